Source: an optimization exercise on an open RTL-to-GDS flow (aim: small area, a short achievable clock period and few clock cycles). Production flows keep margins and buffers that such runs may drop.
The RTL was checked by simulation tests, not by an equivalence proof against the original design.
Order is by start time. A run may have started before the one above it ended, and the first run may already hold edits.
Some runs may be left out. An edit can pass the tests and still lose a function that they never use.

[flow/design.v]
module FFT_TOP #(
    parameter N = 32,
    word_size = 16
) (
    input wire clk, reset, en,
    input wire input_valid, receiver_ready,
    input wire [word_size*2-1: 0] i_input_sample1, i_input_sample2,
    output wire output_valid,
    output wire [word_size*2-1: 0] o_output_sample1, o_output_sample2
);
localparam S_IN = 2'd0, S_COMP = 2'd1, S_OUT = 2'd2;
reg [1:0] state;
reg [3:0] in_cnt;
reg [6:0] q;             
reg [4:0] out_m;         
reg direct;              
reg [2:0] drain;
reg v1, v2;
reg sw1, sw2;
reg [4:0] a1_1, a2_1, a1_2, a2_2;
reg l4_1, l4_2;          
reg [3:0] p_1, p_2;
reg [31:0] bank0 [0:15];
reg [31:0] bank1 [0:15];
wire [2:0] s = q[6:4];
wire [3:0] p = q[3:0];
reg [4:0] a1, a2;
reg [3:0] tw_idx;
always @(*) begin
    case (s)
        3'd0: begin a1 = {p, 1'b0};               a2 = {p, 1'b1};               tw_idx = 4'd0; end
        3'd1: begin a1 = {p[2:0], 1'b0, p[3]};    a2 = {p[2:0], 1'b1, p[3]};    tw_idx = {p[3], 3'b0}; end
        3'd2: begin a1 = {p[1:0], 1'b0, p[3:2]};  a2 = {p[1:0], 1'b1, p[3:2]};  tw_idx = {p[3:2], 2'b0}; end
        3'd3: begin a1 = {p[0], 1'b0, p[3:1]};    a2 = {p[0], 1'b1, p[3:1]};    tw_idx = {p[3:1], 1'b0}; end
        default: begin a1 = {1'b0, p};            a2 = {1'b1, p};               tw_idx = p; end
    endcase
end
wire par1 = ^a1;
wire issuing = (state == S_COMP);
reg [31:0] tw_rom;
always @(*) begin
    case (tw_idx)
        4'd0:  tw_rom = {16'h7fff, 16'h0000};
        4'd1:  tw_rom = {16'h7d89, 16'he708};
        4'd2:  tw_rom = {16'h7640, 16'hcf05};
        4'd3:  tw_rom = {16'h6a6c, 16'hb8e4};
        4'd4:  tw_rom = {16'h5a81, 16'ha57f};
        4'd5:  tw_rom = {16'h471c, 16'h9594};
        4'd6:  tw_rom = {16'h30fb, 16'h89c0};
        4'd7:  tw_rom = {16'h18f8, 16'h8277};
        4'd8:  tw_rom = {16'h0000, 16'h8001};
        4'd9:  tw_rom = {16'he708, 16'h8277};
        4'd10: tw_rom = {16'hcf05, 16'h89c0};
        4'd11: tw_rom = {16'hb8e4, 16'h9594};
        4'd12: tw_rom = {16'ha57f, 16'ha57f};
        4'd13: tw_rom = {16'h9594, 16'hb8e4};
        4'd14: tw_rom = {16'h89c0, 16'hcf05};
        default: tw_rom = {16'h8277, 16'he708};
    endcase
end
wire [4:0] oa0 = {out_m[3:0], 1'b0};
wire opar = ^out_m[3:0];
reg [3:0] ridx0, ridx1;
always @(*) begin
    if (issuing) begin
        ridx0 = par1 ? a2[3:0] : a1[3:0];
        ridx1 = par1 ? a1[3:0] : a2[3:0];
    end else begin
        ridx0 = opar ? {oa0[3:1], 1'b1} : oa0[3:0];
        ridx1 = opar ? oa0[3:0] : {oa0[3:1], 1'b1};
    end
end
wire [31:0] rdata0 = bank0[ridx0];
wire [31:0] rdata1 = bank1[ridx1];
reg [31:0] rd0, rd1;
reg [31:0] tw;
always @(posedge clk) begin
    rd0 <= rdata0;
    rd1 <= rdata1;
    tw <= tw_rom;
end
wire [31:0] A1 = sw1 ? rd1 : rd0;
wire [31:0] B1 = sw1 ? rd0 : rd1;
wire signed [15:0] Wr = tw[31:16], Wi = tw[15:0];
wire signed [15:0] Br = B1[31:16], Bi = B1[15:0];
reg signed [31:0] RR, II, RI, IR;
reg [31:0] A2;
always @(posedge clk) begin
    RR <= Wr * Br;
    II <= Wi * Bi;
    RI <= Wr * Bi;
    IR <= Wi * Br;
    A2 <= A1;
end
wire [31:0] Rs = RR - II + 32'h4000;
wire [31:0] Is = RI + IR + 32'h4000;
wire [15:0] Tr = Rs[30:15], Ti = Is[30:15];
wire [15:0] Ar = A2[31:16], Ai = A2[15:0];
wire [31:0] out1 = {Ar + Tr, Ai + Ti};
wire [31:0] out2 = {Ar - Tr, Ai - Ti};
wire [3:0] in_a = {in_cnt[0], in_cnt[1], in_cnt[2], in_cnt[3]};
wire in_par = ^in_cnt;
reg we;
reg [3:0] widx0, widx1;
reg [31:0] wd0, wd1;
always @(*) begin
    if (state == S_IN) begin
        we = input_valid;
        widx0 = in_a;
        widx1 = in_a;
        wd0 = in_par ? i_input_sample2 : i_input_sample1;
        wd1 = in_par ? i_input_sample1 : i_input_sample2;
    end else begin
        we = v2;
        widx0 = sw2 ? a2_2[3:0] : a1_2[3:0];
        widx1 = sw2 ? a1_2[3:0] : a2_2[3:0];
        wd0 = sw2 ? out2 : out1;
        wd1 = sw2 ? out1 : out2;
    end
end
always @(posedge clk) begin
    if (we) begin
        bank0[widx0] <= wd0;
        bank1[widx1] <= wd1;
    end
end
reg [31:0] o1, o2, hold;
reg ov;
assign output_valid = ov;
assign o_output_sample1 = o1;
assign o_output_sample2 = o2;
wire d_beat = v2 && l4_2 && p_2[0];           
wire m_beat = (state == S_OUT) && (drain == 3'd0) && receiver_ready;
always @(posedge clk) begin
    if (v2 && l4_2 && !p_2[0])
        hold <= out1;
    if (d_beat) begin
        o1 <= hold;
        o2 <= out1;
    end else if (m_beat) begin
        o1 <= opar ? rdata1 : rdata0;
        o2 <= opar ? rdata0 : rdata1;
    end
end
always @(posedge clk or posedge reset) begin
    if (reset) begin
        state <= S_IN;
        in_cnt <= 4'd0;
        q <= 7'd0;
        out_m <= 5'd0;
        direct <= 1'b0;
        drain <= 3'd0;
        v1 <= 1'b0; v2 <= 1'b0;
        sw1 <= 1'b0; sw2 <= 1'b0;
        a1_1 <= 5'd0; a2_1 <= 5'd0; a1_2 <= 5'd0; a2_2 <= 5'd0;
        l4_1 <= 1'b0; l4_2 <= 1'b0;
        p_1 <= 4'd0; p_2 <= 4'd0;
        ov <= 1'b0;
    end else begin
        v1 <= issuing;
        sw1 <= par1;
        a1_1 <= a1; a2_1 <= a2;
        l4_1 <= (s == 3'd4);
        p_1 <= p;
        v2 <= v1;
        sw2 <= sw1;
        a1_2 <= a1_1; a2_2 <= a2_1;
        l4_2 <= l4_1;
        p_2 <= p_1;
        ov <= 1'b0;
        case (state)
            S_IN: begin
                if (input_valid) begin
                    in_cnt <= in_cnt + 4'd1;
                    if (in_cnt == 4'd15) begin
                        state <= S_COMP;
                        q <= 7'd0;
                    end
                end
            end
            S_COMP: begin
                q <= q + 7'd1;
                if (q == 7'd79) begin
                    state <= S_OUT;
                    drain <= 3'd2;
                end
            end
            default: ;
        endcase
        if (d_beat) begin
            if (p_2 == 4'd1) begin
                direct <= receiver_ready;
                if (receiver_ready) begin
                    ov <= 1'b1;
                    out_m <= 5'd1;
                end else
                    out_m <= 5'd0;
            end else if (direct) begin
                ov <= 1'b1;
                out_m <= out_m + 5'd1;
            end
        end
        if (state == S_OUT) begin
            if (drain != 3'd0)
                drain <= drain - 3'd1;
            else if (receiver_ready) begin
                ov <= 1'b1;
                out_m <= out_m + 5'd1;
                if (out_m[3:0] == 4'd15) begin
                    state <= S_IN;
                    out_m <= 5'd0;
                end
            end
        end
    end
end
endmodule
[flow/constraint.sdc]
create_clock -name core_clock -period 10.0 [get_ports {clk}]
set_input_delay 2.0000 -clock core_clock [delete_from_list [all_inputs] [get_ports {clk}]]
set_output_delay 2.0000 -clock core_clock [all_outputs]
set_load 0.01 [all_outputs]
[flow/run.sh]
#!/bin/bash
# synth_recipe.tcl (not shown) runs the flow's synth.tcl, then flattens the netlist and writes it again
# the make line also repeats each setting of config.mk as NAME=value (left out here)
make -C /OpenROAD-flow-scripts/flow DESIGN_CONFIG=/design/flow/config.mk WORK_HOME=/design/flow/orfs CLKGATE_MAP_FILE= SYNTH_SCRIPT=/design/flow/synth_recipe.tcl finish
[flow/config.mk]
export PLATFORM = sky130hd
export DESIGN_NAME = FFT_TOP
export DESIGN_NICKNAME = FFT_TOP
export VERILOG_FILES = /design/flow/design.v
export SDC_FILE = /design/flow/constraint.sdc
export NUM_CORES = 4
export LEC_CHECK = 0
export CAP_MARGIN = 20
export CORE_MARGIN = 2
export CORE_UTILIZATION = 40
export SLEW_MARGIN = 20
==> results of run 1 <==
worst register-to-register path: stages, from the launching register on:
cell and delay, ps:
dfrtp_4 830, mux2_2 930, nand2_1 250, fa_1 540, fa_1 530, fa_1 510, inv_1 60, fa_1 480
fa_1 490, inv_1 50, fa_1 470, inv_1 40, ha_1 340, and3_1 200, nand3_1 90, o31ai_1 540
a211oi_1 260, o31ai_1 790, a21oi_1 220, o21ai_0 320, a21o_1 170, a21oi_1 70, xnor2_1 120
Yosys cell counts (80+ instances only):
cell type,count,area share
a32oi_1,193,0.017
nor2b_1,83,0.0052
xnor2_1,188,0.017
and2_1,428,0.027
nor2_1,285,0.011
edfxtp_1,1120,0.34
fa_1,1028,0.21
dfxtp_1,252,0.051
a21oi_1,214,0.011
mux2i_1,307,0.031
nand2_1,1185,0.045
clkbuf_1,330,0.013
ha_1,509,0.064
o21ai_0,130,0.0066
a21o_1,80,0.0061
inv_1,1314,0.050
worst min path at each step:
stage	endpoint	depth (start not counted)	from
floorplan	a1_2[0]	0	a1_1[0]
global placement	p_2[0]	0	p_1[0]
detailed placement	l4_2	0	l4_1
CTS	a2_2[3]	0	a2_1[3]
global route	a2_2[3]	0	a2_1[3]
finish	a2_2[3]	0	a2_1[3]
metrics by stage:
stage | instance area (um^2) | util | setup WS, ps | cells
after global routing | 109500 | 0.4454 | 971.2 | 12210
after floorplan | 98910 | - | 2699 | 8825
after detailed placement | 104400 | 0.4245 | 1681 | 11930
after CTS | 109500 | 0.4452 | 1640 | 12210
final | 109500 | 0.4454 | 1591 | 12210
after global placement | 104400 | 0.4245 | 1719 | 11930
layer usage:
layer	routed length, um	share of wire
met1	114600	0.40
met2	135000	0.48
met3	22440	0.079
met4	12160	0.043
met5	0	0
layout make-up:
cell class / instances / area [um^2] / share of cell area
Multi-Input combinational cell: 5643 / 52690 / 0.4810
Sequential cell: 1424 / 39990 / 0.3651
Inverter: 1318 / 4947 / 0.04516
Clock buffer: 192 / 4119 / 0.03760
Tap cell: 3220 / 4029 / 0.03678
Timing Repair Buffer: 325 / 2795 / 0.02552
Clock inverter: 86 / 958.4 / 0.008750
Antenna cell: 3 / 7.507 / 0.00006853
kinds of logic (layout without fill, tap and decap cells):
family | count (synthesis) | count (layout) | share of synthesized area
flops | 1424 | 1424 | 0.4042
xor+xnor | 255 | 255 | 0.02258
other cells | 0 | 3 | 0
buf+inv | 1758 | 1921 | 0.06859
fa+ha+maj | 1537 | 1537 | 0.2725
compound gates | 1077 | 1077 | 0.07897
simple gates | 2401 | 2401 | 0.1146
mux | 373 | 373 | 0.03862
state kept, by name, indices dropped and copies added (netlist names), 7 cells and up:
register,flops
RI,31
rd1,32
bank1,512
o2,32
bank0,512
IR,31
o1,32
A2,32
hold,32
tw,32
II,31
rd0,32
RR,31
q,7
==> results.cfg, run 1 <==
[status]
status = timing/DRC/antenna clean

[grt]
grt_pass1_wl_um = 424400
grt.total_usage = 0.2261
grt_antenna_before_repair = 7
use_met1 = 0.2951
grt_pass1_vias = 67740
grtUsageMet3 = 0.04155
grt_max_degree = 118
grtUsageMet2 = 0.3719
grt-busiest-layer = met2
grt.overflow.total = 0

[critical_path]
cp-startpoint = sw1
r2r_end = IR[30]
slowest_stage = mux2_2
worst-r2r-cell-count = 22
max_stage_delay_ps = 880
crit_chain = mux2_2 -> nand2_1 -> fa_1 -> fa_1 -> fa_1 -> inv_1 -> fa_1 -> fa_1 -> inv_1 -> fa_1 -> inv_1 -> ha_1 -> and3_1 -> nand3_1 -> o31ai_1 -> a211oi_1 -> o31ai_1 -> a21oi_1 -> o21ai_0 -> a21o_1 -> a21oi_1 -> xnor2_1
regToRegSetupSlack_ps = 1590
start_kind = flip-flop
crit_fanout = 40
r2r-start = sw1
endpoint_kind = flip-flop
arrival_ps = 9110
setup.worst_path.end = IR[30]
worstSetupPathType = flip-flop to flip-flop
cpMostUsedCell = fa_1
critPathTopFamily = adder cells
crit_buf_inv = 3
path_depth = 22
required_ps = 10700

[routing]
first_iter_violations = 6048
wl_um = 284300
wl_per_cell_um = 23.28
routed_via_density = 5.468
vias = 66770
drc_errors = 0
dr.pass1.iters = 6
ant_nets = 0

[logic_synthesis]
yosys_warnings = 1
avgSynthCellArea_um2 = 11.21
synth_area_um2 = 98910
synth-edff-count = 1120
ys_ff_latch = 1424
synth_cells = 8825
ys.flop_type = edfxtp_1
synthDistinctLibCells = 97
yosysSeqAreaShare = 0.4042
syn_nets = 10430
synth-async-reset-ratio = 0.03652

[clocking]
htree_levels = 4
cts_num_sinks = 1424
ctsResizeCount = 0
cts_setup_buffers = 0
cts_buffer_depth = 3
cts_buffers = 155
cts_tree = built
hold_buffers = 0
clk_pin_slew_ps = 60
clk_latency_ps = 860
root_buffer = clkbuf_16

[timing]
relSlewSlack = 0.1300
min_period_over_period = 0.8409
skew_ps = 119.0
period_needed_ps = 8409
maxSlewViolCount = 0
fin_tns_setup_ps = 0
hold_viol_final = 0
max_freq_ghz = 0.1189
grt_setup_unrepaired = false
whs_ps = 339.5
worstMarginPinSlew_ps = 1296
setup-violations-final = 0

[cells_and_area]
area_delta_synth_final_pct = 10.75
fillers = 22780
final_common_cell = inv_1
layout-drive-gt1-share = 0.07332
nNetsFinal = 10470
layout_common_cells = inv_1 (1,313), nand2_1 (1,184), edfxtp_1 (1,120), fa_1 (1,028), ha_1 (509)

[placement]
gp_congestion = 0.8710
dp_hpwl_um = 196400
portBuffers = 132

[job]
maxCapViolCount = 0

[floorplan]
start_util = 0.4022
die_y_um = 501.3
floorplan.die_area_um2 = 251300
core_area_um2 = 245900
die_x_um = 501.3
ioPinCount = 134
rows = 182

[worst_hold_path]
hold_class = flip-flop to flip-flop
Testbench counts, summed over its fixed seeds: cycles 27,136.
Power of run 1 is left out: the tool's default activity adds up to more than one toggle a clock period on the data nets, which glitch-free logic cannot reach.
==> run 2: changes to the inputs <==
==> flow/design.v (replaced) <==
module FFT_TOP #(
    parameter N = 32,
    word_size = 16
) (
    input wire clk, reset, en,
    input wire input_valid, receiver_ready,
    input wire [word_size*2-1: 0] i_input_sample1, i_input_sample2,
    output wire output_valid,
    output wire [word_size*2-1: 0] o_output_sample1, o_output_sample2
);
localparam S_IN = 2'd0, S_COMP = 2'd1, S_OUT = 2'd2;
reg [1:0] state;
reg [3:0] in_cnt;
reg [6:0] q;             
reg [4:0] out_m;         
reg direct;              
reg [2:0] drain;
reg rr_r;
reg g_v, r_v, m_v;
reg g_sw, r_sw, m_sw;
reg [3:0] g_i0, g_i1;
reg [3:0] r_w0, r_w1, m_w0, m_w1;
reg g_l4, r_l4, m_l4;
reg [3:0] g_tw;
reg [3:0] g_p, r_p, m_p;
reg [31:0] bank0 [0:15];
reg [31:0] bank1 [0:15];
wire [2:0] s = q[6:4];
wire [3:0] p = q[3:0];
reg [4:0] a1, a2;
reg [3:0] tw_idx;
always @(*) begin
    case (s)
        3'd0: begin a1 = {p, 1'b0};               a2 = {p, 1'b1};               tw_idx = 4'd0; end
        3'd1: begin a1 = {p[2:0], 1'b0, p[3]};    a2 = {p[2:0], 1'b1, p[3]};    tw_idx = {p[3], 3'b0}; end
        3'd2: begin a1 = {p[1:0], 1'b0, p[3:2]};  a2 = {p[1:0], 1'b1, p[3:2]};  tw_idx = {p[3:2], 2'b0}; end
        3'd3: begin a1 = {p[0], 1'b0, p[3:1]};    a2 = {p[0], 1'b1, p[3:1]};    tw_idx = {p[3:1], 1'b0}; end
        default: begin a1 = {1'b0, p};            a2 = {1'b1, p};               tw_idx = p; end
    endcase
end
wire par1 = ^a1;
wire issuing = (state == S_COMP);
wire d_beat, m_beat;
reg [4:0] out_m_n;
always @(*) begin
    out_m_n = out_m;
    if (d_beat)
        out_m_n = (m_p == 4'd1) ? (rr_r ? 5'd1 : 5'd0) : (direct ? out_m + 5'd1 : out_m);
    if (m_beat)
        out_m_n = (out_m[3:0] == 4'd15) ? 5'd0 : out_m + 5'd1;
end
wire opar = ^out_m_n[3:0];
wire [3:0] oi0 = opar ? {out_m_n[2:0], 1'b1} : {out_m_n[2:0], 1'b0};
wire [3:0] oi1 = opar ? {out_m_n[2:0], 1'b0} : {out_m_n[2:0], 1'b1};
always @(posedge clk) begin
    g_i0 <= issuing ? (par1 ? a2[3:0] : a1[3:0]) : oi0;
    g_i1 <= issuing ? (par1 ? a1[3:0] : a2[3:0]) : oi1;
    g_sw <= issuing ? par1 : opar;
    g_tw <= tw_idx;
    g_p <= p;
    g_l4 <= (s == 3'd4);
    r_sw <= g_sw; r_w0 <= g_i0; r_w1 <= g_i1; r_l4 <= g_l4; r_p <= g_p;
    m_sw <= r_sw; m_w0 <= r_w0; m_w1 <= r_w1; m_l4 <= r_l4; m_p <= r_p;
end
reg [23:0] dr_c, di_c;
always @(*) begin
    case (g_tw)
        4'd0: begin dr_c = 24'h400005; di_c = 24'h000000; end
        4'd1: begin dr_c = 24'h42ac71; di_c = 24'h195070; end
        4'd2: begin dr_c = 24'h556200; di_c = 24'ha45009; end
        4'd3: begin dr_c = 24'h56e568; di_c = 24'ha31188; end
        4'd4: begin dr_c = 24'h2adc01; di_c = 24'hb89405; end
        4'd5: begin dr_c = 24'h2150a8; di_c = 24'hc4ac48; end
        4'd6: begin dr_c = 24'h34102d; di_c = 24'hc72a00; end
        4'd7: begin dr_c = 24'h0b1030; di_c = 24'hc0e555; end
        4'd8: begin dr_c = 24'h000000; di_c = 24'hc00001; end
        4'd9: begin dr_c = 24'h195070; di_c = 24'hc0e555; end
        4'd10: begin dr_c = 24'ha45009; di_c = 24'hc72a00; end
        4'd11: begin dr_c = 24'ha31188; di_c = 24'hc4ac48; end
        4'd12: begin dr_c = 24'hb89405; di_c = 24'hb89405; end
        4'd13: begin dr_c = 24'hc4ac48; di_c = 24'ha31188; end
        4'd14: begin dr_c = 24'hc72a00; di_c = 24'ha45009; end
        default: begin dr_c = 24'hc0e555; di_c = 24'h195070; end
    endcase
end
wire [31:0] rdata0 = bank0[g_i0];
wire [31:0] rdata1 = bank1[g_i1];
wire [31:0] rA = g_sw ? rdata1 : rdata0;
wire [31:0] rB = g_sw ? rdata0 : rdata1;
reg [31:0] r_A, r_B;
reg [23:0] r_dr, r_di;
always @(posedge clk) begin
    r_A <= rA;
    r_B <= rB;
    r_dr <= dr_c;
    r_di <= di_c;
end
function [17:0] pprow;
    input [15:0] x;
    input [2:0] d;
    reg [16:0] m;
    begin
        m = d[0] ? {x[15], x} : (d[1] ? {x, 1'b0} : 17'd0);
        pprow = {~(m[16] ^ d[2]), m ^ {17{d[2]}}};
    end
endfunction
localparam [30:0] KROW = 31'h00004000 - 31'h55540000;
wire [15:0] Br = r_B[31:16], Bi = r_B[15:0];
wire [31*19-1:0] re_rows, im_rows;
genvar gi;
generate
    for (gi = 0; gi < 8; gi = gi + 1) begin : pp
        wire [2:0] cr = r_dr[3*gi+2:3*gi];
        wire [2:0] ci = r_di[3*gi+2:3*gi];
        wire [2:0] cn = {ci[2] ^ (ci[1] | ci[0]), ci[1:0]};     
        wire [48:0] sr0 = {31'd0, pprow(Br, cr)} << (2*gi);     
        wire [48:0] sr1 = {31'd0, pprow(Bi, cn)} << (2*gi);     
        wire [48:0] si0 = {31'd0, pprow(Bi, cr)} << (2*gi);     
        wire [48:0] si1 = {31'd0, pprow(Br, ci)} << (2*gi);     
        assign re_rows[31*(2*gi)+30:31*(2*gi)] = sr0[30:0];
        assign re_rows[31*(2*gi+1)+30:31*(2*gi+1)] = sr1[30:0];
        assign im_rows[31*(2*gi)+30:31*(2*gi)] = si0[30:0];
        assign im_rows[31*(2*gi+1)+30:31*(2*gi+1)] = si1[30:0];
        assign re_rows[31*16+2*gi+1:31*16+2*gi] = {1'b0, cr[2]};
        assign re_rows[31*17+2*gi+1:31*17+2*gi] = {1'b0, cn[2]};
        assign im_rows[31*16+2*gi+1:31*16+2*gi] = {1'b0, cr[2]};
        assign im_rows[31*17+2*gi+1:31*17+2*gi] = {1'b0, ci[2]};
    end
endgenerate
assign re_rows[31*17-1:31*16+16] = 15'd0;
assign re_rows[31*18-1:31*17+16] = 15'd0;
assign im_rows[31*17-1:31*16+16] = 15'd0;
assign im_rows[31*18-1:31*17+16] = 15'd0;
assign re_rows[31*19-1:31*18] = KROW;
assign im_rows[31*19-1:31*18] = KROW;
wire [30:0] re_s, re_c, im_s, im_c;
csa_tree19 re_tree (.rows(re_rows), .s(re_s), .c(re_c));
csa_tree19 im_tree (.rows(im_rows), .s(im_s), .c(im_c));
reg [30:0] m_sR, m_cR, m_sI, m_cI;
reg [31:0] m_A;
always @(posedge clk) begin
    m_sR <= re_s;
    m_cR <= re_c;
    m_sI <= im_s;
    m_cI <= im_c;
    m_A <= r_A;
end
wire [30:0] Ar15 = {m_A[31:16], 15'd0};
wire [30:0] Ai15 = {m_A[15:0], 15'd0};
wire [30:0] sum1r = Ar15 + m_sR + m_cR;
wire [30:0] sum2r = Ar15 + ~m_sR + ~m_cR + 31'd32769;
wire [30:0] sum1i = Ai15 + m_sI + m_cI;
wire [30:0] sum2i = Ai15 + ~m_sI + ~m_cI + 31'd32769;
wire [31:0] out1 = {sum1r[30:15], sum1i[30:15]};
wire [31:0] out2 = {sum2r[30:15], sum2i[30:15]};
wire [3:0] in_a = {in_cnt[0], in_cnt[1], in_cnt[2], in_cnt[3]};
wire in_par = ^in_cnt;
reg we;
reg [3:0] widx0, widx1;
reg [31:0] wd0, wd1;
always @(*) begin
    if (state == S_IN) begin
        we = 1'b1;
        widx0 = in_a;
        widx1 = in_a;
        wd0 = in_par ? i_input_sample2 : i_input_sample1;
        wd1 = in_par ? i_input_sample1 : i_input_sample2;
    end else begin
        we = m_v;
        widx0 = m_w0;
        widx1 = m_w1;
        wd0 = m_sw ? out2 : out1;
        wd1 = m_sw ? out1 : out2;
    end
end
always @(posedge clk) begin
    if (we) begin
        bank0[widx0] <= wd0;
        bank1[widx1] <= wd1;
    end
end
reg [31:0] o1, o2, hold;
reg ov;
assign output_valid = ov;
assign o_output_sample1 = o1;
assign o_output_sample2 = o2;
assign d_beat = m_v && m_l4 && m_p[0];         
assign m_beat = (state == S_OUT) && (drain == 3'd0) && rr_r;
always @(posedge clk) begin
    if (m_v && m_l4 && !m_p[0])
        hold <= out1;
    if (d_beat) begin
        o1 <= hold;
        o2 <= out1;
    end else if (m_beat) begin
        o1 <= rA;
        o2 <= rB;
    end
end
always @(posedge clk or posedge reset) begin
    if (reset) begin
        state <= S_IN;
        in_cnt <= 4'd0;
        q <= 7'd0;
        out_m <= 5'd0;
        direct <= 1'b0;
        drain <= 3'd0;
        rr_r <= 1'b0;
        g_v <= 1'b0; r_v <= 1'b0; m_v <= 1'b0;
        ov <= 1'b0;
    end else begin
        rr_r <= receiver_ready;
        out_m <= out_m_n;
        g_v <= issuing;
        r_v <= g_v;
        m_v <= r_v;
        ov <= 1'b0;
        case (state)
            S_IN: begin
                if (input_valid) begin
                    in_cnt <= in_cnt + 4'd1;
                    if (in_cnt == 4'd15) begin
                        state <= S_COMP;
                        q <= 7'd0;
                    end
                end
            end
            S_COMP: begin
                q <= q + 7'd1;
                if (q == 7'd79) begin
                    state <= S_OUT;
                    drain <= 3'd3;
                end
            end
            default: ;
        endcase
        if (d_beat) begin
            if (m_p == 4'd1) begin
                direct <= rr_r;
                ov <= rr_r;
            end else
                ov <= direct;
        end
        if (state == S_OUT) begin
            if (drain != 3'd0)
                drain <= drain - 3'd1;
            else if (rr_r) begin
                ov <= 1'b1;
                if (out_m[3:0] == 4'd15)
                    state <= S_IN;
            end
        end
    end
end
endmodule
module csa_tree19 (
    input wire [31*19-1:0] rows,
    output wire [30:0] s, c
);
function [61:0] csa;
    input [30:0] a, b, d;
    begin
        csa[30:0] = a ^ b ^ d;
        csa[61:31] = {(a[29:0] & b[29:0]) | (a[29:0] & d[29:0]) | (b[29:0] & d[29:0]), 1'b0};
    end
endfunction
wire [30:0] r [0:18];
genvar i;
generate
    for (i = 0; i < 19; i = i + 1) begin : split
        assign r[i] = rows[31*i+30:31*i];
    end
endgenerate
wire [61:0] l1_0 = csa(r[0], r[1], r[2]);
wire [61:0] l1_1 = csa(r[3], r[4], r[5]);
wire [61:0] l1_2 = csa(r[6], r[7], r[8]);
wire [61:0] l1_3 = csa(r[9], r[10], r[11]);
wire [61:0] l1_4 = csa(r[12], r[13], r[14]);
wire [61:0] l1_5 = csa(r[15], r[16], r[17]);
wire [61:0] l2_0 = csa(l1_0[30:0], l1_0[61:31], l1_1[30:0]);
wire [61:0] l2_1 = csa(l1_1[61:31], l1_2[30:0], l1_2[61:31]);
wire [61:0] l2_2 = csa(l1_3[30:0], l1_3[61:31], l1_4[30:0]);
wire [61:0] l2_3 = csa(l1_4[61:31], l1_5[30:0], l1_5[61:31]);
wire [61:0] l3_0 = csa(l2_0[30:0], l2_0[61:31], l2_1[30:0]);
wire [61:0] l3_1 = csa(l2_1[61:31], l2_2[30:0], l2_2[61:31]);
wire [61:0] l3_2 = csa(l2_3[30:0], l2_3[61:31], r[18]);
wire [61:0] l4_0 = csa(l3_0[30:0], l3_0[61:31], l3_1[30:0]);
wire [61:0] l4_1 = csa(l3_1[61:31], l3_2[30:0], l3_2[61:31]);
wire [61:0] l5_0 = csa(l4_0[30:0], l4_0[61:31], l4_1[30:0]);
wire [61:0] l6_0 = csa(l5_0[30:0], l5_0[61:31], l4_1[61:31]);
assign s = l6_0[30:0];
assign c = l6_0[61:31];
endmodule
==> run 2 against run 1 <==
Net effect:
- largest cell class unchanged
- sequential cell count increased by 21
- sequential share of layout area rose by 6.1 points
- first-iteration DRC count fell by 8.0%
- design area down 14%
- via count shrank 20%
- clock skew is 42 ps lower
- global-route usage rose by 0.86 points
- still clean on timing, DRC and antenna
- hold slack got worse by 35 ps
==> results.cfg, run 2 <==
[clocking]
cts_tree = built
cts_buffer_depth = 3
cts_buffers = 152
ctsResizeCount = 0
cts_num_sinks = 1445
root_buffer = clkbuf_16
cts_setup_buffers = 0
htree_levels = 4
clk_pin_slew_ps = 70
clk_latency_ps = 840
hold_buffers = 0

[timing]
hold_viol_final = 0
setup-violations-final = 0
skew_ps = 76.98
max_freq_ghz = 0.1584
fin_tns_setup_ps = 0
grt_setup_unrepaired = false
maxSlewViolCount = 0
period_needed_ps = 6314
relSlewSlack = 0.02263
worstMarginPinSlew_ps = 1461
min_period_over_period = 0.6314

[logic_synthesis]
syn_nets = 7582
ys.flop_type = edfxtp_1
synth-edff-count = 1120
yosysSeqAreaShare = 0.4766
synth_top_area_frac = 0.3981
ys_ff_latch = 1445
yosys_warnings = 2
synthTopCellsByArea = edfxtp_1 (40%), fa_1 (12%), mux4_2 (8.5%)
synth_cells = 6593
avgSynthCellArea_um2 = 12.81
synth_area_um2 = 84480
synth-async-reset-ratio = 0.01799
synthDistinctLibCells = 77
post-synth-top-count-cell = edfxtp_1
synth_commonest_cells = edfxtp_1 (1,120), inv_1 (666), nand2_1 (637)
yosysTopAreaCell = edfxtp_1

[grt]
grt_pass1_vias = 54070
grt.overflow.total = 0
grt_antenna_before_repair = 10
grt_max_degree = 130
grt.total_usage = 0.2347
grt_pass1_wl_um = 370300

[job]
maxCapViolCount = 0

[critical_path]
r2r-start = r_di[20]
r2r_end = m_sR[17]
start_kind = flip-flop
required_ps = 10620
worstSetupPathType = flip-flop to flip-flop
endpoint_kind = flip-flop
crit_fanout = 41
cp-startpoint = r_di[20]
regToRegSetupSlack_ps = 3690
arrival_ps = 6940
worst-r2r-cell-count = 13

[placement]
dp_hpwl_um = 167100
gp_congestion = 0.9029
portBuffers = 132

[cells_and_area]
nNetsFinal = 7622
layout-drive-gt1-share = 0.1357
layout_common_cells = edfxtp_1 (1,120), inv_1 (663), nand2_1 (636), fa_1 (516), xnor2_1 (414)
final_common_cell = edfxtp_1
area_delta_synth_final_pct = 12.07
fillers = 19070
top_regs = bank0 x512, bank1 x512

[routing]
met2_length_um = 118400
first_iter_violations = 5565
drt-met1-wl_um = 99680
top_layer_used = met5
ant_nets = 0
wl_met3_um = 19140
routed_via_density = 5.547
vias = 53140
drc_errors = 0
dr.pass1.iters = 6
wl_per_cell_um = 26.26
wl_um = 251600

[floorplan]
die_y_um = 463.6
core_area_um2 = 209800
start_util = 0.4027
ioPinCount = 134
rows = 168
floorplan.die_area_um2 = 214900
die_x_um = 463.6

[worst_hold_path]
min_path_cells = 0
min_from = r_A[14]
whs_endpoint = m_A[14]
hold_class = flip-flop to flip-flop

[status]
status = timing/DRC/antenna clean
[run 2: cell count changes after synthesis, moves of 58 or more]
cell	change
nand2_1	-548
inv_1	-648
mux4_2	+320
xnor2_1	+229
fa_1	-512
ha_1	-105
xor2_1	+138
o211ai_1	-62
and2_1	-412
o21ai_0	+151
a22oi_1	+62
a32oi_1	-176
mux2i_1	-241
nand4_1	-58
[run 2: kinds of logic after synthesis]
family / Yosys count / share of synthesized area
AO/OA/AOI/OAI: 861 / 0.06352
multiplexers: 465 / 0.1037
XOR/XNOR: 622 / 0.06448
adder cells (fa/ha/maj): 929 / 0.1832
buffers and inverters: 1087 / 0.04864
AND/OR/NAND/NOR: 1184 / 0.05991
flip-flops: 1445 / 0.4766
[run 2: worst max path at each step]
stage                          end
after floorplan           m_sI[10]
after detailed placement  m_sR[17]
after CTS                 m_sR[17]
after global placement    m_sR[17]
final                     m_sR[17]
after global routing      m_sR[17]
[run 2: worst max-delay path, cell delays in order, from the launching register on]
cell and delay (ps):
dfxtp_1 300, buf_4 440, nand2b_1 520, clkinv_1 1030, a22oi_1 560, fa_1 500
fa_1 550, inv_1 60, fa_1 500, inv_1 60, fa_1 500, fa_1 500
inv_1 50, fa_1 510
[run 2: through the flow]
step | worst slack [ps] | util | hold WS (ps) | cell area, um^2 | cells
final | 3686 | 0.4513 | 304.3 | 94680 | 9580
after global placement | 3988 | 0.4262 | 310.7 | 89400 | 9281
after detailed placement | 3949 | 0.4262 | 312.1 | 89410 | 9283
after CTS | 3944 | 0.4507 | 304.5 | 94540 | 9556
after floorplan | 5150 | - | 309.6 | 84480 | 6593
after global routing | 3541 | 0.4513 | 311.3 | 94680 | 9578
[run 2: final cells by class]
type                    count  area (um^2)  share of cell area
clock buffers             187         4103             0.04333
repair buffers            304         2623             0.02770
clock inverters            86         1028             0.01086
diodes                     23        57.56           0.0006079
inverters                 669         2511             0.02652
flip-flops and latches   1445        40330              0.4259
well taps                2805         3510             0.03707
multi-input cells        4061        40530              0.4280
[run 2: per-layer routing]
layer  track usage  vias up
met4        0.1239        2
met3       0.03394      446
met5             0        -
li1              -    23040
met1        0.3106    27400
met2        0.3751     2257
Testbench counts for the RTL of run 2, summed over its fixed seeds: cycles 27,392.
Power of run 2 is left out for the same reason.
==> run 3: changes to the inputs <==
--- a/flow/config.mk
+++ b/flow/config.mk
@@ -9,3 +9,4 @@
 export CORE_MARGIN = 2
 export CORE_UTILIZATION = 40
+export SETUP_SLACK_MARGIN = 5
 export SLEW_MARGIN = 20
==> run 3 against run 2 <==
Net effect:
- register-to-register slack better by 1400 ps
- core utilization up 0.19 points
- design area up 0.42%
- highest routed layer unchanged
- critical endpoint unchanged
- clock skew about the same
- sequential cell count did not move
- critical path depth fell by 1
- die area stayed put
- first-iteration DRC count shrank 2.5%
- count of clock-buffer cells in the layout stayed put
- synthesized cell count stayed put
- largest cell class unchanged
==> results.cfg, run 3 <==
[grt]
grtUsageMet2 = 0.3742
grtUsageMet3 = 0.03671
grt.total_usage = 0.2353
grt_pass1_wl_um = 371000
use_met1 = 0.3103
grt-busiest-layer = met2
grt_pass1_vias = 54120
grt_antenna_before_repair = 12
grt_max_degree = 130
grt.overflow.total = 0

[logic_synthesis]
synth-edff-count = 1120
yosysSeqAreaShare = 0.4766
synthTopCellsByArea = edfxtp_1 (40%), fa_1 (12%), mux4_2 (8.5%)
synthAdderAreaFrac = 0.1832
yosysTopAreaCell = edfxtp_1
synth_cells = 6593
yosys_warnings = 2
synth_commonest_cells = edfxtp_1 (1,120), inv_1 (666), nand2_1 (637)
synth_area_um2 = 84480
synth-xor-area-share = 0.06448
synth_compound_area_frac = 0.06352
synth-async-reset-ratio = 0.01799
ys.flop_type = edfxtp_1
synthDistinctLibCells = 77
avgSynthCellArea_um2 = 12.81
synth_top_family_by_area = adder cells
syn_nets = 7582
yosys.area_share.simple = 0.05991
muxShareOfSynthArea = 0.1037
ys_ff_latch = 1445
post-synth-top-count-cell = edfxtp_1
synth_top_area_frac = 0.3981

[worst_hold_path]
min_path_cells = 0
min_from = r_A[14]
hold_class = flip-flop to flip-flop
whs_endpoint = m_A[14]

[routing]
routed_via_density = 5.545
first_iter_violations = 5425
dr.pass1.iters = 6
wl_per_cell_um = 26.35
wl_um = 253000
drc_errors = 0
vias = 53240
ant_nets = 0

[floorplan]
die_x_um = 463.6
ioPinCount = 134
start_util = 0.4027
core_area_um2 = 209800
die_y_um = 463.6
rows = 168
floorplan.die_area_um2 = 214900

[cells_and_area]
final_common_cell = edfxtp_1
seq_area_um2 = 40330
fillers = 19030
layout-drive-gt1-share = 0.1423
nNetsFinal = 7645
layout_common_cells = edfxtp_1 (1,120), inv_1 (659), nand2_1 (634), fa_1 (516), xnor2_1 (414)
area_delta_synth_final_pct = 12.54
multiInputGateArea_um2 = 40620
top_regs = bank0 x512, bank1 x512

[placement]
dp_hpwl_um = 167100
portBuffers = 132
gp_congestion = 0.9029

[critical_path]
arrival_ps = 5560
cpMostUsedCell = fa_1
required_ps = 10620
regToRegSetupSlack_ps = 5070
start_kind = flip-flop
worst-r2r-cell-count = 12
max_stage_delay_ps = 960
crit_buf_inv = 3
endpoint_kind = flip-flop
critPathTopFamily = adder cells
crit_fanout = 28
worstSetupPathType = flip-flop to flip-flop
r2r-start = r_B[20]
crit_chain = nand2_1 -> o21ai_0 -> xnor2_1 -> fa_1 -> fa_1 -> inv_1 -> fa_1 -> inv_1 -> fa_1 -> fa_1 -> inv_1 -> fa_1
slowest_stage = dfxtp_2
r2r_end = m_sR[17]

[timing]
maxSlewViolCount = 0
grt_setup_unrepaired = false
min_period_over_period = 0.4933
period_needed_ps = 4933
skew_ps = 76.58
worstMarginPinSlew_ps = 1460
max_freq_ghz = 0.2027
fin_tns_setup_ps = 0
hold_viol_final = 0
relSlewSlack = 0.02291
setup-violations-final = 0

[clocking]
cts_buffer_depth = 3
cts_num_sinks = 1445
cts_buffers = 152
cts_tree = built
root_buffer = clkbuf_16
clk_pin_slew_ps = 60
clk_latency_ps = 840
htree_levels = 4

[job]
maxCapViolCount = 0

[status]
status = timing/DRC/antenna clean
[run 3: how the worst max path moves through the flow]
| stage | endpoint | startpoint | cells past startpoint | slack [ps] |
|---|---|---|---|---|
| after detailed placement | m_sR[17] | r_di[18] | 13 | 3950 |
| after floorplan | m_sI[10] | r_dr[5] | 14 | 5150 |
| after global placement | m_sR[17] | r_di[18] | 13 | 3990 |
| after global routing | m_sR[17] | r_B[20] | 12 | 5010 |
| after CTS | m_sR[17] | r_dr[7] | 11 | 4970 |
| final | m_sR[17] | r_B[20] | 12 | 5070 |
[run 3: repair_timing]
| item | CTS | global route |
|---|---|---|
| resized for setup | 21 | 34 |
| setup endpoints to repair | 132 | 214 |
| hold buffers | 0 | 0 |
| gates cloned | 3 | 0 |
| buffers inserted | 10 | 10 |
[run 3: area by class of cell]
class                           count  share of cell area
Clock inverter                     86             0.01082
Clock buffer                      187             0.04315
Timing Repair Buffer              324             0.03034
Multi-Input combinational cell   4062              0.4272
Tap cell                         2805             0.03691
Timing Repair inverter              2           0.0001579
Inverter                          669             0.02662
Sequential cell                  1445              0.4242
Antenna cell                       22           0.0005790
[run 3: cell families after synthesis]
group,count (synthesis)
AO/OA/AOI/OAI,861
multiplexers,465
XOR/XNOR,622
AND/OR/NAND/NOR,1184
adder cells (fa/ha/maj),929
buffers and inverters,1087
flip-flops,1445
[run 3: through the flow]
step	instances	utilization	setup WS, ps	hold WS, ps	instance area, um^2
4_1_cts	9569	0.4516	4975	304.5	94730
6_report	9602	0.4532	5067	307.2	95080
2_1_floorplan	6593	-	5150	309.6	84480
5_1_grt	9601	0.4532	5006	311.3	95080
3_3_place_gp	9281	0.4262	3988	310.7	89400
3_5_place_dp	9283	0.4262	3949	312.1	89410
[run 3: metal layers]
metal | up-vias | routed length [um]
met5 | - | 40
li1 | 23100 | -
met4 | 6 | 14770
met3 | 472 | 18990
met2 | 2233 | 118500
met1 | 27430 | 100700
Power of run 3 is left out for the same reason.
==> run 4: changes to the inputs <==
==> flow/flow/run.sh (new file) <==
#!/bin/bash
# The standard layout, with timing repair aimed at a 4 ns period: the clock
# stays at the design's period, repair_timing is only told to keep a 6 ns
# setup margin. Every step's output goes to its own log here.
set -e
export SETUP_SLACK_MARGIN=6.0
bash standard.sh > standard.log 2>&1
==> flow/standard.sh (new file) <==
#!/bin/bash
# synth_recipe.tcl (not shown) runs the flow's synth.tcl, then flattens the netlist and writes it again
# the make line also repeats each setting of config.mk as NAME=value (left out here)
make -C /OpenROAD-flow-scripts/flow DESIGN_CONFIG=/design/flow/config.mk WORK_HOME=/design/flow/orfs CLKGATE_MAP_FILE= SYNTH_SCRIPT=/design/flow/synth_recipe.tcl "${@:-finish}"
--- a/flow/config.mk
+++ b/flow/config.mk
@@ -9,4 +9,3 @@
 export CORE_MARGIN = 2
 export CORE_UTILIZATION = 40
-export SETUP_SLACK_MARGIN = 5
 export SLEW_MARGIN = 20
removed: flow/run.sh
==> run 4 against run 3 <==
Net effect:
- now fails the layout checks on capacitance limit, slew limit
- maximum frequency increased by 8.9%
- final cell count increased by 2.9%
- critical path depth increased by 4
- global-route usage increased by 1.4 points
- register-to-register slack improved by 400 ps
- design area increased by 8.6%
- sequential share of layout area decreased by 3.3 points
- hold slack improved by 0.95 ps
- count of clock-buffer cells in the layout increased by 7
- core utilization increased by 3.9 points
- highest routed layer unchanged
==> results.cfg, run 4 <==
[timing]
fin_tns_setup_ps = 0
grt_setup_unrepaired = true
setup-violations-final = 0
maxSlewViolCount = 29
period_needed_ps = 4529
hold_viol_final = 0
min_period_over_period = 0.4529
skew_ps = 35.36
worstMarginPinSlew_ps = 1593
relSlewSlack = -0.06623
max_freq_ghz = 0.2208

[clocking]
cts_num_sinks = 1445
cts_tree = built
cts_buffers = 151
clk_pin_slew_ps = 60
htree_levels = 4
cts_buffer_depth = 3
hold_buffers = 0
clk_latency_ps = 820
root_buffer = clkbuf_16

[critical_path]
setup.worst_path.end = m_sI[21]
arrival_ps = 5220
required_ps = 10690
regToRegSetupSlack_ps = 5470
worstSetupPathType = flip-flop to flip-flop
start_kind = flip-flop
endpoint_kind = flip-flop
cp-startpoint = r_di[15]
r2r-start = r_di[15]
r2r_end = m_sI[21]
crit_fanout = 5
worst-r2r-cell-count = 16

[routing]
ant_nets = 0
first_iter_violations = 6020
routed_via_density = 5.701
wl_um = 275300
wl_per_cell_um = 27.87
dr.pass1.iters = 6
vias = 56330
drc_errors = 0

[placement]
gp_congestion = 0.8733
dp_hpwl_um = 163600
placement.cell_area_um2 = 89620
dp_cells = 9262
portBuffers = 132

[logic_synthesis]
post-synth-top-count-cell = edfxtp_1
yosys_warnings = 2
yosysSeqAreaShare = 0.4766
synth_cells = 6593
synth_top_area_frac = 0.3981
synth-edff-count = 1120
ys_ff_latch = 1445
synth_commonest_cells = edfxtp_1 (1,120), inv_1 (666), nand2_1 (637)
syn_nets = 7582
ys.flop_type = edfxtp_1
synth-async-reset-ratio = 0.01799
synthTopCellsByArea = edfxtp_1 (40%), fa_1 (12%), mux4_2 (8.5%)
avgSynthCellArea_um2 = 12.81
yosysTopAreaCell = edfxtp_1
synthDistinctLibCells = 77
synth_area_um2 = 84480

[floorplan]
rows = 168
die_x_um = 463.6
core_area_um2 = 209800
floorplan.die_area_um2 = 214900
ioPinCount = 134
start_util = 0.4027
die_y_um = 463.6

[cells_and_area]
final_cell_area_um2 = 103300
seq_area_um2 = 40450
layout_common_cells = edfxtp_1 (1,120), nand2_1 (619), inv_1 (579), fa_1 (391), xnor2_1 (375)
final_common_cell = edfxtp_1
layout-drive-gt1-share = 0.2633
fillers = 18020
final_cells = 9881
area_delta_synth_final_pct = 22.25
multiInputGateArea_um2 = 44010
top_regs = bank0 x512, bank1 x512
nNetsFinal = 7929

[grt]
grt_pass1_vias = 56520
grt_max_degree = 100
grt.overflow.total = 0
grt_pass1_wl_um = 390700
grt_antenna_before_repair = 10
grt.total_usage = 0.2489

[status]
status = failed layout checks
violations = capacitance limit, slew limit

[worst_hold_path]
hold_class = flip-flop to flip-flop

[job]
maxCapViolCount = 2
## run 4: cell counts after synthesis
No cell type changed its count.
## run 4: layout make-up
cell class / instances / share of cell area
Multi-Input combinational cell: 4068 / 0.4261
Sequential cell: 1445 / 0.3916
Timing Repair Buffer: 604 / 0.07385
Clock buffer: 194 / 0.03927
Tap cell: 2805 / 0.03398
Inverter: 669 / 0.02522
Clock inverter: 88 / 0.009619
Antenna cell: 7 / 0.0001696
Timing Repair inverter: 1 / 0.0001090
## run 4: how the worst min path moves through the flow
stage | startpoint | endpoint | depth (start not counted)
2_1_floorplan | r_A[0] | m_A[0] | 0
4_1_cts | r_A[10] | m_A[10] | 0
3_3_place_gp | r_w0[1] | m_w0[1] | 0
6_report | r_A[10] | m_A[10] | 0
5_1_grt | r_A[10] | m_A[10] | 0
3_5_place_dp | r_A[11] | m_A[11] | 0
## run 4: repair_timing
item,CTS,global route
gates cloned,47,13
pin swaps,222,169
endpoints found under the setup margin,1118,1049
gates resized for setup,753,362
setup buffers,206,63
## run 4: metal layers
metal | wire length (um) | vias to the layer above | GRT usage
li1 | - | 23720 | -
met1 | 104400 | 28920 | 0.3219
met2 | 124500 | 2966 | 0.3877
met3 | 26270 | 727 | 0.05000
met4 | 20180 | 2 | 0.1487
met5 | 10 | - | 0
## run 4: kinds of logic after synthesis
kind of cell,share of synthesized area
flops,0.4766
mux,0.1037
fa+ha+maj,0.1832
xor+xnor,0.06448
buf+inv,0.04864
compound gates,0.06352
simple gates,0.05991
## run 4: stage by stage
| step | setup slack [ps] | util | hold WS [ps] |
|---|---|---|---|
| 2_1_floorplan | 5836 | - | 309.6 |
| 3_3_place_gp | 4592 | 0.4272 | 309.6 |
| 3_5_place_dp | 4601 | 0.4272 | 312.1 |
| 4_1_cts | 5556 | 0.4806 | 302.1 |
| 5_1_grt | 5396 | 0.4923 | 302.6 |
| 6_report | 5471 | 0.4923 | 308.2 |
## run 4: critical path, stage by stage, from the launching register on
cell,delay (ps)
dfxtp_4,400
buf_6,150
buf_12,120
buf_16,140
buf_12,130
nand2_4,60
a21boi_4,180
xor2_2,170
fa_1,460
fa_1,530
inv_2,40
fa_2,520
inv_2,40
fa_2,540
fa_2,450
inv_2,70
fa_2,420
Power of run 4 is left out for the same reason.
==> run 5: changes to the inputs <==
--- a/flow/design.v
+++ b/flow/design.v
@@ -63,23 +63,23 @@
     m_sw <= r_sw; m_w0 <= r_w0; m_w1 <= r_w1; m_l4 <= r_l4; m_p <= r_p;
 end
-reg [23:0] dr_c, di_c;
+reg [23:0] dr_c, di_c, dn_c;
 always @(*) begin
     case (g_tw)
-        4'd0: begin dr_c = 24'h400005; di_c = 24'h000000; end
-        4'd1: begin dr_c = 24'h42ac71; di_c = 24'h195070; end
-        4'd2: begin dr_c = 24'h556200; di_c = 24'ha45009; end
-        4'd3: begin dr_c = 24'h56e568; di_c = 24'ha31188; end
-        4'd4: begin dr_c = 24'h2adc01; di_c = 24'hb89405; end
-        4'd5: begin dr_c = 24'h2150a8; di_c = 24'hc4ac48; end
-        4'd6: begin dr_c = 24'h34102d; di_c = 24'hc72a00; end
-        4'd7: begin dr_c = 24'h0b1030; di_c = 24'hc0e555; end
-        4'd8: begin dr_c = 24'h000000; di_c = 24'hc00001; end
-        4'd9: begin dr_c = 24'h195070; di_c = 24'hc0e555; end
-        4'd10: begin dr_c = 24'ha45009; di_c = 24'hc72a00; end
-        4'd11: begin dr_c = 24'ha31188; di_c = 24'hc4ac48; end
-        4'd12: begin dr_c = 24'hb89405; di_c = 24'hb89405; end
-        4'd13: begin dr_c = 24'hc4ac48; di_c = 24'ha31188; end
-        4'd14: begin dr_c = 24'hc72a00; di_c = 24'ha45009; end
-        default: begin dr_c = 24'hc0e555; di_c = 24'h195070; end
+        4'd0: begin dr_c = 24'h400005; di_c = 24'h000000; dn_c = 24'h000000; end
+        4'd1: begin dr_c = 24'h42ac71; di_c = 24'h195070; dn_c = 24'h0b1150; end
+        4'd2: begin dr_c = 24'h556200; di_c = 24'ha45009; dn_c = 24'h34102d; end
+        4'd3: begin dr_c = 24'h56e568; di_c = 24'ha31188; dn_c = 24'h2150a8; end
+        4'd4: begin dr_c = 24'h2adc01; di_c = 24'hb89405; dn_c = 24'h2adc01; end
+        4'd5: begin dr_c = 24'h2150a8; di_c = 24'hc4ac48; dn_c = 24'h56e568; end
+        4'd6: begin dr_c = 24'h34102d; di_c = 24'hc72a00; dn_c = 24'h556200; end
+        4'd7: begin dr_c = 24'h0b1030; di_c = 24'hc0e555; dn_c = 24'h42ac71; end
+        4'd8: begin dr_c = 24'h000000; di_c = 24'hc00001; dn_c = 24'h400005; end
+        4'd9: begin dr_c = 24'h195070; di_c = 24'hc0e555; dn_c = 24'h42ac71; end
+        4'd10: begin dr_c = 24'ha45009; di_c = 24'hc72a00; dn_c = 24'h556200; end
+        4'd11: begin dr_c = 24'ha31188; di_c = 24'hc4ac48; dn_c = 24'h56e568; end
+        4'd12: begin dr_c = 24'hb89405; di_c = 24'hb89405; dn_c = 24'h2adc01; end
+        4'd13: begin dr_c = 24'hc4ac48; di_c = 24'ha31188; dn_c = 24'h2150a8; end
+        4'd14: begin dr_c = 24'hc72a00; di_c = 24'ha45009; dn_c = 24'h34102d; end
+        default: begin dr_c = 24'hc0e555; di_c = 24'h195070; dn_c = 24'h0b1150; end
     endcase
 end
@@ -89,10 +89,12 @@
 wire [31:0] rB = g_sw ? rdata0 : rdata1;
 reg [31:0] r_A, r_B;
-reg [23:0] r_dr, r_di;
+reg [23:0] r_dr0, r_dr1, r_di, r_dn;
 always @(posedge clk) begin
     r_A <= rA;
     r_B <= rB;
-    r_dr <= dr_c;
+    r_dr0 <= dr_c;
+    r_dr1 <= dr_c;
     r_di <= di_c;
+    r_dn <= dn_c;
 end
 function [17:0] pprow;
@@ -111,10 +113,11 @@
 generate
     for (gi = 0; gi < 8; gi = gi + 1) begin : pp
-        wire [2:0] cr = r_dr[3*gi+2:3*gi];
+        wire [2:0] cr0 = r_dr0[3*gi+2:3*gi];
+        wire [2:0] cr1 = r_dr1[3*gi+2:3*gi];
         wire [2:0] ci = r_di[3*gi+2:3*gi];
-        wire [2:0] cn = {ci[2] ^ (ci[1] | ci[0]), ci[1:0]};     
-        wire [48:0] sr0 = {31'd0, pprow(Br, cr)} << (2*gi);     
+        wire [2:0] cn = r_dn[3*gi+2:3*gi];                      
+        wire [48:0] sr0 = {31'd0, pprow(Br, cr0)} << (2*gi);    
         wire [48:0] sr1 = {31'd0, pprow(Bi, cn)} << (2*gi);     
-        wire [48:0] si0 = {31'd0, pprow(Bi, cr)} << (2*gi);     
+        wire [48:0] si0 = {31'd0, pprow(Bi, cr1)} << (2*gi);    
         wire [48:0] si1 = {31'd0, pprow(Br, ci)} << (2*gi);     
         assign re_rows[31*(2*gi)+30:31*(2*gi)] = sr0[30:0];
@@ -122,7 +125,7 @@
         assign im_rows[31*(2*gi)+30:31*(2*gi)] = si0[30:0];
         assign im_rows[31*(2*gi+1)+30:31*(2*gi+1)] = si1[30:0];
-        assign re_rows[31*16+2*gi+1:31*16+2*gi] = {1'b0, cr[2]};
+        assign re_rows[31*16+2*gi+1:31*16+2*gi] = {1'b0, cr0[2]};
         assign re_rows[31*17+2*gi+1:31*17+2*gi] = {1'b0, cn[2]};
-        assign im_rows[31*16+2*gi+1:31*16+2*gi] = {1'b0, cr[2]};
+        assign im_rows[31*16+2*gi+1:31*16+2*gi] = {1'b0, cr1[2]};
         assign im_rows[31*17+2*gi+1:31*17+2*gi] = {1'b0, ci[2]};
     end
@@ -188,13 +191,7 @@
 assign m_beat = (state == S_OUT) && (drain == 3'd0) && rr_r;
 always @(posedge clk) begin
-    if (m_v && m_l4 && !m_p[0])
-        hold <= out1;
-    if (d_beat) begin
-        o1 <= hold;
-        o2 <= out1;
-    end else if (m_beat) begin
-        o1 <= rA;
-        o2 <= rB;
-    end
+    hold <= out1;
+    o1 <= d_beat ? hold : rA;
+    o2 <= d_beat ? out1 : rB;
 end
 always @(posedge clk or posedge reset) begin
==> run 5 against run 4 <==
Net effect:
- the run now finishes clean
- first-iteration DRC count up 15%
- highest routed layer unchanged
- wire length shrank 0.71%
- design area down 1.9%
- global-route usage rose by 0.24 points
==> results.cfg, run 5 <==
[clocking]
root_buffer = clkbuf_16
clk_pin_slew_ps = 60
cts_num_sinks = 1450
cts_tree = built
cts_buffer_depth = 3
clk_latency_ps = 830
cts_buffers = 156
htree_levels = 4

[timing]
fin_tns_setup_ps = 0
maxSlewViolCount = 0
max_freq_ghz = 0.2221
setup-violations-final = 0
worst_slack_ps = 5498
skew_ps = 70.98
min_period_over_period = 0.4502
grt_setup_unrepaired = true
period_needed_ps = 4502
relSlewSlack = 0.2370
hold_viol_final = 0
worstMarginPinSlew_ps = 1144

[routing]
vias = 56110
routed_via_density = 5.672
dr.pass1.iters = 7
wl_um = 273400
wl_per_cell_um = 27.64
first_iter_violations = 6913
ant_nets = 0
drc_errors = 0

[placement]
dp_hpwl_um = 160900
post-place-ws_ps = 4555
placement.cell_area_um2 = 88220
gp_congestion = 0.9047
portBuffers = 132

[worst_hold_path]
hold_class = flip-flop to flip-flop

[floorplan]
die_x_um = 460.5
rows = 167
core_area_um2 = 207100
floorplan.die_area_um2 = 212000
ioPinCount = 134
die_y_um = 460.5
start_util = 0.4025

[logic_synthesis]
yosysTopAreaCell = edfxtp_1
yosys_warnings = 2
synth-edff-count = 1024
synth_commonest_cells = edfxtp_1 (1,024), nand2_1 (770), inv_1 (665)
ys.flop_type = edfxtp_1
synth_top_area_frac = 0.3690
synth_cells = 6654
ys_ff_latch = 1450
synth-async-reset-ratio = 0.01793
post-synth-top-count-cell = edfxtp_1
synthTopCellsByArea = edfxtp_1 (37%), fa_1 (12%), dfxtp_1 (9.6%)
avgSynthCellArea_um2 = 12.52
synthDistinctLibCells = 77
yosysSeqAreaShare = 0.4729
syn_nets = 7645
synth_area_um2 = 83340

[cells_and_area]
area_delta_synth_final_pct = 21.61
seq_area_um2 = 39630
layout-drive-gt1-share = 0.2420
multiInputGateArea_um2 = 43230
nNetsFinal = 7949
final_cell_area_um2 = 101300
top_regs = bank0 x512, bank1 x512
final_common_cell = edfxtp_1
layout_common_cells = edfxtp_1 (1,024), nand2_1 (755), inv_1 (612), fa_1 (419), ha_1 (366)
fillers = 17660

[grt]
grt_pass1_vias = 55750
grt.overflow.total = 0
grt_pass1_wl_um = 384700
grt_antenna_before_repair = 15
grt.total_usage = 0.2514
grt_max_degree = 91

[job]
maxCapViolCount = 0

[critical_path]
required_ps = 10720
worstSetupPathType = flip-flop to flip-flop
arrival_ps = 5230
start_kind = flip-flop
endpoint_kind = flip-flop
crit_fanout = 6

[status]
status = timing/DRC/antenna clean
run 5: cell types whose count changed after synthesis, moves of 24 or more:
cell	delta
o21ai_0	+57
a21boi_0	+24
and3_1	-59
xnor2_1	-57
mux2i_1	-32
edfxtp_1	-96
xor2_1	+41
dfxtp_1	+101
nand2_1	+133
o22ai_1	-29
run 5: repair_timing:
action	in CTS	in global routing
buffers inserted	154	78
hold endpoints to repair	0	0
hold buffers	0	0
pin swaps	142	207
gates resized for setup	562	395
cloned	41	24
endpoints found under the setup margin	1047	1054
run 5: critical path, stage by stage, from the launching register on:
cell	delay, ps
dfxtp_4	360
buf_12	130
nor2b_4	180
buf_12	170
buf_6	100
a22oi_2	60
xnor2_2	160
fa_2	550
inv_2	50
fa_2	550
fa_2	490
fa_2	510
fa_2	550
inv_2	40
fa_2	520
run 5: worst paths after layout:
check	start	to	slack, ps	cells after the start
max	r_dn[6]	m_sI[17]	5500	14
min	r_A[30]	m_A[30]	320	0
max reg2reg	r_dn[6]	m_sI[17]	5500	14
min reg2reg	r_A[30]	m_A[30]	320	0
max in group asynchronous	reset	g_v	8010	2
min in group asynchronous	reset	ov	1620	2
run 5: kinds of logic after synthesis:
group           synth area share
compound gates           0.06619
xor+xnor                 0.06369
fa+ha+maj                 0.1860
buf+inv                  0.04972
flops                     0.4729
mux                       0.1006
simple gates             0.06100
run 5: area by class of cell:
| cell class | count | share of cell area |
|---|---|---|
| clock inverter | 82 | 0.009840 |
| tap | 2788 | 0.03442 |
| clock buffer | 209 | 0.04217 |
| timing repair buffer | 558 | 0.07082 |
| antenna | 13 | 0.0003210 |
| sequential | 1450 | 0.3910 |
| multi-input combinational | 4123 | 0.4266 |
| inverter | 669 | 0.02485 |
run 5: through the flow:
stage	hold slack [ps]	cells	utilization
2_1_floorplan	309.6	6654	-
3_3_place_gp	309.8	9287	0.4258
3_5_place_dp	312.1	9291	0.4260
4_1_cts	306.7	9777	0.4754
5_1_grt	320.6	9892	0.4894
6_report	320.3	9892	0.4894
run 5: layer usage:
metal  share of wire  up-vias  GRT usage  routed length (um)
met5         0.00034        -          0                  92
met4           0.053       12     0.1093               14370
met3            0.11      732    0.06544               31220
met2            0.45     3160     0.3927              123800
met1            0.38    28600     0.3301              103900
li1                -    23610          -                   -
Testbench counts for the RTL of run 5, summed over its fixed seeds: cycles 27,392.
Power of run 5 is left out for the same reason.
==> run 6: changes to the inputs <==
==> flow/flow/run.sh (replaced) <==
#!/bin/bash
# The standard layout, with timing repair aimed at a 4 ns period: the clock
# stays at the design's period, repair_timing is only told to keep a 6 ns
# setup margin, without gate cloning (clones overloaded some nets).
# Every step's output goes to its own log here.
set -e
export SETUP_SLACK_MARGIN=6.0
export SKIP_GATE_CLONING=1
bash standard.sh > standard.log 2>&1
==> run 6 against run 5 <==
Net effect:
- clock skew up 1.1 ps
- global-route usage rose by 0.43 points
- hold slack got worse by 3.6 ps
- synthesized cell count did not move
- critical path type unchanged
==> results.cfg, run 6 <==
[status]
status = timing/DRC/antenna clean

[placement]
gp_congestion = 0.9047
post-place-ws_ps = 4555
dp_hpwl_um = 160900
portBuffers = 132

[routing]
drc_errors = 0
ant_nets = 0
routed_via_density = 5.624
wl_met3_um = 31070
wl_um = 274700
wl_per_cell_um = 27.56
vias = 56060
dr.pass1.iters = 8
met2_length_um = 125600
first_iter_violations = 6788
top_layer_used = met5
drt-met1-wl_um = 104600

[grt]
grt_pass1_vias = 56070
grt_max_degree = 91
grt.overflow.total = 0
grt_pass1_wl_um = 390100
grt.total_usage = 0.2557
grt_antenna_before_repair = 21

[clocking]
clk_latency_ps = 830
cts_tree = built
cts_buffers = 156
root_buffer = clkbuf_16
htree_levels = 4
cts_buffer_depth = 3
cts_num_sinks = 1450
clk_pin_slew_ps = 60
hold_buffers = 0

[logic_synthesis]
synthAdderAreaFrac = 0.1860
synth_commonest_cells = edfxtp_1 (1,024), nand2_1 (770), inv_1 (665)
synth_compound_area_frac = 0.06619
synth_top_family_by_area = adder cells
synth_cells = 6654
ys_ff_latch = 1450
avgSynthCellArea_um2 = 12.52
synth-edff-count = 1024
synth-xor-area-share = 0.06369
synthDistinctLibCells = 77
synthTopCellsByArea = edfxtp_1 (37%), fa_1 (12%), dfxtp_1 (9.6%)
ys.flop_type = edfxtp_1
muxShareOfSynthArea = 0.1006
yosysTopAreaCell = edfxtp_1
post-synth-top-count-cell = edfxtp_1
synth_area_um2 = 83340
synth-async-reset-ratio = 0.01793
syn_nets = 7645
synth_top_area_frac = 0.3690
yosysSeqAreaShare = 0.4729
yosys_warnings = 2
yosys.area_share.simple = 0.06100

[critical_path]
crit_chain = buf_12 -> nor2b_4 -> buf_12 -> buf_16 -> buf_12 -> buf_12 -> a21boi_2 -> xor2_1 -> fa_2 -> fa_1 -> fa_1 -> fa_1 -> inv_1 -> fa_2 -> fa_2
worst-r2r-cell-count = 15
cp-startpoint = r_dr0[15]
required_ps = 10690
cpMostUsedCell = buf_12
endpoint_kind = flip-flop
slowest_stage = fa_1
crit_buf_inv = 6
r2r_end = m_sR[12]
max_stage_delay_ps = 540
worstSetupPathType = flip-flop to flip-flop
arrival_ps = 5230
r2r-start = r_dr0[15]
regToRegSetupSlack_ps = 5460
critPathTopFamily = adder cells
crit_fanout = 6
start_kind = flip-flop

[timing]
relSlewSlack = 0.2243
maxSlewViolCount = 0
period_needed_ps = 4542
fin_tns_setup_ps = 0
grt_setup_unrepaired = true
min_period_over_period = 0.4542
worst_slack_ps = 5458
setup-violations-final = 0
hold_viol_final = 0
worstMarginPinSlew_ps = 1164
skew_ps = 72.06
max_freq_ghz = 0.2202

[floorplan]
start_util = 0.4025
floorplan.die_area_um2 = 212000
die_y_um = 460.5
rows = 167
core_area_um2 = 207100
ioPinCount = 134
die_x_um = 460.5

[cells_and_area]
layout-drive-gt1-share = 0.2588
final_common_cell = edfxtp_1
nNetsFinal = 8017
seq_area_um2 = 39580
area_delta_synth_final_pct = 22.53
top_regs = bank0 x512, bank1 x512
multiInputGateArea_um2 = 43360
fillers = 17570
layout_common_cells = edfxtp_1 (1,024), nand2_1 (742), inv_1 (592), fa_1 (399), ha_1 (364)

[job]
maxCapViolCount = 0

[worst_hold_path]
whs_endpoint = m_A[30]
min_from = r_A[30]
hold_class = flip-flop to flip-flop
min_path_cells = 0
run 6: area by class of cell:
| class | count | share of cell area |
|---|---|---|
| diodes | 20 | 0.0004901 |
| clock buffers | 209 | 0.04186 |
| clock inverters | 82 | 0.009766 |
| inverters | 669 | 0.02485 |
| multi-input cells | 4108 | 0.4246 |
| flip-flops and latches | 1450 | 0.3876 |
| well taps | 2788 | 0.03416 |
| repair buffers | 641 | 0.07670 |
run 6: cells by family after synthesis:
logic type | Yosys count
DFF | 1450
and+or+nand+nor | 1248
buffers and inverters | 1096
adders and majority gates | 931
AOI/OAI and AO/OA | 895
xor gates and xnor gates | 606
muxes | 428
run 6: through the flow:
step	cells	utilization	instance area, um^2	hold slack [ps]
global route	9960	0.4931	102100	323.4
floorplan	6654	-	84320	309.6
finish	9967	0.4931	102100	316.7
detailed placement	9291	0.4260	88220	312.1
global placement	9287	0.4258	88170	309.8
CTS	9835	0.4784	99070	306.7
run 6: what timing repair did:
item,CTS,global route
buffers inserted,253,112
setup endpoints to repair,1047,1063
pin swaps,176,196
gates resized for setup,641,436
hold endpoints to repair,0,0
run 6: how the worst max path moves through the flow:
stage	end	slack (ps)	depth (start not counted)
after global placement	m_sR[14]	4560	13
final	m_sR[12]	5460	15
after floorplan	m_sI[10]	5820	16
after detailed placement	m_sR[14]	4560	13
after CTS	m_sR[12]	5550	15
after global routing	m_sI[17]	5390	15
run 6: layer usage:
layer	vias up	track usage
li1	23700	-
met1	28570	0.3358
met2	3076	0.3974
met3	706	0.06782
met4	10	0.1138
met5	-	0
Power of run 6 is left out for the same reason.
==> run 7: changes to the inputs <==
--- a/flow/design.v
+++ b/flow/design.v
@@ -17,11 +17,11 @@
 reg [2:0] drain;
 reg rr_r;
-reg g_v, r_v, m_v;
-reg g_sw, r_sw, m_sw;
+reg g_v, r_v, k_v, m_v;
+reg g_sw, r_sw, k_sw, m_sw;
 reg [3:0] g_i0, g_i1;
-reg [3:0] r_w0, r_w1, m_w0, m_w1;
-reg g_l4, r_l4, m_l4;
+reg [3:0] r_w0, r_w1, k_w0, k_w1, m_w0, m_w1;
+reg g_l4, r_l4, k_l4, m_l4;
 reg [3:0] g_tw;
-reg [3:0] g_p, r_p, m_p;
+reg [3:0] g_p, r_p, k_p, m_p;
 reg [31:0] bank0 [0:15];
 reg [31:0] bank1 [0:15];
@@ -61,5 +61,6 @@
     g_l4 <= (s == 3'd4);
     r_sw <= g_sw; r_w0 <= g_i0; r_w1 <= g_i1; r_l4 <= g_l4; r_p <= g_p;
-    m_sw <= r_sw; m_w0 <= r_w0; m_w1 <= r_w1; m_l4 <= r_l4; m_p <= r_p;
+    k_sw <= r_sw; k_w0 <= r_w0; k_w1 <= r_w1; k_l4 <= r_l4; k_p <= r_p;
+    m_sw <= k_sw; m_w0 <= k_w0; m_w1 <= k_w1; m_l4 <= k_l4; m_p <= k_p;
 end
 reg [23:0] dr_c, di_c, dn_c;
@@ -137,24 +138,28 @@
 assign re_rows[31*19-1:31*18] = KROW;
 assign im_rows[31*19-1:31*18] = KROW;
+wire [31*4-1:0] re_r4, im_r4;
+csa_19to4 re_tree (.rows(re_rows), .o(re_r4));
+csa_19to4 im_tree (.rows(im_rows), .o(im_r4));
+reg [31*4-1:0] k_re, k_im;
+reg [31:0] k_A;
+always @(posedge clk) begin
+    k_re <= re_r4;
+    k_im <= im_r4;
+    k_A <= r_A;
+end
 wire [30:0] re_s, re_c, im_s, im_c;
-csa_tree19 re_tree (.rows(re_rows), .s(re_s), .c(re_c));
-csa_tree19 im_tree (.rows(im_rows), .s(im_s), .c(im_c));
-reg [30:0] m_sR, m_cR, m_sI, m_cI;
-reg [31:0] m_A;
-always @(posedge clk) begin
-    m_sR <= re_s;
-    m_cR <= re_c;
-    m_sI <= im_s;
-    m_cI <= im_c;
-    m_A <= r_A;
-end
-wire [30:0] Ar15 = {m_A[31:16], 15'd0};
-wire [30:0] Ai15 = {m_A[15:0], 15'd0};
-wire [30:0] sum1r = Ar15 + m_sR + m_cR;
-wire [30:0] sum2r = Ar15 + ~m_sR + ~m_cR + 31'd32769;
-wire [30:0] sum1i = Ai15 + m_sI + m_cI;
-wire [30:0] sum2i = Ai15 + ~m_sI + ~m_cI + 31'd32769;
-wire [31:0] out1 = {sum1r[30:15], sum1i[30:15]};
-wire [31:0] out2 = {sum2r[30:15], sum2i[30:15]};
+csa_4to2 re_tree2 (.rows(k_re), .s(re_s), .c(re_c));
+csa_4to2 im_tree2 (.rows(k_im), .s(im_s), .c(im_c));
+wire [30:0] Rs = re_s + re_c;
+wire [30:0] Is = im_s + im_c;
+reg [31:0] m_T, m_A;
+always @(posedge clk) begin
+    m_T <= {Rs[30:15], Is[30:15]};
+    m_A <= k_A;
+end
+wire [15:0] Tr = m_T[31:16], Ti = m_T[15:0];
+wire [15:0] Ar = m_A[31:16], Ai = m_A[15:0];
+wire [31:0] out1 = {Ar + Tr, Ai + Ti};
+wire [31:0] out2 = {Ar - Tr, Ai - Ti};
 wire [3:0] in_a = {in_cnt[0], in_cnt[1], in_cnt[2], in_cnt[3]};
 wire in_par = ^in_cnt;
@@ -204,5 +209,5 @@
         drain <= 3'd0;
         rr_r <= 1'b0;
-        g_v <= 1'b0; r_v <= 1'b0; m_v <= 1'b0;
+        g_v <= 1'b0; r_v <= 1'b0; k_v <= 1'b0; m_v <= 1'b0;
         ov <= 1'b0;
     end else begin
@@ -211,5 +216,6 @@
         g_v <= issuing;
         r_v <= g_v;
-        m_v <= r_v;
+        k_v <= r_v;
+        m_v <= k_v;
         ov <= 1'b0;
         case (state)
@@ -227,5 +233,5 @@
                 if (q == 7'd79) begin
                     state <= S_OUT;
-                    drain <= 3'd3;
+                    drain <= 3'd4;
                 end
             end
@@ -251,7 +257,7 @@
 end
 endmodule
-module csa_tree19 (
+module csa_19to4 (
     input wire [31*19-1:0] rows,
-    output wire [30:0] s, c
+    output wire [31*4-1:0] o
 );
 function [61:0] csa;
@@ -284,6 +290,19 @@
 wire [61:0] l4_0 = csa(l3_0[30:0], l3_0[61:31], l3_1[30:0]);
 wire [61:0] l4_1 = csa(l3_1[61:31], l3_2[30:0], l3_2[61:31]);
-wire [61:0] l5_0 = csa(l4_0[30:0], l4_0[61:31], l4_1[30:0]);
-wire [61:0] l6_0 = csa(l5_0[30:0], l5_0[61:31], l4_1[61:31]);
+assign o = {l4_1, l4_0};
+endmodule
+module csa_4to2 (
+    input wire [31*4-1:0] rows,
+    output wire [30:0] s, c
+);
+function [61:0] csa;
+    input [30:0] a, b, d;
+    begin
+        csa[30:0] = a ^ b ^ d;
+        csa[61:31] = {(a[29:0] & b[29:0]) | (a[29:0] & d[29:0]) | (b[29:0] & d[29:0]), 1'b0};
+    end
+endfunction
+wire [61:0] l5_0 = csa(rows[30:0], rows[61:31], rows[92:62]);
+wire [61:0] l6_0 = csa(l5_0[30:0], l5_0[61:31], rows[123:93]);
 assign s = l6_0[30:0];
 assign c = l6_0[61:31];
==> run 7 against run 6 <==
Net effect:
- area after synthesis rose by 2.4%
- sequential cell count up 175
- wire length decreased by 15%
- design area fell by 5.5%
- maximum frequency rose by 15%
- non-clock buffer count shrank 339
- hold slack got worse by 12 ps
- worst setup slack improved by 600 ps
- core utilization is 3.8 points lower
- final cell count fell by 1.2%
- critical path depth grew 1
- register-to-register slack gained 600 ps
- critical endpoint is now m_T[15]
- largest cell class is now flip-flops and latches
==> results.cfg, run 7 <==
[critical_path]
required_ps = 10710
crit_fanout = 4
max_stage_delay_ps = 510
setup.worst_path.end = m_T[15]
endpoint_kind = flip-flop
crit_chain = inv_1 -> fa_1 -> fa_1 -> inv_1 -> ha_1 -> nand4_1 -> nor4_2 -> o211ai_1 -> buf_4 -> o211ai_1 -> nand4_1 -> buf_4 -> a311oi_2 -> o21a_1 -> nor2_1 -> xnor2_1
path_depth = 16
slowest_stage = fa_1
arrival_ps = 4650
cp-startpoint = k_im[17]
regToRegSetupSlack_ps = 6060
crit_buf_inv = 4
r2r-start = k_im[17]
worstSetupPathType = flip-flop to flip-flop
start_kind = flip-flop
worst-r2r-cell-count = 16
critPathTopFamily = adder cells
r2r_end = m_T[15]

[timing]
whs_ps = 304.9
min_period_over_period = 0.3939
maxSlewViolCount = 0
hold_viol_final = 0
period_needed_ps = 3939
setup-violations-final = 0
skew_ps = 78.42
worst_slack_ps = 6061
worstMarginPinSlew_ps = 1204
relSlewSlack = 0.1962
grt_setup_unrepaired = true
max_freq_ghz = 0.2539
fin_tns_setup_ps = 0

[logic_synthesis]
synthDistinctLibCells = 70
synth-edff-count = 1024
synth_top_area_frac = 0.3602
ys_ff_latch = 1625
synth_cells = 6833
synth-async-reset-ratio = 0.01662
ys.flop_type = edfxtp_1
syn_nets = 7690
yosys_warnings = 3
post-synth-top-count-cell = edfxtp_1
avgSynthCellArea_um2 = 12.49
yosysSeqAreaShare = 0.5028
synth_commonest_cells = edfxtp_1 (1,024), inv_1 (747), nand2_1 (736)
synth_area_um2 = 85360
synthTopCellsByArea = edfxtp_1 (36%), dfxtp_1 (13%), fa_1 (11%)
yosysTopAreaCell = edfxtp_1

[grt]
grt.total_usage = 0.2157
grt_max_degree = 86
grt_pass1_wl_um = 348000
grt_antenna_before_repair = 11
grt.overflow.total = 0
grt_pass1_vias = 53150

[floorplan]
core_area_um2 = 212100
ioPinCount = 134
floorplan.die_area_um2 = 217100
die_y_um = 466.0
rows = 169
start_util = 0.4025
die_x_um = 466.0

[routing]
drt-met1-wl_um = 97180
vias = 52600
met2_length_um = 111900
ant_nets = 0
routed_via_density = 5.341
wl_met3_um = 15960
dr.pass1.iters = 6
top_layer_used = met5
first_iter_violations = 4964
drc_errors = 0
wl_per_cell_um = 23.72
wl_um = 233700

[clocking]
root_buffer = clkbuf_16
cts_tree = built
cts_num_sinks = 1625
cts_buffers = 170
clk_pin_slew_ps = 70
htree_levels = 4
cts_buffer_depth = 3
clk_latency_ps = 840
hold_buffers = 0

[status]
status = timing/DRC/antenna clean

[job]
maxCapViolCount = 0

[placement]
dp_hpwl_um = 150700
portBuffers = 132
post-place-ws_ps = 5302
dp_cells = 9510
gp_congestion = 0.8833

[cells_and_area]
nNetsFinal = 7724
layout_common_cells = edfxtp_1 (1,024), inv_1 (745), nand2_1 (736), dfxtp_1 (533), fa_1 (469)
top_regs = bank0 x512, bank1 x512
multiInputGateArea_um2 = 38490
final_common_cell = edfxtp_1
layout-drive-gt1-share = 0.1375
fillers = 18980
final_cells = 9849
seq_area_um2 = 42990
area_delta_synth_final_pct = 13.09

[worst_hold_path]
min_from = k_w1[0]
hold_class = flip-flop to flip-flop
run 7: cell count changes in the layout (fill, tap and decap cells not counted), moves of 46 or more:
| cell | change |
|---|---|
| nor2_1 | +57 |
| inv_2 | -70 |
| dfxtp_1 | +202 |
| xnor2_1 | +47 |
| ha_1 | -46 |
| fa_2 | -116 |
| buf_12 | -141 |
| buf_6 | -52 |
| a21boi_0 | +58 |
| o21ai_1 | -58 |
| o21ai_0 | +83 |
| fa_1 | +70 |
| buf_4 | -93 |
| inv_1 | +153 |
run 7: how the worst min path moves through the flow:
stage	end	slack, ps	depth (start not counted)
CTS	m_w1[0]	300	0
global placement	m_p[1]	310	0
finish	m_w1[0]	300	0
floorplan	k_A[0]	310	0
detailed placement	k_w1[3]	310	0
global route	m_w0[3]	310	0
run 7: metrics by stage:
stage	util	instance area [um^2]
5_1_grt	0.4551	96530
4_1_cts	0.4540	96290
3_3_place_gp	0.4248	90100
6_report	0.4551	96530
2_1_floorplan	-	85360
3_5_place_dp	0.4251	90150
run 7: area by class of cell:
class	count	share of cell area
Clock buffer	222	0.04972
Timing Repair Buffer	302	0.02743
Multi-Input combinational cell	4012	0.3987
Sequential cell	1625	0.4454
Inverter	756	0.02940
Tap cell	2821	0.03656
Antenna cell	12	0.0003111
Clock inverter	99	0.01248
run 7: logic make-up after synthesis:
group | count (synthesis) | share of synthesized area
flops | 1625 | 0.5028
simple gates | 1300 | 0.06263
buf+inv | 1196 | 0.05300
compound gates | 877 | 0.06323
fa+ha+maj | 789 | 0.1570
xor+xnor | 627 | 0.06433
mux | 419 | 0.09708
run 7: worst reg2reg max path: cells and delay by family (launching register included):
family | cells | cell delay (ps)
adder cells (fa/ha/maj) | 3 | 1420
AO/OA/AOI/OAI | 4 | 850
AND/OR/NAND/NOR | 4 | 720
buffers and inverters | 4 | 480
flip-flops | 1 | 300
XOR/XNOR | 1 | 110
run 7: repair_timing:
| item | CTS | global route |
|---|---|---|
| resized for setup | 23 | 28 |
| pin swaps | 3 | 7 |
| buffers inserted | 3 | 3 |
| endpoints found under the setup margin | 177 | 134 |
run 7: layer usage:
metal	up-vias	global-route usage
met5	-	0
met2	1854	0.3540
met4	8	0.07812
met1	27020	0.2902
li1	23370	-
met3	359	0.03318
Testbench counts for the RTL of run 7, summed over its fixed seeds: cycles 27,648.
Power of run 7 is left out for the same reason.
==> run 8: changes to the inputs <==
==> flow/design.v (replaced) <==
module FFT_TOP #(
    parameter N = 32,
    word_size = 16
) (
    input wire clk, reset, en,
    input wire input_valid, receiver_ready,
    input wire [word_size*2-1: 0] i_input_sample1, i_input_sample2,
    output wire output_valid,
    output wire [word_size*2-1: 0] o_output_sample1, o_output_sample2
);
localparam S_IN = 2'd0, S_COMP = 2'd1, S_OUT = 2'd2;
reg [1:0] state;
reg [3:0] in_cnt;
reg [5:0] q;             
reg [4:0] out_m;         
reg direct;              
reg [2:0] drain;
reg rr_r;                
function [1:0] bank_of;
    input [4:0] a;
    bank_of = {a[1] ^ a[3] ^ a[4], a[0] ^ a[2] ^ a[4]};
endfunction
function [4:0] rotl5;
    input [4:0] x;
    input [2:0] s;
    case (s)
        3'd0: rotl5 = x;
        3'd1: rotl5 = {x[3:0], x[4]};
        3'd2: rotl5 = {x[2:0], x[4:3]};
        3'd3: rotl5 = {x[1:0], x[4:2]};
        default: rotl5 = {x[0], x[4:1]};
    endcase
endfunction
wire issuing = (state == S_COMP);
wire [2:0] s = (q < 6'd32) ? {1'b0, q[4:3]} : 3'd4;
wire [2:0] i3 = (q < 6'd32) ? q[2:0] : q[2:0] - 3'd2;    
wire slot_v = issuing && !(q == 6'd32 || q == 6'd33);
reg [4:0] aP1, aP2, aQ1, aQ2;
reg [3:0] twP, twQ;
always @(*) begin
    if (s == 3'd4) begin
        aP1 = {1'b0, i3, 1'b0};
        aP2 = {1'b1, i3, 1'b0};
        aQ1 = {1'b0, i3, 1'b1};
        aQ2 = {1'b1, i3, 1'b1};
        twP = {i3, 1'b0};
        twQ = {i3, 1'b1};
    end else begin
        aP1 = rotl5({1'b0, i3, 1'b0}, s);
        aQ1 = rotl5({1'b1, i3, 1'b0}, s);
        aP2 = aP1 | (5'd1 << s);
        aQ2 = aQ1 | (5'd1 << s);
        case (s)
            3'd0: begin twP = 4'd0;              twQ = 4'd0; end
            3'd1: begin twP = 4'd0;              twQ = 4'd8; end
            3'd2: begin twP = {1'b0, i3[2], 2'b0}; twQ = {1'b1, i3[2], 2'b0}; end
            default: begin twP = {1'b0, i3[2:1], 1'b0}; twQ = {1'b1, i3[2:1], 1'b0}; end
        endcase
    end
end
wire d_beat, m_beat, d_first;
reg [4:0] out_m_n;
always @(*) begin
    out_m_n = out_m;
    if (d_beat)
        out_m_n = d_first ? (rr_r ? 5'd1 : 5'd0) : (direct ? out_m + 5'd1 : out_m);
    if (m_beat)
        out_m_n = (out_m[3:0] == 4'd15) ? 5'd0 : out_m + 5'd1;
end
wire [4:0] oa1 = {out_m_n[3:0], 1'b0};
wire [4:0] oa2 = {out_m_n[3:0], 1'b1};
wire [4:0] ad0 = issuing ? aP1 : oa1;
wire [4:0] ad1 = issuing ? aP2 : oa2;
wire [4:0] ad2 = aQ1;
wire [4:0] ad3 = aQ2;
wire [1:0] bk0 = bank_of(ad0), bk1 = bank_of(ad1), bk2 = bank_of(ad2), bk3 = bank_of(ad3);
reg [1:0] g_src0, g_src1, g_src2, g_src3;    
reg [1:0] g_op0, g_op1, g_op2, g_op3;        
reg [2:0] g_ix0, g_ix1, g_ix2, g_ix3;        
reg [3:0] g_twP, g_twQ;
reg g_l4, g_v;
reg [2:0] g_i;
function [1:0] op_in;        
    input [1:0] b, k0, k1, k2, k3;
    op_in = (k0 == b) ? 2'd0 : (k1 == b) ? 2'd1 : (k2 == b) ? 2'd2 : 2'd3;
endfunction
function [2:0] ix_in;
    input [1:0] b, k0, k1, k2, k3;
    input [4:0] x0, x1, x2, x3;
    ix_in = (k0 == b) ? x0[4:2] : (k1 == b) ? x1[4:2] : (k2 == b) ? x2[4:2] : x3[4:2];
endfunction
always @(posedge clk) begin
    g_src0 <= bk0; g_src1 <= bk1; g_src2 <= bk2; g_src3 <= bk3;
    g_op0 <= op_in(2'd0, bk0, bk1, bk2, bk3);
    g_op1 <= op_in(2'd1, bk0, bk1, bk2, bk3);
    g_op2 <= op_in(2'd2, bk0, bk1, bk2, bk3);
    g_op3 <= op_in(2'd3, bk0, bk1, bk2, bk3);
    g_ix0 <= ix_in(2'd0, bk0, bk1, bk2, bk3, ad0, ad1, ad2, ad3);
    g_ix1 <= ix_in(2'd1, bk0, bk1, bk2, bk3, ad0, ad1, ad2, ad3);
    g_ix2 <= ix_in(2'd2, bk0, bk1, bk2, bk3, ad0, ad1, ad2, ad3);
    g_ix3 <= ix_in(2'd3, bk0, bk1, bk2, bk3, ad0, ad1, ad2, ad3);
    g_twP <= twP;
    g_twQ <= twQ;
    g_l4 <= (s == 3'd4);
    g_i <= i3;
end
reg [31:0] bank0 [0:7];
reg [31:0] bank1 [0:7];
reg [31:0] bank2 [0:7];
reg [31:0] bank3 [0:7];
function [71:0] tw_digits;       
    input [3:0] k;
    case (k)
        4'd0: tw_digits = {24'h400005, 24'h000000, 24'h000000};
        4'd1: tw_digits = {24'h42ac71, 24'h195070, 24'h0b1150};
        4'd2: tw_digits = {24'h556200, 24'ha45009, 24'h34102d};
        4'd3: tw_digits = {24'h56e568, 24'ha31188, 24'h2150a8};
        4'd4: tw_digits = {24'h2adc01, 24'hb89405, 24'h2adc01};
        4'd5: tw_digits = {24'h2150a8, 24'hc4ac48, 24'h56e568};
        4'd6: tw_digits = {24'h34102d, 24'hc72a00, 24'h556200};
        4'd7: tw_digits = {24'h0b1030, 24'hc0e555, 24'h42ac71};
        4'd8: tw_digits = {24'h000000, 24'hc00001, 24'h400005};
        4'd9: tw_digits = {24'h195070, 24'hc0e555, 24'h42ac71};
        4'd10: tw_digits = {24'ha45009, 24'hc72a00, 24'h556200};
        4'd11: tw_digits = {24'ha31188, 24'hc4ac48, 24'h56e568};
        4'd12: tw_digits = {24'hb89405, 24'hb89405, 24'h2adc01};
        4'd13: tw_digits = {24'hc4ac48, 24'ha31188, 24'h2150a8};
        4'd14: tw_digits = {24'hc72a00, 24'ha45009, 24'h34102d};
        default: tw_digits = {24'hc0e555, 24'h195070, 24'h0b1150};
    endcase
endfunction
wire [31:0] rd0 = bank0[g_ix0];
wire [31:0] rd1 = bank1[g_ix1];
wire [31:0] rd2 = bank2[g_ix2];
wire [31:0] rd3 = bank3[g_ix3];
function [31:0] pick;
    input [1:0] b;
    input [31:0] x0, x1, x2, x3;
    case (b)
        2'd0: pick = x0;
        2'd1: pick = x1;
        2'd2: pick = x2;
        default: pick = x3;
    endcase
endfunction
wire [31:0] rAP = pick(g_src0, rd0, rd1, rd2, rd3);
wire [31:0] rBP = pick(g_src1, rd0, rd1, rd2, rd3);
wire [31:0] rAQ = pick(g_src2, rd0, rd1, rd2, rd3);
wire [31:0] rBQ = pick(g_src3, rd0, rd1, rd2, rd3);
wire [71:0] dgP = tw_digits(g_twP);
wire [71:0] dgQ = tw_digits(g_twQ);
wire [31:0] outP1, outP2, outQ1, outQ2;
bfu bfP (.clk(clk), .A(rAP), .B(rBP), .dr(dgP[71:48]), .di(dgP[47:24]), .dn(dgP[23:0]),
    .out1(outP1), .out2(outP2));
bfu bfQ (.clk(clk), .A(rAQ), .B(rBQ), .dr(dgQ[71:48]), .di(dgQ[47:24]), .dn(dgQ[23:0]),
    .out1(outQ1), .out2(outQ2));
reg r_v, k_v, m_v;
reg r_l4, k_l4, m_l4;
reg [2:0] r_i, k_i, m_i;
reg [1:0] r_op0, r_op1, r_op2, r_op3, k_op0, k_op1, k_op2, k_op3, m_op0, m_op1, m_op2, m_op3;
reg [2:0] r_ix0, r_ix1, r_ix2, r_ix3, k_ix0, k_ix1, k_ix2, k_ix3, m_ix0, m_ix1, m_ix2, m_ix3;
always @(posedge clk) begin
    r_l4 <= g_l4; k_l4 <= r_l4; m_l4 <= k_l4;
    r_i <= g_i; k_i <= r_i; m_i <= k_i;
    r_op0 <= g_op0; r_op1 <= g_op1; r_op2 <= g_op2; r_op3 <= g_op3;
    k_op0 <= r_op0; k_op1 <= r_op1; k_op2 <= r_op2; k_op3 <= r_op3;
    m_op0 <= k_op0; m_op1 <= k_op1; m_op2 <= k_op2; m_op3 <= k_op3;
    r_ix0 <= g_ix0; r_ix1 <= g_ix1; r_ix2 <= g_ix2; r_ix3 <= g_ix3;
    k_ix0 <= r_ix0; k_ix1 <= r_ix1; k_ix2 <= r_ix2; k_ix3 <= r_ix3;
    m_ix0 <= k_ix0; m_ix1 <= k_ix1; m_ix2 <= k_ix2; m_ix3 <= k_ix3;
end
wire [3:0] in_a = {in_cnt[0], in_cnt[1], in_cnt[2], in_cnt[3]};
wire [1:0] inb1 = bank_of({1'b0, in_a});
wire [1:0] inb2 = bank_of({1'b1, in_a});
wire in_phase = (state == S_IN);
function [31:0] wsel;
    input in_ph;
    input [1:0] b, inb1, op;
    input [31:0] s1, s2, p1, p2, q1, q2;
    if (in_ph)
        wsel = (inb1 == b) ? s1 : s2;
    else
        wsel = pick(op, p1, p2, q1, q2);
endfunction
wire [31:0] wd0 = wsel(in_phase, 2'd0, inb1, m_op0, i_input_sample1, i_input_sample2, outP1, outP2, outQ1, outQ2);
wire [31:0] wd1 = wsel(in_phase, 2'd1, inb1, m_op1, i_input_sample1, i_input_sample2, outP1, outP2, outQ1, outQ2);
wire [31:0] wd2 = wsel(in_phase, 2'd2, inb1, m_op2, i_input_sample1, i_input_sample2, outP1, outP2, outQ1, outQ2);
wire [31:0] wd3 = wsel(in_phase, 2'd3, inb1, m_op3, i_input_sample1, i_input_sample2, outP1, outP2, outQ1, outQ2);
wire [2:0] in_ix1 = {1'b0, in_a[3:2]};
wire [2:0] in_ix2 = {1'b1, in_a[3:2]};
wire we0 = in_phase ? (inb1 == 2'd0 || inb2 == 2'd0) : m_v;
wire we1 = in_phase ? (inb1 == 2'd1 || inb2 == 2'd1) : m_v;
wire we2 = in_phase ? (inb1 == 2'd2 || inb2 == 2'd2) : m_v;
wire we3 = in_phase ? (inb1 == 2'd3 || inb2 == 2'd3) : m_v;
wire [2:0] wi0 = in_phase ? ((inb1 == 2'd0) ? in_ix1 : in_ix2) : m_ix0;
wire [2:0] wi1 = in_phase ? ((inb1 == 2'd1) ? in_ix1 : in_ix2) : m_ix1;
wire [2:0] wi2 = in_phase ? ((inb1 == 2'd2) ? in_ix1 : in_ix2) : m_ix2;
wire [2:0] wi3 = in_phase ? ((inb1 == 2'd3) ? in_ix1 : in_ix2) : m_ix3;
always @(posedge clk) begin
    if (we0) bank0[wi0] <= wd0;
    if (we1) bank1[wi1] <= wd1;
    if (we2) bank2[wi2] <= wd2;
    if (we3) bank3[wi3] <= wd3;
end
reg [31:0] o1, o2;
reg ov;
assign output_valid = ov;
assign o_output_sample1 = o1;
assign o_output_sample2 = o2;
assign d_beat = m_v && m_l4;                  
assign d_first = (m_i == 3'd0);
assign m_beat = (state == S_OUT) && (drain == 3'd0) && rr_r;
always @(posedge clk) begin
    o1 <= d_beat ? outP1 : rAP;
    o2 <= d_beat ? outQ1 : rBP;
end
always @(posedge clk or posedge reset) begin
    if (reset) begin
        state <= S_IN;
        in_cnt <= 4'd0;
        q <= 6'd0;
        out_m <= 5'd0;
        direct <= 1'b0;
        drain <= 3'd0;
        rr_r <= 1'b0;
        g_v <= 1'b0; r_v <= 1'b0; k_v <= 1'b0; m_v <= 1'b0;
        ov <= 1'b0;
    end else begin
        rr_r <= receiver_ready;
        out_m <= out_m_n;
        g_v <= slot_v;
        r_v <= g_v;
        k_v <= r_v;
        m_v <= k_v;
        ov <= 1'b0;
        case (state)
            S_IN: begin
                if (input_valid) begin
                    in_cnt <= in_cnt + 4'd1;
                    if (in_cnt == 4'd15) begin
                        state <= S_COMP;
                        q <= 6'd0;
                    end
                end
            end
            S_COMP: begin
                q <= q + 6'd1;
                if (q == 6'd41) begin
                    state <= S_OUT;
                    drain <= 3'd4;
                end
            end
            default: ;
        endcase
        if (d_beat) begin
            if (d_first) begin
                direct <= rr_r;
                ov <= rr_r;
            end else
                ov <= direct;
        end
        if (state == S_OUT) begin
            if (drain != 3'd0)
                drain <= drain - 3'd1;
            else if (rr_r) begin
                ov <= 1'b1;
                if (out_m[3:0] == 4'd15)
                    state <= S_IN;
            end
        end
    end
end
endmodule
module bfu (
    input wire clk,
    input wire [31:0] A, B,
    input wire [23:0] dr, di, dn,
    output wire [31:0] out1, out2
);
reg [31:0] r_A, r_B;
reg [23:0] r_dr0, r_dr1, r_di, r_dn;
always @(posedge clk) begin
    r_A <= A;
    r_B <= B;
    r_dr0 <= dr;
    r_dr1 <= dr;
    r_di <= di;
    r_dn <= dn;
end
function [17:0] pprow;
    input [15:0] x;
    input [2:0] d;
    reg [16:0] m;
    begin
        m = d[0] ? {x[15], x} : (d[1] ? {x, 1'b0} : 17'd0);
        pprow = {~(m[16] ^ d[2]), m ^ {17{d[2]}}};
    end
endfunction
localparam [30:0] KROW = 31'h00004000 - 31'h55540000;
wire [15:0] Br = r_B[31:16], Bi = r_B[15:0];
wire [31*19-1:0] re_rows, im_rows;
genvar gi;
generate
    for (gi = 0; gi < 8; gi = gi + 1) begin : pp
        wire [2:0] cr0 = r_dr0[3*gi+2:3*gi];
        wire [2:0] cr1 = r_dr1[3*gi+2:3*gi];
        wire [2:0] ci = r_di[3*gi+2:3*gi];
        wire [2:0] cn = r_dn[3*gi+2:3*gi];                      
        wire [48:0] sr0 = {31'd0, pprow(Br, cr0)} << (2*gi);    
        wire [48:0] sr1 = {31'd0, pprow(Bi, cn)} << (2*gi);     
        wire [48:0] si0 = {31'd0, pprow(Bi, cr1)} << (2*gi);    
        wire [48:0] si1 = {31'd0, pprow(Br, ci)} << (2*gi);     
        assign re_rows[31*(2*gi)+30:31*(2*gi)] = sr0[30:0];
        assign re_rows[31*(2*gi+1)+30:31*(2*gi+1)] = sr1[30:0];
        assign im_rows[31*(2*gi)+30:31*(2*gi)] = si0[30:0];
        assign im_rows[31*(2*gi+1)+30:31*(2*gi+1)] = si1[30:0];
        assign re_rows[31*16+2*gi+1:31*16+2*gi] = {1'b0, cr0[2]};
        assign re_rows[31*17+2*gi+1:31*17+2*gi] = {1'b0, cn[2]};
        assign im_rows[31*16+2*gi+1:31*16+2*gi] = {1'b0, cr1[2]};
        assign im_rows[31*17+2*gi+1:31*17+2*gi] = {1'b0, ci[2]};
    end
endgenerate
assign re_rows[31*17-1:31*16+16] = 15'd0;
assign re_rows[31*18-1:31*17+16] = 15'd0;
assign im_rows[31*17-1:31*16+16] = 15'd0;
assign im_rows[31*18-1:31*17+16] = 15'd0;
assign re_rows[31*19-1:31*18] = KROW;
assign im_rows[31*19-1:31*18] = KROW;
wire [31*4-1:0] re_r4, im_r4;
csa_19to4 re_tree (.rows(re_rows), .o(re_r4));
csa_19to4 im_tree (.rows(im_rows), .o(im_r4));
reg [31*4-1:0] k_re, k_im;
reg [31:0] k_A;
always @(posedge clk) begin
    k_re <= re_r4;
    k_im <= im_r4;
    k_A <= r_A;
end
wire [30:0] re_s, re_c, im_s, im_c;
csa_4to2 re_tree2 (.rows(k_re), .s(re_s), .c(re_c));
csa_4to2 im_tree2 (.rows(k_im), .s(im_s), .c(im_c));
wire [30:0] Rs = re_s + re_c;
wire [30:0] Is = im_s + im_c;
reg [31:0] m_T, m_A;
always @(posedge clk) begin
    m_T <= {Rs[30:15], Is[30:15]};
    m_A <= k_A;
end
wire [15:0] Tr = m_T[31:16], Ti = m_T[15:0];
wire [15:0] Ar = m_A[31:16], Ai = m_A[15:0];
assign out1 = {Ar + Tr, Ai + Ti};
assign out2 = {Ar - Tr, Ai - Ti};
endmodule
module csa_19to4 (
    input wire [31*19-1:0] rows,
    output wire [31*4-1:0] o
);
function [61:0] csa;
    input [30:0] a, b, d;
    begin
        csa[30:0] = a ^ b ^ d;
        csa[61:31] = {(a[29:0] & b[29:0]) | (a[29:0] & d[29:0]) | (b[29:0] & d[29:0]), 1'b0};
    end
endfunction
wire [30:0] r [0:18];
genvar i;
generate
    for (i = 0; i < 19; i = i + 1) begin : split
        assign r[i] = rows[31*i+30:31*i];
    end
endgenerate
wire [61:0] l1_0 = csa(r[0], r[1], r[2]);
wire [61:0] l1_1 = csa(r[3], r[4], r[5]);
wire [61:0] l1_2 = csa(r[6], r[7], r[8]);
wire [61:0] l1_3 = csa(r[9], r[10], r[11]);
wire [61:0] l1_4 = csa(r[12], r[13], r[14]);
wire [61:0] l1_5 = csa(r[15], r[16], r[17]);
wire [61:0] l2_0 = csa(l1_0[30:0], l1_0[61:31], l1_1[30:0]);
wire [61:0] l2_1 = csa(l1_1[61:31], l1_2[30:0], l1_2[61:31]);
wire [61:0] l2_2 = csa(l1_3[30:0], l1_3[61:31], l1_4[30:0]);
wire [61:0] l2_3 = csa(l1_4[61:31], l1_5[30:0], l1_5[61:31]);
wire [61:0] l3_0 = csa(l2_0[30:0], l2_0[61:31], l2_1[30:0]);
wire [61:0] l3_1 = csa(l2_1[61:31], l2_2[30:0], l2_2[61:31]);
wire [61:0] l3_2 = csa(l2_3[30:0], l2_3[61:31], r[18]);
wire [61:0] l4_0 = csa(l3_0[30:0], l3_0[61:31], l3_1[30:0]);
wire [61:0] l4_1 = csa(l3_1[61:31], l3_2[30:0], l3_2[61:31]);
assign o = {l4_1, l4_0};
endmodule
module csa_4to2 (
    input wire [31*4-1:0] rows,
    output wire [30:0] s, c
);
function [61:0] csa;
    input [30:0] a, b, d;
    begin
        csa[30:0] = a ^ b ^ d;
        csa[61:31] = {(a[29:0] & b[29:0]) | (a[29:0] & d[29:0]) | (b[29:0] & d[29:0]), 1'b0};
    end
endfunction
wire [61:0] l5_0 = csa(rows[30:0], rows[61:31], rows[92:62]);
wire [61:0] l6_0 = csa(l5_0[30:0], l5_0[61:31], rows[123:93]);
assign s = l6_0[30:0];
assign c = l6_0[61:31];
endmodule
==> run 8 against run 7 <==
Net effect:
- critical path depth decreased by 15
- hold slack improved by 8.3 ps
- area after synthesis increased by 47%
- global-route usage increased by 3.2 points
- register-to-register slack improved by 30 ps
- sequential cell count increased by 403
- worst setup slack improved by 33 ps
- sequential share of layout area decreased by 8.2 points
- highest routed layer unchanged
- wire length increased by 69%
==> results.cfg, run 8 <==
[status]
status = timing/DRC/antenna clean

[cells_and_area]
layout_common_cells = inv_1 (1,525), edfxtp_1 (1,024), nand2_1 (1,008), dfxtp_1 (900), fa_1 (866)
layout-drive-gt1-share = 0.1382
area_delta_synth_final_pct = 11.85
fillers = 28330
final_common_cell = inv_1
nNetsFinal = 12450

[routing]
drc_errors = 0
wl_met3_um = 36560
wl_um = 395500
drt-met1-wl_um = 154700
ant_nets = 0
top_layer_used = met5
routed_via_density = 5.497
wl_per_cell_um = 25.98
vias = 83700
met2_length_um = 178600
first_iter_violations = 8883
dr.pass1.iters = 6

[worst_hold_path]
min_path_cells = 0
min_from = k_ix2[0]
whs_endpoint = m_ix2[0]
hold_class = flip-flop to flip-flop

[timing]
worstMarginPinSlew_ps = 1211
fin_tns_setup_ps = 0
period_needed_ps = 3906
skew_ps = 118.3
max_freq_ghz = 0.2560
maxSlewViolCount = 0
hold_viol_final = 0
setup-violations-final = 0
relSlewSlack = 0.1843
grt_setup_unrepaired = true
min_period_over_period = 0.3906

[placement]
portBuffers = 132
dp_hpwl_um = 284700
gp_congestion = 0.9708

[logic_synthesis]
synth-edff-count = 1024
post-synth-top-count-cell = inv_1
ys.flop_type = edfxtp_1
synth_cells = 10970
yosys_warnings = 4
yosysTopAreaCell = edfxtp_1
synthDistinctLibCells = 104
syn_nets = 12560
avgSynthCellArea_um2 = 11.45
synth_commonest_cells = inv_1 (1,527), edfxtp_1 (1,024), nand2_1 (1,008)
synth_area_um2 = 125600
yosysSeqAreaShare = 0.4059
synth-async-reset-ratio = 0.01282
synth_top_area_frac = 0.2448
synthTopCellsByArea = edfxtp_1 (24%), dfxtp_1 (16%), fa_1 (14%)
ys_ff_latch = 2028

[job]
maxCapViolCount = 0

[critical_path]
crit_buf_inv = 1
worst-r2r-cell-count = 9
worstSetupPathType = flip-flop to output pin
critPathTopFamily = buffers and inverters
regToRegSetupSlack_ps = 6090
required_ps = 8000
crit_chain = clkdlybuf4s50_1
cp-startpoint = o2[20]
r2r_end = bfP.k_re[20]
endpoint_kind = output pin
r2r-start = bfP.r_B[11]
arrival_ps = 1910
max_stage_delay_ps = 600
slowest_stage = clkdlybuf4s50_1
start_kind = flip-flop
crit_fanout = 1

[clocking]
cts_buffers = 218
clk_pin_slew_ps = 60
root_buffer = clkbuf_16
cts_tree = built
cts_buffer_depth = 4
htree_levels = 4
cts_num_sinks = 2028
clk_latency_ps = 940
hold_buffers = 0

[grt]
grt_pass1_vias = 85220
grt.total_usage = 0.2475
grt.overflow.total = 0
grt_max_degree = 115
grt_antenna_before_repair = 34
grt_pass1_wl_um = 577800

[floorplan]
ioPinCount = 134
core_area_um2 = 312200
die_x_um = 564.4
floorplan.die_area_um2 = 318500
rows = 205
die_y_um = 564.4
start_util = 0.4024
[run 8: worst max path at each step]
stage	end	cells past startpoint	slack, ps
floorplan	bfP.k_re[21]	12	6090
global placement	bfQ.m_T[31]	15	4980
detailed placement	bfQ.m_T[31]	15	5000
CTS	bfQ.m_T[31]	17	6000
global route	bfQ.m_T[18]	14	5970
finish	o_output_sample2[20]	1	6090
[run 8: cell families (layout without fill, tap and decap cells)]
logic type | after synthesis | after routing | synth area share
simple gates | 1717 | 1717 | 0.05801
compound gates | 1565 | 1565 | 0.07736
xor+xnor | 1055 | 1055 | 0.07357
flops | 2028 | 2028 | 0.4059
other cells | 0 | 44 | 0
fa+ha+maj | 1532 | 1532 | 0.2043
mux | 837 | 837 | 0.1139
buf+inv | 2231 | 2309 | 0.06700
[run 8: through the flow]
| step | worst slack, ps | hold slack [ps] | utilization | std cells | cell area [um^2] |
|---|---|---|---|---|---|
| 2_1_floorplan | 6090 | 309.6 | - | 10970 | 125600 |
| 3_3_place_gp | 4983 | 309.5 | 0.4207 | 14740 | 131300 |
| 3_5_place_dp | 5002 | 312.1 | 0.4208 | 14740 | 131400 |
| 4_1_cts | 6000 | 316.8 | 0.4474 | 15160 | 139600 |
| 5_1_grt | 5965 | 326.6 | 0.4499 | 15210 | 140400 |
| 6_report | 6094 | 313.2 | 0.4500 | 15230 | 140500 |
[run 8: cell type report]
cell class	count	area, um^2	area share
well taps	4140	5180	0.03687
diodes	44	110.1	0.0007838
repair buffers	363	3312	0.02358
inverters	1539	5777	0.04112
flip-flops and latches	2028	51110	0.3638
clock inverters	117	1544	0.01099
multi-input cells	6706	67310	0.4792
clock buffers	290	6132	0.04365
[run 8: timing repair]
action | 4_1_cts | 5_1_grt
gates cloned | 0 | 0
buffers inserted | 13 | 21
pin swaps | 6 | 28
gates resized for setup | 107 | 96
endpoints found under the setup margin | 706 | 583
[run 8: layer usage]
metal / vias up / GRT usage
met5: - / 0
met4: 14 / 0.1402
met3: 814 / 0.05619
met2: 3756 / 0.3858
met1: 42490 / 0.3176
li1: 36630 / -
Testbench counts for the RTL of run 8, summed over its fixed seeds: cycles 17,920.
Power of run 8 is left out for the same reason.
==> run 9: changes to the inputs <==
==> flow/design.v: back to that of run 7 <==
==> flow/flow/run.sh (replaced) <==
#!/bin/bash
# The standard layout, with timing repair aimed at a 3.6 ns period: the clock
# stays at the design's period, repair_timing is only told to keep a 6.4 ns
# setup margin, without gate cloning (clones overloaded some nets).
# Every step's output goes to its own log here.
set -e
export SETUP_SLACK_MARGIN=6.4
export SKIP_GATE_CLONING=1
bash standard.sh > standard.log 2>&1
==> run 9 against run 8 <==
Net effect:
- core utilization up 1.3 points
- clock skew decreased by 41 ps
- via count is 36% lower
- non-clock buffer count increased by 13
- critical path type is now flip-flop to flip-flop
==> results.cfg, run 9 <==
[clocking]
htree_levels = 4
clk_pin_slew_ps = 60
hold_buffers = 0
cts_tree = built
cts_buffers = 170
root_buffer = clkbuf_16
cts_buffer_depth = 3
clk_latency_ps = 840
cts_num_sinks = 1625

[placement]
gp_congestion = 0.8833
dp_cells = 9510
portBuffers = 132
placement.cell_area_um2 = 90150
dp_hpwl_um = 150700

[floorplan]
floorplan.die_area_um2 = 217100
start_util = 0.4025
die_x_um = 466.0
core_area_um2 = 212100
ioPinCount = 134
rows = 169
die_y_um = 466.0

[grt]
grt.overflow.total = 0
grt_max_degree = 86
grt_antenna_before_repair = 14
grt_pass1_vias = 53490
grt.total_usage = 0.2180
grt_pass1_wl_um = 351200

[critical_path]
critPathTopFamily = compound AO/OA/AOI/OAI gates
slowest_stage = fa_1
required_ps = 10740
crit_buf_inv = 2
endpoint_kind = flip-flop
start_kind = flip-flop
worstSetupPathType = flip-flop to flip-flop
max_stage_delay_ps = 510
crit_fanout = 5
arrival_ps = 4430
regToRegSetupSlack_ps = 6310
crit_chain = inv_2 -> fa_1 -> fa_1 -> inv_2 -> ha_4 -> a211o_1 -> a21oi_4 -> a21oi_2 -> o21a_1 -> a41o_4 -> o211ai_4 -> o21ai_4 -> or3_1 -> a32oi_2

[logic_synthesis]
synth-edff-count = 1024
synth_area_um2 = 85360
yosysSeqAreaShare = 0.5028
synthTopCellsByArea = edfxtp_1 (36%), dfxtp_1 (13%), fa_1 (11%)
syn_nets = 7690
synth_top_area_frac = 0.3602
synth_commonest_cells = edfxtp_1 (1,024), inv_1 (747), nand2_1 (736)
avgSynthCellArea_um2 = 12.49
post-synth-top-count-cell = edfxtp_1
synth_cells = 6833
yosys_warnings = 3
ys_ff_latch = 1625
ys.flop_type = edfxtp_1
synth-async-reset-ratio = 0.01662
synthDistinctLibCells = 70
yosysTopAreaCell = edfxtp_1

[timing]
setup-violations-final = 0
max_freq_ghz = 0.2710
hold_viol_final = 0
worstMarginPinSlew_ps = 1116
fin_tns_setup_ps = 0
maxSlewViolCount = 0
period_needed_ps = 3690
min_period_over_period = 0.3690
relSlewSlack = 0.2465
skew_ps = 77.67
grt_setup_unrepaired = true

[routing]
routed_via_density = 5.387
met2_length_um = 115000
wl_per_cell_um = 24.45
drt-met1-wl_um = 98940
top_layer_used = met5
wl_met3_um = 18560
first_iter_violations = 5335
vias = 53470
drc_errors = 0
dr.pass1.iters = 7
ant_nets = 0
wl_um = 242700

[job]
maxCapViolCount = 0

[cells_and_area]
post-route-util = 0.4630
layout_common_cells = edfxtp_1 (1,024), inv_1 (741), nand2_1 (736), dfxtp_1 (514), fa_1 (469)
layout-drive-gt1-share = 0.1564
final_common_cell = edfxtp_1
top_regs = bank0 x512, bank1 x512
fillers = 18840
final_cell_area_um2 = 98190
final_cells = 9926
nNetsFinal = 7798
area_delta_synth_final_pct = 15.03

[status]
status = timing/DRC/antenna clean

[worst_hold_path]
hold_class = flip-flop to flip-flop
-- run 9: changes by cell type after synthesis, sizes merged, moves of 169 or more --
cell / delta
dfxtp: -404
clkbuf: -180
a21oi: -192
mux2i: -169
fa: -396
ha: -345
xnor2: -191
inv: -782
xor2: -237
nand2: -273
o21ai: -223
-- run 9: final timing paths --
check | depth (start not counted) | endpoint | from
worst max-delay path | 14 | m_T[30] | k_re[73]
worst min-delay path | 0 | m_w1[0] | k_w1[0]
worst max register to register | 14 | m_T[30] | k_re[73]
worst min register to register | 0 | m_w1[0] | k_w1[0]
max in group asynchronous | 2 | in_cnt[3] | reset
min in group asynchronous | 2 | ov | reset
-- run 9: cell type report --
class | count | area (um^2) | share of cell area
clock buffers | 222 | 4800 | 0.04888
well taps | 2821 | 3530 | 0.03595
inverters | 756 | 2838 | 0.02890
flip-flops and latches | 1625 | 43040 | 0.4383
clock inverters | 99 | 1205 | 0.01227
repair buffers | 376 | 3845 | 0.03916
diodes | 15 | 37.54 | 0.0003823
multi-input cells | 4012 | 38890 | 0.3961
-- run 9: kinds of logic after synthesis --
kind of cell | after synthesis | share of synthesized area
AOI/OAI and AO/OA | 877 | 0.06323
xor gates and xnor gates | 627 | 0.06433
adders and majority gates | 789 | 0.1570
buffers and inverters | 1196 | 0.05300
DFF | 1625 | 0.5028
muxes | 419 | 0.09708
and+or+nand+nor | 1300 | 0.06263
-- run 9: layer usage --
| metal | vias to the layer above | GRT usage |
|---|---|---|
| met5 | - | 0 |
| met2 | 2056 | 0.3572 |
| met4 | 8 | 0.08151 |
| met1 | 27470 | 0.2926 |
| met3 | 407 | 0.03374 |
| li1 | 23530 | - |
-- run 9: timing repair --
action | 4_1_cts | 5_1_grt
resized for setup | 197 | 117
pin swaps | 32 | 38
buffers inserted | 34 | 46
gates cloned | 0 | 0
endpoints found under the setup margin | 567 | 642
hold endpoints to repair | 0 | 0
-- run 9: metrics by stage --
| stage | worst slack (ps) | hold WS (ps) |
|---|---|---|
| finish | 6310 | 306.0 |
| global route | 6098 | 309.8 |
| CTS | 6189 | 304.8 |
| detailed placement | 5302 | 312.1 |
| global placement | 5312 | 309.9 |
| floorplan | 6400 | 309.6 |
-- run 9: worst reg2reg max path, cell delays in order (launching register included) --
cell,delay (ps)
dfxtp_2,320
inv_2,30
fa_1,490
fa_1,510
inv_2,50
ha_4,200
a211o_1,330
a21oi_4,180
a21oi_2,90
o21a_1,180
a41o_4,270
o211ai_4,270
o21ai_4,120
or3_1,340
a32oi_2,230
Testbench counts for the RTL of run 9, summed over its fixed seeds: cycles 27,648.
Power of run 9 is left out for the same reason.
==> run 10: changes to the inputs <==
==> flow/design.v (replaced) <==
module FFT_TOP #(
    parameter N = 32,
    word_size = 16
) (
    input wire clk, reset, en,
    input wire input_valid, receiver_ready,
    input wire [word_size*2-1: 0] i_input_sample1, i_input_sample2,
    output wire output_valid,
    output wire [word_size*2-1: 0] o_output_sample1, o_output_sample2
);
localparam S_IN = 2'd0, S_COMP = 2'd1, S_OUT = 2'd2;
reg [1:0] state;
reg [3:0] in_cnt;
reg [5:0] q;             
reg [4:0] out_m;         
reg direct;              
reg [2:0] drain;
reg rr_r;                
function [1:0] bank_of;
    input [4:0] a;
    bank_of = {a[1] ^ a[3] ^ a[4], a[0] ^ a[2] ^ a[4]};
endfunction
function [4:0] rotl5;
    input [4:0] x;
    input [2:0] s;
    case (s)
        3'd0: rotl5 = x;
        3'd1: rotl5 = {x[3:0], x[4]};
        3'd2: rotl5 = {x[2:0], x[4:3]};
        3'd3: rotl5 = {x[1:0], x[4:2]};
        default: rotl5 = {x[0], x[4:1]};
    endcase
endfunction
wire comp = (state == S_COMP);
wire pre = (state == S_IN) && (in_cnt >= 4'd7) && (in_cnt != 4'd15);
wire [2:0] t0 = in_cnt[2:0] + 3'd1;                       
wire issuing = comp || pre;
wire [2:0] s = pre ? 3'd0 : (q < 6'd24) ? {1'b0, q[4:3]} + 3'd1 : 3'd4;
wire [2:0] i3 = pre ? {t0[0], t0[1], t0[2]} : (q < 6'd24) ? q[2:0] : q[2:0] - 3'd2;    
wire slot_v = pre || (comp && !(q == 6'd24 || q == 6'd25));
reg [4:0] aP1, aP2, aQ1, aQ2;
reg [3:0] twP, twQ;
always @(*) begin
    if (s == 3'd4) begin
        aP1 = {1'b0, i3, 1'b0};
        aP2 = {1'b1, i3, 1'b0};
        aQ1 = {1'b0, i3, 1'b1};
        aQ2 = {1'b1, i3, 1'b1};
        twP = {i3, 1'b0};
        twQ = {i3, 1'b1};
    end else begin
        aP1 = rotl5({1'b0, i3, 1'b0}, s);
        aQ1 = rotl5({1'b1, i3, 1'b0}, s);
        aP2 = aP1 | (5'd1 << s);
        aQ2 = aQ1 | (5'd1 << s);
        case (s)
            3'd0: begin twP = 4'd0;              twQ = 4'd0; end
            3'd1: begin twP = 4'd0;              twQ = 4'd8; end
            3'd2: begin twP = {1'b0, i3[2], 2'b0}; twQ = {1'b1, i3[2], 2'b0}; end
            default: begin twP = {1'b0, i3[2:1], 1'b0}; twQ = {1'b1, i3[2:1], 1'b0}; end
        endcase
    end
end
wire d_beat, m_beat, d_first;
reg [4:0] out_m_n;
always @(*) begin
    out_m_n = out_m;
    if (d_beat)
        out_m_n = d_first ? (rr_r ? 5'd1 : 5'd0) : (direct ? out_m + 5'd1 : out_m);
    if (m_beat)
        out_m_n = (out_m[3:0] == 4'd15) ? 5'd0 : out_m + 5'd1;
end
wire [4:0] oa1 = {out_m_n[3:0], 1'b0};
wire [4:0] oa2 = {out_m_n[3:0], 1'b1};
wire [4:0] ad0 = issuing ? aP1 : oa1;
wire [4:0] ad1 = issuing ? aP2 : oa2;
wire [4:0] ad2 = aQ1;
wire [4:0] ad3 = aQ2;
wire [1:0] bk0 = bank_of(ad0), bk1 = bank_of(ad1), bk2 = bank_of(ad2), bk3 = bank_of(ad3);
reg [1:0] g_src0, g_src1, g_src2, g_src3;    
reg [1:0] g_op0, g_op1, g_op2, g_op3;        
reg [2:0] g_ix0, g_ix1, g_ix2, g_ix3;        
reg [3:0] g_twP, g_twQ;
reg g_l4, g_v, g_pre;
reg [2:0] g_i;
function [1:0] op_in;        
    input [1:0] b, k0, k1, k2, k3;
    op_in = (k0 == b) ? 2'd0 : (k1 == b) ? 2'd1 : (k2 == b) ? 2'd2 : 2'd3;
endfunction
function [2:0] ix_in;
    input [1:0] b, k0, k1, k2, k3;
    input [4:0] x0, x1, x2, x3;
    ix_in = (k0 == b) ? x0[4:2] : (k1 == b) ? x1[4:2] : (k2 == b) ? x2[4:2] : x3[4:2];
endfunction
always @(posedge clk) begin
    g_src0 <= bk0; g_src1 <= bk1; g_src2 <= bk2; g_src3 <= bk3;
    g_op0 <= op_in(2'd0, bk0, bk1, bk2, bk3);
    g_op1 <= op_in(2'd1, bk0, bk1, bk2, bk3);
    g_op2 <= op_in(2'd2, bk0, bk1, bk2, bk3);
    g_op3 <= op_in(2'd3, bk0, bk1, bk2, bk3);
    g_ix0 <= ix_in(2'd0, bk0, bk1, bk2, bk3, ad0, ad1, ad2, ad3);
    g_ix1 <= ix_in(2'd1, bk0, bk1, bk2, bk3, ad0, ad1, ad2, ad3);
    g_ix2 <= ix_in(2'd2, bk0, bk1, bk2, bk3, ad0, ad1, ad2, ad3);
    g_ix3 <= ix_in(2'd3, bk0, bk1, bk2, bk3, ad0, ad1, ad2, ad3);
    g_twP <= twP;
    g_twQ <= twQ;
    g_l4 <= (s == 3'd4);
    g_i <= i3;
    g_pre <= pre;
end
reg [31:0] bank0 [0:7];
reg [31:0] bank1 [0:7];
reg [31:0] bank2 [0:7];
reg [31:0] bank3 [0:7];
function [71:0] tw_digits;       
    input [3:0] k;
    case (k)
        4'd0: tw_digits = {24'h400005, 24'h000000, 24'h000000};
        4'd1: tw_digits = {24'h42ac71, 24'h195070, 24'h0b1150};
        4'd2: tw_digits = {24'h556200, 24'ha45009, 24'h34102d};
        4'd3: tw_digits = {24'h56e568, 24'ha31188, 24'h2150a8};
        4'd4: tw_digits = {24'h2adc01, 24'hb89405, 24'h2adc01};
        4'd5: tw_digits = {24'h2150a8, 24'hc4ac48, 24'h56e568};
        4'd6: tw_digits = {24'h34102d, 24'hc72a00, 24'h556200};
        4'd7: tw_digits = {24'h0b1030, 24'hc0e555, 24'h42ac71};
        4'd8: tw_digits = {24'h000000, 24'hc00001, 24'h400005};
        4'd9: tw_digits = {24'h195070, 24'hc0e555, 24'h42ac71};
        4'd10: tw_digits = {24'ha45009, 24'hc72a00, 24'h556200};
        4'd11: tw_digits = {24'ha31188, 24'hc4ac48, 24'h56e568};
        4'd12: tw_digits = {24'hb89405, 24'hb89405, 24'h2adc01};
        4'd13: tw_digits = {24'hc4ac48, 24'ha31188, 24'h2150a8};
        4'd14: tw_digits = {24'hc72a00, 24'ha45009, 24'h34102d};
        default: tw_digits = {24'hc0e555, 24'h195070, 24'h0b1150};
    endcase
endfunction
wire [31:0] rd0 = bank0[g_ix0];
wire [31:0] rd1 = bank1[g_ix1];
wire [31:0] rd2 = bank2[g_ix2];
wire [31:0] rd3 = bank3[g_ix3];
function [31:0] pick;
    input [1:0] b;
    input [31:0] x0, x1, x2, x3;
    case (b)
        2'd0: pick = x0;
        2'd1: pick = x1;
        2'd2: pick = x2;
        default: pick = x3;
    endcase
endfunction
wire [31:0] rAP = pick(g_src0, rd0, rd1, rd2, rd3);
wire [31:0] rBP = g_pre ? i_input_sample1 : pick(g_src1, rd0, rd1, rd2, rd3);
wire [31:0] rAQ = pick(g_src2, rd0, rd1, rd2, rd3);
wire [31:0] rBQ = g_pre ? i_input_sample2 : pick(g_src3, rd0, rd1, rd2, rd3);
wire [71:0] dgP = tw_digits(g_twP);
wire [71:0] dgQ = tw_digits(g_twQ);
wire [31:0] outP1, outP2, outQ1, outQ2;
bfu bfP (.clk(clk), .A(rAP), .B(rBP), .dr(dgP[71:48]), .di(dgP[47:24]), .dn(dgP[23:0]),
    .out1(outP1), .out2(outP2));
bfu bfQ (.clk(clk), .A(rAQ), .B(rBQ), .dr(dgQ[71:48]), .di(dgQ[47:24]), .dn(dgQ[23:0]),
    .out1(outQ1), .out2(outQ2));
reg r_v, k_v, m_v;
reg r_l4, k_l4, m_l4;
reg [2:0] r_i, k_i, m_i;
reg [1:0] r_op0, r_op1, r_op2, r_op3, k_op0, k_op1, k_op2, k_op3, m_op0, m_op1, m_op2, m_op3;
reg [2:0] r_ix0, r_ix1, r_ix2, r_ix3, k_ix0, k_ix1, k_ix2, k_ix3, m_ix0, m_ix1, m_ix2, m_ix3;
always @(posedge clk) begin
    r_l4 <= g_l4; k_l4 <= r_l4; m_l4 <= k_l4;
    r_i <= g_i; k_i <= r_i; m_i <= k_i;
    r_op0 <= g_op0; r_op1 <= g_op1; r_op2 <= g_op2; r_op3 <= g_op3;
    k_op0 <= r_op0; k_op1 <= r_op1; k_op2 <= r_op2; k_op3 <= r_op3;
    m_op0 <= k_op0; m_op1 <= k_op1; m_op2 <= k_op2; m_op3 <= k_op3;
    r_ix0 <= g_ix0; r_ix1 <= g_ix1; r_ix2 <= g_ix2; r_ix3 <= g_ix3;
    k_ix0 <= r_ix0; k_ix1 <= r_ix1; k_ix2 <= r_ix2; k_ix3 <= r_ix3;
    m_ix0 <= k_ix0; m_ix1 <= k_ix1; m_ix2 <= k_ix2; m_ix3 <= k_ix3;
end
wire [3:0] in_a = {in_cnt[0], in_cnt[1], in_cnt[2], in_cnt[3]};
wire [1:0] inb1 = bank_of({1'b0, in_a});
wire [1:0] inb2 = bank_of({1'b1, in_a});
wire in_phase = (state == S_IN) && !in_cnt[3];
function [31:0] wsel;
    input in_ph;
    input [1:0] b, inb1, op;
    input [31:0] s1, s2, p1, p2, q1, q2;
    if (in_ph)
        wsel = (inb1 == b) ? s1 : s2;
    else
        wsel = pick(op, p1, p2, q1, q2);
endfunction
wire [31:0] wd0 = wsel(in_phase, 2'd0, inb1, m_op0, i_input_sample1, i_input_sample2, outP1, outP2, outQ1, outQ2);
wire [31:0] wd1 = wsel(in_phase, 2'd1, inb1, m_op1, i_input_sample1, i_input_sample2, outP1, outP2, outQ1, outQ2);
wire [31:0] wd2 = wsel(in_phase, 2'd2, inb1, m_op2, i_input_sample1, i_input_sample2, outP1, outP2, outQ1, outQ2);
wire [31:0] wd3 = wsel(in_phase, 2'd3, inb1, m_op3, i_input_sample1, i_input_sample2, outP1, outP2, outQ1, outQ2);
wire [2:0] in_ix1 = {1'b0, in_a[3:2]};
wire [2:0] in_ix2 = {1'b1, in_a[3:2]};
wire we0 = in_phase ? (inb1 == 2'd0 || inb2 == 2'd0) : m_v;
wire we1 = in_phase ? (inb1 == 2'd1 || inb2 == 2'd1) : m_v;
wire we2 = in_phase ? (inb1 == 2'd2 || inb2 == 2'd2) : m_v;
wire we3 = in_phase ? (inb1 == 2'd3 || inb2 == 2'd3) : m_v;
wire [2:0] wi0 = in_phase ? ((inb1 == 2'd0) ? in_ix1 : in_ix2) : m_ix0;
wire [2:0] wi1 = in_phase ? ((inb1 == 2'd1) ? in_ix1 : in_ix2) : m_ix1;
wire [2:0] wi2 = in_phase ? ((inb1 == 2'd2) ? in_ix1 : in_ix2) : m_ix2;
wire [2:0] wi3 = in_phase ? ((inb1 == 2'd3) ? in_ix1 : in_ix2) : m_ix3;
always @(posedge clk) begin
    if (we0) bank0[wi0] <= wd0;
    if (we1) bank1[wi1] <= wd1;
    if (we2) bank2[wi2] <= wd2;
    if (we3) bank3[wi3] <= wd3;
end
reg [31:0] o1, o2;
reg ov;
assign output_valid = ov;
assign o_output_sample1 = o1;
assign o_output_sample2 = o2;
assign d_beat = m_v && m_l4;                  
assign d_first = (m_i == 3'd0);
assign m_beat = (state == S_OUT) && (drain == 3'd0) && rr_r;
always @(posedge clk) begin
    o1 <= d_beat ? outP1 : rAP;
    o2 <= d_beat ? outQ1 : rBP;
end
always @(posedge clk or posedge reset) begin
    if (reset) begin
        state <= S_IN;
        in_cnt <= 4'd0;
        q <= 6'd0;
        out_m <= 5'd0;
        direct <= 1'b0;
        drain <= 3'd0;
        rr_r <= 1'b0;
        g_v <= 1'b0; r_v <= 1'b0; k_v <= 1'b0; m_v <= 1'b0;
        ov <= 1'b0;
    end else begin
        rr_r <= receiver_ready;
        out_m <= out_m_n;
        g_v <= slot_v;
        r_v <= g_v;
        k_v <= r_v;
        m_v <= k_v;
        ov <= 1'b0;
        case (state)
            S_IN: begin
                if (input_valid) begin
                    in_cnt <= in_cnt + 4'd1;
                    if (in_cnt == 4'd15) begin
                        state <= S_COMP;
                        q <= 6'd0;
                    end
                end
            end
            S_COMP: begin
                q <= q + 6'd1;
                if (q == 6'd33) begin
                    state <= S_OUT;
                    drain <= 3'd4;
                end
            end
            default: ;
        endcase
        if (d_beat) begin
            if (d_first) begin
                direct <= rr_r;
                ov <= rr_r;
            end else
                ov <= direct;
        end
        if (state == S_OUT) begin
            if (drain != 3'd0)
                drain <= drain - 3'd1;
            else if (rr_r) begin
                ov <= 1'b1;
                if (out_m[3:0] == 4'd15)
                    state <= S_IN;
            end
        end
    end
end
endmodule
module bfu (
    input wire clk,
    input wire [31:0] A, B,
    input wire [23:0] dr, di, dn,
    output wire [31:0] out1, out2
);
reg [31:0] r_A, r_B;
reg [23:0] r_dr0, r_dr1, r_di, r_dn;
always @(posedge clk) begin
    r_A <= A;
    r_B <= B;
    r_dr0 <= dr;
    r_dr1 <= dr;
    r_di <= di;
    r_dn <= dn;
end
function [17:0] pprow;
    input [15:0] x;
    input [2:0] d;
    reg [16:0] m;
    begin
        m = d[0] ? {x[15], x} : (d[1] ? {x, 1'b0} : 17'd0);
        pprow = {~(m[16] ^ d[2]), m ^ {17{d[2]}}};
    end
endfunction
localparam [30:0] KROW = 31'h00004000 - 31'h55540000;
wire [15:0] Br = r_B[31:16], Bi = r_B[15:0];
wire [31*19-1:0] re_rows, im_rows;
genvar gi;
generate
    for (gi = 0; gi < 8; gi = gi + 1) begin : pp
        wire [2:0] cr0 = r_dr0[3*gi+2:3*gi];
        wire [2:0] cr1 = r_dr1[3*gi+2:3*gi];
        wire [2:0] ci = r_di[3*gi+2:3*gi];
        wire [2:0] cn = r_dn[3*gi+2:3*gi];                      
        wire [48:0] sr0 = {31'd0, pprow(Br, cr0)} << (2*gi);    
        wire [48:0] sr1 = {31'd0, pprow(Bi, cn)} << (2*gi);     
        wire [48:0] si0 = {31'd0, pprow(Bi, cr1)} << (2*gi);    
        wire [48:0] si1 = {31'd0, pprow(Br, ci)} << (2*gi);     
        assign re_rows[31*(2*gi)+30:31*(2*gi)] = sr0[30:0];
        assign re_rows[31*(2*gi+1)+30:31*(2*gi+1)] = sr1[30:0];
        assign im_rows[31*(2*gi)+30:31*(2*gi)] = si0[30:0];
        assign im_rows[31*(2*gi+1)+30:31*(2*gi+1)] = si1[30:0];
        assign re_rows[31*16+2*gi+1:31*16+2*gi] = {1'b0, cr0[2]};
        assign re_rows[31*17+2*gi+1:31*17+2*gi] = {1'b0, cn[2]};
        assign im_rows[31*16+2*gi+1:31*16+2*gi] = {1'b0, cr1[2]};
        assign im_rows[31*17+2*gi+1:31*17+2*gi] = {1'b0, ci[2]};
    end
endgenerate
assign re_rows[31*17-1:31*16+16] = 15'd0;
assign re_rows[31*18-1:31*17+16] = 15'd0;
assign im_rows[31*17-1:31*16+16] = 15'd0;
assign im_rows[31*18-1:31*17+16] = 15'd0;
assign re_rows[31*19-1:31*18] = KROW;
assign im_rows[31*19-1:31*18] = KROW;
wire [31*4-1:0] re_r4, im_r4;
dadda19to4 re_tree (.rows(re_rows), .o(re_r4));
dadda19to4 im_tree (.rows(im_rows), .o(im_r4));
reg [31*4-1:0] k_re, k_im;
reg [31:0] k_A;
always @(posedge clk) begin
    k_re <= re_r4;
    k_im <= im_r4;
    k_A <= r_A;
end
wire [30:0] re_s, re_c, im_s, im_c;
csa_4to2 re_tree2 (.rows(k_re), .s(re_s), .c(re_c));
csa_4to2 im_tree2 (.rows(k_im), .s(im_s), .c(im_c));
wire [30:0] Rs = re_s + re_c;
wire [30:0] Is = im_s + im_c;
reg [31:0] m_T, m_A;
always @(posedge clk) begin
    m_T <= {Rs[30:15], Is[30:15]};
    m_A <= k_A;
end
wire [15:0] Tr = m_T[31:16], Ti = m_T[15:0];
wire [15:0] Ar = m_A[31:16], Ai = m_A[15:0];
assign out1 = {Ar + Tr, Ai + Ti};
assign out2 = {Ar - Tr, Ai - Ti};
endmodule
module csa_4to2 (
    input wire [31*4-1:0] rows,
    output wire [30:0] s, c
);
function [61:0] csa;
    input [30:0] a, b, d;
    begin
        csa[30:0] = a ^ b ^ d;
        csa[61:31] = {(a[29:0] & b[29:0]) | (a[29:0] & d[29:0]) | (b[29:0] & d[29:0]), 1'b0};
    end
endfunction
wire [61:0] l5_0 = csa(rows[30:0], rows[61:31], rows[92:62]);
wire [61:0] l6_0 = csa(l5_0[30:0], l5_0[61:31], rows[123:93]);
assign s = l6_0[30:0];
assign c = l6_0[61:31];
endmodule
module dadda19to4 (
    input wire [31*19-1:0] rows,
    output wire [31*4-1:0] o
);
wire h0_s = rows[10] ^ rows[41];
wire h0_c = rows[10] & rows[41];
wire f1_s = rows[12] ^ rows[43] ^ rows[74];
wire f1_c = (rows[12] & rows[43]) | (rows[12] & rows[74]) | (rows[43] & rows[74]);
wire h2_s = rows[105] ^ rows[136];
wire h2_c = rows[105] & rows[136];
wire f3_s = rows[13] ^ rows[44] ^ rows[75];
wire f3_c = (rows[13] & rows[44]) | (rows[13] & rows[75]) | (rows[44] & rows[75]);
wire h4_s = rows[106] ^ rows[137];
wire h4_c = rows[106] & rows[137];
wire f5_s = rows[14] ^ rows[45] ^ rows[76];
wire f5_c = (rows[14] & rows[45]) | (rows[14] & rows[76]) | (rows[45] & rows[76]);
wire f6_s = rows[107] ^ rows[138] ^ rows[169];
wire f6_c = (rows[107] & rows[138]) | (rows[107] & rows[169]) | (rows[138] & rows[169]);
wire f7_s = rows[200] ^ rows[231] ^ rows[262];
wire f7_c = (rows[200] & rows[231]) | (rows[200] & rows[262]) | (rows[231] & rows[262]);
wire f8_s = rows[293] ^ rows[324] ^ rows[355];
wire f8_c = (rows[293] & rows[324]) | (rows[293] & rows[355]) | (rows[324] & rows[355]);
wire f9_s = rows[15] ^ rows[46] ^ rows[77];
wire f9_c = (rows[15] & rows[46]) | (rows[15] & rows[77]) | (rows[46] & rows[77]);
wire f10_s = rows[108] ^ rows[139] ^ rows[170];
wire f10_c = (rows[108] & rows[139]) | (rows[108] & rows[170]) | (rows[139] & rows[170]);
wire f11_s = rows[201] ^ rows[232] ^ rows[263];
wire f11_c = (rows[201] & rows[232]) | (rows[201] & rows[263]) | (rows[232] & rows[263]);
wire h12_s = rows[294] ^ rows[325];
wire h12_c = rows[294] & rows[325];
wire f13_s = rows[16] ^ rows[47] ^ rows[78];
wire f13_c = (rows[16] & rows[47]) | (rows[16] & rows[78]) | (rows[47] & rows[78]);
wire f14_s = rows[109] ^ rows[140] ^ rows[171];
wire f14_c = (rows[109] & rows[140]) | (rows[109] & rows[171]) | (rows[140] & rows[171]);
wire f15_s = rows[202] ^ rows[233] ^ rows[264];
wire f15_c = (rows[202] & rows[233]) | (rows[202] & rows[264]) | (rows[233] & rows[264]);
wire h16_s = rows[295] ^ rows[326];
wire h16_c = rows[295] & rows[326];
wire f17_s = rows[17] ^ rows[48] ^ rows[79];
wire f17_c = (rows[17] & rows[48]) | (rows[17] & rows[79]) | (rows[48] & rows[79]);
wire f18_s = rows[110] ^ rows[141] ^ rows[172];
wire f18_c = (rows[110] & rows[141]) | (rows[110] & rows[172]) | (rows[141] & rows[172]);
wire f19_s = rows[203] ^ rows[234] ^ rows[265];
wire f19_c = (rows[203] & rows[234]) | (rows[203] & rows[265]) | (rows[234] & rows[265]);
wire h20_s = rows[296] ^ rows[327];
wire h20_c = rows[296] & rows[327];
wire f21_s = rows[80] ^ rows[111] ^ rows[142];
wire f21_c = (rows[80] & rows[111]) | (rows[80] & rows[142]) | (rows[111] & rows[142]);
wire f22_s = rows[173] ^ rows[204] ^ rows[235];
wire f22_c = (rows[173] & rows[204]) | (rows[173] & rows[235]) | (rows[204] & rows[235]);
wire f23_s = rows[266] ^ rows[297] ^ rows[328];
wire f23_c = (rows[266] & rows[297]) | (rows[266] & rows[328]) | (rows[297] & rows[328]);
wire f24_s = rows[81] ^ rows[112] ^ rows[143];
wire f24_c = (rows[81] & rows[112]) | (rows[81] & rows[143]) | (rows[112] & rows[143]);
wire f25_s = rows[174] ^ rows[205] ^ rows[236];
wire f25_c = (rows[174] & rows[205]) | (rows[174] & rows[236]) | (rows[205] & rows[236]);
wire h26_s = rows[267] ^ rows[298];
wire h26_c = rows[267] & rows[298];
wire f27_s = rows[144] ^ rows[175] ^ rows[206];
wire f27_c = (rows[144] & rows[175]) | (rows[144] & rows[206]) | (rows[175] & rows[206]);
wire h28_s = rows[145] ^ rows[176];
wire h28_c = rows[145] & rows[176];
wire h29_s = rows[6] ^ rows[37];
wire h29_c = rows[6] & rows[37];
wire f30_s = rows[8] ^ rows[39] ^ rows[70];
wire f30_c = (rows[8] & rows[39]) | (rows[8] & rows[70]) | (rows[39] & rows[70]);
wire h31_s = rows[101] ^ rows[132];
wire h31_c = rows[101] & rows[132];
wire f32_s = rows[9] ^ rows[40] ^ rows[71];
wire f32_c = (rows[9] & rows[40]) | (rows[9] & rows[71]) | (rows[40] & rows[71]);
wire h33_s = rows[102] ^ rows[133];
wire h33_c = rows[102] & rows[133];
wire f34_s = h0_s ^ rows[72] ^ rows[103];
wire f34_c = (h0_s & rows[72]) | (h0_s & rows[103]) | (rows[72] & rows[103]);
wire f35_s = rows[134] ^ rows[165] ^ rows[196];
wire f35_c = (rows[134] & rows[165]) | (rows[134] & rows[196]) | (rows[165] & rows[196]);
wire f36_s = rows[227] ^ rows[258] ^ rows[289];
wire f36_c = (rows[227] & rows[258]) | (rows[227] & rows[289]) | (rows[258] & rows[289]);
wire f37_s = rows[11] ^ rows[42] ^ rows[73];
wire f37_c = (rows[11] & rows[42]) | (rows[11] & rows[73]) | (rows[42] & rows[73]);
wire f38_s = rows[104] ^ rows[135] ^ rows[166];
wire f38_c = (rows[104] & rows[135]) | (rows[104] & rows[166]) | (rows[135] & rows[166]);
wire f39_s = rows[197] ^ rows[228] ^ rows[259];
wire f39_c = (rows[197] & rows[228]) | (rows[197] & rows[259]) | (rows[228] & rows[259]);
wire h40_s = rows[290] ^ rows[321];
wire h40_c = rows[290] & rows[321];
wire f41_s = f1_s ^ h2_s ^ rows[167];
wire f41_c = (f1_s & h2_s) | (f1_s & rows[167]) | (h2_s & rows[167]);
wire f42_s = rows[198] ^ rows[229] ^ rows[260];
wire f42_c = (rows[198] & rows[229]) | (rows[198] & rows[260]) | (rows[229] & rows[260]);
wire f43_s = rows[291] ^ rows[322] ^ rows[353];
wire f43_c = (rows[291] & rows[322]) | (rows[291] & rows[353]) | (rows[322] & rows[353]);
wire f44_s = rows[384] ^ rows[415] ^ rows[508];
wire f44_c = (rows[384] & rows[415]) | (rows[384] & rows[508]) | (rows[415] & rows[508]);
wire f45_s = f3_s ^ h4_s ^ rows[168];
wire f45_c = (f3_s & h4_s) | (f3_s & rows[168]) | (h4_s & rows[168]);
wire f46_s = rows[199] ^ rows[230] ^ rows[261];
wire f46_c = (rows[199] & rows[230]) | (rows[199] & rows[261]) | (rows[230] & rows[261]);
wire f47_s = rows[292] ^ rows[323] ^ rows[354];
wire f47_c = (rows[292] & rows[323]) | (rows[292] & rows[354]) | (rows[323] & rows[354]);
wire f48_s = rows[385] ^ rows[416] ^ f1_c;
wire f48_c = (rows[385] & rows[416]) | (rows[385] & f1_c) | (rows[416] & f1_c);
wire f49_s = f5_s ^ f6_s ^ f7_s;
wire f49_c = (f5_s & f6_s) | (f5_s & f7_s) | (f6_s & f7_s);
wire f50_s = f8_s ^ rows[386] ^ rows[417];
wire f50_c = (f8_s & rows[386]) | (f8_s & rows[417]) | (rows[386] & rows[417]);
wire f51_s = rows[448] ^ rows[479] ^ rows[510];
wire f51_c = (rows[448] & rows[479]) | (rows[448] & rows[510]) | (rows[479] & rows[510]);
wire f52_s = rows[541] ^ 1'b1 ^ f3_c;
wire f52_c = (rows[541] & 1'b1) | (rows[541] & f3_c) | (1'b1 & f3_c);
wire f53_s = f9_s ^ f10_s ^ f11_s;
wire f53_c = (f9_s & f10_s) | (f9_s & f11_s) | (f10_s & f11_s);
wire f54_s = h12_s ^ rows[356] ^ rows[387];
wire f54_c = (h12_s & rows[356]) | (h12_s & rows[387]) | (rows[356] & rows[387]);
wire f55_s = rows[418] ^ rows[449] ^ rows[480];
wire f55_c = (rows[418] & rows[449]) | (rows[418] & rows[480]) | (rows[449] & rows[480]);
wire f56_s = f5_c ^ f6_c ^ f7_c;
wire f56_c = (f5_c & f6_c) | (f5_c & f7_c) | (f6_c & f7_c);
wire f57_s = f13_s ^ f14_s ^ f15_s;
wire f57_c = (f13_s & f14_s) | (f13_s & f15_s) | (f14_s & f15_s);
wire f58_s = h16_s ^ rows[357] ^ rows[388];
wire f58_c = (h16_s & rows[357]) | (h16_s & rows[388]) | (rows[357] & rows[388]);
wire f59_s = rows[419] ^ rows[450] ^ rows[481];
wire f59_c = (rows[419] & rows[450]) | (rows[419] & rows[481]) | (rows[450] & rows[481]);
wire f60_s = f9_c ^ f10_c ^ f11_c;
wire f60_c = (f9_c & f10_c) | (f9_c & f11_c) | (f10_c & f11_c);
wire f61_s = f17_s ^ f18_s ^ f19_s;
wire f61_c = (f17_s & f18_s) | (f17_s & f19_s) | (f18_s & f19_s);
wire f62_s = h20_s ^ rows[358] ^ rows[389];
wire f62_c = (h20_s & rows[358]) | (h20_s & rows[389]) | (rows[358] & rows[389]);
wire f63_s = rows[420] ^ rows[451] ^ rows[482];
wire f63_c = (rows[420] & rows[451]) | (rows[420] & rows[482]) | (rows[451] & rows[482]);
wire f64_s = f13_c ^ f14_c ^ f15_c;
wire f64_c = (f13_c & f14_c) | (f13_c & f15_c) | (f14_c & f15_c);
wire f65_s = f21_s ^ f22_s ^ f23_s;
wire f65_c = (f21_s & f22_s) | (f21_s & f23_s) | (f22_s & f23_s);
wire f66_s = rows[359] ^ rows[390] ^ rows[421];
wire f66_c = (rows[359] & rows[390]) | (rows[359] & rows[421]) | (rows[390] & rows[421]);
wire f67_s = rows[452] ^ rows[483] ^ 1'b1;
wire f67_c = (rows[452] & rows[483]) | (rows[452] & 1'b1) | (rows[483] & 1'b1);
wire f68_s = f17_c ^ f18_c ^ f19_c;
wire f68_c = (f17_c & f18_c) | (f17_c & f19_c) | (f18_c & f19_c);
wire f69_s = f24_s ^ f25_s ^ h26_s;
wire f69_c = (f24_s & f25_s) | (f24_s & h26_s) | (f25_s & h26_s);
wire f70_s = rows[329] ^ rows[360] ^ rows[391];
wire f70_c = (rows[329] & rows[360]) | (rows[329] & rows[391]) | (rows[360] & rows[391]);
wire f71_s = rows[422] ^ rows[453] ^ rows[484];
wire f71_c = (rows[422] & rows[453]) | (rows[422] & rows[484]) | (rows[453] & rows[484]);
wire f72_s = 1'b1 ^ f21_c ^ f22_c;
wire f72_c = (1'b1 & f21_c) | (1'b1 & f22_c) | (f21_c & f22_c);
wire f73_s = f27_s ^ rows[237] ^ rows[268];
wire f73_c = (f27_s & rows[237]) | (f27_s & rows[268]) | (rows[237] & rows[268]);
wire f74_s = rows[299] ^ rows[330] ^ rows[361];
wire f74_c = (rows[299] & rows[330]) | (rows[299] & rows[361]) | (rows[330] & rows[361]);
wire f75_s = rows[392] ^ rows[423] ^ rows[454];
wire f75_c = (rows[392] & rows[423]) | (rows[392] & rows[454]) | (rows[423] & rows[454]);
wire f76_s = rows[485] ^ f24_c ^ f25_c;
wire f76_c = (rows[485] & f24_c) | (rows[485] & f25_c) | (f24_c & f25_c);
wire f77_s = h28_s ^ rows[207] ^ rows[238];
wire f77_c = (h28_s & rows[207]) | (h28_s & rows[238]) | (rows[207] & rows[238]);
wire f78_s = rows[269] ^ rows[300] ^ rows[331];
wire f78_c = (rows[269] & rows[300]) | (rows[269] & rows[331]) | (rows[300] & rows[331]);
wire f79_s = rows[362] ^ rows[393] ^ rows[424];
wire f79_c = (rows[362] & rows[393]) | (rows[362] & rows[424]) | (rows[393] & rows[424]);
wire f80_s = rows[455] ^ rows[486] ^ 1'b1;
wire f80_c = (rows[455] & rows[486]) | (rows[455] & 1'b1) | (rows[486] & 1'b1);
wire f81_s = rows[208] ^ rows[239] ^ rows[270];
wire f81_c = (rows[208] & rows[239]) | (rows[208] & rows[270]) | (rows[239] & rows[270]);
wire f82_s = rows[301] ^ rows[332] ^ rows[363];
wire f82_c = (rows[301] & rows[332]) | (rows[301] & rows[363]) | (rows[332] & rows[363]);
wire f83_s = rows[394] ^ rows[425] ^ rows[456];
wire f83_c = (rows[394] & rows[425]) | (rows[394] & rows[456]) | (rows[425] & rows[456]);
wire f84_s = rows[209] ^ rows[240] ^ rows[271];
wire f84_c = (rows[209] & rows[240]) | (rows[209] & rows[271]) | (rows[240] & rows[271]);
wire f85_s = rows[302] ^ rows[333] ^ rows[364];
wire f85_c = (rows[302] & rows[333]) | (rows[302] & rows[364]) | (rows[333] & rows[364]);
wire h86_s = rows[395] ^ rows[426];
wire h86_c = rows[395] & rows[426];
wire f87_s = rows[272] ^ rows[303] ^ rows[334];
wire f87_c = (rows[272] & rows[303]) | (rows[272] & rows[334]) | (rows[303] & rows[334]);
wire h88_s = rows[273] ^ rows[304];
wire h88_c = rows[273] & rows[304];
wire f89_s = rows[4] ^ rows[35] ^ rows[66];
wire f89_c = (rows[4] & rows[35]) | (rows[4] & rows[66]) | (rows[35] & rows[66]);
wire h90_s = rows[5] ^ rows[36];
wire h90_c = rows[5] & rows[36];
wire f91_s = h29_s ^ rows[68] ^ rows[99];
wire f91_c = (h29_s & rows[68]) | (h29_s & rows[99]) | (rows[68] & rows[99]);
wire f92_s = rows[130] ^ rows[161] ^ rows[192];
wire f92_c = (rows[130] & rows[161]) | (rows[130] & rows[192]) | (rows[161] & rows[192]);
wire f93_s = rows[7] ^ rows[38] ^ rows[69];
wire f93_c = (rows[7] & rows[38]) | (rows[7] & rows[69]) | (rows[38] & rows[69]);
wire f94_s = rows[100] ^ rows[131] ^ rows[162];
wire f94_c = (rows[100] & rows[131]) | (rows[100] & rows[162]) | (rows[131] & rows[162]);
wire h95_s = rows[193] ^ rows[224];
wire h95_c = rows[193] & rows[224];
wire f96_s = f30_s ^ h31_s ^ rows[163];
wire f96_c = (f30_s & h31_s) | (f30_s & rows[163]) | (h31_s & rows[163]);
wire f97_s = rows[194] ^ rows[225] ^ rows[256];
wire f97_c = (rows[194] & rows[225]) | (rows[194] & rows[256]) | (rows[225] & rows[256]);
wire f98_s = rows[287] ^ rows[504] ^ rows[535];
wire f98_c = (rows[287] & rows[504]) | (rows[287] & rows[535]) | (rows[504] & rows[535]);
wire f99_s = f32_s ^ h33_s ^ rows[164];
wire f99_c = (f32_s & h33_s) | (f32_s & rows[164]) | (h33_s & rows[164]);
wire f100_s = rows[195] ^ rows[226] ^ rows[257];
wire f100_c = (rows[195] & rows[226]) | (rows[195] & rows[257]) | (rows[226] & rows[257]);
wire f101_s = rows[288] ^ f30_c ^ h31_c;
wire f101_c = (rows[288] & f30_c) | (rows[288] & h31_c) | (f30_c & h31_c);
wire f102_s = f34_s ^ f35_s ^ f36_s;
wire f102_c = (f34_s & f35_s) | (f34_s & f36_s) | (f35_s & f36_s);
wire f103_s = rows[320] ^ rows[351] ^ rows[506];
wire f103_c = (rows[320] & rows[351]) | (rows[320] & rows[506]) | (rows[351] & rows[506]);
wire f104_s = rows[537] ^ f32_c ^ h33_c;
wire f104_c = (rows[537] & f32_c) | (rows[537] & h33_c) | (f32_c & h33_c);
wire f105_s = f37_s ^ f38_s ^ f39_s;
wire f105_c = (f37_s & f38_s) | (f37_s & f39_s) | (f38_s & f39_s);
wire f106_s = h40_s ^ rows[352] ^ h0_c;
wire f106_c = (h40_s & rows[352]) | (h40_s & h0_c) | (rows[352] & h0_c);
wire f107_s = f34_c ^ f35_c ^ f36_c;
wire f107_c = (f34_c & f35_c) | (f34_c & f36_c) | (f35_c & f36_c);
wire f108_s = f41_s ^ f42_s ^ f43_s;
wire f108_c = (f41_s & f42_s) | (f41_s & f43_s) | (f42_s & f43_s);
wire f109_s = f44_s ^ rows[539] ^ f37_c;
wire f109_c = (f44_s & rows[539]) | (f44_s & f37_c) | (rows[539] & f37_c);
wire f110_s = f38_c ^ f39_c ^ h40_c;
wire f110_c = (f38_c & f39_c) | (f38_c & h40_c) | (f39_c & h40_c);
wire f111_s = f45_s ^ f46_s ^ f47_s;
wire f111_c = (f45_s & f46_s) | (f45_s & f47_s) | (f46_s & f47_s);
wire f112_s = f48_s ^ h2_c ^ f41_c;
wire f112_c = (f48_s & h2_c) | (f48_s & f41_c) | (h2_c & f41_c);
wire f113_s = f42_c ^ f43_c ^ f44_c;
wire f113_c = (f42_c & f43_c) | (f42_c & f44_c) | (f43_c & f44_c);
wire f114_s = f49_s ^ f50_s ^ f51_s;
wire f114_c = (f49_s & f50_s) | (f49_s & f51_s) | (f50_s & f51_s);
wire f115_s = f52_s ^ h4_c ^ f45_c;
wire f115_c = (f52_s & h4_c) | (f52_s & f45_c) | (h4_c & f45_c);
wire f116_s = f46_c ^ f47_c ^ f48_c;
wire f116_c = (f46_c & f47_c) | (f46_c & f48_c) | (f47_c & f48_c);
wire f117_s = f53_s ^ f54_s ^ f55_s;
wire f117_c = (f53_s & f54_s) | (f53_s & f55_s) | (f54_s & f55_s);
wire f118_s = f56_s ^ f8_c ^ f49_c;
wire f118_c = (f56_s & f8_c) | (f56_s & f49_c) | (f8_c & f49_c);
wire f119_s = f50_c ^ f51_c ^ f52_c;
wire f119_c = (f50_c & f51_c) | (f50_c & f52_c) | (f51_c & f52_c);
wire f120_s = f57_s ^ f58_s ^ f59_s;
wire f120_c = (f57_s & f58_s) | (f57_s & f59_s) | (f58_s & f59_s);
wire f121_s = f60_s ^ h12_c ^ f53_c;
wire f121_c = (f60_s & h12_c) | (f60_s & f53_c) | (h12_c & f53_c);
wire f122_s = f54_c ^ f55_c ^ f56_c;
wire f122_c = (f54_c & f55_c) | (f54_c & f56_c) | (f55_c & f56_c);
wire f123_s = f61_s ^ f62_s ^ f63_s;
wire f123_c = (f61_s & f62_s) | (f61_s & f63_s) | (f62_s & f63_s);
wire f124_s = f64_s ^ h16_c ^ f57_c;
wire f124_c = (f64_s & h16_c) | (f64_s & f57_c) | (h16_c & f57_c);
wire f125_s = f58_c ^ f59_c ^ f60_c;
wire f125_c = (f58_c & f59_c) | (f58_c & f60_c) | (f59_c & f60_c);
wire f126_s = f65_s ^ f66_s ^ f67_s;
wire f126_c = (f65_s & f66_s) | (f65_s & f67_s) | (f66_s & f67_s);
wire f127_s = f68_s ^ h20_c ^ f61_c;
wire f127_c = (f68_s & h20_c) | (f68_s & f61_c) | (h20_c & f61_c);
wire f128_s = f62_c ^ f63_c ^ f64_c;
wire f128_c = (f62_c & f63_c) | (f62_c & f64_c) | (f63_c & f64_c);
wire f129_s = f69_s ^ f70_s ^ f71_s;
wire f129_c = (f69_s & f70_s) | (f69_s & f71_s) | (f70_s & f71_s);
wire f130_s = f72_s ^ f23_c ^ f65_c;
wire f130_c = (f72_s & f23_c) | (f72_s & f65_c) | (f23_c & f65_c);
wire f131_s = f66_c ^ f67_c ^ f68_c;
wire f131_c = (f66_c & f67_c) | (f66_c & f68_c) | (f67_c & f68_c);
wire f132_s = f73_s ^ f74_s ^ f75_s;
wire f132_c = (f73_s & f74_s) | (f73_s & f75_s) | (f74_s & f75_s);
wire f133_s = f76_s ^ h26_c ^ f69_c;
wire f133_c = (f76_s & h26_c) | (f76_s & f69_c) | (h26_c & f69_c);
wire f134_s = f70_c ^ f71_c ^ f72_c;
wire f134_c = (f70_c & f71_c) | (f70_c & f72_c) | (f71_c & f72_c);
wire f135_s = f77_s ^ f78_s ^ f79_s;
wire f135_c = (f77_s & f78_s) | (f77_s & f79_s) | (f78_s & f79_s);
wire f136_s = f80_s ^ f27_c ^ f73_c;
wire f136_c = (f80_s & f27_c) | (f80_s & f73_c) | (f27_c & f73_c);
wire f137_s = f74_c ^ f75_c ^ f76_c;
wire f137_c = (f74_c & f75_c) | (f74_c & f76_c) | (f75_c & f76_c);
wire f138_s = f81_s ^ f82_s ^ f83_s;
wire f138_c = (f81_s & f82_s) | (f81_s & f83_s) | (f82_s & f83_s);
wire f139_s = rows[487] ^ h28_c ^ f77_c;
wire f139_c = (rows[487] & h28_c) | (rows[487] & f77_c) | (h28_c & f77_c);
wire f140_s = f78_c ^ f79_c ^ f80_c;
wire f140_c = (f78_c & f79_c) | (f78_c & f80_c) | (f79_c & f80_c);
wire f141_s = f84_s ^ f85_s ^ h86_s;
wire f141_c = (f84_s & f85_s) | (f84_s & h86_s) | (f85_s & h86_s);
wire f142_s = rows[457] ^ rows[488] ^ 1'b1;
wire f142_c = (rows[457] & rows[488]) | (rows[457] & 1'b1) | (rows[488] & 1'b1);
wire f143_s = f81_c ^ f82_c ^ f83_c;
wire f143_c = (f81_c & f82_c) | (f81_c & f83_c) | (f82_c & f83_c);
wire f144_s = f87_s ^ rows[365] ^ rows[396];
wire f144_c = (f87_s & rows[365]) | (f87_s & rows[396]) | (rows[365] & rows[396]);
wire f145_s = rows[427] ^ rows[458] ^ rows[489];
wire f145_c = (rows[427] & rows[458]) | (rows[427] & rows[489]) | (rows[458] & rows[489]);
wire f146_s = f84_c ^ f85_c ^ h86_c;
wire f146_c = (f84_c & f85_c) | (f84_c & h86_c) | (f85_c & h86_c);
wire f147_s = h88_s ^ rows[335] ^ rows[366];
wire f147_c = (h88_s & rows[335]) | (h88_s & rows[366]) | (rows[335] & rows[366]);
wire f148_s = rows[397] ^ rows[428] ^ rows[459];
wire f148_c = (rows[397] & rows[428]) | (rows[397] & rows[459]) | (rows[428] & rows[459]);
wire f149_s = rows[490] ^ 1'b1 ^ f87_c;
wire f149_c = (rows[490] & 1'b1) | (rows[490] & f87_c) | (1'b1 & f87_c);
wire f150_s = rows[336] ^ rows[367] ^ rows[398];
wire f150_c = (rows[336] & rows[367]) | (rows[336] & rows[398]) | (rows[367] & rows[398]);
wire f151_s = rows[429] ^ rows[460] ^ rows[491];
wire f151_c = (rows[429] & rows[460]) | (rows[429] & rows[491]) | (rows[460] & rows[491]);
wire f152_s = rows[337] ^ rows[368] ^ rows[399];
wire f152_c = (rows[337] & rows[368]) | (rows[337] & rows[399]) | (rows[368] & rows[399]);
wire h153_s = rows[430] ^ rows[461];
wire h153_c = rows[430] & rows[461];
wire f154_s = rows[2] ^ rows[33] ^ rows[64];
wire f154_c = (rows[2] & rows[33]) | (rows[2] & rows[64]) | (rows[33] & rows[64]);
wire h155_s = rows[3] ^ rows[34];
wire h155_c = rows[3] & rows[34];
wire f156_s = f89_s ^ rows[97] ^ rows[128];
wire f156_c = (f89_s & rows[97]) | (f89_s & rows[128]) | (rows[97] & rows[128]);
wire h157_s = rows[159] ^ rows[500];
wire h157_c = rows[159] & rows[500];
wire f158_s = h90_s ^ rows[67] ^ rows[98];
wire f158_c = (h90_s & rows[67]) | (h90_s & rows[98]) | (rows[67] & rows[98]);
wire f159_s = rows[129] ^ rows[160] ^ f89_c;
wire f159_c = (rows[129] & rows[160]) | (rows[129] & f89_c) | (rows[160] & f89_c);
wire f160_s = f91_s ^ f92_s ^ rows[223];
wire f160_c = (f91_s & f92_s) | (f91_s & rows[223]) | (f92_s & rows[223]);
wire f161_s = rows[502] ^ rows[533] ^ h90_c;
wire f161_c = (rows[502] & rows[533]) | (rows[502] & h90_c) | (rows[533] & h90_c);
wire f162_s = f93_s ^ f94_s ^ h95_s;
wire f162_c = (f93_s & f94_s) | (f93_s & h95_s) | (f94_s & h95_s);
wire f163_s = h29_c ^ f91_c ^ f92_c;
wire f163_c = (h29_c & f91_c) | (h29_c & f92_c) | (f91_c & f92_c);
wire f164_s = f96_s ^ f97_s ^ f98_s;
wire f164_c = (f96_s & f97_s) | (f96_s & f98_s) | (f97_s & f98_s);
wire f165_s = f93_c ^ f94_c ^ h95_c;
wire f165_c = (f93_c & f94_c) | (f93_c & h95_c) | (f94_c & h95_c);
wire f166_s = f99_s ^ f100_s ^ f101_s;
wire f166_c = (f99_s & f100_s) | (f99_s & f101_s) | (f100_s & f101_s);
wire f167_s = f96_c ^ f97_c ^ f98_c;
wire f167_c = (f96_c & f97_c) | (f96_c & f98_c) | (f97_c & f98_c);
wire f168_s = f102_s ^ f103_s ^ f104_s;
wire f168_c = (f102_s & f103_s) | (f102_s & f104_s) | (f103_s & f104_s);
wire f169_s = f99_c ^ f100_c ^ f101_c;
wire f169_c = (f99_c & f100_c) | (f99_c & f101_c) | (f100_c & f101_c);
wire f170_s = f105_s ^ f106_s ^ f107_s;
wire f170_c = (f105_s & f106_s) | (f105_s & f107_s) | (f106_s & f107_s);
wire f171_s = f102_c ^ f103_c ^ f104_c;
wire f171_c = (f102_c & f103_c) | (f102_c & f104_c) | (f103_c & f104_c);
wire f172_s = f108_s ^ f109_s ^ f110_s;
wire f172_c = (f108_s & f109_s) | (f108_s & f110_s) | (f109_s & f110_s);
wire f173_s = f105_c ^ f106_c ^ f107_c;
wire f173_c = (f105_c & f106_c) | (f105_c & f107_c) | (f106_c & f107_c);
wire f174_s = f111_s ^ f112_s ^ f113_s;
wire f174_c = (f111_s & f112_s) | (f111_s & f113_s) | (f112_s & f113_s);
wire f175_s = f108_c ^ f109_c ^ f110_c;
wire f175_c = (f108_c & f109_c) | (f108_c & f110_c) | (f109_c & f110_c);
wire f176_s = f114_s ^ f115_s ^ f116_s;
wire f176_c = (f114_s & f115_s) | (f114_s & f116_s) | (f115_s & f116_s);
wire f177_s = f111_c ^ f112_c ^ f113_c;
wire f177_c = (f111_c & f112_c) | (f111_c & f113_c) | (f112_c & f113_c);
wire f178_s = f117_s ^ f118_s ^ f119_s;
wire f178_c = (f117_s & f118_s) | (f117_s & f119_s) | (f118_s & f119_s);
wire f179_s = f114_c ^ f115_c ^ f116_c;
wire f179_c = (f114_c & f115_c) | (f114_c & f116_c) | (f115_c & f116_c);
wire f180_s = f120_s ^ f121_s ^ f122_s;
wire f180_c = (f120_s & f121_s) | (f120_s & f122_s) | (f121_s & f122_s);
wire f181_s = f117_c ^ f118_c ^ f119_c;
wire f181_c = (f117_c & f118_c) | (f117_c & f119_c) | (f118_c & f119_c);
wire f182_s = f123_s ^ f124_s ^ f125_s;
wire f182_c = (f123_s & f124_s) | (f123_s & f125_s) | (f124_s & f125_s);
wire f183_s = f120_c ^ f121_c ^ f122_c;
wire f183_c = (f120_c & f121_c) | (f120_c & f122_c) | (f121_c & f122_c);
wire f184_s = f126_s ^ f127_s ^ f128_s;
wire f184_c = (f126_s & f127_s) | (f126_s & f128_s) | (f127_s & f128_s);
wire f185_s = f123_c ^ f124_c ^ f125_c;
wire f185_c = (f123_c & f124_c) | (f123_c & f125_c) | (f124_c & f125_c);
wire f186_s = f129_s ^ f130_s ^ f131_s;
wire f186_c = (f129_s & f130_s) | (f129_s & f131_s) | (f130_s & f131_s);
wire f187_s = f126_c ^ f127_c ^ f128_c;
wire f187_c = (f126_c & f127_c) | (f126_c & f128_c) | (f127_c & f128_c);
wire f188_s = f132_s ^ f133_s ^ f134_s;
wire f188_c = (f132_s & f133_s) | (f132_s & f134_s) | (f133_s & f134_s);
wire f189_s = f129_c ^ f130_c ^ f131_c;
wire f189_c = (f129_c & f130_c) | (f129_c & f131_c) | (f130_c & f131_c);
wire f190_s = f135_s ^ f136_s ^ f137_s;
wire f190_c = (f135_s & f136_s) | (f135_s & f137_s) | (f136_s & f137_s);
wire f191_s = f132_c ^ f133_c ^ f134_c;
wire f191_c = (f132_c & f133_c) | (f132_c & f134_c) | (f133_c & f134_c);
wire f192_s = f138_s ^ f139_s ^ f140_s;
wire f192_c = (f138_s & f139_s) | (f138_s & f140_s) | (f139_s & f140_s);
wire f193_s = f135_c ^ f136_c ^ f137_c;
wire f193_c = (f135_c & f136_c) | (f135_c & f137_c) | (f136_c & f137_c);
wire f194_s = f141_s ^ f142_s ^ f143_s;
wire f194_c = (f141_s & f142_s) | (f141_s & f143_s) | (f142_s & f143_s);
wire f195_s = f138_c ^ f139_c ^ f140_c;
wire f195_c = (f138_c & f139_c) | (f138_c & f140_c) | (f139_c & f140_c);
wire f196_s = f144_s ^ f145_s ^ f146_s;
wire f196_c = (f144_s & f145_s) | (f144_s & f146_s) | (f145_s & f146_s);
wire f197_s = f141_c ^ f142_c ^ f143_c;
wire f197_c = (f141_c & f142_c) | (f141_c & f143_c) | (f142_c & f143_c);
wire f198_s = f147_s ^ f148_s ^ f149_s;
wire f198_c = (f147_s & f148_s) | (f147_s & f149_s) | (f148_s & f149_s);
wire f199_s = f144_c ^ f145_c ^ f146_c;
wire f199_c = (f144_c & f145_c) | (f144_c & f146_c) | (f145_c & f146_c);
wire f200_s = f150_s ^ f151_s ^ h88_c;
wire f200_c = (f150_s & f151_s) | (f150_s & h88_c) | (f151_s & h88_c);
wire f201_s = f147_c ^ f148_c ^ f149_c;
wire f201_c = (f147_c & f148_c) | (f147_c & f149_c) | (f148_c & f149_c);
wire f202_s = f152_s ^ h153_s ^ rows[492];
wire f202_c = (f152_s & h153_s) | (f152_s & rows[492]) | (h153_s & rows[492]);
wire f203_s = 1'b1 ^ f150_c ^ f151_c;
wire f203_c = (1'b1 & f150_c) | (1'b1 & f151_c) | (f150_c & f151_c);
wire f204_s = rows[400] ^ rows[431] ^ rows[462];
wire f204_c = (rows[400] & rows[431]) | (rows[400] & rows[462]) | (rows[431] & rows[462]);
wire f205_s = rows[493] ^ f152_c ^ h153_c;
wire f205_c = (rows[493] & f152_c) | (rows[493] & h153_c) | (f152_c & h153_c);
wire f206_s = rows[401] ^ rows[432] ^ rows[463];
wire f206_c = (rows[401] & rows[432]) | (rows[401] & rows[463]) | (rows[432] & rows[463]);
wire h207_s = rows[494] ^ 1'b1;
wire h207_c = rows[494] & 1'b1;
assign o[30:0] = {rows[464], f206_s, f204_s, f202_s, f200_s, f198_s, f196_s, f194_s, f192_s, f190_s, f188_s, f186_s, f184_s, f182_s, f180_s, f178_s, f176_s, f174_s, f172_s, f170_s, f168_s, f166_s, f164_s, f162_s, f160_s, f158_s, f156_s, h155_s, f154_s, rows[1], rows[0]};
assign o[61:31] = {rows[495], h207_s, f205_s, f203_s, f201_s, f199_s, f197_s, f195_s, f193_s, f191_s, f189_s, f187_s, f185_s, f183_s, f181_s, f179_s, f177_s, f175_s, f173_s, f171_s, f169_s, f167_s, f165_s, f163_s, f161_s, f159_s, h157_s, rows[65], rows[95], rows[32], rows[31]};
assign o[92:62] = {f206_c, f204_c, f202_c, f200_c, f198_c, f196_c, f194_c, f192_c, f190_c, f188_c, f186_c, f184_c, f182_c, f180_c, f178_c, f176_c, f174_c, f172_c, f170_c, f168_c, f166_c, f164_c, f162_c, f160_c, f158_c, f156_c, rows[531], rows[96], rows[498], 1'b0, rows[496]};
assign o[123:93] = {h207_c, f205_c, f203_c, f201_c, f199_c, f197_c, f195_c, f193_c, f191_c, f189_c, f187_c, f185_c, f183_c, f181_c, f179_c, f177_c, f175_c, f173_c, f171_c, f169_c, f167_c, f165_c, f163_c, f161_c, f159_c, h157_c, h155_c, f154_c, rows[529], 1'b0, rows[527]};
endmodule
==> run 10 against run 9 <==
Net effect:
- via count increased by 55%
- clock skew grew 56 ps
- hold slack worse by 36 ps
- worst setup slack lost 360 ps
- sequential cell count up 460
- area after synthesis rose by 43%
- count of clock-buffer cells in the layout is 84 higher
- final cell count rose by 48%
- global-route usage is 4.0 points higher
- maximum frequency decreased by 8.8%
- core utilization decreased by 0.49 points
- wire length increased by 67%
==> results.cfg, run 10 <==
[critical_path]
worstSetupPathType = flip-flop to flip-flop
endpoint_kind = flip-flop
crit_fanout = 4
cpMostUsedCell = fa_1
arrival_ps = 4860
crit_buf_inv = 0
start_kind = flip-flop
required_ps = 10810
crit_chain = fa_1 -> fa_1 -> ha_1 -> a211o_1 -> a21oi_2 -> a221o_2 -> or4_4 -> a211oi_4 -> o31a_1 -> o21a_1 -> nor2_2 -> xnor2_2
critPathTopFamily = compound AO/OA/AOI/OAI gates
slowest_stage = or4_4
max_stage_delay_ps = 600

[placement]
portBuffers = 132
gp_congestion = 0.9659
dp_hpwl_um = 285800

[floorplan]
floorplan.die_area_um2 = 310200
rows = 203
die_y_um = 557.0
die_x_um = 557.0
start_util = 0.4009
ioPinCount = 134
core_area_um2 = 305000

[worst_hold_path]
hold_class = flip-flop to flip-flop

[routing]
dr.pass1.iters = 9
first_iter_violations = 8420
ant_nets = 0
routed_via_density = 5.659
vias = 82860
drc_errors = 0
wl_per_cell_um = 27.64
wl_um = 404700

[clocking]
hold_buffers = 0
htree_levels = 4
cts_buffer_depth = 4
clk_pin_slew_ps = 60
cts_num_sinks = 2085
clk_latency_ps = 940
cts_tree = built
root_buffer = clkbuf_16
cts_buffers = 225

[grt]
grt_antenna_before_repair = 58
grt_pass1_vias = 84390
grt.total_usage = 0.2582
grt.overflow.total = 0
grt_pass1_wl_um = 585100
grt_max_degree = 70

[timing]
max_freq_ghz = 0.2472
grt_setup_unrepaired = true
setup-violations-final = 0
relSlewSlack = 0.1175
hold_viol_final = 0
maxSlewViolCount = 0
period_needed_ps = 4046
worstMarginPinSlew_ps = 1315
skew_ps = 133.8
fin_tns_setup_ps = 0
min_period_over_period = 0.4046

[logic_synthesis]
ys_ff_latch = 2085
synth_commonest_cells = dfxtp_1 (1,035), edfxtp_1 (1,024), nand2_1 (1,002)
yosysTopAreaCell = edfxtp_1
avgSynthCellArea_um2 = 11.94
synth_top_area_frac = 0.2514
ys.flop_type = dfxtp_1
post-synth-top-count-cell = dfxtp_1
synth_area_um2 = 122300
synth-async-reset-ratio = 0.01247
synth_cells = 10240
synthDistinctLibCells = 111
synthTopCellsByArea = edfxtp_1 (25%), dfxtp_1 (17%), fa_1 (14%)
syn_nets = 11590
yosys_warnings = 3
synth-edff-count = 1024
yosysSeqAreaShare = 0.4261

[cells_and_area]
nNetsFinal = 11580
layout_common_cells = edfxtp_1 (1,024), nand2_1 (995), dfxtp_1 (947), fa_1 (864), inv_1 (789)
area_delta_synth_final_pct = 14.25
fillers = 27470
final_common_cell = edfxtp_1
layout-drive-gt1-share = 0.1796

[job]
maxCapViolCount = 0

[status]
status = timing/DRC/antenna clean
## run 10: changes by cell type in the layout (fill, tap and decap cells not counted), sizes merged, moves of 178 or more
cell / previous run / this run
a21oi: 142 / 320
dfxtp: 574 / 1035
fa: 470 / 869
mux2: 71 / 255
nand2: 736 / 1003
o21ai: 345 / 565
xnor2: 367 / 716
## run 10: area by class of cell
class / instances / area [um^2] / share of cell area
Multi-Input combinational cell: 6637 / 66620 / 0.4767
Sequential cell: 2085 / 52280 / 0.3741
Clock buffer: 306 / 6337 / 0.04535
Tap cell: 4100 / 5130 / 0.03671
Timing Repair Buffer: 470 / 4658 / 0.03334
Inverter: 815 / 3065 / 0.02194
Clock inverter: 116 / 1366 / 0.009778
Antenna cell: 114 / 285.3 / 0.002042
## run 10: final timing paths
| kind | startpoint | endpoint | slack, ps | depth (start not counted) |
|---|---|---|---|---|
| min in group asynchronous | reset | rr_r | 1590 | 2 |
| worst min register to register | bfP.k_A[28] | bfP.m_A[28] | 270 | 0 |
| worst min-delay path | bfP.k_A[28] | bfP.m_A[28] | 270 | 0 |
| worst max-delay path | bfQ.k_re[11] | bfQ.m_T[29] | 5950 | 12 |
| worst max register to register | bfQ.k_re[11] | bfQ.m_T[29] | 5950 | 12 |
| max in group asynchronous | reset | q[3] | 7950 | 2 |
## run 10: repair_timing
item                                    in CTS  in global routing
gates cloned                                 0                  0
pin swaps                                   65                102
endpoints found under the setup margin    1035                801
gates resized for setup                    387                255
setup buffers                               65                 68
endpoints found under the hold margin        0                  0
## run 10: logic make-up after synthesis
logic type | share of synthesized area
compound gates | 0.08111
xor+xnor | 0.07610
fa+ha+maj | 0.1842
buf+inv | 0.04744
flops | 0.4261
mux | 0.1197
simple gates | 0.06535
## run 10: metrics by stage
stage / cells / hold WS [ps] / cell area [um^2] / util / worst slack (ps)
CTS: 14460 / 266.5 / 137700 / 0.4513 / 5948
floorplan: 10240 / 309.6 / 122400 / - / 5996
detailed placement: 13970 / 312.0 / 127900 / 0.4194 / 5243
finish: 14640 / 270.0 / 139700 / 0.4581 / 5954
global placement: 13970 / 310.1 / 127900 / 0.4194 / 5339
global route: 14630 / 282.2 / 139700 / 0.4580 / 5883
## run 10: per-layer routing
metal  part of all wire  vias up  GRT usage
met5            0.00036        -          0
met4              0.060       22     0.1358
met3              0.089     1085    0.04876
met2               0.46     4099     0.4097
met1               0.39    42310     0.3357
li1                   -    35340          -
## run 10: worst register-to-register path, delay by kind of cell, from the launching register on
| family | cells | cell delay [ps] |
|---|---|---|
| adder cells (fa/ha/maj) | 3 | 1350 |
| flip-flops | 1 | 320 |
| AO/OA/AOI/OAI | 6 | 1380 |
| AND/OR/NAND/NOR | 2 | 680 |
| XOR/XNOR | 1 | 220 |
Testbench counts for the RTL of run 10, summed over its fixed seeds: cycles 15,872.
Power of run 10 is left out for the same reason.
==> run 11: changes to the inputs <==
--- a/flow/config.mk
+++ b/flow/config.mk
@@ -8,4 +8,4 @@
 export CAP_MARGIN = 20
 export CORE_MARGIN = 2
-export CORE_UTILIZATION = 40
+export CORE_UTILIZATION = 55
 export SLEW_MARGIN = 20
==> run 11 against run 10 <==
Net effect:
- final cell count shrank 8.4%
- critical endpoint is now bfQ.m_T[31]
- worst setup slack gained 100 ps
- clock skew shrank 50 ps
- global-route usage grew 9.8 points
- sequential share of layout area grew 0.49 points
- sequential cell count is the same
- area after synthesis is the same
- still clean on timing, DRC and antenna
- core utilization grew 16 points
- design area shrank 1.3%
==> results.cfg, run 11 <==
[status]
status = timing/DRC/antenna clean

[critical_path]
slowest_stage = fa_1
r2r_end = bfQ.m_T[31]
start_kind = flip-flop
max_stage_delay_ps = 580
arrival_ps = 4700
worstSetupPathType = flip-flop to flip-flop
r2r-start = bfQ.k_re[33]
crit_chain = fa_1 -> fa_1 -> ha_1 -> nand4b_1 -> a211o_1 -> o211a_4 -> or4_4 -> a211oi_4 -> o31a_1 -> o41a_1 -> a21oi_1 -> xnor2_1
regToRegSetupSlack_ps = 6060
crit_fanout = 3
required_ps = 10760
cpMostUsedCell = fa_1
endpoint_kind = flip-flop
worst-r2r-cell-count = 12

[clocking]
clk_latency_ps = 920
root_buffer = clkbuf_16
cts_buffers = 215
cts_num_sinks = 2085
hold_buffers = 0
htree_levels = 4
cts_buffer_depth = 3
cts_tree = built
clk_pin_slew_ps = 60

[cells_and_area]
layout-drive-gt1-share = 0.1773
final_common_cell = edfxtp_1
layout_common_cells = edfxtp_1 (1,024), nand2_1 (991), dfxtp_1 (956), fa_1 (864), inv_1 (789)
final_cell_area_um2 = 137900
fillers = 17570
area_delta_synth_final_pct = 12.75
nNetsFinal = 11550

[routing]
drc_errors = 0
dr.pass1.iters = 8
wl_um = 403900
first_iter_violations = 8861
routed_via_density = 6.158
wl_per_cell_um = 30.11
ant_nets = 0
vias = 82590

[worst_hold_path]
min_from = k_i[0]
whs_endpoint = m_i[0]
hold_class = flip-flop to flip-flop
min_path_cells = 0

[logic_synthesis]
post-synth-top-count-cell = dfxtp_1
ys_ff_latch = 2085
yosys_warnings = 3
synth_cells = 10240
synth_area_um2 = 122300
synth_commonest_cells = dfxtp_1 (1,035), edfxtp_1 (1,024), nand2_1 (1,002)
syn_nets = 11590
ys.flop_type = dfxtp_1
synth-async-reset-ratio = 0.01247
avgSynthCellArea_um2 = 11.94
yosysSeqAreaShare = 0.4261
synth-edff-count = 1024
synthDistinctLibCells = 111
synthTopCellsByArea = edfxtp_1 (25%), dfxtp_1 (17%), fa_1 (14%)
yosysTopAreaCell = edfxtp_1
synth_top_area_frac = 0.2514

[placement]
gp_congestion = 0.9677
placement.cell_area_um2 = 126600
portBuffers = 132
dp_hpwl_um = 279300

[grt]
grt_max_degree = 128
grt_antenna_before_repair = 41
grt_pass1_vias = 83460
grt.total_usage = 0.3566
grt.overflow.total = 0
grt_pass1_wl_um = 578300

[floorplan]
start_util = 0.5518
ioPinCount = 134
die_x_um = 475.6
rows = 173
die_y_um = 475.6
core_area_um2 = 221700
floorplan.die_area_um2 = 226200

[timing]
relSlewSlack = 0.2017
whs_ps = 300.6
worstMarginPinSlew_ps = 1197
skew_ps = 83.63
hold_viol_final = 0
period_needed_ps = 3943
min_period_over_period = 0.3943
maxSlewViolCount = 0
grt_setup_unrepaired = true
fin_tns_setup_ps = 0
max_freq_ghz = 0.2536
setup-violations-final = 0

[job]
maxCapViolCount = 0
## run 11: critical path: cells and delay by family (launching register included)
family,cells,cell delay [ps]
and+or+nand+nor,2,610
adders and majority gates,3,1310
AOI/OAI and AO/OA,6,1370
DFF,1,320
xor gates and xnor gates,1,190
## run 11: layout make-up
class | instances | area [um^2] | area share
inverter | 815 | 3077 | 0.02231
clock buffer | 296 | 6202 | 0.04498
tap | 2975 | 3722 | 0.02699
antenna | 48 | 120.1 | 0.0008711
timing repair buffer | 447 | 4359 | 0.03161
clock inverter | 110 | 1473 | 0.01068
multi-input combinational | 6637 | 66680 | 0.4835
sequential | 2085 | 52260 | 0.3790
## run 11: routing by layer
metal,up-vias,GRT usage,part of all wire,wire length (um)
met2,4301,0.5583,0.46,185500
met4,16,0.1560,0.052,20940
li1,35190,-,-,-
met1,42210,0.4781,0.39,156900
met3,885,0.08065,0.10,40250
met5,-,0,0.00064,260
## run 11: worst max path at each step
| stage | cells past startpoint | from | slack (ps) | to |
|---|---|---|---|---|
| 3_3_place_gp | 12 | q[3] | 5200 | g_ix1[1] |
| 3_5_place_dp | 12 | q[3] | 5220 | g_ix1[1] |
| 4_1_cts | 14 | bfQ.k_re[4] | 6000 | bfQ.m_T[31] |
| 6_report | 12 | bfQ.k_re[33] | 6060 | bfQ.m_T[31] |
| 5_1_grt | 12 | bfQ.k_re[33] | 5870 | bfQ.m_T[31] |
| 2_1_floorplan | 8 | in_cnt[0] | 6000 | bank3[2][0] |
## run 11: through the flow
step	setup WS, ps	utilization	instances
after floorplan	5996	-	10240
after global placement	5196	0.5709	12850
after detailed placement	5224	0.5709	12850
after CTS	6004	0.6143	13320
after global routing	5866	0.6220	13400
final	6058	0.6221	13410
## run 11: repair_timing
action,4_1_cts,5_1_grt
endpoints found under the hold margin,0,0
gates resized for setup,381,249
buffers inserted,57,48
endpoints found under the setup margin,1348,1287
pin swaps,85,110
## run 11: logic make-up after synthesis
| logic type | synth area share |
|---|---|
| AOI/OAI and AO/OA | 0.08111 |
| xor gates and xnor gates | 0.07610 |
| DFF | 0.4261 |
| adders and majority gates | 0.1842 |
| and+or+nand+nor | 0.06535 |
| buffers and inverters | 0.04744 |
| muxes | 0.1197 |
Power of run 11 is left out for the same reason.
==> run 12: changes to the inputs <==
--- a/flow/design.v
+++ b/flow/design.v
@@ -36,7 +36,7 @@
 wire [2:0] t0 = in_cnt[2:0] + 3'd1;                       
 wire issuing = comp || pre;
-wire [2:0] s = pre ? 3'd0 : (q < 6'd24) ? {1'b0, q[4:3]} + 3'd1 : 3'd4;
-wire [2:0] i3 = pre ? {t0[0], t0[1], t0[2]} : (q < 6'd24) ? q[2:0] : q[2:0] - 3'd2;    
-wire slot_v = pre || (comp && !(q == 6'd24 || q == 6'd25));
+wire [2:0] s = pre ? 3'd0 : {1'b0, q[4:3]} + 3'd1;
+wire [2:0] i3 = pre ? {t0[0], t0[1], t0[2]} : q[2:0];
+wire slot_v = pre || comp;
 reg [4:0] aP1, aP2, aQ1, aQ2;
 reg [3:0] twP, twQ;
@@ -49,4 +49,11 @@
         twP = {i3, 1'b0};
         twQ = {i3, 1'b1};
+    end else if (s == 3'd3) begin
+        aP1 = rotl5({i3[1:0], i3[2], 2'b00}, 3'd3);
+        aQ1 = rotl5({i3[1:0], i3[2], 2'b10}, 3'd3);
+        aP2 = aP1 | 5'd8;
+        aQ2 = aQ1 | 5'd8;
+        twP = {i3[1:0], i3[2], 1'b0};
+        twQ = {i3[1:0], i3[2], 1'b0};
     end else begin
         aP1 = rotl5({1'b0, i3, 1'b0}, s);
@@ -58,5 +65,5 @@
             3'd1: begin twP = 4'd0;              twQ = 4'd8; end
             3'd2: begin twP = {1'b0, i3[2], 2'b0}; twQ = {1'b1, i3[2], 2'b0}; end
-            default: begin twP = {1'b0, i3[2:1], 1'b0}; twQ = {1'b1, i3[2:1], 1'b0}; end
+            default: begin twP = 4'd0;              twQ = 4'd0; end
         endcase
     end
@@ -250,5 +257,5 @@
             S_COMP: begin
                 q <= q + 6'd1;
-                if (q == 6'd33) begin
+                if (q == 6'd31) begin
                     state <= S_OUT;
                     drain <= 3'd4;
@@ -344,15 +351,21 @@
 csa_4to2 re_tree2 (.rows(k_re), .s(re_s), .c(re_c));
 csa_4to2 im_tree2 (.rows(k_im), .s(im_s), .c(im_c));
-wire [30:0] Rs = re_s + re_c;
-wire [30:0] Is = im_s + im_c;
-reg [31:0] m_T, m_A;
+wire [15:0] re_lo = {1'b0, re_s[14:0]} + {1'b0, re_c[14:0]};
+wire [15:0] im_lo = {1'b0, im_s[14:0]} + {1'b0, im_c[14:0]};
+reg [15:0] m_sR, m_cR, m_sI, m_cI;
+reg m_kR, m_kI;
+reg [31:0] m_A;
 always @(posedge clk) begin
-    m_T <= {Rs[30:15], Is[30:15]};
+    m_sR <= re_s[30:15];
+    m_cR <= re_c[30:15];
+    m_kR <= re_lo[15];
+    m_sI <= im_s[30:15];
+    m_cI <= im_c[30:15];
+    m_kI <= im_lo[15];
     m_A <= k_A;
 end
-wire [15:0] Tr = m_T[31:16], Ti = m_T[15:0];
 wire [15:0] Ar = m_A[31:16], Ai = m_A[15:0];
-assign out1 = {Ar + Tr, Ai + Ti};
-assign out2 = {Ar - Tr, Ai - Ti};
+assign out1 = {Ar + m_sR + m_cR + {15'd0, m_kR}, Ai + m_sI + m_cI + {15'd0, m_kI}};
+assign out2 = {Ar + ~m_sR + ~m_cR + {15'd0, ~m_kR} + 16'd1, Ai + ~m_sI + ~m_cI + {15'd0, ~m_kI} + 16'd1};
 endmodule
 module csa_4to2 (
==> run 12 against run 11 <==
Net effect:
- count of clock-buffer cells in the layout is the same
- critical path depth grew 4
- register-to-register slack is essentially flat
- worst setup slack gained 4.9 ps
- sequential share of layout area shrank 0.072 points
- critical path type unchanged
- critical endpoint is now bank2[1][14]
==> results.cfg, run 12 <==
[status]
status = timing/DRC/antenna clean

[placement]
portBuffers = 132
post-place-ws_ps = 4811
placement.cell_area_um2 = 128400
gp_congestion = 1.013
dp_hpwl_um = 297600
dp_cells = 12810

[timing]
max_freq_ghz = 0.2540
skew_ps = 103.7
period_needed_ps = 3938
maxSlewViolCount = 0
setup-violations-final = 0
hold_viol_final = 0
worst_slack_ps = 6062
relSlewSlack = 0.1901
min_period_over_period = 0.3938
grt_setup_unrepaired = true
worstMarginPinSlew_ps = 1215
fin_tns_setup_ps = 0

[logic_synthesis]
synthDistinctLibCells = 95
yosys.area_share.simple = 0.05952
yosysTopAreaCell = edfxtp_1
avgSynthCellArea_um2 = 12.21
yosys_warnings = 3
synth_cells = 10130
synth_compound_area_frac = 0.07582
ys_ff_latch = 2152
synth_commonest_cells = dfxtp_1 (1,102), edfxtp_1 (1,024), fa_1 (989)
syn_nets = 11540
synthAdderAreaFrac = 0.1951
synth-xor-area-share = 0.06988
yosysSeqAreaShare = 0.4321
synth_top_family_by_area = adder cells
ys.flop_type = dfxtp_1
synth-edff-count = 1024
post-synth-top-count-cell = dfxtp_1
synthTopCellsByArea = edfxtp_1 (25%), dfxtp_1 (18%), fa_1 (16%)
synth-async-reset-ratio = 0.01208
muxShareOfSynthArea = 0.1206
synth_top_area_frac = 0.2485
synth_area_um2 = 123700

[critical_path]
slowest_stage = fa_1
crit_chain = inv_2 -> fa_1 -> inv_2 -> ha_4 -> fa_2 -> a21o_1 -> a21o_1 -> a21oi_4 -> o21ai_4 -> a211oi_4 -> buf_6 -> mux2i_4 -> a21oi_2 -> a21oi_2 -> a211oi_4 -> buf_12
required_ps = 10710
worstSetupPathType = flip-flop to flip-flop
critPathTopFamily = compound AO/OA/AOI/OAI gates
crit_fanout = 8
arrival_ps = 4650
crit_buf_inv = 4
endpoint_kind = flip-flop
max_stage_delay_ps = 510
start_kind = flip-flop

[routing]
vias = 84200
drc_errors = 0
wl_per_cell_um = 32.21
routed_via_density = 6.269
first_iter_violations = 10520
wl_um = 432600
dr.pass1.iters = 6
ant_nets = 0

[grt]
grt.overflow.total = 0
grt.total_usage = 0.3758
grt_pass1_vias = 84200
grt_max_degree = 82
grt_pass1_wl_um = 610500
grt_antenna_before_repair = 52

[floorplan]
start_util = 0.5517
floorplan.die_area_um2 = 228800
ioPinCount = 134
die_y_um = 478.3
die_x_um = 478.3
rows = 174
core_area_um2 = 224200

[clocking]
root_buffer = clkbuf_16
clk_latency_ps = 960
cts_buffers = 223
cts_tree = built
cts_buffer_depth = 3
htree_levels = 4
clk_pin_slew_ps = 70
cts_num_sinks = 2152

[cells_and_area]
nNetsFinal = 11620
area_delta_synth_final_pct = 14.62
layout_common_cells = edfxtp_1 (1,024), dfxtp_1 (1,008), fa_1 (974), nand2_1 (931), inv_1 (834)
layout-drive-gt1-share = 0.1997
final_cells = 13430
final_cell_area_um2 = 141800
final_common_cell = edfxtp_1

[job]
maxCapViolCount = 0

[worst_hold_path]
hold_class = flip-flop to flip-flop
## run 12: final cells by class
class,count,area [um^2]
sequential,2152,53650
clock buffer,296,6282
clock inverter,126,1563
fill,17340,82430
timing repair buffer,527,5231
multi-input combinational,6438,67990
antenna,29,72.57
tap,2992,3744
inverter,870,3279
## run 12: worst paths after layout
path | endpoint | from | depth (start not counted) | slack, ps
worst min register to register | bfP.m_A[17] | bfP.k_A[17] | 0 | 290
max in group asynchronous | q[3] | reset | 2 | 7990
worst max-delay path | bank2[1][14] | bfQ.m_sI[0] | 16 | 6060
min in group asynchronous | r_v | reset | 2 | 1580
worst max register to register | bank2[1][14] | bfQ.m_sI[0] | 16 | 6060
worst min-delay path | bfP.m_A[17] | bfP.k_A[17] | 0 | 290
## run 12: logic make-up after synthesis
group	Yosys count
DFF	2152
and+or+nand+nor	1739
buffers and inverters	1541
AOI/OAI and AO/OA	1514
adders and majority gates	1336
xor gates and xnor gates	982
muxes	867
## run 12: per-layer routing
| metal | track usage | vias to the layer above | part of all wire |
|---|---|---|---|
| met5 | 0 | - | 0.00052 |
| met4 | 0.2033 | 28 | 0.065 |
| met3 | 0.09920 | 1202 | 0.12 |
| met2 | 0.5544 | 5146 | 0.44 |
| met1 | 0.5091 | 42890 | 0.38 |
| li1 | - | 34930 | - |
## run 12: metrics by stage
step	utilization	hold slack [ps]
after floorplan	-	309.6
after global routing	0.6322	295.2
after global placement	0.5727	310.1
final	0.6324	286.0
after detailed placement	0.5728	312.1
after CTS	0.6236	289.5
## run 12: repair_timing
| item | CTS | global route |
|---|---|---|
| buffers inserted | 108 | 65 |
| gates resized for setup | 636 | 289 |
| hold endpoints to repair | 0 | 0 |
| setup endpoints to repair | 1336 | 1285 |
| pin swaps | 132 | 101 |
| hold buffers | 0 | 0 |
Testbench counts for the RTL of run 12, summed over its fixed seeds: cycles 15,360.
Power of run 12 is left out for the same reason.
==> run 13: changes to the inputs <==
==> flow/flow/run.sh (replaced) <==
#!/bin/bash
# The standard layout, with timing repair aimed at a 3.3 ns period: the clock
# stays at the design's period, repair_timing is only told to keep a 6.7 ns
# setup margin, without gate cloning (clones overloaded some nets).
# Every step's output goes to its own log here.
set -e
export SETUP_SLACK_MARGIN=6.7
export SKIP_GATE_CLONING=1
bash standard.sh > standard.log 2>&1
--- a/flow/config.mk
+++ b/flow/config.mk
@@ -8,4 +8,4 @@
 export CAP_MARGIN = 20
 export CORE_MARGIN = 2
-export CORE_UTILIZATION = 55
+export CORE_UTILIZATION = 60
 export SLEW_MARGIN = 20
==> run 13 against run 12 <==
Net effect:
- die area fell by 8.3%
- core utilization is 8.3 points higher
- critical path type unchanged
- first-iteration DRC count is 9.1% higher
- sequential cell count unchanged
- area after synthesis is the same
- wire length up 1.2%
- non-clock buffer count up 209
- worst setup slack worse by 130 ps
- via count rose by 2.7%
- final cell count fell by 0.87%
- sequential share of layout area fell by 1.1 points
==> results.cfg, run 13 <==
[clocking]
cts_num_sinks = 2152
htree_levels = 4
clk_pin_slew_ps = 70
cts_buffers = 215
hold_buffers = 0
root_buffer = clkbuf_16
clk_latency_ps = 900
cts_buffer_depth = 3
cts_tree = built

[cells_and_area]
multiInputGateArea_um2 = 69860
nNetsFinal = 11820
fillers = 14000
seq_area_um2 = 53730
layout_common_cells = edfxtp_1 (1,024), dfxtp_1 (964), fa_1 (946), nand2_1 (881), inv_1 (832)
final_common_cell = edfxtp_1
post-route-util = 0.7149
layout-drive-gt1-share = 0.2490
area_delta_synth_final_pct = 18.34
final_cell_area_um2 = 146400

[timing]
period_needed_ps = 4068
relSlewSlack = 0.1313
setup-violations-final = 0
hold_viol_final = 0
worstMarginPinSlew_ps = 1294
maxSlewViolCount = 0
max_freq_ghz = 0.2458
grt_setup_unrepaired = true
skew_ps = 48.65
fin_tns_setup_ps = 0
min_period_over_period = 0.4068

[routing]
vias = 86450
wl_um = 437700
dr.pass1.iters = 8
first_iter_violations = 11470
ant_nets = 0
drc_errors = 0
routed_via_density = 6.494
wl_per_cell_um = 32.88

[logic_synthesis]
post-synth-top-count-cell = dfxtp_1
synth_top_area_frac = 0.2485
synth-edff-count = 1024
synth_commonest_cells = dfxtp_1 (1,102), edfxtp_1 (1,024), fa_1 (989)
synth-async-reset-ratio = 0.01208
avgSynthCellArea_um2 = 12.21
synth_area_um2 = 123700
ys.flop_type = dfxtp_1
syn_nets = 11540
synth_cells = 10130
ys_ff_latch = 2152
synthTopCellsByArea = edfxtp_1 (25%), dfxtp_1 (18%), fa_1 (16%)
yosysTopAreaCell = edfxtp_1
yosys_warnings = 3
synthDistinctLibCells = 95
yosysSeqAreaShare = 0.4321

[grt]
grt.total_usage = 0.4086
grt_pass1_wl_um = 608000
grt_pass1_vias = 86030
grt.overflow.total = 0
grt_max_degree = 71
grt_antenna_before_repair = 46

[floorplan]
core_area_um2 = 204800
rows = 166
start_util = 0.6041
floorplan.die_area_um2 = 209800
die_x_um = 458.1
ioPinCount = 134
die_y_um = 458.1

[critical_path]
crit_fanout = 8
start_kind = flip-flop
worstSetupPathType = flip-flop to flip-flop
endpoint_kind = flip-flop
required_ps = 10640
arrival_ps = 4710

[status]
status = timing/DRC/antenna clean

[job]
maxCapViolCount = 0

[worst_hold_path]
hold_class = flip-flop to flip-flop

[placement]
dp_hpwl_um = 285500
placement.cell_area_um2 = 128300
gp_congestion = 1.006
portBuffers = 132
[run 13: cell counts after synthesis]
No cell type changed its count.
[run 13: area by class of cell]
class / instances / share of cell area
inverter: 870 / 0.02254
tap: 2688 / 0.02297
sequential: 2152 / 0.3670
antenna: 26 / 0.0004444
clock inverter: 120 / 0.01014
timing repair buffer: 736 / 0.05874
multi-input combinational: 6438 / 0.4771
clock buffer: 283 / 0.04105
[run 13: cells by family after synthesis]
family | Yosys count | synth area share
flops | 2152 | 0.4321
simple gates | 1739 | 0.05952
buf+inv | 1541 | 0.04695
compound gates | 1514 | 0.07582
fa+ha+maj | 1336 | 0.1951
xor+xnor | 982 | 0.06988
mux | 867 | 0.1206
[run 13: path summary, 6_finish.rpt]
kind	cells after the start	startpoint	slack [ps]	to
hold / removal	0	bfP.k_A[13]	320	bfP.m_A[13]
setup reg to reg	14	bfP.m_cR[1]	5930	bank0[6][29]
max in group asynchronous	3	reset	8140	state[0]
hold reg to reg	0	bfP.k_A[13]	320	bfP.m_A[13]
min in group asynchronous	3	reset	1520	ov
setup / recovery	14	bfP.m_cR[1]	5930	bank0[6][29]
[run 13: what timing repair did]
action	CTS	global route
hold endpoints to repair	0	0
pin swaps	189	251
setup buffers	215	175
gates resized for setup	1198	600
setup endpoints to repair	1879	1297
[run 13: critical path: stages, from the launching register on]
cell	delay (ps)
dfxtp_2	340
fa_2	610
ha_4	210
a211o_1	320
a211oi_2	280
o32ai_2	170
o41ai_2	230
buf_4	190
o211ai_1	180
xnor2_4	470
buf_4	200
nor2_2	40
a2111oi_4	250
a211oi_2	80
buf_4	220
[run 13: layer usage]
layer  part of all wire  track usage  wire length (um)  vias up
met3               0.14       0.1438             59960     1596
met4              0.082       0.2571             35880       28
met2               0.42       0.5843            184400     6078
li1                   -            -                 -    35330
met5            0.00053            0               231        -
met1               0.36       0.5330            157300    43430
[run 13: per-stage QoR]
step                      setup WS [ps]  cells  hold WS [ps]
after floorplan                    6285  10130         309.5
after global placement             5156  12490         309.6
after detailed placement           5062  12490         312.1
after CTS                          6036  13110         302.2
after global routing               5843  13290         307.2
final                              5932  13310         316.6
Power of run 13 is left out for the same reason.
==> run 14: changes to the inputs <==
--- a/flow/design.v
+++ b/flow/design.v
@@ -351,21 +351,15 @@
 csa_4to2 re_tree2 (.rows(k_re), .s(re_s), .c(re_c));
 csa_4to2 im_tree2 (.rows(k_im), .s(im_s), .c(im_c));
-wire [15:0] re_lo = {1'b0, re_s[14:0]} + {1'b0, re_c[14:0]};
-wire [15:0] im_lo = {1'b0, im_s[14:0]} + {1'b0, im_c[14:0]};
-reg [15:0] m_sR, m_cR, m_sI, m_cI;
-reg m_kR, m_kI;
-reg [31:0] m_A;
+wire [30:0] Rs = re_s + re_c;
+wire [30:0] Is = im_s + im_c;
+reg [31:0] m_T, m_A;
 always @(posedge clk) begin
-    m_sR <= re_s[30:15];
-    m_cR <= re_c[30:15];
-    m_kR <= re_lo[15];
-    m_sI <= im_s[30:15];
-    m_cI <= im_c[30:15];
-    m_kI <= im_lo[15];
+    m_T <= {Rs[30:15], Is[30:15]};
     m_A <= k_A;
 end
+wire [15:0] Tr = m_T[31:16], Ti = m_T[15:0];
 wire [15:0] Ar = m_A[31:16], Ai = m_A[15:0];
-assign out1 = {Ar + m_sR + m_cR + {15'd0, m_kR}, Ai + m_sI + m_cI + {15'd0, m_kI}};
-assign out2 = {Ar + ~m_sR + ~m_cR + {15'd0, ~m_kR} + 16'd1, Ai + ~m_sI + ~m_cI + {15'd0, ~m_kI} + 16'd1};
+assign out1 = {Ar + Tr, Ai + Ti};
+assign out2 = {Ar - Tr, Ai - Ti};
 endmodule
 module csa_4to2 (
==> flow/flow/run.sh (replaced) <==
#!/bin/bash
# The standard layout, with timing repair aimed at a 3.6 ns period: the clock
# stays at the design's period, repair_timing is only told to keep a 6.4 ns
# setup margin, without gate cloning (clones overloaded some nets).
# Every step's output goes to its own log here.
set -e
export SETUP_SLACK_MARGIN=6.4
export SKIP_GATE_CLONING=1
bash standard.sh > standard.log 2>&1
--- a/flow/config.mk
+++ b/flow/config.mk
@@ -8,4 +8,4 @@
 export CAP_MARGIN = 20
 export CORE_MARGIN = 2
-export CORE_UTILIZATION = 60
+export CORE_UTILIZATION = 55
 export SLEW_MARGIN = 20
==> run 14 against run 13 <==
Net effect:
- die area rose by 7.2%
- final cell count fell by 0.30%
- highest routed layer unchanged
- wire length fell by 11%
- area after synthesis fell by 1.7%
- core utilization fell by 9.1 points
- register-to-register slack improved by 210 ps
- critical path depth fell by 2
- worst setup slack improved by 210 ps
- first-iteration DRC count fell by 15%
- design area fell by 6.4%
- sequential share of layout area rose by 1.4 points
- count of clock-buffer cells in the layout rose by 10
==> results.cfg, run 14 <==
[critical_path]
worstSetupPathType = flip-flop to flip-flop
crit_fanout = 3
start_kind = flip-flop
required_ps = 10780
endpoint_kind = flip-flop
arrival_ps = 4650

[cells_and_area]
final_common_cell = edfxtp_1
area_delta_synth_final_pct = 12.66
layout_common_cells = edfxtp_1 (1,024), nand2_1 (969), dfxtp_1 (950), fa_1 (866), inv_1 (811)
nNetsFinal = 11440
layout-drive-gt1-share = 0.1754
final_cell_area_um2 = 137000

[routing]
wl_per_cell_um = 29.47
ant_nets = 0
dr.pass1.iters = 8
first_iter_violations = 9796
drc_errors = 0
routed_via_density = 6.136
wl_um = 391100
vias = 81450

[placement]
placement.cell_area_um2 = 125800
post-place-ws_ps = 5399
gp_congestion = 0.9509
portBuffers = 132
dp_hpwl_um = 270800

[grt]
grt.total_usage = 0.3474
grt-busiest-layer = met2
grtUsageMet3 = 0.07422
grt.overflow.total = 0
grtUsageMet2 = 0.5444
use_met1 = 0.4717
grt_pass1_vias = 82280
grt_antenna_before_repair = 32
grt_max_degree = 159
grt_pass1_wl_um = 562900

[logic_synthesis]
avgSynthCellArea_um2 = 11.98
ys.flop_type = dfxtp_1
synthTopCellsByArea = edfxtp_1 (25%), dfxtp_1 (17%), fa_1 (14%)
synth_cells = 10150
synth-edff-count = 1024
synth-async-reset-ratio = 0.01248
post-synth-top-count-cell = dfxtp_1
synth_top_area_frac = 0.2528
syn_nets = 11500
yosysTopAreaCell = edfxtp_1
synth_area_um2 = 121600
synthDistinctLibCells = 91
yosys_warnings = 3
ys_ff_latch = 2084
synth_commonest_cells = dfxtp_1 (1,034), edfxtp_1 (1,024), nand2_1 (975)
yosysSeqAreaShare = 0.4283

[timing]
hold_viol_final = 0
max_freq_ghz = 0.2589
grt_setup_unrepaired = true
worstMarginPinSlew_ps = 1114
setup-violations-final = 0
skew_ps = 74.55
whs_ps = 305.2
maxSlewViolCount = 0
worst_slack_ps = 6137
relSlewSlack = 0.2529
min_period_over_period = 0.3863
period_needed_ps = 3863
fin_tns_setup_ps = 0

[floorplan]
die_x_um = 474.3
ioPinCount = 134
floorplan.die_area_um2 = 224900
start_util = 0.5536
rows = 172
core_area_um2 = 219700
die_y_um = 474.3

[clocking]
htree_levels = 4
cts_buffers = 217
clk_latency_ps = 920
cts_tree = built
clk_pin_slew_ps = 70
cts_buffer_depth = 3
root_buffer = clkbuf_16
cts_num_sinks = 2084
hold_buffers = 0

[status]
status = timing/DRC/antenna clean

[job]
maxCapViolCount = 0

[worst_hold_path]
hold_class = flip-flop to flip-flop
-- run 14: cell types whose count changed after synthesis, sizes merged, moves of 25 or more --
cell    change
ha         +60
inv        -42
o21ai      -66
dfxtp      -68
clkbuf     +28
nand3      -28
nor2       +67
a21oi      +52
mux2i      +25
fa        -120
xor2       +35
-- run 14: path summary, 6_finish.rpt --
kind,slack [ps],cells after the start,to,start
max,6140,12,bfP.m_T[14],bfP.k_im[73]
min,310,0,bfP.k_A[11],bfP.r_A[11]
max reg2reg,6140,12,bfP.m_T[14],bfP.k_im[73]
min reg2reg,310,0,bfP.k_A[11],bfP.r_A[11]
max in group asynchronous,8070,2,q[3],reset
min in group asynchronous,1470,2,ov,reset
-- run 14: repair_timing --
action,4_1_cts,5_1_grt
setup endpoints to repair,1188,848
resized for setup,366,262
endpoints found under the hold margin,0,0
pin swaps,82,122
buffers inserted,59,50
-- run 14: layout make-up --
type,instances,area [um^2]
Multi-Input combinational cell,6529,66080
Sequential cell,2084,52280
Clock inverter,118,1499
Antenna cell,24,60.06
Fill cell,17100,82690
Timing Repair Buffer,434,4190
Inverter,833,3133
Tap cell,2958,3701
Clock buffer,293,6105
-- run 14: cell families after synthesis --
| family | after synthesis | share of synthesized area |
|---|---|---|
| xor+xnor | 1040 | 0.07507 |
| buf+inv | 1539 | 0.04790 |
| simple gates | 1799 | 0.06238 |
| mux | 898 | 0.1240 |
| compound gates | 1516 | 0.07745 |
| fa+ha+maj | 1276 | 0.1849 |
| flops | 2084 | 0.4283 |
-- run 14: worst max-delay path, stage by stage, from the launching register on --
cell and delay [ps]:
dfxtp_2 320, fa_1 560, fa_1 430, ha_1 280, and3_4 170, a221o_2 450, nor4_4 350, o21ai_4 140
nand4_1 210, a21oi_2 120, or3_4 440, and2_4 150, xor2_1 140
-- run 14: through the flow --
stage	std cells	utilization
global route	13260	0.6236
global placement	12730	0.5726
detailed placement	12730	0.5726
floorplan	10150	-
CTS	13200	0.6159
finish	13270	0.6237
-- run 14: layer usage --
| metal | wire length [um] | up-vias | part of all wire |
|---|---|---|---|
| met1 | 154100 | 41650 | 0.39 |
| li1 | - | 34760 | - |
| met3 | 37840 | 824 | 0.097 |
| met2 | 180500 | 4205 | 0.46 |
| met5 | 256 | - | 0.00065 |
| met4 | 18360 | 14 | 0.047 |
Testbench counts for the RTL of run 14, summed over its fixed seeds: cycles 15,360.
Power of run 14 is left out for the same reason.
==> run 15: changes to the inputs <==
--- a/flow/config.mk
+++ b/flow/config.mk
@@ -9,3 +9,4 @@
 export CORE_MARGIN = 2
 export CORE_UTILIZATION = 55
+export CTS_CLUSTER_SIZE = 30
 export SLEW_MARGIN = 20
==> run 15 against run 14 <==
Net effect:
- core utilization stayed put
- first-iteration DRC count unchanged
- die area did not move
- critical path depth did not move
- hold slack unchanged
- global-route usage stayed put
- final cell count unchanged
- area after synthesis unchanged
- synthesized cell count unchanged
- maximum frequency unchanged
- count of clock-buffer cells in the layout did not move
- critical endpoint unchanged
- sequential share of layout area is the same
==> results.cfg, run 15 <==
[status]
status = timing/DRC/antenna clean

[floorplan]
ioPinCount = 134
rows = 172
floorplan.die_area_um2 = 224900
core_area_um2 = 219700
start_util = 0.5536
die_x_um = 474.3
die_y_um = 474.3

[timing]
max_freq_ghz = 0.2589
skew_ps = 74.55
setup-violations-final = 0
min_period_over_period = 0.3863
hold_viol_final = 0
worstMarginPinSlew_ps = 1114
relSlewSlack = 0.2529
grt_setup_unrepaired = true
period_needed_ps = 3863
fin_tns_setup_ps = 0
maxSlewViolCount = 0

[logic_synthesis]
yosysTopAreaCell = edfxtp_1
synthTopCellsByArea = edfxtp_1 (25%), dfxtp_1 (17%), fa_1 (14%)
synth_area_um2 = 121600
avgSynthCellArea_um2 = 11.98
syn_nets = 11500
synth_top_area_frac = 0.2528
yosysSeqAreaShare = 0.4283
synth_commonest_cells = dfxtp_1 (1,034), edfxtp_1 (1,024), nand2_1 (975)
post-synth-top-count-cell = dfxtp_1
yosys_warnings = 3
ys.flop_type = dfxtp_1
synth-edff-count = 1024
synth-async-reset-ratio = 0.01248
ys_ff_latch = 2084
synth_cells = 10150
synthDistinctLibCells = 91

[cells_and_area]
final_common_cell = edfxtp_1
post-route-util = 0.6237
layout_common_cells = edfxtp_1 (1,024), nand2_1 (969), dfxtp_1 (950), fa_1 (866), inv_1 (811)
layout-drive-gt1-share = 0.1754
area_delta_synth_final_pct = 12.66
nNetsFinal = 11440

[critical_path]
arrival_ps = 4650
r2r-start = bfP.k_im[73]
required_ps = 10780
start_kind = flip-flop
endpoint_kind = flip-flop
regToRegSetupSlack_ps = 6140
worstSetupPathType = flip-flop to flip-flop
r2r_end = bfP.m_T[14]
crit_fanout = 3
worst-r2r-cell-count = 12

[clocking]
cts_buffers = 217
clk_latency_ps = 920
root_buffer = clkbuf_16
hold_buffers = 0
cts_num_sinks = 2084
cts_tree = built
clk_pin_slew_ps = 70
cts_buffer_depth = 3
htree_levels = 4

[placement]
gp_congestion = 0.9509
portBuffers = 132
dp_hpwl_um = 270800

[routing]
drc_errors = 0
ant_nets = 0
first_iter_violations = 9796
vias = 81450
routed_via_density = 6.136
wl_per_cell_um = 29.47
wl_um = 391100
dr.pass1.iters = 8

[grt]
grt_pass1_vias = 82280
grt_max_degree = 159
grt_antenna_before_repair = 32
grt.overflow.total = 0
grt.total_usage = 0.3474
grt_pass1_wl_um = 562900

[worst_hold_path]
min_path_cells = 0
hold_class = flip-flop to flip-flop
min_from = bfP.r_A[11]
whs_endpoint = bfP.k_A[11]

[job]
maxCapViolCount = 0
[run 15: routing by layer]
| layer | GRT usage | wire (um) | vias to the layer above |
|---|---|---|---|
| li1 | - | - | 34760 |
| met1 | 0.4717 | 154100 | 41650 |
| met2 | 0.5444 | 180500 | 4205 |
| met3 | 0.07422 | 37840 | 824 |
| met4 | 0.1420 | 18360 | 14 |
| met5 | 0.004975 | 256 | - |
[run 15: critical path, stage by stage, from the launching register on]
cell and delay, ps:
dfxtp_2 320, fa_1 560, fa_1 430, ha_1 280, and3_4 170, a221o_2 450
nor4_4 350, o21ai_4 140, nand4_1 210, a21oi_2 120, or3_4 440, and2_4 150
xor2_1 140
[run 15: what timing repair did]
item | in CTS | in global routing
pin swaps | 82 | 122
resized for setup | 366 | 262
endpoints found under the setup margin | 1188 | 848
buffers inserted | 59 | 50
[run 15: logic make-up after synthesis]
logic type	share of synthesized area
adder cells (fa/ha/maj)	0.1849
multiplexers	0.1240
AO/OA/AOI/OAI	0.07745
flip-flops	0.4283
buffers and inverters	0.04790
XOR/XNOR	0.07507
AND/OR/NAND/NOR	0.06238
[run 15: worst max path at each step]
stage                       startpoint            to  slack (ps)
after floorplan              in_cnt[0]   bank0[4][0]        6090
final                     bfP.k_im[73]   bfP.m_T[14]        6140
after global placement    bfQ.k_re[13]   bfQ.m_T[30]        5380
after CTS                  bfP.k_im[7]   bfP.m_T[14]        6120
after detailed placement    bfP.m_T[1]  bank2[1][15]        5400
after global routing      bfP.k_im[73]   bfP.m_T[14]        5980
[run 15: layout make-up]
type / instances / area (um^2)
flip-flops and latches: 2084 / 52280
clock inverters: 118 / 1499
inverters: 833 / 3133
repair buffers: 434 / 4190
fillers: 17100 / 82690
diodes: 24 / 60.06
clock buffers: 293 / 6105
well taps: 2958 / 3701
multi-input cells: 6529 / 66080
[run 15: per-stage QoR]
step / setup slack [ps] / area (um^2) / std cells / hold slack, ps
after global placement: 5380 / 125800 / 12730 / 310.0
after global routing: 5982 / 137000 / 13260 / 310.8
after detailed placement: 5399 / 125800 / 12730 / 312.1
after floorplan: 6094 / 121800 / 10150 / 309.6
final: 6137 / 137000 / 13270 / 305.2
after CTS: 6117 / 135300 / 13200 / 308.7
Power of run 15 is left out for the same reason.
==> run 16: changes to the inputs <==
--- a/flow/config.mk
+++ b/flow/config.mk
@@ -8,5 +8,4 @@
 export CAP_MARGIN = 20
 export CORE_MARGIN = 2
-export CORE_UTILIZATION = 55
-export CTS_CLUSTER_SIZE = 30
+export CORE_UTILIZATION = 65
 export SLEW_MARGIN = 20
==> run 16 against run 15 <==
Net effect:
- maximum frequency shrank 0.30%
- first-iteration DRC count grew 4.6%
- via count grew 1.8%
- core utilization grew 11 points
- sequential share of layout area grew 0.17 points
- wire length shrank 2.9%
- largest cell class unchanged
- highest routed layer unchanged
==> results.cfg, run 16 <==
[grt]
grt.total_usage = 0.3998
grt-busiest-layer = met2
grtUsageMet2 = 0.6150
use_met1 = 0.5174
grt_pass1_wl_um = 554400
grt.overflow.total = 0
grtUsageMet3 = 0.1031
grt_max_degree = 86
grt_antenna_before_repair = 51
grt_pass1_vias = 84110

[clocking]
cts_tree = built
clk_latency_ps = 890
cts_num_sinks = 2084
clk_pin_slew_ps = 60
root_buffer = clkbuf_16
cts_buffer_depth = 3
cts_buffers = 210
htree_levels = 4
hold_buffers = 0

[critical_path]
regToRegSetupSlack_ps = 6130
crit_chain = fa_1 -> fa_1 -> ha_1 -> a311o_1 -> o221a_4 -> nor4_4 -> o21ai_4 -> buf_4 -> buf_6 -> nand3_4 -> a21boi_4 -> o21a_4 -> nor2_4 -> xnor2_4
crit_fanout = 3
cpMostUsedCell = fa_1
required_ps = 10770
worstSetupPathType = flip-flop to flip-flop
slowest_stage = fa_1
endpoint_kind = flip-flop
max_stage_delay_ps = 560
arrival_ps = 4640
start_kind = flip-flop

[timing]
skew_ps = 60.16
relSlewSlack = 0.2278
grt_setup_unrepaired = true
min_period_over_period = 0.3874
hold_viol_final = 0
max_freq_ghz = 0.2581
worstMarginPinSlew_ps = 1158
maxSlewViolCount = 0
fin_tns_setup_ps = 0
period_needed_ps = 3874
setup-violations-final = 0

[floorplan]
floorplan.die_area_um2 = 190600
ioPinCount = 134
core_area_um2 = 185600
rows = 158
start_util = 0.6553
die_x_um = 436.6
die_y_um = 436.6

[logic_synthesis]
synth_area_um2 = 121600
synth-async-reset-ratio = 0.01248
synth_commonest_cells = dfxtp_1 (1,034), edfxtp_1 (1,024), nand2_1 (975)
synth_cells = 10150
avgSynthCellArea_um2 = 11.98
syn_nets = 11500
synthTopCellsByArea = edfxtp_1 (25%), dfxtp_1 (17%), fa_1 (14%)
synth_top_area_frac = 0.2528
post-synth-top-count-cell = dfxtp_1
yosysTopAreaCell = edfxtp_1
yosys_warnings = 3
ys.flop_type = dfxtp_1
synthDistinctLibCells = 91
yosysSeqAreaShare = 0.4283
synth-edff-count = 1024
ys_ff_latch = 2084

[job]
maxCapViolCount = 0

[placement]
dp_hpwl_um = 260000
portBuffers = 132
gp_congestion = 0.9769

[cells_and_area]
fillers = 12300
layout-drive-gt1-share = 0.1753
post-route-util = 0.7353
nNetsFinal = 11460
final_common_cell = edfxtp_1
area_delta_synth_final_pct = 12.22
layout_common_cells = edfxtp_1 (1,024), nand2_1 (969), dfxtp_1 (940), fa_1 (864), inv_1 (806)

[routing]
wl_per_cell_um = 29.61
vias = 82890
wl_um = 379600
dr.pass1.iters = 8
first_iter_violations = 10240
drc_errors = 0
routed_via_density = 6.466
ant_nets = 0

[worst_hold_path]
hold_class = flip-flop to flip-flop

[status]
status = timing/DRC/antenna clean
-- run 16: cell count changes in the layout (fill, tap and decap cells not counted), moves of 5 or more --
cell | before | now
buf_12 | 16 | 24
buf_4 | 212 | 227
clkbuf_16 | 221 | 215
clkinv_4 | 9 | 1
dfxtp_1 | 950 | 940
dfxtp_4 | 25 | 34
diode_2 | 24 | 42
ha_1 | 389 | 384
ha_2 | 3 | 8
inv_1 | 811 | 806
inv_6 | 11 | 6
nor2_4 | 46 | 41
-- run 16: path summary, 6_finish.rpt --
check / startpoint / to / cells after the start
min reg2reg: bfP.r_A[18] / bfP.k_A[18] / 0
min in group asynchronous: reset / ov / 2
max: bfP.k_im[7] / bfP.m_T[8] / 14
max reg2reg: bfP.k_im[7] / bfP.m_T[8] / 14
max in group asynchronous: reset / q[3] / 2
min: bfP.r_A[18] / bfP.k_A[18] / 0
-- run 16: per-stage QoR --
step / std cells / hold slack [ps] / setup slack (ps) / cell area [um^2]
3_3_place_gp: 12250 / 309.8 / 5165 / 125200
3_5_place_dp: 12250 / 312.0 / 5354 / 125200
5_1_grt: 12800 / 311.4 / 6066 / 136500
4_1_cts: 12710 / 319.5 / 6148 / 134600
2_1_floorplan: 10150 / 309.6 / 6094 / 121800
6_report: 12820 / 313.3 / 6126 / 136500
-- run 16: metal layers --
| metal | vias to the layer above | routed length, um |
|---|---|---|
| met5 | - | 209 |
| met4 | 30 | 25650 |
| met3 | 1244 | 46390 |
| met2 | 5427 | 173000 |
| met1 | 41380 | 134400 |
| li1 | 34810 | - |
-- run 16: kinds of logic (layout without fill, tap and decap cells) --
family          Yosys count  in the layout  share of synthesized area
simple gates           1799           1799                    0.06238
buf+inv                1539           1684                    0.04790
mux                     898            898                     0.1240
fa+ha+maj              1276           1276                     0.1849
other cells               0             42                          0
xor+xnor               1040           1040                    0.07507
flops                  2084           2084                     0.4283
compound gates         1516           1516                    0.07745
-- run 16: cell type report --
| type | count | area, um^2 | share of cell area |
|---|---|---|---|
| inverters | 833 | 3133 | 0.02295 |
| repair buffers | 456 | 4462 | 0.03269 |
| clock inverters | 111 | 1535 | 0.01125 |
| multi-input cells | 6529 | 65980 | 0.4834 |
| well taps | 2480 | 3103 | 0.02273 |
| diodes | 42 | 105.1 | 0.0007700 |
| clock buffers | 284 | 5869 | 0.04300 |
| flip-flops and latches | 2084 | 52310 | 0.3832 |
-- run 16: worst max-delay path, delay by kind of cell, from the launching register on --
family | cells | cell delay, ps
buffers and inverters | 2 | 300
adders and majority gates | 3 | 1300
DFF | 1 | 310
AOI/OAI and AO/OA | 5 | 1070
xor gates and xnor gates | 1 | 190
and+or+nand+nor | 3 | 590
-- run 16: what timing repair did --
action | CTS | global route
resized for setup | 367 | 263
pin swaps | 95 | 104
setup endpoints to repair | 1225 | 898
buffers inserted | 63 | 67
Power of run 16 is left out for the same reason.
==> run 17: changes to the inputs <==
--- a/flow/design.v
+++ b/flow/design.v
@@ -351,15 +351,20 @@
 csa_4to2 re_tree2 (.rows(k_re), .s(re_s), .c(re_c));
 csa_4to2 im_tree2 (.rows(k_im), .s(im_s), .c(im_c));
-wire [30:0] Rs = re_s + re_c;
-wire [30:0] Is = im_s + im_c;
+wire [15:0] re_lo = {1'b0, re_s[14:0]} + {1'b0, re_c[14:0]};
+wire [15:0] im_lo = {1'b0, im_s[14:0]} + {1'b0, im_c[14:0]};
+wire [15:0] re_hi = re_s[30:15] + re_c[30:15];
+wire [15:0] im_hi = im_s[30:15] + im_c[30:15];
 reg [31:0] m_T, m_A;
+reg m_kR, m_kI;
 always @(posedge clk) begin
-    m_T <= {Rs[30:15], Is[30:15]};
+    m_T <= {re_hi, im_hi};
+    m_kR <= re_lo[15];
+    m_kI <= im_lo[15];
     m_A <= k_A;
 end
 wire [15:0] Tr = m_T[31:16], Ti = m_T[15:0];
 wire [15:0] Ar = m_A[31:16], Ai = m_A[15:0];
-assign out1 = {Ar + Tr, Ai + Ti};
-assign out2 = {Ar - Tr, Ai - Ti};
+assign out1 = {Ar + Tr + {15'd0, m_kR}, Ai + Ti + {15'd0, m_kI}};
+assign out2 = {Ar + ~Tr + {15'd0, ~m_kR}, Ai + ~Ti + {15'd0, ~m_kI}};
 endmodule
 module csa_4to2 (
--- a/flow/config.mk
+++ b/flow/config.mk
@@ -8,4 +8,4 @@
 export CAP_MARGIN = 20
 export CORE_MARGIN = 2
-export CORE_UTILIZATION = 65
+export CORE_UTILIZATION = 55
 export SLEW_MARGIN = 20
==> run 17 against run 16 <==
Net effect:
- design area rose by 0.88%
- first-iteration DRC count fell by 0.72%
- worst setup slack better by 230 ps
- die area rose by 19%
- via count increased by 0.39%
- critical path depth fell by 2
- global-route usage decreased by 3.9 points
==> results.cfg, run 17 <==
[grt]
grt_pass1_vias = 84370
grt_antenna_before_repair = 27
grt_max_degree = 99
grt_pass1_wl_um = 583500
grt.overflow.total = 0
grt.total_usage = 0.3604

[routing]
routed_via_density = 6.204
vias = 83210
first_iter_violations = 10170
drc_errors = 0
wl_per_cell_um = 30.43
dr.pass1.iters = 6
wl_um = 408100
ant_nets = 0

[logic_synthesis]
ys_ff_latch = 2088
synth-async-reset-ratio = 0.01245
synth_area_um2 = 122500
synthDistinctLibCells = 103
ys.flop_type = dfxtp_1
yosysSeqAreaShare = 0.4261
synth-edff-count = 1024
synth_commonest_cells = dfxtp_1 (1,038), edfxtp_1 (1,024), nand2_1 (957)
yosys_warnings = 3
synthTopCellsByArea = edfxtp_1 (25%), dfxtp_1 (17%), fa_1 (14%)
synth_cells = 10290
post-synth-top-count-cell = dfxtp_1
avgSynthCellArea_um2 = 11.90
synth_top_area_frac = 0.2511
syn_nets = 11640
yosysTopAreaCell = edfxtp_1

[floorplan]
die_y_um = 475.8
core_area_um2 = 221900
die_x_um = 475.8
rows = 173
ioPinCount = 134
floorplan.die_area_um2 = 226400
start_util = 0.5519

[timing]
skew_ps = 82.48
relSlewSlack = 0.2385
maxSlewViolCount = 0
fin_tns_setup_ps = 0
grt_setup_unrepaired = true
hold_viol_final = 0
setup-violations-final = 0
period_needed_ps = 3643
worstMarginPinSlew_ps = 1130
max_freq_ghz = 0.2745
min_period_over_period = 0.3643

[critical_path]
slowest_stage = mux4_2
start_kind = flip-flop
cpMostUsedCell = fa_2
worstSetupPathType = flip-flop to flip-flop
critPathTopFamily = compound AO/OA/AOI/OAI gates
crit_buf_inv = 1
crit_chain = inv_2 -> fa_2 -> fa_2 -> or2_4 -> a221oi_4 -> o221ai_2 -> o311ai_2 -> and2_4 -> xnor2_4 -> mux4_2 -> nor2_4 -> a21oi_4
max_stage_delay_ps = 510
crit_fanout = 8
endpoint_kind = flip-flop
arrival_ps = 4230
required_ps = 10590

[cells_and_area]
area_delta_synth_final_pct = 12.46
post-route-util = 0.6207
nNetsFinal = 11590
final_common_cell = edfxtp_1
final_cell_area_um2 = 137700
layout_common_cells = edfxtp_1 (1,024), nand2_1 (951), dfxtp_1 (951), fa_1 (868), inv_1 (814)
fillers = 17590
layout-drive-gt1-share = 0.1746

[placement]
gp_congestion = 0.9698
dp_hpwl_um = 274700
placement.cell_area_um2 = 126700
portBuffers = 132

[worst_hold_path]
hold_class = flip-flop to flip-flop

[clocking]
htree_levels = 4
clk_pin_slew_ps = 70
cts_buffer_depth = 3
cts_buffers = 214
clk_latency_ps = 900
cts_tree = built
hold_buffers = 0
root_buffer = clkbuf_16
cts_num_sinks = 2088

[status]
status = timing/DRC/antenna clean

[job]
maxCapViolCount = 0
==> run 17: cell types whose count changed in the layout (fill, tap and decap cells not counted), moves of 12 or more <==
cell / change
diode_2: -29
a21o_1: -12
buf_6: -15
o21ai_0: +31
nor2_1: +34
nand2_1: -18
a31oi_1: +13
xnor2_1: +32
a211oi_1: +18
mux2i_1: -30
mux2_2: -15
nor2b_1: +31
xor2_1: -27
==> run 17: repair_timing <==
item,in CTS,in global routing
setup buffers,54,57
resized for setup,397,249
setup endpoints to repair,1478,870
pin swaps,44,110
==> run 17: area by class of cell <==
class                      instances  area (um^2)  area share
tap                             2975         3722     0.02703
timing repair buffer             445         4399     0.03195
multi-input combinational       6652        66620      0.4838
inverter                         837         3153     0.02290
clock buffer                     300         6191     0.04496
clock inverter                   102         1225    0.008895
antenna                           13        32.53   0.0002362
sequential                      2088        52360      0.3803
==> run 17: cells by family after synthesis <==
| kind of cell | after synthesis | share of synthesized area |
|---|---|---|
| simple gates | 1863 | 0.06541 |
| xor+xnor | 1034 | 0.07448 |
| flops | 2088 | 0.4261 |
| buf+inv | 1553 | 0.04802 |
| fa+ha+maj | 1280 | 0.1848 |
| mux | 845 | 0.1181 |
| compound gates | 1630 | 0.08306 |
==> run 17: path summary, 6_finish.rpt <==
kind,startpoint,endpoint,slack [ps],cells after the start
min in group asynchronous,reset,out_m[3],1430,2
worst min register to register,bfP.k_A[2],bfP.m_A[2],310,0
worst min-delay path,bfP.k_A[2],bfP.m_A[2],310,0
worst max register to register,bfQ.m_T[16],bank1[0][28],6360,12
max in group asynchronous,reset,q[3],8050,3
worst max-delay path,bfQ.m_T[16],bank1[0][28],6360,12
==> run 17: worst register-to-register path, delay by kind of cell (launching register included) <==
kind / cells / cell delay [ps]
simple gates: 3 / 760
flops: 1 / 340
xor+xnor: 1 / 100
mux: 1 / 510
compound gates: 4 / 910
buf+inv: 1 / 40
fa+ha+maj: 2 / 760
==> run 17: layer usage <==
layer	global-route usage	vias to the layer above	wire length (um)
li1	-	35280	-
met1	0.4761	42400	155200
met2	0.5610	4492	186400
met3	0.08988	1024	43620
met4	0.1687	16	22800
met5	0.002985	-	99
==> run 17: through the flow <==
stage               hold WS (ps)  cells  setup slack, ps
finish                     305.5  13410             6357
global route               311.5  13400             6242
CTS                        314.6  13340             6317
detailed placement         312.0  12890             4533
global placement           310.2  12890             4644
floorplan                  309.6  10290             6007
Testbench counts for the RTL of run 17, summed over its fixed seeds: cycles 15,360.
Power of run 17 is left out for the same reason.
==> run 18: changes to the inputs <==
==> flow/flow/run.sh (replaced) <==
#!/bin/bash
# The standard layout, with timing repair aimed at a 3.4 ns period: the clock
# stays at the design's period, repair_timing is only told to keep a 6.6 ns
# setup margin, without gate cloning (clones overloaded some nets).
# Every step's output goes to its own log here.
set -e
export SETUP_SLACK_MARGIN=6.6
export SKIP_GATE_CLONING=1
bash standard.sh > standard.log 2>&1
==> run 18 against run 17 <==
Net effect:
- still clean
- wire length up 0.31%
- die area did not move
- synthesized cell count did not move
- via count increased by 1.2%
- non-clock buffer count rose by 173
- clock skew is 1.6 ps higher
- core utilization grew 1.6 points
- first-iteration DRC count down 3.6%
- final cell count is 1.3% higher
- critical endpoint is now bank1[5][28]
==> results.cfg, run 18 <==
[timing]
fin_tns_setup_ps = 0
skew_ps = 84.09
min_period_over_period = 0.3578
relSlewSlack = 0.2510
worstMarginPinSlew_ps = 1123
worst_slack_ps = 6422
period_needed_ps = 3578
setup-violations-final = 0
max_freq_ghz = 0.2795
grt_setup_unrepaired = true
hold_viol_final = 0
maxSlewViolCount = 0

[clocking]
cts_num_sinks = 2088
clk_latency_ps = 920
root_buffer = clkbuf_16
cts_tree = built
cts_buffers = 214
clk_pin_slew_ps = 60
htree_levels = 4
cts_buffer_depth = 3
hold_buffers = 0

[floorplan]
core_area_um2 = 221900
floorplan.die_area_um2 = 226400
rows = 173
die_x_um = 475.8
ioPinCount = 134
start_util = 0.5519
die_y_um = 475.8

[grt]
grt_max_degree = 71
grt_pass1_vias = 84690
grt.overflow.total = 0
grt.total_usage = 0.3593
grt_pass1_wl_um = 583800
grt_antenna_before_repair = 45

[worst_hold_path]
hold_class = flip-flop to flip-flop

[cells_and_area]
layout-drive-gt1-share = 0.2143
multiInputGateArea_um2 = 67760
final_common_cell = edfxtp_1
seq_area_um2 = 52390
area_delta_synth_final_pct = 15.41
layout_common_cells = edfxtp_1 (1,024), nand2_1 (941), dfxtp_1 (924), fa_1 (847), inv_1 (803)
nNetsFinal = 11760
fillers = 17030

[logic_synthesis]
ys.flop_type = dfxtp_1
synth-edff-count = 1024
avgSynthCellArea_um2 = 11.90
synth-async-reset-ratio = 0.01245
syn_nets = 11640
yosysTopAreaCell = edfxtp_1
yosys_warnings = 3
synthDistinctLibCells = 103
synth_top_area_frac = 0.2511
synth_area_um2 = 122500
ys_ff_latch = 2088
synthTopCellsByArea = edfxtp_1 (25%), dfxtp_1 (17%), fa_1 (14%)
synth_commonest_cells = dfxtp_1 (1,038), edfxtp_1 (1,024), nand2_1 (957)
synth_cells = 10290
post-synth-top-count-cell = dfxtp_1
yosysSeqAreaShare = 0.4261

[critical_path]
max_stage_delay_ps = 600
critPathTopFamily = compound AO/OA/AOI/OAI gates
crit_fanout = 8
start_kind = flip-flop
crit_chain = inv_2 -> fa_2 -> fa_2 -> or2_4 -> a221oi_4 -> o221ai_4 -> o311ai_4 -> and2_4 -> xnor2_4 -> mux4_2 -> nor2_4 -> a21oi_4
crit_buf_inv = 1
required_ps = 10610
slowest_stage = mux4_2
worstSetupPathType = flip-flop to flip-flop
endpoint_kind = flip-flop
arrival_ps = 4190
cpMostUsedCell = fa_2

[routing]
first_iter_violations = 9804
drc_errors = 0
routed_via_density = 6.196
dr.pass1.iters = 6
wl_um = 409400
vias = 84200
wl_per_cell_um = 30.12
ant_nets = 0

[placement]
portBuffers = 132
dp_hpwl_um = 271100
post-place-ws_ps = 4684
gp_congestion = 0.9462

[status]
status = timing/DRC/antenna clean

[job]
maxCapViolCount = 0
## run 18: kinds of logic (layout without fill, tap and decap cells)
kind of cell,after synthesis,in the layout,synth area share
flip-flops,2088,2088,0.4261
AND/OR/NAND/NOR,1863,1863,0.06541
AO/OA/AOI/OAI,1630,1630,0.08306
buffers and inverters,1553,1858,0.04802
adder cells (fa/ha/maj),1280,1280,0.1848
XOR/XNOR,1034,1034,0.07448
multiplexers,845,845,0.1181
other,0,16,0
## run 18: cell type report
| class | instances | share of cell area |
|---|---|---|
| Antenna cell | 16 | 0.0002833 |
| Clock buffer | 281 | 0.04307 |
| Clock inverter | 122 | 0.01076 |
| Inverter | 837 | 0.02248 |
| Multi-Input combinational cell | 6652 | 0.4795 |
| Sequential cell | 2088 | 0.3707 |
| Tap cell | 2975 | 0.02634 |
| Timing Repair Buffer | 618 | 0.04691 |
## run 18: timing repair
action / in CTS / in global routing
setup buffers: 150 / 116
setup endpoints to repair: 1956 / 1406
pin swaps: 151 / 229
resized for setup: 855 / 497
## run 18: routing by layer
| metal | track usage | share of wire | vias up |
|---|---|---|---|
| li1 | - | - | 35620 |
| met1 | 0.4743 | 0.38 | 42540 |
| met2 | 0.5521 | 0.45 | 4848 |
| met3 | 0.1000 | 0.11 | 1163 |
| met4 | 0.1682 | 0.057 | 34 |
| met5 | 0 | 0.00078 | - |
## run 18: final timing paths
check | from | endpoint | slack, ps | cells after the start
max in group asynchronous | reset | q[3] | 8100 | 2
hold / removal | bfP.k_A[28] | bfP.m_A[28] | 280 | 0
min in group asynchronous | reset | in_cnt[0] | 1470 | 2
hold reg to reg | bfP.k_A[28] | bfP.m_A[28] | 280 | 0
setup / recovery | bfQ.m_kR | bank1[5][28] | 6420 | 12
setup reg to reg | bfQ.m_kR | bank1[5][28] | 6420 | 12
## run 18: worst reg2reg max path, delay by kind of cell, from the launching register on
| family | cells | cell delay [ps] |
|---|---|---|
| AOI/OAI and AO/OA | 4 | 850 |
| xor gates and xnor gates | 1 | 80 |
| DFF | 1 | 340 |
| and+or+nand+nor | 3 | 640 |
| adders and majority gates | 2 | 750 |
| muxes | 1 | 610 |
| buffers and inverters | 1 | 40 |
## run 18: stage by stage
stage,std cells,hold slack (ps),cell area (um^2),util
final,13590,278.4,141300,0.6370
after global routing,13580,283.8,141300,0.6368
after CTS,13460,283.3,138300,0.6235
after detailed placement,12900,312.0,126800,0.5715
after global placement,12900,309.6,126800,0.5715
after floorplan,10290,309.6,122600,-
Power of run 18 is left out for the same reason.

## what the ideal ports hide
How much do the figures lean on ideal ports? The routed layouts below were timed once more, with nothing changed but the port constraints. Step 1 (the two cells are an assumption about what drives the block):
set clk [get_ports {clk}]
set_driving_cell -lib_cell sky130_fd_sc_hd__clkbuf_16 $clk
set_driving_cell -lib_cell sky130_fd_sc_hd__buf_2 [delete_from_list [all_inputs] $clk]
Step 2, shift: input delay + t, output delay - t, t = (earliest + latest rising clock arrival at the registers) / 2. This alone moves slack from input paths to output paths. Three values: ideal ports, drivers, drivers and shift; two values: the first two.
run | t (ns) | setup slack, ns | hold WS [ns]
run 1 | 0.890 | 1.591 / 1.591 / 1.591 | 0.339 / 0.339 / 0.339
run 2 | 0.892 | 3.686 / 3.686 / 3.686 | 0.304 / 0.304 / 0.304
run 3 | 0.889 | 5.067 / 5.067 / 5.067 | 0.307 / 0.307 / 0.307
run 4 | 0.888 | 5.471 / 5.471 / 5.471 | 0.308 / 0.308 / 0.308
run 5 | 0.889 | 5.498 / 5.498 / 5.498 | 0.320 / 0.320 / 0.320
run 6 | 0.887 | 5.458 / 5.458 / 5.458 | 0.317 / 0.317 / 0.317
run 7 | 0.888 | 6.061 / 5.997 / 6.050 | 0.305 / 0.305 / 0.305
run 8 | 0.983 | 6.094 / 5.988 / 5.739 | 0.313 / 0.313 / 0.313
run 9 | 0.892 | 6.310 / 6.310 / 6.006 | 0.306 / 0.306 / 0.306
run 10 | 0.981 | 5.954 / 5.954 / 5.649 | 0.270 / 0.270 / 0.270
run 11 | 0.982 | 6.058 / 6.058 / 5.517 | 0.301 / 0.301 / 0.301
run 12 | 1.000 | 6.062 / 6.062 / 5.776 | 0.286 / 0.286 / 0.286
run 13 | 0.964 | 5.932 / 5.932 / 5.932 | 0.317 / 0.317 / 0.317
run 14 | 0.979 | 6.137 / 6.137 / 5.827 | 0.305 / 0.305 / 0.305
run 15 | 0.979 | 6.137 / 6.137 / 5.827 | 0.305 / 0.305 / 0.305
run 16 | 0.966 | 6.126 / 6.126 / 5.835 | 0.313 / 0.313 / 0.313
run 17 | 0.963 | 6.357 / 6.357 / 5.908 | 0.306 / 0.306 / 0.306
run 18 | 0.977 | 6.422 / 6.422 / 5.949 | 0.278 / 0.278 / 0.278
The setup slack of run 11, which loses most, moves by 0.000 ns with the drivers and by -0.541 ns with both steps.
